From an optimization exercise on the open Yosys and OpenROAD flow, aimed at small area, a short achievable clock period and few clock cycles; shortcuts taken in it are not production practice.
At most, simulation tests tie the RTL to the original design; equivalence was not proved.
Order is by start time. A run may have started before the one above it ended, and the first run may already hold edits.
The series may have gaps, and a smaller design here may also do less where the tests do not look.
The RTL of run 2 was laid out without a check of its function.
Power figures rest on the tool's default switching activity, not on a simulated workload.

File: flow/design.v
`default_nettype none
module register_file (
    input clk,
    input [4:0] WriteAddress,
    input [31:0] WritePort,
    input WriteEnable,
    input [4:0] ReadAddress1,
    input [4:0] ReadAddress2,
    input rst,
    output [31:0] ReadPort1,
    output [31:0] ReadPort2
);
  reg [31:0] registers[31];
  integer i;
  always @(posedge clk) begin
    if (!rst) begin
      if (WriteEnable & (WriteAddress !== 31)) begin
        registers[WriteAddress] <= WritePort;
      end
    end else begin
      for (i = 0; i < 31; i = i + 1) begin
        registers[i] <= 0;
      end
    end
  end
  assign ReadPort1 = (ReadAddress1 !== 31) ? registers[ReadAddress1] : 0;
  assign ReadPort2 = (ReadAddress2 !== 31) ? registers[ReadAddress2] : 0;
endmodule
`default_nettype none
module Beta_bypass (
    input [4:0] RFAin,
    input [31:0] RFDin,
    input [31:0] ALUin,
    input [31:0] MEMin,
    input [31:0] WBin,
    input [6:0] aP0,
    input [6:0] aP1,
    input [6:0] aP2,
    output logic [31:0] Dout,
    output stall
);
  wire aEq0;
  wire aEq1;
  wire aEq2;
  wire ready0;
  wire ready1;
  logic [31:0] intermediate1;
  logic [31:0] intermediate2;
  assign aEq0   = RFAin == aP0[4:0];
  assign aEq1   = RFAin == aP1[4:0];
  assign aEq2   = RFAin == aP2[4:0];
  assign ready0 = !(aP0[6] || aP0[5]) && aEq0;
  assign ready1 = !(aP1[6] || aP1[5]) && aEq1;
  assign stall  = (ready0 || ready1) && (RFAin != 31);
  always_comb begin
    case (aEq1)   
      1: intermediate1 = MEMin;
      default: intermediate1 = WBin;
    endcase
    case (aEq0)   
      1: intermediate2 = ALUin;
      default: intermediate2 = intermediate1;
    endcase
    case (aEq0 || aEq1 || aEq2)  
      1: Dout = (RFAin != 31) ? intermediate2 : RFDin;
      default: Dout = RFDin;
    endcase
  end
endmodule
`default_nettype none
module Beta_ALU (
    input clk,
    input [3:0] AluFn,
    input [31:0] InA,
    input [31:0] InB,
    output logic [31:0] Result
);
  wire cmpeq;
  wire cmplt;
  assign cmpeq = InA == InB;
  assign cmplt = $signed(InA) < $signed(InB);
  always_comb begin
    case (AluFn)
      default: Result = InA + InB;
      4'b0001: Result = InA - InB;
      4'b0100: Result = cmpeq;
      4'b0101: Result = cmplt;
      4'b0110: Result = cmpeq || cmplt;
      4'b1000: Result = InA & InB;
      4'b1001: Result = InA | InB;
      4'b1010: Result = InA ^ InB;
      4'b1011: Result = ~(InA ^ InB);
      4'b1100: Result = InA << InB[4:0];
      4'b1101: Result = InA >> InB[4:0];
      4'b1110: Result = $signed(InA) >>> InB[4:0];
      4'b1111: Result = InA;
    endcase
  end
endmodule
`default_nettype none
module Beta_IF (
    input clk,
    input rst,
    input stall,
    input [31:0] cRelativeA,
    input [31:0] jt,
    input [31:0] memWaitAddr,
    input [2:0] PCSEL,
    output [31:0] pcOut,
    output [31:0] iAddress,
    input [31:0] iData,
    output [31:0] irout
);
  reg  [31:0] pc;   
  wire [31:0] pcNext;
  assign iAddress = pc;
  assign pcNext = pc + 4;
  assign pcOut = pcNext;
  assign irout = iData;
  always @(posedge clk) begin
    if (rst) begin
      pc <= 32'h0;
    end else if (stall) begin
      pc <= pc;
    end else begin
      case (PCSEL)
        default: pc <= 32'h4;
        0: pc <= pcNext;
        1: pc <= cRelativeA;
        2: pc <= jt;
        3: pc <= 32'h4;
        4: pc <= 32'h8;
        5: pc <= memWaitAddr;
      endcase
    end
  end
endmodule
`default_nettype none
module Beta_RF (
    input clk,
    input rst,
    input stall,
    input [1:0] irsrc,
    input [31:0] pcin,
    input [31:0] irin,
    output [4:0] ra1,
    output [4:0] ra2,
    input [31:0] rd1,
    input [31:0] rd2,
    output [31:0] pcout,
    output [31:0] irout,
    output [31:0] cRelativeA,
    output [31:0] a,
    output [31:0] b,
    output [31:0] d,
    output [31:0] jt,
    output logic [1:0] pcsel,
    output [6:0] bypassAddr,
    output halt
);
  reg [31:0] pc;
  reg [31:0] ir;
  wire [31:0] sxtConstant;
  wire ra2sel;
  wire asel;
  wire bsel;
  wire ra1Disable;
  wire ra2Disable;
  wire z;
  wire [5:0] opcode;
  assign opcode = ir[31:26];   
  assign sxtConstant = $signed(ir[15:0]);   
  assign cRelativeA = pc + (sxtConstant << 2);  
  assign ra2sel = (ir[31:26] == 6'b011001);   
  assign asel = (ir[31:26] == 6'b011111);   
  assign bsel = !(ir[31:30] == 2'b10);   
  assign ra1Disable = asel;   
  assign ra2Disable = bsel && !(ra2sel);   
  assign ra1 = ra1Disable ? 5'b11111 : ir[20:16];   
  assign ra2 = ra2Disable ? 5'b11111 : (ra2sel ? ir[25:21] : ir[15:11]);  
  assign a = asel ? cRelativeA : rd1;   
  assign b = bsel ? sxtConstant : rd2;   
  assign jt = rd1;   
  assign d = rd2;   
  assign z = !(|rd1);   
  assign bypassAddr = {
    (ir[31:26] == 6'b011011 || ir[31:26] == 6'b011101 || ir[31:26] == 6'b011110),
    ir[31],
    (ir[31:26] == 6'b011001) ? 5'b11111 : ir[25:21]
  };   
  always @(posedge clk) begin
    if (rst) begin
      ir <= 32'b10000011111111111111111111111111;
    end else if (stall) begin   
      pc <= pc;
      ir <= ir;
    end else begin   
      pc <= pcin;
      case (irsrc)   
        0: ir <= irin;
        1: ir <= 32'b01111011110111111111111111111111;
        default: ir <= 32'b10000011111111111111111111111111;
      endcase
    end
  end
  assign pcout = pc;   
  assign irout = ir;
  assign halt  = !(|ir);   
  always_comb begin   
    if (opcode[5]) begin
      if (!(opcode[3:1] == 3'b001 || opcode[2:0] == 3'b111)) begin
        pcsel = 0;
      end else pcsel = 3;
    end else begin
      case (opcode[2:0])
        3'b000:  pcsel = 0;
        3'b001:  pcsel = 0;
        3'b011:  pcsel = 2;
        3'b101:  pcsel = z;
        3'b110:  pcsel = !z;
        3'b111:  pcsel = 0;
        default: pcsel = 3;
      endcase
    end
  end
endmodule
`default_nettype none
module Beta_ALU_stage (
    input clk,
    input rst,
    input [1:0] irsrc,
    input [31:0] pcin,
    input [31:0] irin,
    input [31:0] ain,
    input [31:0] bin,
    input [31:0] din,
    output [31:0] yout,
    output [31:0] pcout,
    output [31:0] irout,
    output [31:0] dout
);
  reg  [31:0] a;
  reg  [31:0] b;
  reg  [31:0] d;
  reg  [31:0] pc;
  reg  [31:0] ir;   
  logic [ 3:0] AluFn;
  always_comb begin
    if (ir[31:30] == 2'b01) begin   
      AluFn = {(ir[28:26] == 3'b111), (ir[28:26] == 3'b111), (ir[28:26] == 3'b111), (ir[28:26] == 3'b111)};   
    end else begin
      AluFn = ir[29:26];
    end
  end
  Beta_ALU ALU (
      .clk(clk),
      .AluFn(AluFn),
      .InA(a),
      .InB(b),
      .Result(yout)
  );
  assign pcout = pc;
  assign irout = ir;
  assign dout  = d;
  always @(posedge clk) begin
    pc <= pcin;
    a  <= ain;
    b  <= bin;
    d  <= din;
    if (rst) ir <= 32'b10000011111111111111111111111111;
    else
    case (irsrc)   
      0: ir <= irin;
      1: ir <= 32'b01111011110111111111111111111111;
      default: ir <= 32'b10000011111111111111111111111111;
    endcase
  end
endmodule
`default_nettype none
module Beta_MEM (
    input clk,
    input rst,
    input [1:0] irsrc,
    input [31:0] pcin,
    input [31:0] irin,
    input [31:0] yin,
    input [31:0] din,
    output [31:0] wd,
    output [31:0] addr,
    output mwr,
    output moe,
    output [31:0] pcout,
    output [31:0] irout,
    output [31:0] yout
);
  reg [31:0] pc;
  reg [31:0] ir;   
  reg [31:0] y;
  reg [31:0] d;
  assign addr = y;   
  assign yout = y;   
  assign pcout = pc;   
  assign irout = ir;
  assign wd = d;   
  assign mwr = (ir[31:26] == 5'b011001);   
  assign moe = ((ir[31:26] == 5'b011000) | (ir[31:26] == 5'b011111));   
  always @(posedge clk) begin
    pc <= pcin;   
    y  <= yin;
    d  <= din;
    if (rst) ir <= 32'b10000011111111111111111111111111;
    else
    case (irsrc)   
      0: ir <= irin;
      1: ir <= 32'b01111011110111111111111111111111;
      default: ir <= 32'b10000011111111111111111111111111;
    endcase
  end
endmodule
`default_nettype none
module Beta_WB (
    input clk,
    input rst,
    input [1:0] irsrc,
    input [31:0] pcin,
    input [31:0] irin,
    input [31:0] yin,
    input [31:0] rd,
    input memwait,
    output [4:0] wa,
    output logic [31:0] wd,
    output WERF
);
  reg  [31:0] pc;
  reg  [31:0] ir;
  reg  [31:0] y;
  logic [ 1:0] WDSEL;
  assign WERF = (!(ir[31:26] == 6'b011001) && !memwait);  
  assign wa = ir[25:21];   
  always_comb begin   
    case (WDSEL)
      default: wd = pc;
      1: wd = y;
      2: wd = rd;
    endcase
  end
  always_comb begin   
    if (ir[31]) begin
      WDSEL = 1;
    end else begin
      if (ir[30:26] == 5'b11000 || ir[30:26] == 5'b11111) begin
        WDSEL = 2;
      end else begin
        WDSEL = 0;
      end
    end
  end
  always @(posedge clk) begin
    if (rst) begin
      ir <= 32'b10000011111111111111111111111111;
    end else if (!memwait) begin   
      pc <= pcin;   
      y  <= yin;
      case (irsrc)
        0: ir <= irin;
        1: ir <= 32'b01111011110111111111111111111111;
        default: ir <= 32'b10000011111111111111111111111111;
      endcase
    end
  end
endmodule
`default_nettype none
module Beta_core (
    input clk,
    output [31:0] InstructionAddress,
    input [31:0] InstructionData,
    input instructionReady,
    input iMemfault,
    output [31:0] DataAddress,
    input [31:0] DataRead,
    input dataReady,
    input dMemfault,
    output [31:0] DataWrite,
    output logic WriteEnable,
    output ReadEnable,
    input irq,
    input rst
);
  reg halt;
  wire halts;
  wire [31:0] memWaitAddr = 32'h0;
  reg [6:0] accessPipeline[3];
  wire interruptEnable = 1;
  wire [2:0] bypassControl[2];
  logic [1:0] irsrc[4];
  logic irsrcCtrl[3];
  wire [31:0] pcPipe[5];
  wire [31:0] irPipe[5];
  wire [31:0] rd1Bypass;
  wire [31:0] rd2Bypass;
  wire [6:0] bypassAddr;
  wire [31:0] ALUbypass;
  wire [31:0] MEMbypass;
  wire [31:0] WBbypass;
  wire [31:0] a;
  wire [31:0] b;
  wire [31:0] yPipe[2];
  wire [31:0] dPipe[2];
  logic [2:0] PCSEL;
  wire [2:0] pcselRF;
  wire ALUException = 0;
  wire mwr;
  wire stall1;
  wire stall2;
  wire stall;
  wire interrupt;
  wire [4:0] wa;
  wire [31:0] wd;
  wire [4:0] ra1;
  wire [4:0] ra2;
  wire [31:0] rd1;
  wire [31:0] rd2;
  wire werf;
  wire register_rst = rst;
  wire [31:0] cRelativeA;
  wire [31:0] jt;
  always @(posedge clk) begin   
    if (rst) begin
      accessPipeline[0] <= 7'b1111111;
      accessPipeline[1] <= 7'b1111111;
      accessPipeline[2] <= 7'b1111111;
    end else begin
    case (irsrc[1])
      default: accessPipeline[0] <= bypassAddr;
      1: accessPipeline[0] <= 7'b1011110;
      2: accessPipeline[0] <= 6'b111111;
    endcase
    case (irsrc[2])
      default: accessPipeline[1] <= accessPipeline[0];
      1: accessPipeline[1] <= 7'b1011110;
      2: accessPipeline[1] <= 6'b111111;
    endcase
    case (irsrc[3])
      default: accessPipeline[2] <= accessPipeline[1];
      1: accessPipeline[2] <= 7'b1011110;
      2: accessPipeline[2] <= 6'b111111;
    endcase
    end
  end
  always @(posedge clk) begin   
    halt <= rst ? 1'b0 : (halt || halts);
  end
  assign stall = (stall1 || stall2 || !instructionReady || halt);  
  assign interrupt = irq && interruptEnable;  
  assign ALUbypass = accessPipeline[0][6] ? pcPipe[2] : yPipe[0];  
  assign MEMbypass = accessPipeline[1][6] ? pcPipe[3] : yPipe[1];
  assign WBbypass = wd;
  always_comb begin
    if (interrupt) begin   
      PCSEL = 4;
    end else begin
      case ({
        dataReady, (pcselRF != 0)
      })
        default: PCSEL = 3'h0;
        0: PCSEL = 5;
        1: PCSEL = 5;
        3: PCSEL = pcselRF;
      endcase
    end
    if (dataReady) begin
      if (dMemfault) begin
        irsrcCtrl[2] = 1;
        irsrc[3] = 2'd1;
      end else begin
        irsrcCtrl[2] = 0;
        irsrc[3] = 2'd0;
      end
      WriteEnable = mwr;
    end else begin
      WriteEnable = 0;
      irsrc[3] = 2'd2;
      irsrcCtrl[2] = 1;
    end
    if (ALUException) begin
      irsrcCtrl[1] = 1;
      irsrc[2] = irsrcCtrl[2] ? 2'd2 : 2'd1;
    end else begin
      irsrcCtrl[1] = irsrcCtrl[2];
      irsrc[2] = irsrcCtrl[2] ? 2'd2 : 2'd0;
    end
    if (pcselRF != 0) begin
      irsrcCtrl[0] = 1;
      irsrc[1] = (irsrcCtrl[1] || stall) ? 2'd2 : ((pcselRF == 3 || pcselRF == 4) ? 2'd1 : 2'd0);
    end else begin
      irsrcCtrl[0] = irsrcCtrl[1];
      irsrc[1] = (irsrcCtrl[1] || stall) ? 2'd2 : 2'd0;
    end
    if (iMemfault) begin   
      irsrc[0] = (irsrcCtrl[0] && !interrupt) ? 2'd2 : 2'd1;
    end else begin   
      irsrc[0] = interrupt ? 2'd1 : (irsrcCtrl[0] ? 2'd2 : 2'd0);
    end
  end
  Beta_bypass bypass1 (
      .RFAin(ra1),
      .RFDin(rd1),
      .ALUin(ALUbypass),
      .MEMin(MEMbypass),
      .WBin (WBbypass),
      .aP0  (accessPipeline[0]),
      .aP1  (accessPipeline[1]),
      .aP2  (accessPipeline[2]),
      .Dout (rd1Bypass),
      .stall(stall1)
  );
  Beta_bypass bypass2 (
      .RFAin(ra2),
      .RFDin(rd2),
      .ALUin(ALUbypass),
      .MEMin(MEMbypass),
      .WBin (WBbypass),
      .aP0  (accessPipeline[0]),
      .aP1  (accessPipeline[1]),
      .aP2  (accessPipeline[2]),
      .Dout (rd2Bypass),
      .stall(stall2)
  );
  register_file registers (
      .clk(clk),
      .WriteAddress(wa),
      .WritePort(wd),
      .WriteEnable(werf),
      .ReadAddress1(ra1),
      .ReadAddress2(ra2),
      .rst(register_rst),
      .ReadPort1(rd1),
      .ReadPort2(rd2)
  );
  Beta_IF IF (
      .clk(clk),
      .rst(rst),
      .stall(stall),
      .cRelativeA(cRelativeA),
      .jt(jt),
      .PCSEL(PCSEL),
      .pcOut(pcPipe[0]),
      .iAddress(InstructionAddress),
      .iData(InstructionData),
      .irout(irPipe[0]),
      .memWaitAddr(memWaitAddr)
  );
  Beta_RF RF (
      .clk(clk),
      .rst(rst),
      .halt(halts),
      .stall(stall),
      .irsrc(irsrc[0]),
      .pcin(pcPipe[0]),
      .irin(irPipe[0]),
      .ra1(ra1),
      .ra2(ra2),
      .rd1(rd1Bypass),
      .rd2(rd2Bypass),
      .pcout(pcPipe[1]),
      .irout(irPipe[1]),
      .cRelativeA(cRelativeA),
      .a(a),
      .b(b),
      .d(dPipe[0]),
      .jt(jt),
      .pcsel(pcselRF),
      .bypassAddr(bypassAddr)
  );
  Beta_ALU_stage ALU (
      .clk  (clk),
      .rst  (rst),
      .irsrc(irsrc[1]),
      .pcin (pcPipe[1]),
      .irin (irPipe[1]),
      .ain  (a),
      .bin  (b),
      .din  (dPipe[0]),
      .yout (yPipe[0]),
      .pcout(pcPipe[2]),
      .irout(irPipe[2]),
      .dout (dPipe[1])
  );
  Beta_MEM MEM (
      .clk(clk),
      .rst(rst),
      .irsrc(irsrc[2]),
      .pcin(pcPipe[2]),
      .irin(irPipe[2]),
      .yin(yPipe[0]),
      .din(dPipe[1]),
      .wd(DataWrite),
      .addr(DataAddress),
      .mwr(mwr),
      .moe(ReadEnable),
      .pcout(pcPipe[3]),
      .irout(irPipe[3]),
      .yout(yPipe[1])
  );
  Beta_WB WB (
      .clk(clk),
      .rst(rst),
      .irsrc(irsrc[3]),
      .pcin(pcPipe[3]),
      .irin(irPipe[3]),
      .yin(yPipe[1]),
      .rd(DataRead),
      .memwait(!dataReady),
      .wa(wa),
      .wd(wd),
      .WERF(werf)
  );
endmodule
`default_nettype none
module Beta (
    input clk,
    output [31:0] InstructionAddress,
    input [31:0] InstructionData,
    output [31:0] DataAddress,
    input [31:0] DataRead,
    output [31:0] DataWrite,
    output WriteEnable,
    output ReadEnable,
    input rst
);
  Beta_core mainCpu (
      .clk(clk),
      .InstructionAddress(InstructionAddress),
      .InstructionData(InstructionData),
      .instructionReady(1'b1),
      .iMemfault(1'b0),
      .DataAddress(DataAddress),
      .DataRead(DataRead),
      .dataReady(1'b1),
      .dMemfault(1'b0),
      .DataWrite(DataWrite),
      .WriteEnable(WriteEnable),
      .ReadEnable(ReadEnable),
      .irq(1'b0),
      .rst(rst)
  );
endmodule
`default_nettype none
module top (
    input clk,
    output [31:0] InstructionAddress,
    input [31:0] InstructionData,
    output [31:0] DataAddress,
    output [31:0] WriteData,
    input [31:0] ReadData,
    output oe,
    output we,
    input rst
);
  Beta test (
      .clk(clk),
      .InstructionAddress(InstructionAddress),
      .InstructionData(InstructionData),
      .DataAddress(DataAddress),
      .DataRead(ReadData),
      .DataWrite(WriteData),
      .WriteEnable(we),
      .ReadEnable(oe),
      .rst(rst)
  );
endmodule
File: flow/run.sh
#!/bin/bash
# synth_recipe.tcl (not shown) runs the flow's synth.tcl, then flattens the netlist and writes it again
# the make line also repeats each setting of config.mk as NAME=value (left out here)
make -C /OpenROAD-flow-scripts/flow DESIGN_CONFIG=/design/flow/config.mk WORK_HOME=/design/flow/orfs CLKGATE_MAP_FILE= SYNTH_SCRIPT=/design/flow/synth_recipe.tcl finish
File: flow/config.mk
export PLATFORM = sky130hd
export DESIGN_NAME = top
export DESIGN_NICKNAME = top
export VERILOG_FILES = /design/flow/design.v
export SDC_FILE = /design/flow/constraint.sdc
export NUM_CORES = 4
export LEC_CHECK = 0
export CAP_MARGIN = 20
export CORE_MARGIN = 2
export CORE_UTILIZATION = 40
export PLACE_DENSITY = 0.6
export SLEW_MARGIN = 20
File: flow/constraint.sdc
create_clock -name core_clock -period 9.0 [get_ports {clk}]
set_input_delay 1.8000 -clock core_clock [delete_from_list [all_inputs] [get_ports {clk}]]
set_output_delay 1.8000 -clock core_clock [all_outputs]
set_load 0.01 [all_outputs]
==> metrics.cfg, run 1 <==
[pwr]
switching_share_pct=46.6
clock_power_share_pct=25.8
p_seq_share_pct=28.7
p_sw_mw=13.1
power_density_nw_per_um2=307
vdd_drop_max_mv=0.196
p_comb_share_pct=45.4
p_int_mw=15.0
power_leakage_nw=34.0

[sta]
setup_viol=0
fmax_mhz=132
fin_crit_sh_pct=84.1
hold_violations=0
relSlewSlack_pct=14.3
tightest_slew_ns=1.28
finalMaxSlewViolations=0
finalWorstSetupSlack_ns=1.43
post-route-min-period_ns=7.57
rsz0062_at_grt=no
skew_ns=0.0636
setup_tns_ns=0
hold_slack_ns=0.313

[critical_path]
crit_path_max_fanout=57
r2r_cells=21
reg2reg_to=test.mainCpu.IF.pc[26]
start_kind=register
crit_required_ns=9.74
r2r_slack_ns=1.43
crit_start=test.mainCpu.ALU.b[0]
timing.rr.start=test.mainCpu.ALU.b[0]
arrival_ns=8.31
crit_type=register to register
crit_end=test.mainCpu.IF.pc[26]
cp-end-kind=register

[finish]
nets=10700
fill_cells=20100
seqCellArea_um2=30600
top_register=test.mainCpu.registers.registers
final_util_pct=45.2
layout_commonest_cell=nand2_1
largest_reg_flops=1024
drive_above_1_share_pct=9.28
final_cells=13400
multiInputGateArea_um2=47400
final_cell_mix=nand2_1 (1,995), nor2_1 (1,714), dfxtp_1 (1,322)
area_growth_pct=12.0

[place]
gp_congestion=1.02
pre_cts_slack_ns=1.11
portBuffers=163
dp.final_hpwl_um=281000
post-place-cells=13000

[routing]
wire_per_inst_um=31.2
drt-total-wl_um=416000
dr.pass1.iters=7
drtIter0Drc=14300
drc_errors=0
vias=86500
vias_per_cell=6.48
postRouteAntennaNets=0

[clock_network]
cts.sinks=1461
ctsHoldBuffers=0
h-tree-depth=4
clock_latency_ns=0.87
cts-buffers-inserted=166
cts_resized=0
cts-root-buf=clkbuf_16
cts.clk_slew.worst_paths_ns=0.06
cts_tree=built
clock_path_buffers=3
postCtsSetupRepairBufs=0

[global_route]
antenna_found_initial=30
grt_max_degree=205
grt_pass1_vias=78700
grt_usage_pct=38.1
grt_pass1_wl_um=584000
overflow=0

[worst_hold_path]
hold_class=register to register
min_from=test.mainCpu.ALU.d[19]

[floorplanning]
num_rows=165
die_w_um=456
start_util_pct=40.3
ios=164
core-area_um2=203000
die-area_um2=208000
die_h_um=456

[logic_synthesis]
postSynthAreaPerCell_um2=7.50
ys_seq_elements=1461
ys_warn_count=16
syn_area_um2=81700
ys_types=102
synthArstFlopShare_pct=0
syn_inst=10900
synth_edf_count=128
synth_flop_cell=dfxtp_1
ys_seq_area_share_pct=37.4

[status]
outcome=no timing/DRC/antenna violations

[job]
maxCapViolCount=0

-- critical path, cell delays in order (launching register included) --
cell       delay [ns]
dfxtp_4          0.97
ha_1             0.32
inv_1            0.06
fa_1             0.41
nor2b_1          0.19
o21ai_0          0.45
a211oi_1         0.32
o211ai_1         0.34
nand2_1          0.19
a221o_1          0.36
a2111oi_1        0.89
buf_4            0.25
and2_1           0.26
o22a_1           0.24
nand3b_1         0.09
nor3b_1          0.32
nand3_1          0.31
o41a_1           0.43
o21ai_4          0.27
buf_4            0.35
a222oi_1         0.16
a21oi_1          0.18
-- kinds of logic (layout without fill, tap and decap cells) --
kind of cell / count (synthesis) / after routing / synth area share [%]
and+or+nand+nor: 4923 / 4923 / 25.3
AOI/OAI and AO/OA: 2612 / 2612 / 20.0
DFF: 1461 / 1461 / 37.4
buffers and inverters: 1160 / 909 / 5.58
muxes: 514 / 514 / 8.71
adders and majority gates: 134 / 134 / 2.08
xor gates and xnor gates: 89 / 89 / 0.954
other: 1 / 43 / 0.00459
-- worst min-delay path by stage --
stage / end / slack, ns / cells past startpoint
global placement: test.mainCpu.MEM.d[12] / 0.31 / 0
finish: test.mainCpu.MEM.d[19] / 0.31 / 0
floorplan: test.mainCpu.MEM.d[0] / 0.31 / 0
CTS: test.mainCpu.MEM.d[19] / 0.30 / 0
global route: test.mainCpu.MEM.d[19] / 0.31 / 0
detailed placement: test.mainCpu.MEM.d[1] / 0.31 / 0
-- layer usage --
metal  share of wire, %  global-route usage (%)
met4                7.6                    24.5
met2                 42                    57.1
met1                 38                    49.4
met5              0.036                       0
met3                 11                    8.41
-- Yosys cell counts (14+ instances only) --
master | n | share of area, %
nand2_1 | 2027 | 9.3
nor2_1 | 1723 | 7.9
dfxtp_1 | 1333 | 33
a21oi_1 | 1285 | 7.9
clkbuf_1 | 802 | 3.7
nand3_1 | 597 | 3.7
mux2i_1 | 243 | 3.0
o21ai_0 | 243 | 1.5
a311oi_1 | 180 | 1.9
inv_1 | 162 | 0.74
mux4_2 | 145 | 4.0
o22ai_1 | 140 | 1.1
ha_1 | 131 | 2.0
edfxtp_1 | 128 | 4.7
mux2_2 | 123 | 1.7
nor3_1 | 116 | 0.71
and3_1 | 113 | 0.87
buf_1 | 97 | 0.45
o211ai_1 | 82 | 0.75
buf_2 | 68 | 0.42
a31oi_1 | 64 | 0.49
xnor2_1 | 59 | 0.63
nand2b_1 | 53 | 0.41
o221ai_1 | 53 | 0.57
a221oi_1 | 51 | 0.55
a211oi_1 | 50 | 0.46
a22oi_1 | 49 | 0.45
o31ai_1 | 44 | 0.40
nor4_1 | 43 | 0.33
nor2b_1 | 41 | 0.31
or2_2 | 39 | 0.30
a21o_1 | 35 | 0.32
and2_1 | 33 | 0.25
o21a_1 | 33 | 0.30
nand4_1 | 31 | 0.24
xor2_1 | 30 | 0.32
or3_1 | 28 | 0.21
a2111oi_0 | 25 | 0.27
o2111ai_1 | 24 | 0.26
o21ai_1 | 24 | 0.15
o311ai_0 | 21 | 0.23
buf_4 | 18 | 0.17
o31a_1 | 16 | 0.17
a221o_1 | 14 | 0.17
a222oi_1 | 14 | 0.17
-- area by class of cell --
class | count | share of cell area [%]
antenna | 11 | 0.0301
multi-input combinational | 8304 | 51.8
clock inverter | 80 | 1.12
timing repair buffer | 432 | 4.21
inverter | 168 | 0.690
sequential | 1461 | 33.4
clock buffer | 229 | 5.16
tap | 2672 | 3.65
-- power groups by stage --
stage	clock (mW)	combinational, mW	sequential, mW
4_1_cts	7.29	12.2	8.02
6_report	7.26	12.8	8.08
3_3_place_gp	0	12.2	8.15
2_1_floorplan	0	7.06	7.61
3_5_place_dp	0	12.2	8.16
5_1_grt	7.57	13.1	8.07
-- stage by stage --
stage	power, mW	cell area (um2)
6_report	28.1	91500
5_1_grt	28.7	91500
4_1_cts	27.5	91500
3_5_place_dp	20.3	85700
3_3_place_gp	20.4	85700
2_1_floorplan	14.7	81800
Testbench counts, summed over its fixed seeds: cycles 70,625.
==> run 2: changes to the inputs <==
==> flow/design.v (replaced) <==
`default_nettype none
module top (
    input clk,
    output [31:0] InstructionAddress,
    input [31:0] InstructionData,
    output [31:0] DataAddress,
    output [31:0] WriteData,
    input [31:0] ReadData,
    output oe,
    output we,
    input rst
);
  reg  [31:2] pc;   
  reg  [31:0] ir;
  reg         vD;
  reg  [31:0] eA, eB, eS;
  reg  [ 3:0] eFn;
  reg         eWen, eLd, eSt;
  reg  [ 4:0] eRc;
  reg  [31:0] mY;
  reg         mWen, mLd;
  reg  [ 4:0] mRc;
  reg  [31:0] rf   [0:30];
  reg  [30:0] rfv;
  assign InstructionAddress = {pc, 2'b00};
  assign DataAddress = eA;
  assign WriteData = eS;
  assign oe = eLd;
  assign we = eSt;
  wire [5:0] op = ir[31:26];
  wire [4:0] rc = ir[25:21];
  wire [4:0] ra = ir[20:16];
  wire [4:0] rb = ir[15:11];
  wire [31:0] sxt = {{16{ir[15]}}, ir[15:0]};
  wire isAlu = op[5] & ~((op[3:1] == 3'b001) | (op[2:0] == 3'b111));
  wire isAluR = isAlu & ~op[4];
  wire isHalt = (op == 6'b0);
  wire o5 = ~op[5] & ~isHalt;   
  wire isLd = o5 & (op[2:0] == 3'b000);
  wire isSt = o5 & (op[2:0] == 3'b001);
  wire isJmp = o5 & (op[2:0] == 3'b011);
  wire isBeq = o5 & (op[2:0] == 3'b101);
  wire isBne = o5 & (op[2:0] == 3'b110);
  wire isLdr = o5 & (op[2:0] == 3'b111);
  wire isIll = ~isHalt & ~isAlu & ~isLd & ~isSt & ~isJmp & ~isBeq & ~isBne & ~isLdr;
  wire isMem = isLd | isSt;
  wire [4:0] rbx = isSt ? rc : rb;
  wire useA = ~isLdr;
  wire useB = isAluR | isSt;
  wire [31:0] aluY;
  wire [31:0] wd = mLd ? ReadData : mY;
  function automatic [31:0] rfread(input [4:0] r);
    integer i;
    begin
      rfread = 32'b0;
      for (i = 0; i < 31; i = i + 1) rfread = rfread | (rf[i] & {32{(r == i) & rfv[i]}});
    end
  endfunction
  wire eHitA = eWen & (eRc == ra);
  wire eHitB = eWen & (eRc == rbx);
  wire mHitA = mWen & (mRc == ra);
  wire mHitB = mWen & (mRc == rbx);
  wire [31:0] rdA = eHitA ? aluY : (mHitA ? wd : rfread(ra));
  wire [31:0] rdB = eHitB ? aluY : (mHitB ? wd : rfread(rbx));
  wire stall = vD & (isHalt | (eLd & ((eHitA & useA) | (eHitB & useB))) | (isMem & eHitA));
  wire go = vD & ~stall;
  wire z = (rdA == 32'b0);
  wire [31:2] brT = pc + sxt[29:0];
  wire taken = (isBeq & z) | (isBne & ~z);
  wire redirect = go & (taken | isJmp | isIll);
  wire [31:2] target = isJmp ? rdA[31:2] : (isIll ? 30'd1 : brT);
  always @(posedge clk) begin
    if (rst) begin
      pc <= 30'b0;
      vD <= 1'b0;
    end else if (!stall) begin
      pc <= redirect ? target : pc + 30'd1;
      vD <= ~redirect;
    end
    if (!stall) ir <= InstructionData;
  end
  wire link = isJmp | isBeq | isBne | isIll;
  wire [31:0] addr = rdA + sxt;
  always @(posedge clk) begin
    if (rst) begin
      eWen <= 1'b0;
      eLd  <= 1'b0;
      eSt  <= 1'b0;
    end else begin
      eWen <= go & ~isSt & ((isIll ? 5'd30 : rc) != 5'd31);
      eLd  <= go & (isLd | isLdr);
      eSt  <= go & isSt;
    end
    eRc <= isIll ? 5'd30 : rc;
    eA  <= isMem ? addr : (isLdr ? {brT, 2'b00} : (link ? {pc, 2'b00} : rdA));
    eB  <= link ? 32'b0 : (op[4] ? sxt : rdB);
    eFn <= isAlu ? op[3:0] : 4'b0000;
    eS  <= rdB;
  end
  wire sub = (eFn[3:2] == 2'b01) | eFn[0];   
  wire [31:0] bx = sub ? ~eB : eB;
  wire [32:0] sum = {1'b0, eA} + {1'b0, bx} + {32'b0, sub};
  wire lt = (eA[31] ^ eB[31]) ? eA[31] : sum[31];
  wire [31:0] lg;
  assign lg = eFn[1] ? (eFn[0] ? ~(eA ^ eB) : (eA ^ eB)) : (eFn[0] ? (eA | eB) : (eA & eB));
  wire eq = ~|(eA ^ eB);
  wire cmp = (eFn[1:0] == 2'b00) ? eq : (eFn[1:0] == 2'b01) ? lt : (lt | eq);
  wire shl = (eFn[1:0] == 2'b00);
  wire fill = (eFn[1:0] == 2'b10) & eA[31];
  reg [31:0] shin, shout, shr;
  integer k;
  always @* begin
    for (k = 0; k < 32; k = k + 1) shin[k] = shl ? eA[31-k] : eA[k];
    shr = shin;
    if (eB[0]) shr = {{1{fill}}, shr[31:1]};
    if (eB[1]) shr = {{2{fill}}, shr[31:2]};
    if (eB[2]) shr = {{4{fill}}, shr[31:4]};
    if (eB[3]) shr = {{8{fill}}, shr[31:8]};
    if (eB[4]) shr = {{16{fill}}, shr[31:16]};
    for (k = 0; k < 32; k = k + 1) shout[k] = shl ? shr[31-k] : shr[k];
  end
  assign aluY = (eFn[3:2] == 2'b00) ? sum[31:0] :
                (eFn[3:2] == 2'b01) ? {31'b0, cmp} :
                (eFn[3:2] == 2'b10) ? lg : shout;
  always @(posedge clk) begin
    if (rst) begin
      mWen <= 1'b0;
    end else begin
      mWen <= eWen;
    end
    mLd <= eLd;
    mRc <= eRc;
    mY  <= aluY;
  end
  integer j;
  always @(posedge clk) begin
    for (j = 0; j < 31; j = j + 1) begin
      if (mWen && mRc == j) rf[j] <= wd;
    end
    if (rst) rfv <= 31'b0;
    else
      for (j = 0; j < 31; j = j + 1) begin
        if (mWen && mRc == j) rfv[j] <= 1'b1;
      end
  end
endmodule
==> run 2 against run 1 <==
Effect of this change:
- final area decreased by 20%
- count of clock-buffer cells in the layout decreased by 63
- non-clock buffer count decreased by 10
- critical path depth increased by 9
- power decreased by 46%
- first-iteration DRC count decreased by 5.7%
- sequential cell count decreased by 228
- setup slack got worse by 0.52 ns
- worst hold slack improved by 0.10 ns
- final cell count decreased by 41%
- critical path type unchanged
- largest cell class is now sequential cells
- highest routed layer unchanged
==> metrics.cfg, run 2 <==
[sta]
relSlewSlack_pct=10.4  ; was 14.3%
post-route-min-period_ns=8.09  ; was 7.57 ns
fmax_mhz=124  ; was 132 MHz
hold_violations=0  ; unchanged
skew_ns=0.0744  ; was 0.0636 ns
fin_crit_sh_pct=89.9  ; was 84.1%
rsz0062_at_grt=no  ; unchanged
finalMaxSlewViolations=0  ; unchanged
setup_tns_ns=0  ; unchanged
setup_viol=0  ; unchanged
tightest_slew_ns=1.34  ; was 1.28 ns

[logic_synthesis]
synth_flop_cell=edfxtp_1  ; was dfxtp_1
ys_warn_count=2  ; was 16
post-synth-top-count-cell=edfxtp_1  ; was nand2_1
ys_seq_area_share_pct=55.1  ; was 37.4%
netlist_top_cells_area=edfxtp_1 (48%), a22oi_1 (7.2%), dfxtp_1 (6.6%), ha_1 (3.1%), mux2i_1 (2.5%)  ; was dfxtp_1 (33%), nand2_1 (9.3%), nor2_1 (7.9%), a21oi_1 (7.9%), edfxtp_1 (4.7%)
synth_edf_count=1024  ; was 128
ys_types=108  ; was 102
synth_top_cells_by_count=edfxtp_1 (1,024), a22oi_1 (606), nor2_1 (378)  ; was nand2_1 (2,027), nor2_1 (1,723), dfxtp_1 (1,333)
synthArstFlopShare_pct=0  ; unchanged
syn_area_um2=63400  ; was 81,700 um2
ys_seq_elements=1233  ; was 1,461
yosysTopAreaCellShare_pct=48.5  ; was 32.7%
syn_inst=5495  ; was 10,900
postSynthAreaPerCell_um2=11.5  ; was 7.50 um2
synth_top_area_cell=edfxtp_1  ; was dfxtp_1

[floorplanning]
core-area_um2=158000  ; was 203,000 um2
die_w_um=402  ; was 456 um
start_util_pct=40.2  ; was 40.3%
ios=164  ; unchanged
die_h_um=402  ; was 456 um
num_rows=146  ; was 165
die-area_um2=162000  ; was 208,000 um2

[clock_network]
cts.sinks=1233  ; was 1,461
h-tree-depth=4  ; unchanged
cts.clk_slew.worst_paths_ns=0.06  ; about the same
postCtsSetupRepairBufs=0  ; unchanged
clock_latency_ns=0.84  ; was 0.87 ns
ctsHoldBuffers=0  ; unchanged
cts_tree=built  ; unchanged
cts_resized=0  ; unchanged
clock_path_buffers=3  ; unchanged
cts-buffers-inserted=137  ; was 166
cts-root-buf=clkbuf_16  ; unchanged

[critical_path]
arrival_ns=8.77  ; was 8.31 ns
crit_type=register to register  ; unchanged
cp_slowest_stage_delay_ns=0.67  ; was 0.97 ns
cp-end-kind=register  ; unchanged
crit_path_max_fanout=16  ; was 57
r2r_cells=30  ; was 21
timing.rr.start=eFn[2]  ; was test.mainCpu.ALU.b[0]
crit_end=eA[30]  ; was test.mainCpu.IF.pc[26]
reg2reg_to=eA[30]  ; was test.mainCpu.IF.pc[26]
r2r_slack_ns=0.91  ; was 1.43 ns
start_kind=register  ; unchanged
crit_start=eFn[2]  ; was test.mainCpu.ALU.b[0]
crit_top_cell=a21oi_1  ; was buf_4
crit_required_ns=9.68  ; was 9.74 ns
crit_slowest_cell=o41ai_1  ; was dfxtp_4

[global_route]
grt_pass1_vias=55100  ; was 78,700
grt_pass1_wl_um=461000  ; was 584,000 um
grt_usage_pct=41.3  ; was 38.1%
overflow=0  ; unchanged
antenna_found_initial=38  ; was 30
grt_max_degree=59  ; was 205

[pwr]
power_density_nw_per_um2=208  ; was 307 nW/um2
power_leakage_nw=25.8  ; was 34.0 nW
vdd_drop_max_mv=0.281  ; was 0.196 mV

[routing]
vias_per_cell=7.55  ; was 6.48
drc_errors=0  ; unchanged
vias=59300  ; was 86,500
drt-total-wl_um=346000  ; was 416,000 um
dr.pass1.iters=14  ; was 7
wire_per_inst_um=44.1  ; was 31.2 um
drtIter0Drc=13400  ; was 14,300
postRouteAntennaNets=0  ; unchanged

[place]
gp_congestion=1.06  ; was 1.02
place_area_um2=68500  ; was 85,700 um2
portBuffers=161  ; was 163
dp.final_hpwl_um=218000  ; was 281,000 um

[finish]
drive_above_1_share_pct=12.4  ; was 9.28%
largest_reg_flops=992  ; was 1,024
area_growth_pct=15.6  ; was 12.0%
layout_commonest_cell=edfxtp_1  ; was nand2_1
nets=5872  ; was 10,700
final_cell_mix=edfxtp_1 (1,024), a22oi_1 (606), nor2_1 (340)  ; was nand2_1 (1,995), nor2_1 (1,714), dfxtp_1 (1,322)
final_util_pct=46.4  ; was 45.2%
top_register=rf  ; was test.mainCpu.registers.registers
fin_area_um2=73300  ; was 91,500 um2
fill_cells=14200  ; was 20,100

[worst_hold_path]
hold_class=register to register  ; unchanged
min_from=eLd  ; was test.mainCpu.ALU.d[19]

[status]
outcome=no timing/DRC/antenna violations  ; unchanged

[job]
maxCapViolCount=0  ; unchanged

run 2: cell count changes after synthesis, moves of 88 or more:
cell	delta
nor2_1	-1345
clkbuf_1	-468
o22ai_1	-88
a22o_1	+130
nand3_1	-404
edfxtp_1	+896
a311oi_1	-174
a22oi_1	+557
mux4_2	-122
nand4_1	+93
dfxtp_1	-1124
a21oi_1	-1110
o21ai_0	-125
nand2_1	-1774
run 2: worst min-delay path by stage:
stage                        end  slack [ns]  cells past startpoint
after floorplan           mRc[0]        0.37                      0
after global placement    mRc[0]        0.40                      0
after detailed placement  mRc[2]        0.39                      0
after CTS                    mLd        0.41                      0
after global routing      mRc[2]        0.42                      0
final                        mLd        0.41                      0
run 2: where the power goes:
| part | internal (mW) | total (mW) | switching [mW] |
|---|---|---|---|
| registers | 6.75 | 6.93 | 0.180 |
| logic | 0.670 | 2.40 | 1.73 |
| clock network | 3.28 | 5.89 | 2.61 |
| total | 10.7 | 15.2 | 4.52 |
run 2: metrics by stage:
step / hold slack, ns / power, mW / instances / setup slack [ns]
after floorplan: 0.374 / 8.24 / 5496 / 2.17
after global placement: 0.401 / 9.29 / 7575 / 0.958
after detailed placement: 0.394 / 9.30 / 7578 / 1.04
after CTS: 0.415 / 15.1 / 7827 / 1.01
after global routing: 0.418 / 15.5 / 7833 / 0.297
final: 0.413 / 15.2 / 7850 / 0.910
run 2: layer usage:
layer  track usage, %  routed length [um]  share of wire (%)
met2             58.3              139000                 40
met5            0.327                 134              0.039
met4             32.0               35200                 10
met1             48.0              114000                 33
met3             19.8               57700                 17
run 2: cells by family after synthesis:
family	Yosys count	share of synthesized area [%]
other	1	0.00591
flip-flops	1233	55.1
adder cells (fa/ha/maj)	160	3.19
multiplexers	249	4.54
XOR/XNOR	112	1.55
buffers and inverters	522	3.27
AND/OR/NAND/NOR	1513	12.2
AO/OA/AOI/OAI	1705	20.1
run 2: final cells by class:
type / instances / area, um2 / share of cell area (%)
Sequential cell: 1233 / 34900 / 47.7
Inverter: 111 / 418 / 0.570
Clock buffer: 166 / 3580 / 4.88
Clock inverter: 83 / 1100 / 1.51
Antenna cell: 22 / 55.1 / 0.0751
Tap cell: 2072 / 2590 / 3.54
Multi-Input combinational cell: 3741 / 26900 / 36.8
Timing Repair Buffer: 422 / 3680 / 5.02
run 2: worst max-delay path: cells and delay by family (launching register included):
kind / cells / cell delay, ns
buffers and inverters: 1 / 0.07
adders and majority gates: 3 / 1.05
and+or+nand+nor: 6 / 1.44
AOI/OAI and AO/OA: 18 / 4.80
DFF: 1 / 0.31
xor gates and xnor gates: 2 / 0.28
==> run 3: changes to the inputs <==
==> flow/design.v (replaced) <==
`default_nettype none
module top (
    input clk,
    output [31:0] InstructionAddress,
    input [31:0] InstructionData,
    output [31:0] DataAddress,
    output [31:0] WriteData,
    input [31:0] ReadData,
    output oe,
    output we,
    input rst
);
  reg  [31:2] pc;   
  reg  [31:2] pcD;   
  reg         pT;   
  reg  [31:0] ir;
  reg         vD;
  reg  [ 4:0] irB;   
  reg hAE, hAM, hAW, hBE, hBM, hBW;   
  reg  [31:0] eA, eB, eS;
  reg  [ 3:0] eFn;
  reg         eSub, eSlowZ;
  reg  [ 4:0] eSh;   
  reg         eWen, eLd, eSt;
  reg  [ 4:0] eRc;
  reg  [31:0] mY, mS;
  reg         mWen, mLd, mSt;
  reg  [ 4:0] mRc;
  reg         mZ, wZ;   
  reg  [31:0] wY;
  reg         wWen, wLd;
  reg  [ 4:0] wRc;
  reg  [31:0] rf   [0:30];
  reg  [30:0] rfv;
  assign InstructionAddress = {pc, 2'b00};
  assign DataAddress = mY;
  assign WriteData = mS;
  assign oe = mLd;
  assign we = mSt;
  wire [5:0] op = ir[31:26];
  wire [4:0] rc = ir[25:21];
  wire [4:0] ra = ir[20:16];
  wire [4:0] rb = ir[15:11];
  wire [31:0] sxt = {{16{ir[15]}}, ir[15:0]};
  wire isAlu = op[5] & ~((op[3:1] == 3'b001) | (op[2:0] == 3'b111));
  wire isAluR = isAlu & ~op[4];
  wire isHalt = (op == 6'b0);
  wire o5 = ~op[5] & ~isHalt;   
  wire isLd = o5 & (op[2:0] == 3'b000);
  wire isSt = o5 & (op[2:0] == 3'b001);
  wire isJmp = o5 & (op[2:0] == 3'b011);
  wire isBeq = o5 & (op[2:0] == 3'b101);
  wire isBne = o5 & (op[2:0] == 3'b110);
  wire isLdr = o5 & (op[2:0] == 3'b111);
  wire isIll = ~isHalt & ~isAlu & ~isLd & ~isSt & ~isJmp & ~isBeq & ~isBne & ~isLdr;
  wire isBr = isBeq | isBne;
  wire link = isJmp | isBr | isIll;
  wire [4:0] rbx = irB;
  wire useA = ~isLdr;
  wire useB = isAluR | isSt;
  wire [31:0] aluY;
  wire zE;
  wire [31:0] wd = wLd ? ReadData : wY;
  function automatic [31:0] rfread(input [4:0] r);
    integer i;
    begin
      rfread = 32'b0;
      for (i = 0; i < 31; i = i + 1) rfread = rfread | (rf[i] & {32{(r == i) & rfv[i]}});
    end
  endfunction
  wire eHitA = hAE;
  wire eHitB = hBE;
  wire mHitA = hAM;
  wire mHitB = hBM;
  wire wHitA = hAW;
  wire wHitB = hBW;
  wire [31:0] rdA0 = mHitA ? mY : (wHitA ? wd : rfread(ra));
  wire [31:0] rdB0 = mHitB ? mY : (wHitB ? wd : rfread(rbx));
  wire [31:0] rdA = eHitA ? aluY : rdA0;
  wire [31:0] rdB = eHitB ? aluY : rdB0;
  wire ldHaz = ((eLd & eHitA) | (mLd & mHitA)) & useA | ((eLd & eHitB) | (mLd & mHitB)) & useB;
  wire stall = vD & (isHalt | ldHaz | (isBr & eHitA & eSlowZ));
  wire go = vD & ~stall;
  reg [30:0] rfz;   
  reg zRF;
  integer q;
  always @* begin
    zRF = 1'b1;
    for (q = 0; q < 31; q = q + 1) if (ra == q && rfv[q] && !rfz[q]) zRF = 1'b0;
  end
  wire zW = wLd ? (ReadData == 32'b0) : wZ;
  wire z = eHitA ? zE : (mHitA ? mZ : (wHitA ? zW : zRF));
  wire [31:2] brT = pcD + sxt[29:0];
  wire taken = (isBeq & z) | (isBne & ~z);
  wire redirect = go & ((taken ^ pT) | isJmp | isIll);
  wire [31:2] target = isJmp ? rdA[31:2] : (isIll ? 30'd1 : (pT ? pcD : brT));
  wire [5:0] fop = InstructionData[31:26];
  wire fo5 = ~fop[5] & (fop != 6'b0);
  wire fBeq = fo5 & (fop[2:0] == 3'b101);
  wire fBne = fo5 & (fop[2:0] == 3'b110);
  wire fRa31 = (InstructionData[20:16] == 5'd31);
  wire fPred = (fBeq & fRa31) | ((fBeq | fBne) & InstructionData[15] & ~(fBne & fRa31));
  wire [31:2] pcInc = pc + 30'd1;
  wire [31:2] fT = pcInc + {{14{InstructionData[15]}}, InstructionData[15:0]};
  always @(posedge clk) begin
    if (rst) begin
      pc <= 30'b0;
      vD <= 1'b0;
      pT <= 1'b0;
    end else if (!stall) begin
      pc <= redirect ? target : (fPred ? fT : pcInc);
      vD <= ~redirect;
      pT <= fPred;
    end
    if (!stall) ir <= InstructionData;
    if (!stall) pcD <= pcInc;
    if (!stall) irB <= nrb;
    if (rst) begin
      {hAE, hAM, hAW, hBE, hBM, hBW} <= 6'b0;
    end else begin
      hAE <= eWenN & (eRcN == nra);
      hAM <= eWen & (eRc == nra);
      hAW <= mWen & (mRc == nra);
      hBE <= eWenN & (eRcN == nrb);
      hBM <= eWen & (eRc == nrb);
      hBW <= mWen & (mRc == nrb);
    end
  end
  wire [31:0] id = InstructionData;
  wire idSt = ~id[31] & (id[28:26] == 3'b001);
  wire [4:0] nra = stall ? ra : id[20:16];
  wire [4:0] nrb = stall ? irB : (idSt ? id[25:21] : id[15:11]);
  wire sub = isAlu & ((op[3:0] == 4'b0001) | (op[3:2] == 2'b01));
  wire [31:0] imm = link ? 32'b0 : (isLdr ? {sxt[29:0], 2'b00} : sxt);
  wire [31:0] bsel = isAluR ? rdB : imm;
  wire [4:0] eRcN = isIll ? 5'd30 : rc;
  wire eWenN = go & ~isSt & (eRcN != 5'd31);
  always @(posedge clk) begin
    if (rst) begin
      eWen <= 1'b0;
      eLd  <= 1'b0;
      eSt  <= 1'b0;
    end else begin
      eWen <= eWenN;
      eLd  <= go & (isLd | isLdr);
      eSt  <= go & isSt;
    end
    eRc <= eRcN;
    eA <= (isLdr | link) ? {pcD, 2'b00} : rdA;
    eB <= sub ? ~bsel : bsel;
    eSub <= sub;
    eFn <= isAlu ? op[3:0] : 4'b0000;
    eSlowZ <= isAlu & (op[3] ? op[2] : (op[2] & (op[1:0] != 2'b00)));
    eS <= rdB;
    eSh <= (isAlu & op[3] & op[2]) ? bsel[4:0] : 5'b0;
  end
  wire [32:0] sum1 = {eA, eSub} + {eB, eSub};   
  wire [31:0] sum = sum1[32:1];
  wire [31:0] t = eA ^ eB;
  wire eq = &t;   
  wire lt = (eA[31] == eB[31]) ? eA[31] : sum[31];
  wire [31:0] lg = eFn[1] ? (eFn[0] ? ~t : t) : (eFn[0] ? (eA | eB) : (eA & eB));
  wire cmp = (eFn[1:0] == 2'b00) ? eq : (eFn[1:0] == 2'b01) ? lt : (lt | eq);
  wire shl = (eFn[1:0] == 2'b00);
  wire fill = (eFn[1:0] == 2'b10) & eA[31];
  reg [31:0] shin, shout, shr;
  integer k;
  always @* begin
    for (k = 0; k < 32; k = k + 1) shin[k] = shl ? eA[31-k] : eA[k];
    shr = shin;
    if (eSh[0]) shr = {{1{fill}}, shr[31:1]};
    if (eSh[1]) shr = {{2{fill}}, shr[31:2]};
    if (eSh[2]) shr = {{4{fill}}, shr[31:4]};
    if (eSh[3]) shr = {{8{fill}}, shr[31:8]};
    if (eSh[4]) shr = {{16{fill}}, shr[31:16]};
    for (k = 0; k < 32; k = k + 1) shout[k] = shl ? shr[31-k] : shr[k];
  end
  assign aluY = (eFn[3:2] == 2'b00) ? sum :
                (eFn[3:2] == 2'b01) ? {31'b0, cmp} :
                (eFn[3:2] == 2'b10) ? lg : shout;
  wire zSum = (t == {eA[30:0] | eB[30:0], eSub});
  assign zE = (eFn[3:2] == 2'b00) ? zSum : (eFn[3:2] == 2'b01) ? ~eq : ~|lg;
  always @(posedge clk) begin
    if (rst) begin
      mWen <= 1'b0;
      mLd  <= 1'b0;
      mSt  <= 1'b0;
      wWen <= 1'b0;
    end else begin
      mWen <= eWen;
      mLd  <= eLd;
      mSt  <= eSt;
      wWen <= mWen;
    end
    mRc <= eRc;
    mY  <= aluY;
    mZ  <= (aluY == 32'b0);
    wZ  <= mZ;
    mS  <= eS;
    wLd <= mLd;
    wRc <= mRc;
    wY  <= mY;
  end
  integer j;
  always @(posedge clk) begin
    for (j = 0; j < 31; j = j + 1) begin
      if (wWen && wRc == j) rf[j] <= wd;
      if (wWen && wRc == j) rfz[j] <= zW;
    end
    if (rst) rfv <= 31'b0;
    else
      for (j = 0; j < 31; j = j + 1) begin
        if (wWen && wRc == j) rfv[j] <= 1'b1;
      end
  end
endmodule
--- a/flow/config.mk
+++ b/flow/config.mk
@@ -8,5 +8,6 @@
 export CAP_MARGIN = 20
 export CORE_MARGIN = 2
-export CORE_UTILIZATION = 40
-export PLACE_DENSITY = 0.6
+export CORE_UTILIZATION = 45
+export PLACE_DENSITY = 0.5
+export SETUP_SLACK_MARGIN = 5.0
 export SLEW_MARGIN = 20
==> run 3 against run 2 <==
Effect of this change:
- via count up 3.1%
- clock skew shrank 0.031 ns
- die area shrank 4.9%
- count of clock-buffer cells in the layout is 31 higher
- sequential power up about 10%
- synthesized cell count grew 4.3%
- critical path type unchanged
==> metrics.cfg, run 3 <==
[global_route]
use_met2_pct=68.0  ; was 58.3%
grt_pass1_vias=56600  ; was 55,100
grt_usage_pct=46.5  ; was 41.3%
overflow=0  ; unchanged
top_usage_layer=met2  ; unchanged
met3_usage_pct=16.8  ; was 19.8%
grtUsageMet1_pct=56.8  ; was 48.0%
grt_max_degree=66  ; was 59
antenna_found_initial=21  ; was 38
grt_pass1_wl_um=487000  ; was 461,000 um

[logic_synthesis]
ys_seq_elements=1387  ; was 1,233
ys_types=96  ; was 108
synth_edf_count=1090  ; was 1,024
ys_warn_count=2  ; unchanged
syn_inst=5731  ; was 5,495
synth_top_cells_by_count=edfxtp_1 (1,090), a22oi_1 (475), clkbuf_1 (361)  ; was edfxtp_1 (1,024), a22oi_1 (606), nor2_1 (378)
synthArstFlopShare_pct=0  ; unchanged
postSynthAreaPerCell_um2=11.8  ; was 11.5 um2
netlist_top_cells_area=edfxtp_1 (48%), dfxtp_1 (8.8%), a22oi_1 (5.3%), a221oi_1 (3.5%), a22o_1 (3.4%)  ; was edfxtp_1 (48%), a22oi_1 (7.2%), dfxtp_1 (6.6%), ha_1 (3.1%), mux2i_1 (2.5%)
syn_area_um2=67900  ; was 63,400 um2
ys_seq_area_share_pct=57.0  ; was 55.1%
yosysTopAreaCellShare_pct=48.2  ; was 48.5%
post-synth-top-count-cell=edfxtp_1  ; unchanged
synth_top_area_cell=edfxtp_1  ; unchanged
synth_flop_cell=edfxtp_1  ; unchanged

[finish]
nets=6165  ; was 5,872
multiInputGateArea_um2=30100  ; was 26,900 um2
fill_cells=12700  ; was 14,200
drive_above_1_share_pct=21.2  ; was 12.4%
final_cell_mix=edfxtp_1 (1,090), a22oi_1 (467), nand2_1 (304)  ; was edfxtp_1 (1,024), a22oi_1 (606), nor2_1 (340)
area_growth_pct=21.8  ; was 15.6%
seqCellArea_um2=38800  ; was 34,900 um2
fin_area_um2=82700  ; was 73,300 um2
top_register=rf  ; unchanged
layout_commonest_cell=edfxtp_1  ; unchanged
largest_reg_flops=992  ; unchanged

[pwr]
power_leakage_nw=28.4  ; was 25.8 nW
power_density_nw_per_um2=203  ; was 208 nW/um2
p_comb_share_pct=15.9  ; was 15.8%
clock_power_share_pct=38.5  ; was 38.7%
p_int_mw=11.9  ; was 10.7 mW
p_seq_share_pct=45.6  ; was 45.5%
p_sw_mw=4.85  ; was 4.52 mW
totalPowerFinal_mw=16.8  ; was 15.2 mW
vdd_drop_max_mv=0.159  ; was 0.281 mV
switching_share_pct=28.9  ; was 29.7%

[routing]
vias_per_cell=7.51  ; was 7.55
drt-total-wl_um=367000  ; was 346,000 um
drtIter0Drc=11800  ; was 13,400
postRouteAntennaNets=0  ; unchanged
dr.pass1.iters=9  ; was 14
wire_per_inst_um=45.0  ; was 44.1 um
vias=61100  ; was 59,300
drc_errors=0  ; unchanged

[status]
outcome=no timing/DRC/antenna violations  ; unchanged

[sta]
post-route-min-period_ns=4.31  ; was 8.09 ns
finalWorstSetupSlack_ns=4.69  ; was 0.910 ns
skew_ns=0.0437  ; was 0.0744 ns
rsz0062_at_grt=yes  ; was no
relSlewSlack_pct=11.2  ; was 10.4%
tightest_slew_ns=1.31  ; was 1.34 ns
setup_tns_ns=0  ; unchanged
hold_violations=0  ; unchanged
finalMaxSlewViolations=0  ; unchanged
fin_crit_sh_pct=47.9  ; was 89.9%
fmax_mhz=232  ; was 124 MHz
setup_viol=0  ; unchanged

[critical_path]
cp-end-kind=register  ; unchanged
timing.rr.start=ir[19]  ; was eFn[2]
arrival_ns=5.07  ; was 8.77 ns
cp_slowest_stage_delay_ns=0.55  ; was 0.67 ns
r2r_slack_ns=4.69  ; was 0.91 ns
path_cells=buf_4, nor2_2, and3_4, buf_6, a21oi_1, and4_1, nand4_1, nor3_1, buf_4, a211oi_2, a211oi_1, or3_4, a311o_1, a21oi_1
reg2reg_to=pc[12]  ; was eA[30]
crit_type=register to register  ; unchanged
crit_slowest_cell=and3_4  ; was o41ai_1
r2r_cells=14  ; was 30
crit_required_ns=9.76  ; was 9.68 ns
start_kind=register  ; unchanged
crit_path_max_fanout=22  ; was 16

[place]
dp.final_hpwl_um=221000  ; was 218,000 um
gp_congestion=0.986  ; was 1.06
place_area_um2=72400  ; was 68,500 um2
portBuffers=161  ; unchanged
pre_cts_slack_ns=2.37  ; was 1.04 ns

[clock_network]
ctsHoldBuffers=0  ; unchanged
clock_latency_ns=0.84  ; about the same
h-tree-depth=4  ; unchanged
cts-root-buf=clkbuf_16  ; unchanged
cts-buffers-inserted=155  ; was 137
cts_tree=built  ; unchanged
cts.sinks=1387  ; was 1,233
cts.clk_slew.worst_paths_ns=0.06  ; about the same
clock_path_buffers=3  ; unchanged

[floorplanning]
start_util_pct=45.3  ; was 40.2%
die_h_um=392  ; was 402 um
die-area_um2=154000  ; was 162,000 um2
ios=164  ; unchanged
core-area_um2=150000  ; was 158,000 um2
die_w_um=392  ; was 402 um
num_rows=142  ; was 146

[job]
maxCapViolCount=0  ; unchanged

[worst_hold_path]
min_from=eS[4]  ; was eLd
whs_path_depth=0  ; unchanged
min_to=mS[4]  ; was mLd
hold_class=register to register  ; unchanged

## run 3: how the worst max path moves through the flow
stage                         to               start  cells after the start
after floorplan           pc[22]  InstructionData[0]                     13
after global placement    pc[24]        ReadData[28]                     13
after CTS                 eB[29]              irB[2]                     14
final                     pc[12]              ir[19]                     14
after detailed placement  pc[24]        ReadData[28]                     13
after global routing      pc[28]        ReadData[29]                     16
## run 3: kinds of logic after synthesis
| kind of cell | after synthesis | synth area share (%) |
|---|---|---|
| other | 1 | 0.00553 |
| XOR/XNOR | 178 | 2.30 |
| adder cells (fa/ha/maj) | 126 | 2.36 |
| AO/OA/AOI/OAI | 1847 | 20.3 |
| buffers and inverters | 632 | 3.66 |
| multiplexers | 252 | 4.70 |
| flip-flops | 1387 | 57.0 |
| AND/OR/NAND/NOR | 1308 | 9.69 |
## run 3: area by class of cell
class                      count  share of cell area (%)
sequential                  1387                    47.0
clock inverter                89                    1.06
inverter                     177                   0.852
antenna                       19                  0.0575
tap                         2016                    3.05
multi-input combinational   3713                    36.3
clock buffer                 197                    5.08
timing repair buffer         536                    6.58
timing repair inverter         3                  0.0227
## run 3: stage by stage
step / instances / hold slack [ns] / utilization (%)
after global routing: 8123 / 0.330 / 55.2
after floorplan: 5732 / 0.310 / -
after CTS: 8065 / 0.324 / 54.3
after global placement: 7644 / 0.312 / 48.3
final: 8137 / 0.324 / 55.2
after detailed placement: 7645 / 0.312 / 48.3
## run 3: power by group through the flow
stage / Combinational [mW] / Clock [mW] / Sequential, mW
CTS: 2.47 / 6.45 / 7.64
floorplan: 1.23 / 0 / 7.65
global placement: 2.18 / 0 / 7.78
global route: 2.77 / 6.72 / 7.65
detailed placement: 2.18 / 0 / 7.78
finish: 2.67 / 6.46 / 7.65
## run 3: what timing repair did
action                     4_1_cts  5_1_grt
setup buffers                  121       50
gates resized for setup        654      214
setup endpoints to repair      153       96
pin swaps                       92       79
cloned                          13        3
## run 3: worst max-delay path: cells and delay by family (launching register included)
kind | cells | cell delay (ns)
DFF | 1 | 0.50
buffers and inverters | 3 | 0.87
and+or+nand+nor | 6 | 1.73
AOI/OAI and AO/OA | 5 | 1.10
## run 3: metal layers
metal  wire [um]  vias to the layer above  part of all wire (%)
met3       52200                     1673                    14
met2      154000                     5851                    42
met1      126000                    30100                    34
met4       34200                       18                   9.3
met5         167                        -                 0.046
li1            -                    23400                     -
Testbench counts for the RTL of run 3, summed over its fixed seeds: cycles 67,600.
==> run 4: changes to the inputs <==
--- a/flow/config.mk
+++ b/flow/config.mk
@@ -9,4 +9,6 @@
 export CORE_MARGIN = 2
 export CORE_UTILIZATION = 45
+export CTS_CLUSTER_DIAMETER = 100
+export CTS_CLUSTER_SIZE = 20
 export PLACE_DENSITY = 0.5
 export SETUP_SLACK_MARGIN = 5.0
==> run 4 against run 3 <==
Effect of this change:
- register-to-register slack got worse by 0.02 ns
- clock power decreased by 37%
- worst hold slack improved by 0.0053 ns
- count of clock-buffer cells in the layout decreased by 88
- highest routed layer unchanged
- largest cell class unchanged
- final area decreased by 3.7%
- non-clock buffer count decreased by 36
- final cell count decreased by 2.4%
- still clean on timing, DRC and antenna
- combinational power decreased by 2%
==> metrics.cfg, run 4 <==
[floorplanning]
die_h_um=392  ; unchanged
ios=164  ; unchanged
start_util_pct=45.3  ; unchanged
num_rows=142  ; unchanged
die-area_um2=154000  ; unchanged
core-area_um2=150000  ; unchanged
die_w_um=392  ; unchanged

[routing]
drt-total-wl_um=364000  ; was 367,000 um
dr.pass1.iters=7  ; was 9
wire_per_inst_um=45.9  ; was 45.0 um
postRouteAntennaNets=0  ; unchanged
drtIter0Drc=11500  ; was 11,800
drc_errors=0  ; unchanged
vias=60400  ; was 61,100
vias_per_cell=7.61  ; was 7.51

[critical_path]
reg2reg_to=pc[28]  ; was pc[12]
arrival_ns=4.97  ; was 5.07 ns
crit_path_max_fanout=6  ; was 22
crit_required_ns=9.64  ; was 9.76 ns
timing.rr.start=eFn[1]  ; was ir[19]
r2r_cells=18  ; was 14
crit_type=register to register  ; unchanged
r2r_slack_ns=4.67  ; was 4.69 ns
start_kind=register  ; unchanged
cp-end-kind=register  ; unchanged

[logic_synthesis]
yosysTopAreaCellShare_pct=48.2  ; unchanged
synthArstFlopShare_pct=0  ; unchanged
ys_warn_count=2  ; unchanged
syn_area_um2=67900  ; unchanged
post-synth-top-count-cell=edfxtp_1  ; unchanged
ys_seq_area_share_pct=57.0  ; unchanged
synth_edf_count=1090  ; unchanged
netlist_top_cells_area=edfxtp_1 (48%), dfxtp_1 (8.8%), a22oi_1 (5.3%), a221oi_1 (3.5%), a22o_1 (3.4%)  ; unchanged
ys_seq_elements=1387  ; unchanged
synth_top_area_cell=edfxtp_1  ; unchanged
ys_types=96  ; unchanged
syn_inst=5731  ; unchanged
postSynthAreaPerCell_um2=11.8  ; unchanged
synth_flop_cell=edfxtp_1  ; unchanged
synth_top_cells_by_count=edfxtp_1 (1,090), a22oi_1 (475), clkbuf_1 (361)  ; unchanged

[clock_network]
ctsHoldBuffers=0  ; unchanged
cts-root-buf=clkbuf_16  ; unchanged
clock_path_buffers=3  ; unchanged
h-tree-depth=3  ; was 4
cts-buffers-inserted=81  ; was 155
cts_tree=built  ; unchanged
clock_latency_ns=0.77  ; was 0.84 ns
cts.sinks=1387  ; unchanged
cts.clk_slew.worst_paths_ns=0.09  ; was 0.06 ns

[finish]
seqCellArea_um2=38800  ; about the same
largest_reg_flops=992  ; unchanged
multiInputGateArea_um2=30000  ; was 30,100 um2
layout_commonest_cell=edfxtp_1  ; unchanged
drive_above_1_share_pct=18.9  ; was 21.2%
top_register=rf  ; unchanged
nets=6056  ; was 6,165
final_cell_mix=edfxtp_1 (1,090), a22oi_1 (468), nand2_1 (306)  ; was edfxtp_1 (1,090), a22oi_1 (467), nand2_1 (304)
fill_cells=12900  ; was 12,700
area_growth_pct=17.3  ; was 21.8%

[sta]
setup_viol=0  ; unchanged
fmax_mhz=231  ; was 232 MHz
tightest_slew_ns=1.33  ; was 1.31 ns
finalWorstSetupSlack_ns=4.67  ; was 4.69 ns
setup_tns_ns=0  ; unchanged
post-route-min-period_ns=4.33  ; was 4.31 ns
fin_crit_sh_pct=48.1  ; was 47.9%
hold_violations=0  ; unchanged
skew_ns=0.0492  ; was 0.0437 ns
relSlewSlack_pct=9.53  ; was 11.2%
rsz0062_at_grt=yes  ; unchanged
finalMaxSlewViolations=0  ; unchanged

[global_route]
antenna_found_initial=21  ; unchanged
grt_pass1_vias=56000  ; was 56,600
grt_usage_pct=46.1  ; was 46.5%
overflow=0  ; unchanged
grt_pass1_wl_um=484000  ; was 487,000 um
grt_max_degree=66  ; unchanged

[worst_hold_path]
whs_path_depth=0  ; unchanged
min_from=eS[24]  ; was eS[4]
hold_class=register to register  ; unchanged
min_to=mS[24]  ; was mS[4]

[status]
outcome=no timing/DRC/antenna violations  ; unchanged

[pwr]
switching_share_pct=29.9  ; was 28.9%
p_sw_mw=4.29  ; was 4.85 mW
p_seq_share_pct=53.2  ; was 45.6%
totalPowerFinal_mw=14.4  ; was 16.8 mW
clock_power_share_pct=28.6  ; was 38.5%
p_int_mw=10.1  ; was 11.9 mW
power_density_nw_per_um2=180  ; was 203 nW/um2
p_comb_share_pct=18.2  ; was 15.9%
power_leakage_nw=26.9  ; was 28.4 nW
vdd_drop_max_mv=0.141  ; was 0.159 mV

[place]
gp_congestion=0.986  ; unchanged
pre_cts_slack_ns=2.37  ; unchanged
dp.final_hpwl_um=221000  ; unchanged
portBuffers=161  ; unchanged

[job]
maxCapViolCount=0  ; unchanged

[run 4: cell counts after synthesis]
Identical to the previous run, type by type.
[run 4: cell families (layout without fill, tap and decap cells)]
kind of cell | count (synthesis) | in the layout | synth area share, %
fa+ha+maj | 126 | 126 | 2.36
xor+xnor | 178 | 178 | 2.30
other cells | 1 | 20 | 0.00553
buf+inv | 632 | 805 | 3.66
flops | 1387 | 1387 | 57.0
compound gates | 1847 | 1847 | 20.3
simple gates | 1308 | 1308 | 9.69
mux | 252 | 252 | 4.70
[run 4: worst max path at each step]
stage	startpoint	endpoint	slack (ns)
after global placement	ReadData[28]	pc[24]	2.35
after global routing	ReadData[27]	pc[30]	4.64
after CTS	ReadData[29]	pc[28]	4.79
final	eFn[1]	pc[28]	4.67
after detailed placement	ReadData[28]	pc[24]	2.37
after floorplan	InstructionData[0]	pc[22]	4.50
[run 4: layout make-up]
class	instances	share of cell area (%)
sequential	1387	48.8
timing repair inverter	4	0.0299
tap	2016	3.17
clock inverter	15	0.316
multi-input combinational	3713	37.7
inverter	177	0.880
antenna	18	0.0566
timing repair buffer	500	6.36
clock buffer	109	2.72
[run 4: power groups by stage]
stage	Clock, mW	Sequential [mW]	Combinational, mW
finish	4.10	7.64	2.62
global route	4.31	7.65	2.72
CTS	4.08	7.63	2.43
detailed placement	0	7.78	2.18
global placement	0	7.78	2.18
floorplan	0	7.65	1.23
[run 4: per-layer routing]
layer / vias to the layer above / wire [um] / track usage, %
met1: 29900 / 126000 / 56.8
met4: 14 / 34000 / 33.9
li1: 23100 / - / -
met5: - / 85 / 0
met3: 1618 / 51600 / 15.4
met2: 5841 / 153000 / 67.5
[run 4: what timing repair did]
action,in CTS,in global routing
gates cloned,12,4
hold endpoints to repair,0,0
resized for setup,632,220
pin swaps,100,81
setup buffers,104,31
endpoints found under the setup margin,185,95
[run 4: worst max-delay path: stages, from the launching register on]
cell       delay [ns]
dfxtp_4          0.45
buf_8            0.18
buf_4            0.16
mux2_2           0.36
o22ai_4          0.24
nand4_1          0.17
nor4_2           0.35
nand4_1          0.13
buf_4            0.19
a2111o_1         0.46
buf_6            0.14
a2111oi_4        0.38
a2111oi_4        0.08
buf_4            0.18
buf_12           0.13
nor2_4           0.17
clkbuf_16        0.19
o211ai_1         0.07
and3_1           0.17
[run 4: metrics by stage]
stage	hold WS (ns)	instance area [um2]	util, %	cells
after floorplan	0.310	68200	-	5732
after global placement	0.312	72400	48.3	7644
after detailed placement	0.312	72400	48.3	7645
after CTS	0.329	78300	52.3	7885
after global routing	0.336	79600	53.1	7924
final	0.329	79600	53.2	7939
==> run 5: changes to the inputs <==
--- a/flow/design.v
+++ b/flow/design.v
@@ -80,5 +80,5 @@
   wire [31:0] rdB = eHitB ? aluY : rdB0;
   wire ldHaz = ((eLd & eHitA) | (mLd & mHitA)) & useA | ((eLd & eHitB) | (mLd & mHitB)) & useB;
-  wire stall = vD & (isHalt | ldHaz | (isBr & eHitA & eSlowZ));
+  wire stall = vD & (isHalt | ldHaz | (isBr & eHitA & eSlowZ) | ((isBr | isJmp) & wHitA & wLd));
   wire go = vD & ~stall;
   reg [30:0] rfz;   
@@ -90,5 +90,5 @@
   end
   wire zW = wLd ? (ReadData == 32'b0) : wZ;
-  wire z = eHitA ? zE : (mHitA ? mZ : (wHitA ? zW : zRF));
+  wire z = eHitA ? zE : (mHitA ? mZ : (wHitA ? wZ : zRF));   
   wire [31:2] brT = pcD + sxt[29:0];
   wire taken = (isBeq & z) | (isBne & ~z);
@@ -102,5 +102,6 @@
   wire fPred = (fBeq & fRa31) | ((fBeq | fBne) & InstructionData[15] & ~(fBne & fRa31));
   wire [31:2] pcInc = pc + 30'd1;
-  wire [31:2] fT = pcInc + {{14{InstructionData[15]}}, InstructionData[15:0]};
+  wire [30:0] fT1 = {pc, 1'b1} + {{14{InstructionData[15]}}, InstructionData[15:0], 1'b1};
+  wire [31:2] fT = fT1[30:1];   
   always @(posedge clk) begin
     if (rst) begin
--- a/flow/config.mk
+++ b/flow/config.mk
@@ -14,2 +14,3 @@
 export SETUP_SLACK_MARGIN = 5.0
 export SLEW_MARGIN = 20
+export TNS_END_PERCENT = 10
==> run 5 against run 4 <==
Effect of this change:
- still clean on timing, DRC and antenna
- final area shrank 2.3%
- first-iteration DRC count shrank 0.94%
- via count shrank 0.53%
- wire length shrank 0.54%
- global-route usage shrank 0.70 points
- combinational power shrank 5%
- sequential power grew 1%
- setup slack gained 0.11 ns
- non-clock buffer count shrank 20
- power is essentially flat
- largest cell class unchanged
==> metrics.cfg, run 5 <==
[routing]
wire_per_inst_um=45.8  ; was 45.9 um
drt-total-wl_um=362000  ; was 364,000 um
vias=60100  ; was 60,400
vias_per_cell=7.59  ; was 7.61
postRouteAntennaNets=0  ; unchanged
drtIter0Drc=11400  ; was 11,500
drc_errors=0  ; unchanged
dr.pass1.iters=9  ; was 7

[logic_synthesis]
yosysTopAreaCellShare_pct=48.3  ; was 48.2%
synth_xor_area_share_pct=2.39  ; was 2.30%
ys_warn_count=2  ; unchanged
syn_area_um2=67800  ; was 67,900 um2
synth_edf_count=1090  ; unchanged
ys_types=88  ; was 96
synthArstFlopShare_pct=0  ; unchanged
synth_flop_cell=edfxtp_1  ; unchanged
synthMuxAreaShare_pct=4.38  ; was 4.70%
syn_inst=5749  ; was 5,731
postSynthAreaPerCell_um2=11.8  ; about the same
ys_seq_elements=1387  ; unchanged
ys_seq_area_share_pct=57.1  ; was 57.0%
synth_simple_gate_area_share_pct=9.30  ; was 9.69%
synth-compound-area-share_pct=20.7  ; was 20.3%
synth_top_cells_by_count=edfxtp_1 (1,090), a22oi_1 (434), clkbuf_1 (393)  ; was edfxtp_1 (1,090), a22oi_1 (475), clkbuf_1 (361)
netlist_top_cells_area=edfxtp_1 (48%), dfxtp_1 (8.8%), a22oi_1 (4.8%), a221oi_1 (3.9%), a22o_1 (3.6%)  ; was edfxtp_1 (48%), dfxtp_1 (8.8%), a22oi_1 (5.3%), a221oi_1 (3.5%), a22o_1 (3.4%)
post-synth-top-count-cell=edfxtp_1  ; unchanged
synth_top_area_cell=edfxtp_1  ; unchanged
synth_top_family_by_area=compound AO/OA/AOI/OAI gates  ; unchanged
synth_fa_ha_area_share_pct=2.36  ; about the same

[critical_path]
crit_slowest_cell=buf_4  ; was a2111o_1
path_cells=buf_4, nor4b_1, and3_2, buf_4, a22o_1, a221oi_1, nand4_1, nor3_4, a211oi_1, a211oi_1, a21oi_1, o21ai_0, xnor2_1  ; was buf_8, buf_4, mux2_2, o22ai_4, nand4_1, nor4_2, nand4_1, buf_4, a2111o_1, buf_6, a2111oi_4, a2111oi_4, buf_4, buf_12, nor2_4, clkbuf_16, o211ai_1, and3_1
cp-end-kind=register  ; unchanged
arrival_ns=4.77  ; was 4.97 ns
reg2reg_to=eB[15]  ; was pc[28]
start_kind=register  ; unchanged
path_buf_inv=2  ; was 7
r2r_slack_ns=4.78  ; was 4.67 ns
r2r_cells=13  ; was 18
timing.rr.start=irB[1]  ; was eFn[1]
path_delay_family=compound AO/OA/AOI/OAI gates  ; unchanged
crit_required_ns=9.55  ; was 9.64 ns
crit_path_max_fanout=32  ; was 6
cp_slowest_stage_delay_ns=0.75  ; was 0.46 ns
crit_type=register to register  ; unchanged

[global_route]
grt_usage_pct=45.5  ; was 46.1%
overflow=0  ; unchanged
met3_usage_pct=14.4  ; was 15.4%
use_met2_pct=67.9  ; was 67.5%
grt_pass1_wl_um=477000  ; was 484,000 um
top_usage_layer=met2  ; unchanged
grt_max_degree=66  ; unchanged
antenna_found_initial=24  ; was 21
grtUsageMet1_pct=56.0  ; was 56.8%
grt_pass1_vias=55300  ; was 56,000

[sta]
hold_violations=0  ; unchanged
rsz0062_at_grt=yes  ; unchanged
post-route-min-period_ns=4.22  ; was 4.33 ns
setup_tns_ns=0  ; unchanged
skew_ns=0.0541  ; was 0.0492 ns
finalMaxSlewViolations=0  ; unchanged
fin_crit_sh_pct=46.9  ; was 48.1%
relSlewSlack_pct=18.8  ; was 9.53%
tightest_slew_ns=1.22  ; was 1.33 ns
fmax_mhz=237  ; was 231 MHz
setup_viol=0  ; unchanged

[pwr]
power_density_nw_per_um2=185  ; was 180 nW/um2
power_leakage_nw=26.6  ; was 26.9 nW
vdd_drop_max_mv=0.165  ; was 0.141 mV

[worst_hold_path]
whs_path_depth=0  ; unchanged
min_from=eS[23]  ; was eS[24]
hold_class=register to register  ; unchanged
min_to=mS[23]  ; was mS[24]

[finish]
largest_reg_flops=992  ; unchanged
drive_above_1_share_pct=15.3  ; was 18.9%
multiInputGateArea_um2=28700  ; was 30,000 um2
nets=6039  ; was 6,056
final_util_pct=52.0  ; was 53.2%
final_cell_mix=edfxtp_1 (1,090), a22oi_1 (430), nand2_1 (288)  ; was edfxtp_1 (1,090), a22oi_1 (468), nand2_1 (306)
fill_cells=13100  ; was 12,900
area_growth_pct=14.8  ; was 17.3%
top_register=rf  ; unchanged
seqCellArea_um2=38800  ; about the same
layout_commonest_cell=edfxtp_1  ; unchanged

[clock_network]
cts.sinks=1387  ; unchanged
clock_latency_ns=0.76  ; was 0.77 ns
h-tree-depth=3  ; unchanged
cts-buffers-inserted=84  ; was 81
cts_tree=built  ; unchanged
clock_path_buffers=3  ; unchanged
cts-root-buf=clkbuf_16  ; unchanged
cts.clk_slew.worst_paths_ns=0.10  ; was 0.09 ns

[floorplanning]
die_w_um=392  ; about the same
ios=164  ; unchanged
core-area_um2=150000  ; about the same
num_rows=142  ; unchanged
die_h_um=392  ; about the same
die-area_um2=154000  ; about the same
start_util_pct=45.3  ; about the same

[job]
maxCapViolCount=0  ; unchanged

[place]
gp_congestion=1.04  ; was 0.986
dp.final_hpwl_um=218000  ; was 221,000 um
portBuffers=161  ; unchanged

[status]
outcome=no timing/DRC/antenna violations  ; unchanged

==> run 5: cell count changes after synthesis, sizes merged, moves of 22 or more <==
cell,previous run,this run
a211oi,115,150
a221oi,276,298
a22oi,475,434
clkbuf,361,393
nand2,318,288
a21oi,242,269
==> run 5: worst max path at each step <==
stage	slack [ns]	cells after the start	to	startpoint
final	4.78	13	eB[15]	irB[1]
after global routing	4.87	14	pc[11]	ir[18]
after floorplan	4.86	15	pc[24]	InstructionData[0]
after CTS	4.87	13	eB[10]	irB[3]
after global placement	3.32	13	pc[27]	eA[22]
after detailed placement	3.37	13	pc[21]	eA[23]
==> run 5: repair_timing <==
item,4_1_cts,5_1_grt
hold buffers,0,0
pin swaps,51,64
gates resized for setup,315,177
setup buffers,81,56
setup endpoints to repair,143,87
cloned,3,6
==> run 5: cells by family (layout without fill, tap and decap cells) <==
family                   Yosys count  in the layout
flip-flops                      1387           1387
adder cells (fa/ha/maj)          126            126
multiplexers                     243            243
AND/OR/NAND/NOR                 1258           1262
other                              1             15
AO/OA/AOI/OAI                   1886           1886
buffers and inverters            663            800
XOR/XNOR                         185            185
==> run 5: report_power, final <==
part	switching, mW	leakage (nW)	internal [mW]
combinational	1.68	12.8	0.825
clock	2.35	1.18	1.79
sequential	0.303	12.6	7.42
total	4.33	26.6	10.0
==> run 5: layout make-up <==
cell class,count,area share [%]
Clock inverter,16,0.252
Tap cell,2016,3.24
Inverter,190,0.944
Clock buffer,114,2.90
Multi-Input combinational cell,3704,36.9
Timing Repair Buffer,480,5.88
Antenna cell,13,0.0418
Sequential cell,1387,49.8
==> run 5: worst reg2reg max path, cell delays in order, from the launching register on <==
cell	delay [ns]
edfxtp_1	0.37
buf_4	0.20
nor4b_1	0.40
and3_2	0.23
buf_4	0.75
a22o_1	0.28
a221oi_1	0.06
nand4_1	0.14
nor3_4	0.09
a211oi_1	0.31
a211oi_1	0.12
a21oi_1	0.37
o21ai_0	0.16
xnor2_1	0.57
==> run 5: per-layer routing <==
layer	vias up	wire length, um
met5	-	133
met4	20	32200
met3	1618	50000
met2	5690	154000
met1	29800	126000
li1	23000	-
==> run 5: stage by stage <==
step	setup slack [ns]	area, um2	total power, mW	hold WS, ns	std cells
after floorplan	4.86	68000	8.96	0.310	5750
after global placement	3.32	72000	10.0	0.311	7628
after detailed placement	3.37	72000	10.0	0.312	7629
after CTS	4.87	76400	14.1	0.329	7843
after global routing	4.87	77800	14.7	0.335	7909
final	4.78	77800	14.4	0.330	7920
Testbench counts for the RTL of run 5, summed over its fixed seeds: cycles 67,753.
==> run 6: changes to the inputs <==
--- a/flow/config.mk
+++ b/flow/config.mk
@@ -8,8 +8,8 @@
 export CAP_MARGIN = 20
 export CORE_MARGIN = 2
-export CORE_UTILIZATION = 45
+export CORE_UTILIZATION = 60
 export CTS_CLUSTER_DIAMETER = 100
 export CTS_CLUSTER_SIZE = 20
-export PLACE_DENSITY = 0.5
+export PLACE_DENSITY = 0.55
 export SETUP_SLACK_MARGIN = 5.0
 export SLEW_MARGIN = 20
==> run 6 against run 5 <==
Effect of this change:
- sequential share of layout area is 0.98 points higher
- final cell count fell by 7.2%
- sequential power barely moved
- synthesized area did not move
- first-iteration DRC count up 28%
- setup slack lost 0.18 ns
==> metrics.cfg, run 6 <==
[status]
outcome=no timing/DRC/antenna violations  ; unchanged

[pwr]
vdd_drop_max_mv=0.239  ; was 0.165 mV
power_leakage_nw=26.1  ; was 26.6 nW
power_density_nw_per_um2=184  ; was 185 nW/um2
p_seq_share_pct=54.7  ; was 53.7%
p_int_mw=9.93  ; was 10.0 mW
clock_power_share_pct=27.9  ; was 28.9%
p_sw_mw=4.14  ; was 4.33 mW
p_comb_share_pct=17.4  ; about the same
switching_share_pct=29.4  ; was 30.1%

[routing]
postRouteAntennaNets=0  ; unchanged
drt-total-wl_um=323000  ; was 362,000 um
vias_per_cell=8.28  ; was 7.59
vias=60800  ; was 60,100
wire_per_inst_um=44.0  ; was 45.8 um
drtIter0Drc=14600  ; was 11,400
drc_errors=0  ; unchanged
dr.pass1.iters=13  ; was 9

[logic_synthesis]
synth_fa_ha_area_share_pct=2.36  ; unchanged
netlist_top_cells_area=edfxtp_1 (48%), dfxtp_1 (8.8%), a22oi_1 (4.8%), a221oi_1 (3.9%), a22o_1 (3.6%)  ; unchanged
ys_seq_area_share_pct=57.1  ; unchanged
ys_warn_count=2  ; unchanged
synth_simple_gate_area_share_pct=9.30  ; unchanged
synthMuxAreaShare_pct=4.38  ; unchanged
syn_inst=5749  ; unchanged
syn_area_um2=67800  ; unchanged
ys_types=88  ; unchanged
synth_top_family_by_area=compound AO/OA/AOI/OAI gates  ; unchanged
post-synth-top-count-cell=edfxtp_1  ; unchanged
synth_edf_count=1090  ; unchanged
ys_seq_elements=1387  ; unchanged
synth_flop_cell=edfxtp_1  ; unchanged
synth_xor_area_share_pct=2.39  ; unchanged
synth_top_area_cell=edfxtp_1  ; unchanged
synth_top_cells_by_count=edfxtp_1 (1,090), a22oi_1 (434), clkbuf_1 (393)  ; unchanged
yosysTopAreaCellShare_pct=48.3  ; unchanged
synthArstFlopShare_pct=0  ; unchanged
synth-compound-area-share_pct=20.7  ; unchanged
postSynthAreaPerCell_um2=11.8  ; unchanged

[clock_network]
cts.sinks=1387  ; unchanged
clock_path_buffers=3  ; unchanged
cts-root-buf=clkbuf_16  ; unchanged
cts-buffers-inserted=81  ; was 84
cts.clk_slew.worst_paths_ns=0.09  ; was 0.10 ns
cts_tree=built  ; unchanged
h-tree-depth=3  ; unchanged
clock_latency_ns=0.75  ; was 0.76 ns

[finish]
layout_commonest_cell=edfxtp_1  ; unchanged
seqCellArea_um2=38700  ; was 38,800 um2
largest_reg_flops=992  ; unchanged
fin_area_um2=76300  ; was 77,800 um2
drive_above_1_share_pct=13.7  ; was 15.3%
fill_cells=8200  ; was 13,100
final_cell_mix=edfxtp_1 (1,090), a22oi_1 (432), a221oi_1 (294)  ; was edfxtp_1 (1,090), a22oi_1 (430), nand2_1 (288)
multiInputGateArea_um2=28400  ; was 28,700 um2
top_register=rf  ; unchanged
nets=5990  ; was 6,039
area_growth_pct=12.6  ; was 14.8%

[worst_hold_path]
min_from=eS[18]  ; was eS[23]
hold_class=register to register  ; unchanged
whs_path_depth=0  ; unchanged
min_to=mS[18]  ; was mS[23]

[sta]
setup_tns_ns=0  ; unchanged
finalMaxSlewViolations=0  ; unchanged
hold_violations=0  ; unchanged
fmax_mhz=227  ; was 237 MHz
fin_crit_sh_pct=49.0  ; was 46.9%
skew_ns=0.0454  ; was 0.0541 ns
rsz0062_at_grt=yes  ; unchanged
setup_viol=0  ; unchanged
post-route-min-period_ns=4.41  ; was 4.22 ns
relSlewSlack_pct=16.7  ; was 18.8%
tightest_slew_ns=1.21  ; was 1.22 ns

[critical_path]
reg2reg_to=eB[4]  ; was eB[15]
arrival_ns=5.00  ; was 4.77 ns
crit_required_ns=9.59  ; was 9.55 ns
crit_path_max_fanout=18  ; was 32
timing.rr.start=irB[3]  ; was irB[1]
start_kind=register  ; unchanged
r2r_cells=13  ; unchanged
r2r_slack_ns=4.59  ; was 4.78 ns
cp-end-kind=register  ; unchanged
crit_type=register to register  ; unchanged

[global_route]
grt_max_degree=77  ; was 66
overflow=0  ; unchanged
grt_pass1_wl_um=433000  ; was 477,000 um
grt_usage_pct=53.7  ; was 45.5%
antenna_found_initial=17  ; was 24
grt_pass1_vias=55500  ; was 55,300

[floorplanning]
die-area_um2=116000  ; was 154,000 um2
num_rows=123  ; was 142
die_w_um=340  ; was 392 um
die_h_um=340  ; was 392 um
core-area_um2=112000  ; was 150,000 um2
ios=164  ; unchanged
start_util_pct=60.4  ; was 45.3%

[place]
place_area_um2=71200  ; was 72,000 um2
dp.final_hpwl_um=195000  ; was 218,000 um
gp_congestion=1.09  ; was 1.04
portBuffers=161  ; unchanged

[job]
maxCapViolCount=0  ; unchanged

[run 6: logic make-up after synthesis]
group / after synthesis
adders and majority gates: 126
buffers and inverters: 663
muxes: 243
other: 1
and+or+nand+nor: 1258
xor gates and xnor gates: 185
DFF: 1387
AOI/OAI and AO/OA: 1886
[run 6: worst max path at each step]
| stage | from | to | slack (ns) | cells after the start |
|---|---|---|---|---|
| after floorplan | InstructionData[0] | pc[24] | 4.86 | 15 |
| after global placement | InstructionData[15] | pc[31] | 3.47 | 11 |
| after detailed placement | InstructionData[15] | pc[31] | 3.49 | 11 |
| after CTS | ir[16] | pc[18] | 4.81 | 12 |
| after global routing | irB[1] | eB[13] | 4.77 | 13 |
| final | irB[3] | eB[4] | 4.59 | 13 |
[run 6: per-stage QoR]
stage                     std cells  util, %  power [mW]  hold slack [ns]  setup WS (ns)
after floorplan                5750        -        8.96            0.310           4.86
after global placement         7103     63.5        9.93            0.311           3.47
after detailed placement       7103     63.5        9.95            0.312           3.49
after CTS                      7268     66.6        13.8            0.329           4.81
after global routing           7339     68.0        14.3            0.332           4.77
final                          7346     68.0        14.1            0.329           4.59
[run 6: routing by layer]
metal  wire length, um  up-vias  GRT usage [%]
met1            101000    28700           62.8
li1                  -    22900              -
met5               939        -           2.04
met3             59400     2312           28.9
met4             35200       56           40.9
met2            127000     6856           73.6
[run 6: final cells by class]
cell class | instances | area share (%)
Antenna cell | 8 | 0.0262
Multi-Input combinational cell | 3702 | 37.3
Tap cell | 1500 | 2.46
Timing Repair Buffer | 436 | 5.46
Clock inverter | 12 | 0.239
Inverter | 190 | 0.961
Sequential cell | 1387 | 50.8
Clock buffer | 111 | 2.80
[run 6: worst max-delay path: stages (launching register included)]
cell	delay, ns
edfxtp_1	0.57
buf_2	0.27
nor2_1	0.19
and4_4	0.59
buf_4	0.60
a22o_1	0.23
a221oi_1	0.05
nand3_1	0.14
nor3_2	0.12
a211oi_1	0.29
a21oi_2	0.12
a21oi_2	0.46
a21oi_1	0.21
xnor2_2	0.37
[run 6: power by group through the flow]
| stage | combinational (mW) | clock, mW | sequential, mW |
|---|---|---|---|
| global route | 2.53 | 4.08 | 7.69 |
| CTS | 2.23 | 3.86 | 7.67 |
| floorplan | 1.27 | 0 | 7.69 |
| global placement | 2.12 | 0 | 7.82 |
| detailed placement | 2.13 | 0 | 7.82 |
| finish | 2.44 | 3.93 | 7.69 |
[run 6: repair_timing]
item                       CTS  global route
hold endpoints to repair     0             0
setup buffers               40            65
hold buffers                 0             0
setup endpoints to repair  137           161
resized for setup          208           216
cloned                       2             3
pin swaps                   37            44
==> run 7: changes to the inputs <==
--- a/flow/design.v
+++ b/flow/design.v
@@ -27,5 +27,4 @@
   reg         mWen, mLd, mSt;
   reg  [ 4:0] mRc;
-  reg         mZ, wZ;   
   reg  [31:0] wY;
   reg         wWen, wLd;
@@ -89,6 +88,7 @@
     for (q = 0; q < 31; q = q + 1) if (ra == q && rfv[q] && !rfz[q]) zRF = 1'b0;
   end
+  wire wZ = (wY == 32'b0);
   wire zW = wLd ? (ReadData == 32'b0) : wZ;
-  wire z = eHitA ? zE : (mHitA ? mZ : (wHitA ? wZ : zRF));   
+  wire z = eHitA ? zE : (mHitA ? (mY == 32'b0) : (wHitA ? wZ : zRF));   
   wire [31:2] brT = pcD + sxt[29:0];
   wire taken = (isBeq & z) | (isBne & ~z);
@@ -104,4 +104,12 @@
   wire [30:0] fT1 = {pc, 1'b1} + {{14{InstructionData[15]}}, InstructionData[15:0], 1'b1};
   wire [31:2] fT = fT1[30:1];   
+  wire [31:2] seqPc = fPred ? fT : pcInc;
+  wire [31:2] brPc = pT ? pcD : brT;
+  wire jmpIll = go & (isJmp | isIll);
+  wire rdZ = jmpIll | (go & isBr & (isBeq ^ pT));   
+  wire rdNZ = jmpIll | (go & isBr & (isBne ^ pT));   
+  wire [31:2] jiPc = isJmp ? rdA[31:2] : 30'd1;
+  wire [31:2] pcZ = jmpIll ? jiPc : ((go & isBr & (isBeq ^ pT)) ? brPc : seqPc);
+  wire [31:2] pcNZ = jmpIll ? jiPc : ((go & isBr & (isBne ^ pT)) ? brPc : seqPc);
   always @(posedge clk) begin
     if (rst) begin
@@ -110,6 +118,6 @@
       pT <= 1'b0;
     end else if (!stall) begin
-      pc <= redirect ? target : (fPred ? fT : pcInc);
-      vD <= ~redirect;
+      pc <= z ? pcZ : pcNZ;
+      vD <= z ? ~rdZ : ~rdNZ;
       pT <= fPred;
     end
@@ -134,5 +142,8 @@
   wire sub = isAlu & ((op[3:0] == 4'b0001) | (op[3:2] == 2'b01));
   wire [31:0] imm = link ? 32'b0 : (isLdr ? {sxt[29:0], 2'b00} : sxt);
-  wire [31:0] bsel = isAluR ? rdB : imm;
+  wire [31:0] bsel0 = isAluR ? rdB0 : imm;
+  wire bFwd = eHitB & isAluR;   
+  wire aFwd = eHitA & ~(isLdr | link);
+  wire [31:0] aluYx = sub ? ~aluY : aluY;
   wire [4:0] eRcN = isIll ? 5'd30 : rc;
   wire eWenN = go & ~isSt & (eRcN != 5'd31);
@@ -148,11 +159,11 @@
     end
     eRc <= eRcN;
-    eA <= (isLdr | link) ? {pcD, 2'b00} : rdA;
-    eB <= sub ? ~bsel : bsel;
+    eA <= aFwd ? aluY : ((isLdr | link) ? {pcD, 2'b00} : rdA0);
+    eB <= bFwd ? aluYx : (sub ? ~bsel0 : bsel0);
     eSub <= sub;
     eFn <= isAlu ? op[3:0] : 4'b0000;
     eSlowZ <= isAlu & (op[3] ? op[2] : (op[2] & (op[1:0] != 2'b00)));
     eS <= rdB;
-    eSh <= (isAlu & op[3] & op[2]) ? bsel[4:0] : 5'b0;
+    eSh <= (isAlu & op[3] & op[2]) ? (bFwd ? aluY[4:0] : bsel0[4:0]) : 5'b0;
   end
   wire [32:0] sum1 = {eA, eSub} + {eB, eSub};   
@@ -181,5 +192,6 @@
                 (eFn[3:2] == 2'b10) ? lg : shout;
   wire zSum = (t == {eA[30:0] | eB[30:0], eSub});
-  assign zE = (eFn[3:2] == 2'b00) ? zSum : (eFn[3:2] == 2'b01) ? ~eq : ~|lg;
+  wire zLg = eFn[1] ? (eFn[0] ? eq : ~|t) : (eFn[0] ? ~|(eA | eB) : ~|(eA & eB));
+  assign zE = (eFn[3:2] == 2'b00) ? zSum : (eFn[3:2] == 2'b01) ? ~eq : zLg;
   always @(posedge clk) begin
     if (rst) begin
@@ -196,6 +208,4 @@
     mRc <= eRc;
     mY  <= aluY;
-    mZ  <= (aluY == 32'b0);
-    wZ  <= mZ;
     mS  <= eS;
     wLd <= mLd;
--- a/flow/config.mk
+++ b/flow/config.mk
@@ -8,8 +8,8 @@
 export CAP_MARGIN = 20
 export CORE_MARGIN = 2
-export CORE_UTILIZATION = 60
+export CORE_UTILIZATION = 45
 export CTS_CLUSTER_DIAMETER = 100
 export CTS_CLUSTER_SIZE = 20
-export PLACE_DENSITY = 0.55
+export PLACE_DENSITY = 0.5
 export SETUP_SLACK_MARGIN = 5.0
 export SLEW_MARGIN = 20
==> run 7 against run 6 <==
Effect of this change:
- still clean on timing, DRC and antenna
- sequential cell count is 2 lower
- wire length increased by 13%
- maximum frequency increased by 2.5%
- critical path depth fell by 1
- final area is 1.4% higher
- sequential power decreased by 2%
- utilization is 16 points lower
- power is 4.8% lower
- via count is 0.27% higher
- sequential share of layout area fell by 0.74 points
- critical endpoint is now eSh[1]
==> metrics.cfg, run 7 <==
[logic_synthesis]
synthArstFlopShare_pct=0  ; unchanged
netlist_top_cells_area=edfxtp_1 (48%), dfxtp_1 (8.7%), a22oi_1 (6.0%), a221oi_1 (3.0%), a22o_1 (2.8%)  ; was edfxtp_1 (48%), dfxtp_1 (8.8%), a22oi_1 (4.8%), a221oi_1 (3.9%), a22o_1 (3.6%)
ys_warn_count=2  ; unchanged
synth_flop_cell=edfxtp_1  ; unchanged
synth_edf_count=1090  ; unchanged
ys_seq_area_share_pct=56.7  ; was 57.1%
syn_area_um2=68200  ; was 67,800 um2
yosysTopAreaCellShare_pct=48.0  ; was 48.3%
post-synth-top-count-cell=edfxtp_1  ; unchanged
ys_types=98  ; was 88
syn_inst=5851  ; was 5,749
ys_seq_elements=1385  ; was 1,387
synth_top_area_cell=edfxtp_1  ; unchanged
synth_top_cells_by_count=edfxtp_1 (1,090), a22oi_1 (541), clkbuf_1 (382)  ; was edfxtp_1 (1,090), a22oi_1 (434), clkbuf_1 (393)
postSynthAreaPerCell_um2=11.7  ; was 11.8 um2

[pwr]
p_seq_share_pct=56.2  ; was 54.7%
power_density_nw_per_um2=173  ; was 184 nW/um2
switching_share_pct=28.6  ; was 29.4%
clock_power_share_pct=29.9  ; was 27.9%
totalPowerFinal_mw=13.4  ; was 14.1 mW
p_sw_mw=3.83  ; was 4.14 mW
power_leakage_nw=26.4  ; was 26.1 nW
vdd_drop_max_mv=0.145  ; was 0.239 mV
p_int_mw=9.57  ; was 9.93 mW
p_comb_share_pct=13.8  ; was 17.4%

[clock_network]
ctsHoldBuffers=0  ; unchanged
h-tree-depth=3  ; unchanged
cts_tree=built  ; unchanged
cts-buffers-inserted=80  ; was 81
cts.clk_slew.worst_paths_ns=0.09  ; about the same
cts.sinks=1385  ; was 1,387
clock_path_buffers=3  ; unchanged
clock_latency_ns=0.79  ; was 0.75 ns
cts-root-buf=clkbuf_16  ; unchanged

[critical_path]
start_kind=register  ; unchanged
crit_type=register to register  ; unchanged
reg2reg_to=eSh[1]  ; was eB[4]
crit_path_max_fanout=19  ; was 18
arrival_ns=4.87  ; was 5.00 ns
cp-end-kind=register  ; unchanged
crit_required_ns=9.56  ; was 9.59 ns
path_cells=clkbuf_2, and3b_1, and3_2, buf_4, a22o_1, a221oi_1, nand4_1, o31ai_4, o21ai_0, mux2_2, a22oi_1, nor2_1  ; was buf_2, nor2_1, and4_4, buf_4, a22o_1, a221oi_1, nand3_1, nor3_2, a211oi_1, a21oi_2, a21oi_2, a21oi_1, xnor2_2
r2r_slack_ns=4.70  ; was 4.59 ns
crit_slowest_cell=edfxtp_1  ; was buf_4
cp_slowest_stage_delay_ns=0.50  ; was 0.60 ns
r2r_cells=12  ; was 13
timing.rr.start=irB[0]  ; was irB[3]

[finish]
fill_cells=13200  ; was 8,200
final_cell_mix=edfxtp_1 (1,090), a22oi_1 (541), nand2_1 (348)  ; was edfxtp_1 (1,090), a22oi_1 (432), a221oi_1 (294)
top_register=rf  ; unchanged
largest_reg_flops=992  ; unchanged
nets=6096  ; was 5,990
area_growth_pct=13.4  ; was 12.6%
drive_above_1_share_pct=13.6  ; was 13.7%
layout_commonest_cell=edfxtp_1  ; unchanged

[place]
gp_congestion=1.05  ; was 1.09
portBuffers=161  ; unchanged
pre_cts_slack_ns=3.62  ; was 3.49 ns
dp.final_hpwl_um=224000  ; was 195,000 um

[global_route]
grt_max_degree=65  ; was 77
overflow=0  ; unchanged
grt_usage_pct=45.3  ; was 53.7%
grt_pass1_wl_um=485000  ; was 433,000 um
antenna_found_initial=26  ; was 17
grt_pass1_vias=56300  ; was 55,500

[routing]
drt-total-wl_um=365000  ; was 323,000 um
wire_per_inst_um=45.9  ; was 44.0 um
postRouteAntennaNets=0  ; unchanged
drc_errors=0  ; unchanged
drtIter0Drc=11300  ; was 14,600
vias_per_cell=7.66  ; was 8.28
vias=61000  ; was 60,800
dr.pass1.iters=8  ; was 13

[sta]
rsz0062_at_grt=yes  ; unchanged
finalWorstSetupSlack_ns=4.70  ; was 4.59 ns
finalMaxSlewViolations=0  ; unchanged
setup_tns_ns=0  ; unchanged
skew_ns=0.0746  ; was 0.0454 ns
hold_slack_ns=0.328  ; was 0.329 ns
fin_crit_sh_pct=47.8  ; was 49.0%
hold_violations=0  ; unchanged
post-route-min-period_ns=4.30  ; was 4.41 ns
fmax_mhz=232  ; was 227 MHz
tightest_slew_ns=1.32  ; was 1.21 ns
setup_viol=0  ; unchanged
relSlewSlack_pct=9.34  ; was 16.7%

[floorplanning]
die-area_um2=155000  ; was 116,000 um2
core-area_um2=150000  ; was 112,000 um2
ios=164  ; unchanged
start_util_pct=45.4  ; was 60.4%
die_w_um=393  ; was 340 um
die_h_um=393  ; was 340 um
num_rows=142  ; was 123

[worst_hold_path]
min_from=eS[2]  ; was eS[18]
min_to=mS[2]  ; was mS[18]
hold_class=register to register  ; unchanged
whs_path_depth=0  ; unchanged

[job]
maxCapViolCount=0  ; unchanged

[status]
outcome=no timing/DRC/antenna violations  ; unchanged

-- run 7: cell count changes in the layout (fill, tap and decap cells not counted), moves of 30 or more --
cell / delta
nor4_1: +42
nor2_1: -30
nand3_1: +38
nand2_1: +61
a22oi_1: +109
a221oi_1: -65
a22o_1: -59
a21oi_1: +30
-- run 7: per-layer routing --
layer | share of wire, % | GRT usage [%] | wire length (um)
met3 | 14 | 14.7 | 49600
met1 | 35 | 55.6 | 127000
met2 | 43 | 67.8 | 156000
met4 | 8.7 | 30.8 | 31800
met5 | 0.048 | 0.216 | 176
-- run 7: stage by stage --
stage               util (%)  area [um2]  instances
finish                  51.5       77300       7966
floorplan                  -       68300       5852
CTS                     50.5       75900       7900
global route            51.5       77300       7955
global placement        48.2       72300       7738
detailed placement      48.2       72400       7740
-- run 7: kinds of logic (layout without fill, tap and decap cells) --
| group | count (synthesis) | in the layout | share of synthesized area (%) |
|---|---|---|---|
| buf+inv | 652 | 737 | 3.73 |
| flops | 1385 | 1385 | 56.7 |
| mux | 225 | 225 | 4.25 |
| compound gates | 1895 | 1895 | 20.4 |
| xor+xnor | 186 | 186 | 2.39 |
| simple gates | 1381 | 1382 | 10.3 |
| fa+ha+maj | 126 | 126 | 2.34 |
| other cells | 1 | 14 | 0.00550 |
-- run 7: layout make-up --
class / instances / area, um2 / share of cell area, %
inverters: 181 / 703 / 0.909
repair buffers: 439 / 4190 / 5.41
repair inverters: 1 / 5.00 / 0.00647
clock inverters: 12 / 224 / 0.290
multi-input cells: 3816 / 28800 / 37.3
flip-flops and latches: 1385 / 38700 / 50.1
well taps: 2016 / 2520 / 3.26
clock buffers: 104 / 2120 / 2.74
diodes: 12 / 30.0 / 0.0388
-- run 7: worst max-delay path by stage --
stage                     endpoint  depth (start not counted)  slack, ns                start
final                       eSh[1]                         12       4.70               irB[0]
after global routing        pc[30]                         13       4.86  InstructionData[10]
after CTS                   eB[17]                         13       4.79               irB[1]
after detailed placement     pc[2]                         11       3.62  InstructionData[15]
after global placement       pc[2]                         11       3.60  InstructionData[15]
after floorplan             pc[30]                         15       4.72   InstructionData[0]
-- run 7: timing repair --
| item | in CTS | in global routing |
|---|---|---|
| gates cloned | 0 | 2 |
| pin swaps | 18 | 47 |
| resized for setup | 203 | 226 |
| setup endpoints to repair | 181 | 111 |
| setup buffers | 44 | 52 |
-- run 7: power groups by stage --
stage / clock, mW / combinational [mW] / sequential [mW]
floorplan: 0 / 0.952 / 7.52
global placement: 0 / 1.67 / 7.66
detailed placement: 0 / 1.68 / 7.66
CTS: 4.00 / 1.71 / 7.51
global route: 4.20 / 1.93 / 7.53
finish: 4.01 / 1.86 / 7.53
-- run 7: critical path: cells and delay by family (launching register included) --
kind,cells,cell delay (ns)
AO/OA/AOI/OAI,5,1.77
AND/OR/NAND/NOR,4,0.89
multiplexers,1,0.39
flip-flops,1,0.50
buffers and inverters,2,0.53
Testbench counts for the RTL of run 7, summed over its fixed seeds: cycles 67,753.
==> run 8: changes to the inputs <==
==> flow/flow/run.sh (new file) <==
#!/bin/bash
# The standard layout (standard.sh), with the input and output port buffers
# made of sky130_fd_sc_hd__buf_4 rather than the cell buffer_ports picks by
# default (a slow delay cell). Every port is still buffered.
export BUFFER_PORTS_ARGS="-buffer_cell sky130_fd_sc_hd__buf_4"
bash standard.sh > standard.log 2>&1
==> flow/standard.sh (new file) <==
#!/bin/bash
# synth_recipe.tcl (not shown) runs the flow's synth.tcl, then flattens the netlist and writes it again
# the make line also repeats each setting of config.mk as NAME=value (left out here)
make -C /OpenROAD-flow-scripts/flow DESIGN_CONFIG=/design/flow/config.mk WORK_HOME=/design/flow/orfs CLKGATE_MAP_FILE= SYNTH_SCRIPT=/design/flow/synth_recipe.tcl "${@:-finish}"
removed: flow/run.sh
==> run 8 against run 7 <==
Effect of this change:
- global-route usage is 0.51 points lower
- maximum frequency is 2.6% higher
- final area decreased by 1.7%
- power fell by 0.25%
- clock skew is 0.0040 ns lower
- utilization decreased by 0.89 points
- non-clock buffer count down 59
- sequential cell count unchanged
- critical path depth up 1
- largest cell class unchanged
- highest routed layer unchanged
==> metrics.cfg, run 8 <==
[critical_path]
path_delay_family=compound AO/OA/AOI/OAI gates  ; unchanged
arrival_ns=4.86  ; was 4.87 ns
timing.rr.start=eFn[0]  ; was irB[0]
r2r_cells=13  ; was 12
path_buf_inv=2  ; unchanged
crit_type=register to register  ; unchanged
start_kind=register  ; unchanged
crit_path_max_fanout=39  ; was 19
crit_slowest_cell=mux4_2  ; was edfxtp_1
crit_top_cell=a21oi_1
crit_required_ns=9.66  ; was 9.56 ns
reg2reg_to=pc[28]  ; was eSh[1]
path_cells=buf_8, or2_4, buf_6, mux2i_1, mux4_2, a31o_1, nor4b_2, a21oi_1, nand2b_1, a22o_1, a21oi_1, nand2_1, a311oi_2  ; was clkbuf_2, and3b_1, and3_2, buf_4, a22o_1, a221oi_1, nand4_1, o31ai_4, o21ai_0, mux2_2, a22oi_1, nor2_1
cp_slowest_stage_delay_ns=0.53  ; was 0.50 ns
r2r_slack_ns=4.81  ; was 4.70 ns
cp-end-kind=register  ; unchanged

[logic_synthesis]
netlist_top_cells_area=edfxtp_1 (48%), dfxtp_1 (8.7%), a22oi_1 (6.0%), a221oi_1 (3.0%), a22o_1 (2.8%)  ; unchanged
postSynthAreaPerCell_um2=11.7  ; unchanged
ys_seq_area_share_pct=56.7  ; unchanged
ys_types=98  ; unchanged
ys_seq_elements=1385  ; unchanged
ys_warn_count=2  ; unchanged
syn_inst=5851  ; unchanged
synthArstFlopShare_pct=0  ; unchanged
synth_top_area_cell=edfxtp_1  ; unchanged
synth_fa_ha_area_share_pct=2.34  ; unchanged
synth_top_family_by_area=compound AO/OA/AOI/OAI gates  ; unchanged
synthMuxAreaShare_pct=4.25  ; unchanged
yosysTopAreaCellShare_pct=48.0  ; unchanged
synth-compound-area-share_pct=20.4  ; unchanged
syn_area_um2=68200  ; unchanged
post-synth-top-count-cell=edfxtp_1  ; unchanged
synth_top_cells_by_count=edfxtp_1 (1,090), a22oi_1 (541), clkbuf_1 (382)  ; unchanged
synth_xor_area_share_pct=2.39  ; unchanged
synth_flop_cell=edfxtp_1  ; unchanged
synth_edf_count=1090  ; unchanged
synth_simple_gate_area_share_pct=10.3  ; unchanged

[worst_hold_path]
hold_class=register to register  ; unchanged
whs_path_depth=0  ; unchanged
min_from=eS[18]  ; was eS[2]
min_to=mS[18]  ; was mS[2]

[sta]
finalMaxSlewViolations=0  ; unchanged
setup_tns_ns=0  ; unchanged
skew_ns=0.0706  ; was 0.0746 ns
fmax_mhz=239  ; was 232 MHz
hold_violations=0  ; unchanged
finalWorstSetupSlack_ns=4.81  ; was 4.70 ns
relSlewSlack_pct=17.5  ; was 9.34%
fin_crit_sh_pct=46.6  ; was 47.8%
rsz0062_at_grt=yes  ; unchanged
setup_viol=0  ; unchanged
tightest_slew_ns=1.20  ; was 1.32 ns
post-route-min-period_ns=4.19  ; was 4.30 ns

[global_route]
grtUsageMet1_pct=56.4  ; was 55.6%
grt_pass1_vias=55600  ; was 56,300
grt_usage_pct=44.8  ; was 45.3%
top_usage_layer=met2  ; unchanged
use_met2_pct=67.0  ; was 67.8%
grt_pass1_wl_um=481000  ; was 485,000 um
overflow=0  ; unchanged
antenna_found_initial=16  ; was 26
grt_max_degree=67  ; was 65
met3_usage_pct=13.2  ; was 14.7%

[routing]
dr.pass1.iters=9  ; was 8
drc_errors=0  ; unchanged
vias_per_cell=7.62  ; was 7.66
wire_per_inst_um=45.8  ; was 45.9 um
drt-total-wl_um=362000  ; was 365,000 um
postRouteAntennaNets=0  ; unchanged
vias=60200  ; was 61,000
drtIter0Drc=11800  ; was 11,300

[floorplanning]
core-area_um2=150000  ; unchanged
num_rows=142  ; unchanged
start_util_pct=45.4  ; unchanged
die_w_um=393  ; unchanged
die_h_um=393  ; unchanged
die-area_um2=155000  ; unchanged
ios=164  ; unchanged

[clock_network]
clock_path_buffers=3  ; unchanged
h-tree-depth=3  ; unchanged
clock_latency_ns=0.78  ; was 0.79 ns
ctsHoldBuffers=0  ; unchanged
cts.clk_slew.worst_paths_ns=0.09  ; about the same
cts-buffers-inserted=81  ; was 80
cts-root-buf=clkbuf_16  ; unchanged
cts_tree=built  ; unchanged
cts.sinks=1385  ; unchanged

[place]
portBuffers=161  ; unchanged
dp.final_hpwl_um=221000  ; was 224,000 um
pre_cts_slack_ns=4.07  ; was 3.62 ns
gp_congestion=1.05  ; about the same

[pwr]
power_leakage_nw=26.1  ; was 26.4 nW
power_density_nw_per_um2=176  ; was 173 nW/um2
vdd_drop_max_mv=0.163  ; was 0.145 mV

[finish]
final_cell_mix=edfxtp_1 (1,090), a22oi_1 (540), nand2_1 (348)  ; was edfxtp_1 (1,090), a22oi_1 (541), nand2_1 (348)
largest_reg_flops=992  ; unchanged
nets=6039  ; was 6,096
top_register=rf  ; unchanged
layout_commonest_cell=edfxtp_1  ; unchanged
area_growth_pct=11.4  ; was 13.4%
drive_above_1_share_pct=14.6  ; was 13.6%

[status]
outcome=no timing/DRC/antenna violations  ; unchanged

[job]
maxCapViolCount=0  ; unchanged

-- run 8: cell counts after synthesis --
Identical to the previous run, type by type.
-- run 8: final cells by class --
type	count	area [um2]
Clock buffer	106	2140
Timing Repair Buffer	380	3160
Inverter	181	694
Tap cell	2016	2520
Multi-Input combinational cell	3818	28500
Sequential cell	1385	38700
Antenna cell	7	17.5
Clock inverter	12	236
Fill cell	13200	74200
-- run 8: how the worst max path moves through the flow --
stage,start,end,depth (start not counted)
floorplan,InstructionData[0],pc[30],15
global placement,ReadData[2],rfz[28],6
global route,irB[4],eB[8],12
detailed placement,eFn[0],pc[29],13
finish,eFn[0],pc[28],13
CTS,ir[17],pc[4],12
-- run 8: per-layer routing --
layer | up-vias | share of wire, %
li1 | 23200 | -
met1 | 29700 | 35
met2 | 5832 | 43
met3 | 1530 | 14
met4 | 22 | 8.5
met5 | - | 0.066
-- run 8: cells by family after synthesis --
logic type      after synthesis
other cells                   1
mux                         225
simple gates               1381
fa+ha+maj                   126
compound gates             1895
xor+xnor                    186
flops                      1385
buf+inv                     652
-- run 8: metrics by stage --
step	std cells	hold WS, ns	power (mW)	area [um2]	utilization, %
floorplan	5852	0.310	8.48	68300	-
global placement	7734	0.314	9.29	71900	47.9
detailed placement	7734	0.313	9.29	71900	47.9
CTS	7860	0.292	13.2	74900	49.9
global route	7899	0.301	13.6	76000	50.6
finish	7905	0.312	13.4	76000	50.6
-- run 8: repair_timing --
action | 4_1_cts | 5_1_grt
pin swaps | 6 | 24
hold endpoints to repair | 0 | 0
gates cloned | 1 | 2
endpoints found under the setup margin | 147 | 123
setup buffers | 7 | 35
resized for setup | 139 | 198
-- run 8: report_power, final --
group	switching, mW	total [mW]	internal (mW)
combinational	1.23	1.76	0.532
clock	2.33	4.05	1.72
sequential	0.274	7.55	7.27
==> run 9: changes to the inputs <==
--- a/flow/design.v
+++ b/flow/design.v
@@ -20,5 +20,6 @@
   reg  [31:0] eA, eB, eS;
   reg  [ 3:0] eFn;
-  reg         eSub, eSlowZ;
+  reg         eSub;
+  reg         eBr, eBeq, ePT;   
   reg  [ 4:0] eSh;   
   reg         eWen, eLd, eSt;
@@ -30,5 +31,5 @@
   reg         wWen, wLd;
   reg  [ 4:0] wRc;
-  reg  [31:0] rf   [0:30];
+  reg  [991:0] rf;   
   reg  [30:0] rfv;
   assign InstructionAddress = {pc, 2'b00};
@@ -59,11 +60,10 @@
   wire useB = isAluR | isSt;
   wire [31:0] aluY;
-  wire zE;
   wire [31:0] wd = wLd ? ReadData : wY;
-  function automatic [31:0] rfread(input [4:0] r);
+  function automatic [31:0] rfread(input [4:0] r, input [991:0] regs, input [30:0] v);
     integer i;
     begin
       rfread = 32'b0;
-      for (i = 0; i < 31; i = i + 1) rfread = rfread | (rf[i] & {32{(r == i) & rfv[i]}});
+      for (i = 0; i < 31; i = i + 1) rfread = rfread | (regs[i*32+:32] & {32{(r == i) & v[i]}});
     end
   endfunction
@@ -74,11 +74,14 @@
   wire wHitA = hAW;
   wire wHitB = hBW;
-  wire [31:0] rdA0 = mHitA ? mY : (wHitA ? wd : rfread(ra));
-  wire [31:0] rdB0 = mHitB ? mY : (wHitB ? wd : rfread(rbx));
+  wire [31:0] rdA0 = mHitA ? mY : (wHitA ? wd : rfread(ra, rf, rfv));
+  wire [31:0] rdB0 = mHitB ? mY : (wHitB ? wd : rfread(rbx, rf, rfv));
   wire [31:0] rdA = eHitA ? aluY : rdA0;
   wire [31:0] rdB = eHitB ? aluY : rdB0;
   wire ldHaz = ((eLd & eHitA) | (mLd & mHitA)) & useA | ((eLd & eHitB) | (mLd & mHitB)) & useB;
-  wire stall = vD & (isHalt | ldHaz | (isBr & eHitA & eSlowZ) | ((isBr | isJmp) & wHitA & wLd));
-  wire go = vD & ~stall;
+  wire stall = vD & (isHalt | ldHaz | ((isBr | isJmp) & wHitA & wLd));
+  wire mZ = (mY == 32'b0);
+  wire eRedir = eBr & ((eBeq ? mZ : ~mZ) ^ ePT);
+  wire go = vD & ~stall & ~eRedir;
+  wire defer = isBr & eHitA;
   reg [30:0] rfz;   
   reg zRF;
@@ -90,9 +93,6 @@
   wire wZ = (wY == 32'b0);
   wire zW = wLd ? (ReadData == 32'b0) : wZ;
-  wire z = eHitA ? zE : (mHitA ? (mY == 32'b0) : (wHitA ? wZ : zRF));   
+  wire z = mHitA ? mZ : (wHitA ? wZ : zRF);   
   wire [31:2] brT = pcD + sxt[29:0];
-  wire taken = (isBeq & z) | (isBne & ~z);
-  wire redirect = go & ((taken ^ pT) | isJmp | isIll);
-  wire [31:2] target = isJmp ? rdA[31:2] : (isIll ? 30'd1 : (pT ? pcD : brT));
   wire [5:0] fop = InstructionData[31:26];
   wire fo5 = ~fop[5] & (fop != 6'b0);
@@ -107,9 +107,10 @@
   wire [31:2] brPc = pT ? pcD : brT;
   wire jmpIll = go & (isJmp | isIll);
-  wire rdZ = jmpIll | (go & isBr & (isBeq ^ pT));   
-  wire rdNZ = jmpIll | (go & isBr & (isBne ^ pT));   
+  wire brNow = go & isBr & ~defer;
+  wire rdZ = jmpIll | (brNow & (isBeq ^ pT));   
+  wire rdNZ = jmpIll | (brNow & (isBne ^ pT));   
   wire [31:2] jiPc = isJmp ? rdA[31:2] : 30'd1;
-  wire [31:2] pcZ = jmpIll ? jiPc : ((go & isBr & (isBeq ^ pT)) ? brPc : seqPc);
-  wire [31:2] pcNZ = jmpIll ? jiPc : ((go & isBr & (isBne ^ pT)) ? brPc : seqPc);
+  wire [31:2] pcZ = jmpIll ? jiPc : ((brNow & (isBeq ^ pT)) ? brPc : seqPc);
+  wire [31:2] pcNZ = jmpIll ? jiPc : ((brNow & (isBne ^ pT)) ? brPc : seqPc);
   always @(posedge clk) begin
     if (rst) begin
@@ -117,4 +118,7 @@
       vD <= 1'b0;
       pT <= 1'b0;
+    end else if (eRedir) begin
+      pc <= eS[31:2];
+      vD <= 1'b0;
     end else if (!stall) begin
       pc <= z ? pcZ : pcNZ;
@@ -153,9 +157,13 @@
       eLd  <= 1'b0;
       eSt  <= 1'b0;
+      eBr  <= 1'b0;
     end else begin
       eWen <= eWenN;
       eLd  <= go & (isLd | isLdr);
       eSt  <= go & isSt;
-    end
+      eBr  <= go & defer;
+    end
+    eBeq <= isBeq;
+    ePT <= pT;
     eRc <= eRcN;
     eA <= aFwd ? aluY : ((isLdr | link) ? {pcD, 2'b00} : rdA0);
@@ -163,6 +171,5 @@
     eSub <= sub;
     eFn <= isAlu ? op[3:0] : 4'b0000;
-    eSlowZ <= isAlu & (op[3] ? op[2] : (op[2] & (op[1:0] != 2'b00)));
-    eS <= rdB;
+    eS <= defer ? {brPc, 2'b00} : rdB;   
     eSh <= (isAlu & op[3] & op[2]) ? (bFwd ? aluY[4:0] : bsel0[4:0]) : 5'b0;
   end
@@ -191,7 +198,4 @@
                 (eFn[3:2] == 2'b01) ? {31'b0, cmp} :
                 (eFn[3:2] == 2'b10) ? lg : shout;
-  wire zSum = (t == {eA[30:0] | eB[30:0], eSub});
-  wire zLg = eFn[1] ? (eFn[0] ? eq : ~|t) : (eFn[0] ? ~|(eA | eB) : ~|(eA & eB));
-  assign zE = (eFn[3:2] == 2'b00) ? zSum : (eFn[3:2] == 2'b01) ? ~eq : zLg;
   always @(posedge clk) begin
     if (rst) begin
@@ -216,5 +220,5 @@
   always @(posedge clk) begin
     for (j = 0; j < 31; j = j + 1) begin
-      if (wWen && wRc == j) rf[j] <= wd;
+      if (wWen && wRc == j) rf[j*32+:32] <= wd;
       if (wWen && wRc == j) rfz[j] <= zW;
     end
==> run 9 against run 8 <==
Effect of this change:
- still clean
- synthesized cell count grew 4.8%
- final area is 1.2% higher
- die area grew 1.2%
- synthesized area grew 1.2%
- critical path depth fell by 2
- final cell count increased by 4.4%
- maximum frequency grew 0.38%
- clock skew down 0.027 ns
- utilization fell by 0.074 points
- critical path type unchanged
- critical endpoint is now eB[29]
==> metrics.cfg, run 9 <==
[logic_synthesis]
ys_seq_elements=1387  ; was 1,385
synthMuxAreaShare_pct=4.04  ; was 4.25%
postSynthAreaPerCell_um2=11.3  ; was 11.7 um2
ys_seq_area_share_pct=56.1  ; was 56.7%
synth_fa_ha_area_share_pct=2.32  ; was 2.34%
ys_types=94  ; was 98
yosysTopAreaCellShare_pct=47.4  ; was 48.0%
synth_top_cells_by_count=edfxtp_1 (1,090), a22oi_1 (852), nand2_1 (537)  ; was edfxtp_1 (1,090), a22oi_1 (541), clkbuf_1 (382)
synth_flop_cell=edfxtp_1  ; unchanged
netlist_top_cells_area=edfxtp_1 (47%), a22oi_1 (9.3%), dfxtp_1 (8.6%), nand2_1 (2.9%), ha_1 (2.2%)  ; was edfxtp_1 (48%), dfxtp_1 (8.7%), a22oi_1 (6.0%), a221oi_1 (3.0%), a22o_1 (2.8%)
synth_edf_count=1090  ; unchanged
synth-compound-area-share_pct=20.2  ; was 20.4%
synth_simple_gate_area_share_pct=11.9  ; was 10.3%
syn_area_um2=69000  ; was 68,200 um2
synthArstFlopShare_pct=0  ; unchanged
synth_top_family_by_area=compound AO/OA/AOI/OAI gates  ; unchanged
synth_xor_area_share_pct=1.90  ; was 2.39%
post-synth-top-count-cell=edfxtp_1  ; unchanged
ys_warn_count=1  ; was 2
syn_inst=6131  ; was 5,851
synth_top_area_cell=edfxtp_1  ; unchanged

[pwr]
vdd_drop_max_mv=0.170  ; was 0.163 mV
p_int_mw=9.48  ; was 9.52 mW
power_leakage_nw=27.1  ; was 26.1 nW
clock_power_share_pct=30.7  ; was 30.3%
totalPowerFinal_mw=13.2  ; was 13.4 mW
switching_share_pct=28.2  ; was 28.7%
power_density_nw_per_um2=172  ; was 176 nW/um2
p_sw_mw=3.72  ; was 3.84 mW
p_seq_share_pct=57.1  ; was 56.5%
p_comb_share_pct=12.3  ; was 13.2%

[global_route]
overflow=0  ; unchanged
grt_pass1_vias=57600  ; was 55,600
antenna_found_initial=28  ; was 16
grt_pass1_wl_um=497000  ; was 481,000 um
grt_max_degree=70  ; was 67
grt_usage_pct=46.2  ; was 44.8%

[critical_path]
path_buf_inv=1  ; was 2
arrival_ns=4.82  ; was 4.86 ns
crit_type=register to register  ; unchanged
cp-end-kind=register  ; unchanged
start_kind=register  ; unchanged
path_cells=and3b_1, and3_4, buf_4, a22oi_1, nand2_1, nor3_1, a221oi_2, a211oi_1, o21a_1, a21oi_1, xor2_1  ; was buf_8, or2_4, buf_6, mux2i_1, mux4_2, a31o_1, nor4b_2, a21oi_1, nand2b_1, a22o_1, a21oi_1, nand2_1, a311oi_2
crit_path_max_fanout=20  ; was 39
path_delay_family=compound AO/OA/AOI/OAI gates  ; unchanged
crit_required_ns=9.64  ; was 9.66 ns
cp_slowest_stage_delay_ns=0.58  ; was 0.53 ns
crit_slowest_cell=buf_4  ; was mux4_2

[routing]
wire_per_inst_um=45.3  ; was 45.8 um
postRouteAntennaNets=0  ; unchanged
drtIter0Drc=13100  ; was 11,800
vias=62600  ; was 60,200
dr.pass1.iters=12  ; was 9
drc_errors=0  ; unchanged
drt-total-wl_um=374000  ; was 362,000 um
vias_per_cell=7.58  ; was 7.62

[clock_network]
ctsHoldBuffers=0  ; unchanged
cts_tree=built  ; unchanged
cts-buffers-inserted=82  ; was 81
h-tree-depth=3  ; unchanged
clock_latency_ns=0.75  ; was 0.78 ns
clock_path_buffers=3  ; unchanged
cts-root-buf=clkbuf_16  ; unchanged
cts.sinks=1387  ; was 1,385
cts.clk_slew.worst_paths_ns=0.09  ; about the same

[finish]
largest_reg_flops=992  ; unchanged
fin_area_um2=76900  ; was 76,000 um2
area_growth_pct=11.4  ; about the same
layout_commonest_cell=edfxtp_1  ; unchanged
final_cell_mix=edfxtp_1 (1,090), a22oi_1 (851), nand2_1 (534)  ; was edfxtp_1 (1,090), a22oi_1 (540), nand2_1 (348)
multiInputGateArea_um2=29200  ; was 28,500 um2
drive_above_1_share_pct=14.1  ; was 14.6%
top_register=rf  ; unchanged
fill_cells=13600  ; was 13,200
seqCellArea_um2=38700  ; about the same
nets=6363  ; was 6,039

[floorplanning]
num_rows=143  ; was 142
start_util_pct=45.4  ; about the same
die_h_um=396  ; was 393 um
core-area_um2=152000  ; was 150,000 um2
die-area_um2=156000  ; was 155,000 um2
die_w_um=396  ; was 393 um
ios=164  ; unchanged

[place]
pre_cts_slack_ns=3.62  ; was 4.07 ns
dp.final_hpwl_um=238000  ; was 221,000 um
portBuffers=161  ; unchanged
gp_congestion=1.03  ; was 1.05
place_area_um2=72900  ; was 71,900 um2

[sta]
skew_ns=0.0432  ; was 0.0706 ns
tightest_slew_ns=1.27  ; was 1.20 ns
finalMaxSlewViolations=0  ; unchanged
setup_viol=0  ; unchanged
rsz0062_at_grt=yes  ; unchanged
fin_crit_sh_pct=46.4  ; was 46.6%
setup_tns_ns=0  ; unchanged
relSlewSlack_pct=12.8  ; was 17.5%
post-route-min-period_ns=4.18  ; was 4.19 ns
finalWorstSetupSlack_ns=4.82  ; was 4.81 ns
fmax_mhz=239  ; about the same
hold_violations=0  ; unchanged

[worst_hold_path]
hold_class=register to register  ; unchanged

[job]
maxCapViolCount=0  ; unchanged

[status]
outcome=no timing/DRC/antenna violations  ; unchanged

-- run 9: stage by stage --
stage / cells / utilization (%) / hold slack (ns)
global route: 8241 / 50.5 / 0.323
global placement: 8054 / 47.9 / 0.314
floorplan: 6132 / - / 0.310
detailed placement: 8058 / 47.9 / 0.312
CTS: 8204 / 49.9 / 0.323
finish: 8254 / 50.5 / 0.322
-- run 9: what timing repair did --
| action | CTS | global route |
|---|---|---|
| buffers inserted | 21 | 35 |
| resized for setup | 135 | 128 |
| setup endpoints to repair | 137 | 120 |
| pin swaps | 6 | 16 |
| cloned | 1 | 1 |
-- run 9: layer usage --
| metal | vias to the layer above | GRT usage (%) | share of wire (%) |
|---|---|---|---|
| met3 | 1605 | 14.2 | 14 |
| met2 | 6053 | 68.4 | 42 |
| met4 | 18 | 31.0 | 8.6 |
| li1 | 24100 | - | - |
| met1 | 30800 | 58.0 | 35 |
| met5 | - | 0 | 0.039 |
-- run 9: path summary, 6_finish.rpt --
kind / from / end / slack (ns) / depth (start not counted)
max: irB[0] / eB[29] / 4.82 / 11
min: eS[1] / mS[1] / 0.32 / 0
max reg2reg: irB[0] / eB[29] / 4.82 / 11
min reg2reg: eS[1] / mS[1] / 0.32 / 0
-- run 9: area by class of cell --
| type | instances | share of cell area, % |
|---|---|---|
| Sequential cell | 1387 | 50.4 |
| Inverter | 172 | 0.853 |
| Antenna cell | 13 | 0.0423 |
| Tap cell | 2030 | 3.30 |
| Clock inverter | 9 | 0.142 |
| Clock buffer | 115 | 2.90 |
| Multi-Input combinational cell | 4114 | 38.0 |
| Timing Repair Buffer | 414 | 4.42 |
-- run 9: cell families (layout without fill, tap and decap cells) --
group                    after synthesis  after routing
AO/OA/AOI/OAI                       1960           1960
buffers and inverters                633            710
other                                  1             15
AND/OR/NAND/NOR                     1662           1664
flip-flops                          1387           1387
multiplexers                         212            212
XOR/XNOR                             150            150
adder cells (fa/ha/maj)              126            126
-- run 9: power groups by stage --
stage / combinational [mW] / sequential (mW) / clock, mW
finish: 1.62 / 7.53 / 4.05
global route: 1.70 / 7.52 / 4.25
CTS: 1.53 / 7.51 / 4.03
detailed placement: 1.49 / 7.66 / 0
global placement: 1.48 / 7.66 / 0
floorplan: 0.846 / 7.51 / 0
Testbench counts for the RTL of run 9, summed over its fixed seeds: cycles 68,480.
==> run 10: changes to the inputs <==
==> flow/design.v: back to that of run 7 <==
==> flow/flow/run.sh (replaced) <==
#!/bin/bash
# The standard layout (standard.sh), with the input and output port buffers
# made of sky130_fd_sc_hd__buf_2 rather than the cell buffer_ports picks by
# default (a slow delay cell). Every port is still buffered.
export BUFFER_PORTS_ARGS="-buffer_cell sky130_fd_sc_hd__buf_2"
bash standard.sh > standard.log 2>&1
==> run 10 against run 9 <==
Effect of this change:
- clock power down 1%
- critical path depth up 2
- via count down 3.4%
- non-clock buffer count down 25
- setup slack worse by 0.11 ns
- count of clock-buffer cells in the layout down 11
- worst hold slack better by 0.0073 ns
- largest cell class unchanged
- largest power group unchanged
- highest routed layer unchanged
==> metrics.cfg, run 10 <==
[logic_synthesis]
synth_top_cells_by_count=edfxtp_1 (1,090), a22oi_1 (541), clkbuf_1 (382)  ; was edfxtp_1 (1,090), a22oi_1 (852), nand2_1 (537)
synth_flop_cell=edfxtp_1  ; unchanged
ys_warn_count=2  ; was 1
postSynthAreaPerCell_um2=11.7  ; was 11.3 um2
netlist_top_cells_area=edfxtp_1 (48%), dfxtp_1 (8.7%), a22oi_1 (6.0%), a221oi_1 (3.0%), a22o_1 (2.8%)  ; was edfxtp_1 (47%), a22oi_1 (9.3%), dfxtp_1 (8.6%), nand2_1 (2.9%), ha_1 (2.2%)
synth_edf_count=1090  ; unchanged
ys_seq_area_share_pct=56.7  ; was 56.1%
syn_area_um2=68200  ; was 69,000 um2
ys_types=98  ; was 94
syn_inst=5851  ; was 6,131
ys_seq_elements=1385  ; was 1,387
post-synth-top-count-cell=edfxtp_1  ; unchanged
yosysTopAreaCellShare_pct=48.0  ; was 47.4%
synthArstFlopShare_pct=0  ; unchanged
synth_top_area_cell=edfxtp_1  ; unchanged

[sta]
fin_crit_sh_pct=47.7  ; was 46.4%
skew_ns=0.0620  ; was 0.0432 ns
fmax_mhz=233  ; was 239 MHz
hold_violations=0  ; unchanged
relSlewSlack_pct=7.42  ; was 12.8%
rsz0062_at_grt=yes  ; unchanged
setup_viol=0  ; unchanged
finalMaxSlewViolations=0  ; unchanged
setup_tns_ns=0  ; unchanged
tightest_slew_ns=1.35  ; was 1.27 ns
post-route-min-period_ns=4.29  ; was 4.18 ns

[finish]
top_register=rf  ; unchanged
drive_above_1_share_pct=14.7  ; was 14.1%
nets=6045  ; was 6,363
layout_commonest_cell=edfxtp_1  ; unchanged
area_growth_pct=10.9  ; was 11.4%
final_cells=7910  ; was 8,254
final_cell_mix=edfxtp_1 (1,090), a22oi_1 (540), nand2_1 (346)  ; was edfxtp_1 (1,090), a22oi_1 (851), nand2_1 (534)
largest_reg_flops=992  ; unchanged

[global_route]
grt_usage_pct=45.2  ; was 46.2%
grt_max_degree=65  ; was 70
overflow=0  ; unchanged
grt_pass1_vias=55500  ; was 57,600
antenna_found_initial=25  ; was 28
grt_pass1_wl_um=483000  ; was 497,000 um

[critical_path]
crit_path_max_fanout=16  ; was 20
reg2reg_to=eB[14]  ; was eB[29]
crit_type=register to register  ; unchanged
r2r_slack_ns=4.71  ; was 4.82 ns
r2r_cells=13  ; was 11
cp-end-kind=register  ; unchanged
start_kind=register  ; unchanged
arrival_ns=4.88  ; was 4.82 ns
crit_required_ns=9.59  ; was 9.64 ns
timing.rr.start=irB[4]  ; was irB[0]

[job]
maxCapViolCount=0  ; unchanged

[floorplanning]
die-area_um2=155000  ; was 156,000 um2
die_w_um=393  ; was 396 um
start_util_pct=45.4  ; about the same
ios=164  ; unchanged
die_h_um=393  ; was 396 um
core-area_um2=150000  ; was 152,000 um2
num_rows=142  ; was 143

[clock_network]
clock_path_buffers=3  ; unchanged
cts.clk_slew.worst_paths_ns=0.08  ; was 0.09 ns
cts_tree=built  ; unchanged
ctsHoldBuffers=0  ; unchanged
clock_latency_ns=0.78  ; was 0.75 ns
cts-root-buf=clkbuf_16  ; unchanged
cts.sinks=1385  ; was 1,387
cts-buffers-inserted=81  ; was 82
h-tree-depth=3  ; unchanged

[pwr]
power_density_nw_per_um2=176  ; was 172 nW/um2
power_leakage_nw=26.1  ; was 27.1 nW
vdd_drop_max_mv=0.160  ; was 0.170 mV

[routing]
postRouteAntennaNets=0  ; unchanged
wire_per_inst_um=45.9  ; was 45.3 um
dr.pass1.iters=9  ; was 12
drt-total-wl_um=363000  ; was 374,000 um
drc_errors=0  ; unchanged
vias=60400  ; was 62,600
vias_per_cell=7.64  ; was 7.58
drtIter0Drc=11200  ; was 13,100

[place]
gp_congestion=1.03  ; unchanged
post-place-cells=7749  ; was 8,058
portBuffers=161  ; unchanged
dp.final_hpwl_um=225000  ; was 238,000 um

[worst_hold_path]
whs_path_depth=0  ; unchanged
min_from=eS[20]  ; was eS[1]
min_to=mS[20]  ; was mS[1]
hold_class=register to register  ; unchanged

[status]
outcome=no timing/DRC/antenna violations  ; unchanged

run 10: changes by cell type in the layout (fill, tap and decap cells not counted), moves of 61 or more:
cell      previous run  this run
a22o_1              33       221
buf_4              365       161
buf_2                2       160
nor3_1             133        60
o21ai_0            186       125
a221oi_1            84       226
a22oi_1            851       540
nand2_1            534       346
run 10: layout make-up:
type                       instances  area, um2
antenna                            8       20.0
clock buffer                     104       2110
clock inverter                    12        223
fill                           13300      74500
inverter                         181        694
multi-input combinational       3815      28400
sequential                      1385      38700
tap                             2016       2520
timing repair buffer             389       2940
run 10: worst max-delay path: stages (launching register included):
cell and delay [ns]:
edfxtp_1 0.50, nor2b_2 0.30, and3_4 0.31, buf_4 0.26
buf_8 0.26, a22o_1 0.28, a221oi_2 0.18, nand3_1 0.18
nor4_4 0.71, a211oi_2 0.17, a211oi_2 0.33, a21oi_2 0.13
a21oi_2 0.31, xnor2_4 0.14
run 10: power breakdown:
| group | internal [mW] | switching [mW] |
|---|---|---|
| registers | 7.27 | 0.257 |
| clock network | 1.69 | 2.31 |
| logic | 0.501 | 1.24 |
| total | 9.47 | 3.81 |
run 10: how the worst max path moves through the flow:
| stage | startpoint | to | depth (start not counted) |
|---|---|---|---|
| floorplan | InstructionData[0] | pc[30] | 15 |
| global placement | ReadData[2] | rfz[10] | 6 |
| detailed placement | eA[16] | pc[24] | 13 |
| CTS | irB[1] | eB[17] | 13 |
| global route | ir[18] | pc[11] | 13 |
| finish | irB[4] | eB[14] | 13 |
run 10: layer usage:
layer | wire (um) | share of wire [%] | up-vias | track usage, %
met5 | 171 | 0.047 | - | 0.0924
met4 | 32300 | 8.9 | 26 | 31.8
met3 | 50700 | 14 | 1613 | 15.3
met2 | 155000 | 43 | 5743 | 66.9
met1 | 125000 | 34 | 29800 | 55.3
li1 | - | - | 23200 | -
run 10: logic make-up (layout without fill, tap and decap cells):
kind of cell    count (synthesis)  in the layout  synth area share, %
compound gates               1895           1895                 20.4
xor+xnor                      186            186                 2.39
fa+ha+maj                     126            126                 2.34
buf+inv                       652            686                 3.73
flops                        1385           1385                 56.7
mux                           225            225                 4.25
other cells                     1             10              0.00550
simple gates                 1381           1381                 10.3
run 10: stage by stage:
stage | total power [mW] | cell area, um2 | hold slack [ns] | setup WS [ns] | utilization (%)
floorplan | 8.48 | 68300 | 0.310 | 4.72 | -
global placement | 9.27 | 71600 | 0.311 | 3.93 | 47.7
detailed placement | 9.27 | 71600 | 0.312 | 3.98 | 47.7
CTS | 13.1 | 74700 | 0.328 | 4.74 | 49.8
global route | 13.5 | 75600 | 0.333 | 4.76 | 50.4
finish | 13.3 | 75600 | 0.329 | 4.71 | 50.4
run 10: timing repair:
| action | 4_1_cts | 5_1_grt |
|---|---|---|
| pin swaps | 7 | 27 |
| gates resized for setup | 165 | 155 |
| gates cloned | 1 | 1 |
| endpoints found under the setup margin | 144 | 116 |
| setup buffers | 13 | 21 |
Testbench counts for the RTL of run 10, summed over its fixed seeds: cycles 67,753.
==> run 11: changes to the inputs <==
--- a/flow/design.v
+++ b/flow/design.v
@@ -16,9 +16,11 @@
   reg  [31:0] ir;
   reg         vD;
-  reg  [ 4:0] irB;   
+  reg  [30:0] selA, selB;   
+  integer u;
   reg hAE, hAM, hAW, hBE, hBM, hBW;   
   reg  [31:0] eA, eB, eS;
   reg  [ 3:0] eFn;
-  reg         eSub, eSlowZ;
+  reg         eSub;
+  reg         eBr, eBeq, ePT;   
   reg  [ 4:0] eSh;   
   reg         eWen, eLd, eSt;
@@ -30,5 +32,5 @@
   reg         wWen, wLd;
   reg  [ 4:0] wRc;
-  reg  [31:0] rf   [0:30];
+  reg  [991:0] rf;   
   reg  [30:0] rfv;
   assign InstructionAddress = {pc, 2'b00};
@@ -55,15 +57,14 @@
   wire isBr = isBeq | isBne;
   wire link = isJmp | isBr | isIll;
-  wire [4:0] rbx = irB;
+  wire [4:0] rbx = isSt ? rc : rb;
   wire useA = ~isLdr;
   wire useB = isAluR | isSt;
   wire [31:0] aluY;
-  wire zE;
   wire [31:0] wd = wLd ? ReadData : wY;
-  function automatic [31:0] rfread(input [4:0] r);
+  function automatic [31:0] rfread(input [30:0] sel, input [991:0] regs);
     integer i;
     begin
       rfread = 32'b0;
-      for (i = 0; i < 31; i = i + 1) rfread = rfread | (rf[i] & {32{(r == i) & rfv[i]}});
+      for (i = 0; i < 31; i = i + 1) rfread = rfread | (regs[i*32+:32] & {32{sel[i]}});
     end
   endfunction
@@ -74,11 +75,14 @@
   wire wHitA = hAW;
   wire wHitB = hBW;
-  wire [31:0] rdA0 = mHitA ? mY : (wHitA ? wd : rfread(ra));
-  wire [31:0] rdB0 = mHitB ? mY : (wHitB ? wd : rfread(rbx));
+  wire [31:0] rdA0 = mHitA ? mY : (wHitA ? wd : rfread(selA, rf));
+  wire [31:0] rdB0 = mHitB ? mY : (wHitB ? wd : rfread(selB, rf));
   wire [31:0] rdA = eHitA ? aluY : rdA0;
   wire [31:0] rdB = eHitB ? aluY : rdB0;
   wire ldHaz = ((eLd & eHitA) | (mLd & mHitA)) & useA | ((eLd & eHitB) | (mLd & mHitB)) & useB;
-  wire stall = vD & (isHalt | ldHaz | (isBr & eHitA & eSlowZ) | ((isBr | isJmp) & wHitA & wLd));
-  wire go = vD & ~stall;
+  wire stall = vD & (isHalt | ldHaz | ((isBr | isJmp) & wHitA & wLd));
+  wire mZ = (mY == 32'b0);
+  wire eRedir = eBr & ((eBeq ? mZ : ~mZ) ^ ePT);
+  wire go = vD & ~stall & ~eRedir;
+  wire defer = isBr & eHitA;
   reg [30:0] rfz;   
   reg zRF;
@@ -86,13 +90,10 @@
   always @* begin
     zRF = 1'b1;
-    for (q = 0; q < 31; q = q + 1) if (ra == q && rfv[q] && !rfz[q]) zRF = 1'b0;
+    for (q = 0; q < 31; q = q + 1) if (selA[q] && !rfz[q]) zRF = 1'b0;
   end
   wire wZ = (wY == 32'b0);
   wire zW = wLd ? (ReadData == 32'b0) : wZ;
-  wire z = eHitA ? zE : (mHitA ? (mY == 32'b0) : (wHitA ? wZ : zRF));   
+  wire z = mHitA ? mZ : (wHitA ? wZ : zRF);   
   wire [31:2] brT = pcD + sxt[29:0];
-  wire taken = (isBeq & z) | (isBne & ~z);
-  wire redirect = go & ((taken ^ pT) | isJmp | isIll);
-  wire [31:2] target = isJmp ? rdA[31:2] : (isIll ? 30'd1 : (pT ? pcD : brT));
   wire [5:0] fop = InstructionData[31:26];
   wire fo5 = ~fop[5] & (fop != 6'b0);
@@ -107,9 +108,10 @@
   wire [31:2] brPc = pT ? pcD : brT;
   wire jmpIll = go & (isJmp | isIll);
-  wire rdZ = jmpIll | (go & isBr & (isBeq ^ pT));   
-  wire rdNZ = jmpIll | (go & isBr & (isBne ^ pT));   
+  wire brNow = go & isBr & ~defer;
+  wire rdZ = jmpIll | (brNow & (isBeq ^ pT));   
+  wire rdNZ = jmpIll | (brNow & (isBne ^ pT));   
   wire [31:2] jiPc = isJmp ? rdA[31:2] : 30'd1;
-  wire [31:2] pcZ = jmpIll ? jiPc : ((go & isBr & (isBeq ^ pT)) ? brPc : seqPc);
-  wire [31:2] pcNZ = jmpIll ? jiPc : ((go & isBr & (isBne ^ pT)) ? brPc : seqPc);
+  wire [31:2] pcZ = jmpIll ? jiPc : ((brNow & (isBeq ^ pT)) ? brPc : seqPc);
+  wire [31:2] pcNZ = jmpIll ? jiPc : ((brNow & (isBne ^ pT)) ? brPc : seqPc);
   always @(posedge clk) begin
     if (rst) begin
@@ -117,4 +119,7 @@
       vD <= 1'b0;
       pT <= 1'b0;
+    end else if (eRedir) begin
+      pc <= eS[31:2];
+      vD <= 1'b0;
     end else if (!stall) begin
       pc <= z ? pcZ : pcNZ;
@@ -124,5 +129,8 @@
     if (!stall) ir <= InstructionData;
     if (!stall) pcD <= pcInc;
-    if (!stall) irB <= nrb;
+    for (u = 0; u < 31; u = u + 1) begin
+      selA[u] <= (nra == u) & rfvN[u];
+      selB[u] <= (nrb == u) & rfvN[u];
+    end
     if (rst) begin
       {hAE, hAM, hAW, hBE, hBM, hBW} <= 6'b0;
@@ -139,5 +147,10 @@
   wire idSt = ~id[31] & (id[28:26] == 3'b001);
   wire [4:0] nra = stall ? ra : id[20:16];
-  wire [4:0] nrb = stall ? irB : (idSt ? id[25:21] : id[15:11]);
+  wire [4:0] nrb = stall ? rbx : (idSt ? id[25:21] : id[15:11]);
+  reg [30:0] rfvN;
+  integer n;
+  always @* begin
+    for (n = 0; n < 31; n = n + 1) rfvN[n] = ~rst & (rfv[n] | (wWen && wRc == n));
+  end
   wire sub = isAlu & ((op[3:0] == 4'b0001) | (op[3:2] == 2'b01));
   wire [31:0] imm = link ? 32'b0 : (isLdr ? {sxt[29:0], 2'b00} : sxt);
@@ -153,9 +166,13 @@
       eLd  <= 1'b0;
       eSt  <= 1'b0;
+      eBr  <= 1'b0;
     end else begin
       eWen <= eWenN;
       eLd  <= go & (isLd | isLdr);
       eSt  <= go & isSt;
-    end
+      eBr  <= go & defer;
+    end
+    eBeq <= isBeq;
+    ePT <= pT;
     eRc <= eRcN;
     eA <= aFwd ? aluY : ((isLdr | link) ? {pcD, 2'b00} : rdA0);
@@ -163,6 +180,5 @@
     eSub <= sub;
     eFn <= isAlu ? op[3:0] : 4'b0000;
-    eSlowZ <= isAlu & (op[3] ? op[2] : (op[2] & (op[1:0] != 2'b00)));
-    eS <= rdB;
+    eS <= defer ? {brPc, 2'b00} : rdB;   
     eSh <= (isAlu & op[3] & op[2]) ? (bFwd ? aluY[4:0] : bsel0[4:0]) : 5'b0;
   end
@@ -191,7 +207,4 @@
                 (eFn[3:2] == 2'b01) ? {31'b0, cmp} :
                 (eFn[3:2] == 2'b10) ? lg : shout;
-  wire zSum = (t == {eA[30:0] | eB[30:0], eSub});
-  wire zLg = eFn[1] ? (eFn[0] ? eq : ~|t) : (eFn[0] ? ~|(eA | eB) : ~|(eA & eB));
-  assign zE = (eFn[3:2] == 2'b00) ? zSum : (eFn[3:2] == 2'b01) ? ~eq : zLg;
   always @(posedge clk) begin
     if (rst) begin
@@ -216,5 +229,5 @@
   always @(posedge clk) begin
     for (j = 0; j < 31; j = j + 1) begin
-      if (wWen && wRc == j) rf[j] <= wd;
+      if (wWen && wRc == j) rf[j*32+:32] <= wd;
       if (wWen && wRc == j) rfz[j] <= zW;
     end
==> flow/flow/run.sh (replaced) <==
#!/bin/bash
# The standard layout (standard.sh), with the input and output port buffers
# made of sky130_fd_sc_hd__buf_4 rather than the cell buffer_ports picks by
# default (a slow delay cell). Every port is still buffered.
export BUFFER_PORTS_ARGS="-buffer_cell sky130_fd_sc_hd__buf_4"
bash standard.sh > standard.log 2>&1
==> run 11 against run 10 <==
Effect of this change:
- first-iteration DRC count fell by 0.50%
- worst hold slack better by 0.011 ns
- utilization fell by 0.27 points
- sequential power up 3.5%
- largest cell class unchanged
- critical path type unchanged
- final cell count grew 1.0%
- critical path depth is 2 lower
- critical endpoint is now pc[14]
==> metrics.cfg, run 11 <==
[finish]
nets=6104  ; was 6,045
seqCellArea_um2=39900  ; was 38,700 um2
layout_commonest_cell=edfxtp_1  ; unchanged
drive_above_1_share_pct=13.2  ; was 14.7%
top_register=rf  ; unchanged
multiInputGateArea_um2=28000  ; was 28,400 um2
final_util_pct=50.1  ; was 50.4%
fill_cells=13700  ; was 13,300
area_growth_pct=10.3  ; was 10.9%
final_cells=7989  ; was 7,910
largest_reg_flops=992  ; unchanged
final_cell_mix=edfxtp_1 (1,085), a22oi_1 (479), buf_4 (350)  ; was edfxtp_1 (1,090), a22oi_1 (540), nand2_1 (346)

[logic_synthesis]
syn_inst=5867  ; was 5,851
post-synth-top-count-cell=edfxtp_1  ; unchanged
synth_top_cells_by_count=edfxtp_1 (1,085), a22oi_1 (480), dfxtp_1 (359)  ; was edfxtp_1 (1,090), a22oi_1 (541), clkbuf_1 (382)
synthArstFlopShare_pct=0  ; unchanged
ys_seq_elements=1444  ; was 1,385
ys_types=97  ; was 98
yosysTopAreaCellShare_pct=47.0  ; was 48.0%
synth_top_area_cell=edfxtp_1  ; unchanged
ys_seq_area_share_pct=57.4  ; was 56.7%
ys_warn_count=1  ; was 2
synth_edf_count=1085  ; was 1,090
synth_flop_cell=edfxtp_1  ; unchanged
syn_area_um2=69300  ; was 68,200 um2
netlist_top_cells_area=edfxtp_1 (47%), dfxtp_1 (10%), a22oi_1 (5.2%), a221oi_1 (3.3%), a22o_1 (3.2%)  ; was edfxtp_1 (48%), dfxtp_1 (8.7%), a22oi_1 (6.0%), a221oi_1 (3.0%), a22o_1 (2.8%)
postSynthAreaPerCell_um2=11.8  ; was 11.7 um2

[sta]
finalMaxSlewViolations=0  ; unchanged
fin_crit_sh_pct=46.3  ; was 47.7%
hold_violations=0  ; unchanged
post-route-min-period_ns=4.17  ; was 4.29 ns
relSlewSlack_pct=12.3  ; was 7.42%
rsz0062_at_grt=yes  ; unchanged
fmax_mhz=240  ; was 233 MHz
skew_ns=0.0358  ; was 0.0620 ns
setup_viol=0  ; unchanged
hold_slack_ns=0.340  ; was 0.329 ns
tightest_slew_ns=1.32  ; was 1.35 ns
setup_tns_ns=0  ; unchanged

[worst_hold_path]
min_from=eS[0]  ; was eS[20]
min_to=mS[0]  ; was mS[20]
hold_class=register to register  ; unchanged
whs_path_depth=0  ; unchanged

[pwr]
p_int_mw=9.78  ; was 9.47 mW
switching_share_pct=27.8  ; was 28.7%
power_leakage_nw=26.1  ; about the same
vdd_drop_max_mv=0.171  ; was 0.160 mV
clock_power_share_pct=30.4  ; was 30.2%
p_seq_share_pct=57.5  ; was 56.7%
totalPowerFinal_mw=13.5  ; was 13.3 mW
p_sw_mw=3.77  ; was 3.81 mW
power_density_nw_per_um2=177  ; was 176 nW/um2
p_comb_share_pct=12.1  ; was 13.1%

[global_route]
grt_pass1_wl_um=484000  ; was 483,000 um
grt_max_degree=74  ; was 65
antenna_found_initial=20  ; was 25
grt_pass1_vias=56100  ; was 55,500
overflow=0  ; unchanged
grt_usage_pct=44.9  ; was 45.2%

[routing]
postRouteAntennaNets=0  ; unchanged
vias_per_cell=7.60  ; was 7.64
routed.top_layer=met5  ; unchanged
wl_met1_um=129000  ; was 125,000 um
vias=60700  ; was 60,400
dr_wl_met3_um=50600  ; was 50,700 um
drc_errors=0  ; unchanged
wire_per_inst_um=45.4  ; was 45.9 um
route.met2.wl_um=153000  ; was 155,000 um
dr.pass1.iters=12  ; was 9
drt-total-wl_um=362000  ; was 363,000 um
drtIter0Drc=11200  ; about the same

[floorplanning]
die_w_um=396  ; was 393 um
start_util_pct=45.4  ; about the same
ios=164  ; unchanged
core-area_um2=152000  ; was 150,000 um2
die_h_um=396  ; was 393 um
die-area_um2=157000  ; was 155,000 um2
num_rows=143  ; was 142

[critical_path]
arrival_ns=4.79  ; was 4.88 ns
path_delay_family=compound AO/OA/AOI/OAI gates  ; was simple AND/OR/NAND/NOR gates
r2r_slack_ns=4.83  ; was 4.71 ns
path_cells=buf_4, buf_4, a22o_1, a221oi_1, nand4_1, nor3_2, a211oi_1, a211oi_1, a21oi_1, nand2_1, a21oi_1  ; was nor2b_2, and3_4, buf_4, buf_8, a22o_1, a221oi_2, nand3_1, nor4_4, a211oi_2, a211oi_2, a21oi_2, a21oi_2, xnor2_4
start_kind=register  ; unchanged
path_buf_inv=2  ; unchanged
reg2reg_to=pc[14]  ; was eB[14]
timing.rr.start=selA[4]  ; was irB[4]
cp_slowest_stage_delay_ns=0.75  ; was 0.71 ns
crit_type=register to register  ; unchanged
crit_required_ns=9.62  ; was 9.59 ns
r2r_cells=11  ; was 13
crit_slowest_cell=a211oi_1  ; was nor4_4
cp-end-kind=register  ; unchanged
crit_path_max_fanout=13  ; was 16

[clock_network]
clock_latency_ns=0.76  ; was 0.78 ns
cts-buffers-inserted=83  ; was 81
cts_tree=built  ; unchanged
clock_path_buffers=3  ; unchanged
h-tree-depth=3  ; unchanged
cts-root-buf=clkbuf_16  ; unchanged
cts.clk_slew.worst_paths_ns=0.09  ; was 0.08 ns
cts.sinks=1444  ; was 1,385

[status]
outcome=no timing/DRC/antenna violations  ; unchanged

[place]
portBuffers=161  ; unchanged
dp.final_hpwl_um=222000  ; was 225,000 um
post-place-cells=7828  ; was 7,749
gp_congestion=1.04  ; was 1.03

[job]
maxCapViolCount=0  ; unchanged

## run 11: cell types whose count changed after synthesis, moves of 23 or more
cell,before,now
a221oi_1,235,260
nand3_1,164,134
nand2_1,350,314
clkbuf_1,382,340
xor2_1,84,47
a22oi_1,541,480
dfxtp_1,295,359
mux2_2,20,43
o21ai_0,129,156
a22o_1,221,252
## run 11: area by class of cell
cell class	count	share of cell area, %
Antenna cell	4	0.0131
Clock buffer	119	2.92
Clock inverter	9	0.205
Inverter	192	0.976
Multi-Input combinational cell	3824	36.6
Sequential cell	1444	52.2
Tap cell	2030	3.33
Timing Repair Buffer	367	3.72
## run 11: worst max-delay path by stage
stage              to  cells past startpoint          startpoint
4_1_cts        pc[10]                     11             selA[4]
3_3_place_gp   pc[27]                     12  InstructionData[1]
6_report       pc[14]                     11             selA[4]
5_1_grt        pc[21]                     11              eFn[1]
2_1_floorplan  pc[26]                     14  InstructionData[0]
3_5_place_dp   pc[27]                     12  InstructionData[1]
## run 11: worst register-to-register path, stage by stage (launching register included)
cell      delay, ns
dfxtp_2        0.60
buf_4          0.38
buf_4          0.31
a22o_1         0.27
a221oi_1       0.26
nand4_1        0.16
nor3_2         0.61
a211oi_1       0.12
a211oi_1       0.75
a21oi_1        0.22
nand2_1        0.28
a21oi_1        0.10
## run 11: metrics by stage
step,setup WS [ns],instance area [um2]
4_1_cts,4.80,76000
2_1_floorplan,4.96,69300
3_5_place_dp,4.04,73200
3_3_place_gp,3.86,73200
5_1_grt,4.84,76400
6_report,4.83,76400
## run 11: per-layer routing
layer	global-route usage, %	vias up
met5	0	-
met4	29.1	28
met3	13.3	1409
met2	66.4	5628
met1	57.2	30200
li1	-	23500
## run 11: cells by family (layout without fill, tap and decap cells)
family | Yosys count | after routing | synth area share [%]
muxes | 235 | 235 | 4.39
DFF | 1444 | 1444 | 57.4
buffers and inverters | 600 | 687 | 3.38
and+or+nand+nor | 1335 | 1335 | 9.64
AOI/OAI and AO/OA | 1977 | 1977 | 21.0
xor gates and xnor gates | 149 | 149 | 1.88
adders and majority gates | 126 | 126 | 2.31
other | 1 | 6 | 0.00541
## run 11: power groups by stage
stage	Clock, mW	Combinational, mW	Sequential, mW
4_1_cts	4.11	1.56	7.77
6_report	4.12	1.64	7.79
5_1_grt	4.34	1.72	7.78
2_1_floorplan	0	0.889	7.79
3_3_place_gp	0	1.52	7.93
3_5_place_dp	0	1.53	7.93
## run 11: what timing repair did
item | CTS | global route
hold buffers | 0 | 0
endpoints found under the setup margin | 185 | 152
pin swaps | 5 | 5
endpoints found under the hold margin | 0 | 0
resized for setup | 42 | 61
setup buffers | 22 | 7
Testbench counts for the RTL of run 11, summed over its fixed seeds: cycles 68,480.
==> run 12: changes to the inputs <==
==> flow/design.v: back to that of run 7 <==
--- a/flow/config.mk
+++ b/flow/config.mk
@@ -10,5 +10,5 @@
 export CORE_UTILIZATION = 45
 export CTS_CLUSTER_DIAMETER = 100
-export CTS_CLUSTER_SIZE = 20
+export CTS_CLUSTER_SIZE = 24
 export PLACE_DENSITY = 0.5
 export SETUP_SLACK_MARGIN = 5.0
==> run 12 against run 11 <==
Effect of this change:
- critical path type unchanged
- register-to-register slack got worse by 0.06 ns
- critical path depth up 2
- wire length is 0.31% lower
- first-iteration DRC count is 5.3% higher
- worst hold slack got worse by 0.0074 ns
- combinational power up 8%
- sequential cell count fell by 59
- non-clock buffer count rose by 41
- critical endpoint is now pc[9]
==> metrics.cfg, run 12 <==
[status]
outcome=no timing/DRC/antenna violations  ; unchanged

[routing]
postRouteAntennaNets=0  ; unchanged
vias=60200  ; was 60,700
drc_errors=0  ; unchanged
dr.pass1.iters=7  ; was 12
wire_per_inst_um=45.6  ; was 45.4 um
drtIter0Drc=11800  ; was 11,200
vias_per_cell=7.60  ; about the same
drt-total-wl_um=361000  ; was 362,000 um

[finish]
area_growth_pct=11.5  ; was 10.3%
final_cells=7919  ; was 7,989
drive_above_1_share_pct=15.2  ; was 13.2%
top_register=rf  ; unchanged
final_cell_mix=edfxtp_1 (1,090), a22oi_1 (540), nand2_1 (348)  ; was edfxtp_1 (1,085), a22oi_1 (479), buf_4 (350)
layout_commonest_cell=edfxtp_1  ; unchanged
largest_reg_flops=992  ; unchanged
nets=6056  ; was 6,104

[critical_path]
crit_path_max_fanout=21  ; was 13
crit_start=ir[16]  ; was selA[4]
timing.rr.start=ir[16]  ; was selA[4]
start_kind=register  ; unchanged
cp-end-kind=register  ; unchanged
arrival_ns=4.85  ; was 4.79 ns
r2r_slack_ns=4.77  ; was 4.83 ns
r2r_cells=13  ; was 11
crit_type=register to register  ; unchanged
crit_end=pc[9]  ; was pc[14]
reg2reg_to=pc[9]  ; was pc[14]
crit_required_ns=9.62  ; about the same

[global_route]
met3_usage_pct=13.2  ; was 13.3%
use_met2_pct=66.8  ; was 66.4%
grtUsageMet1_pct=56.3  ; was 57.2%
top_usage_layer=met2  ; unchanged
grt_pass1_vias=55300  ; was 56,100
antenna_found_initial=20  ; unchanged
overflow=0  ; unchanged
grt_usage_pct=44.7  ; was 44.9%
grt_max_degree=67  ; was 74
grt_pass1_wl_um=480000  ; was 484,000 um

[logic_synthesis]
synthArstFlopShare_pct=0  ; unchanged
ys_seq_area_share_pct=56.7  ; was 57.4%
yosysTopAreaCellShare_pct=48.0  ; was 47.0%
ys_warn_count=2  ; was 1
postSynthAreaPerCell_um2=11.7  ; was 11.8 um2
synth_flop_cell=edfxtp_1  ; unchanged
synth_top_family_by_area=compound AO/OA/AOI/OAI gates  ; unchanged
syn_inst=5851  ; was 5,867
netlist_top_cells_area=edfxtp_1 (48%), dfxtp_1 (8.7%), a22oi_1 (6.0%), a221oi_1 (3.0%), a22o_1 (2.8%)  ; was edfxtp_1 (47%), dfxtp_1 (10%), a22oi_1 (5.2%), a221oi_1 (3.3%), a22o_1 (3.2%)
synth_top_cells_by_count=edfxtp_1 (1,090), a22oi_1 (541), clkbuf_1 (382)  ; was edfxtp_1 (1,085), a22oi_1 (480), dfxtp_1 (359)
post-synth-top-count-cell=edfxtp_1  ; unchanged
synth_fa_ha_area_share_pct=2.34  ; was 2.31%
synth_edf_count=1090  ; was 1,085
ys_seq_elements=1385  ; was 1,444
synth_xor_area_share_pct=2.39  ; was 1.88%
synth_simple_gate_area_share_pct=10.3  ; was 9.64%
synth-compound-area-share_pct=20.4  ; was 21.0%
ys_types=98  ; was 97
synth_top_area_cell=edfxtp_1  ; unchanged
syn_area_um2=68200  ; was 69,300 um2
synthMuxAreaShare_pct=4.25  ; was 4.39%

[worst_hold_path]
hold_class=register to register  ; unchanged

[clock_network]
clock_latency_ns=0.74  ; was 0.76 ns
cts-root-buf=clkbuf_16  ; unchanged
cts_tree=built  ; unchanged
h-tree-depth=3  ; unchanged
cts.sinks=1385  ; was 1,444
clock_path_buffers=3  ; unchanged
cts.clk_slew.worst_paths_ns=0.10  ; was 0.09 ns
cts-buffers-inserted=70  ; was 83

[pwr]
vdd_drop_max_mv=0.163  ; was 0.171 mV
power_leakage_nw=26.2  ; was 26.1 nW
power_density_nw_per_um2=172  ; was 177 nW/um2

[floorplanning]
die-area_um2=155000  ; was 157,000 um2
ios=164  ; unchanged
die_w_um=393  ; was 396 um
num_rows=142  ; was 143
die_h_um=393  ; was 396 um
core-area_um2=150000  ; was 152,000 um2
start_util_pct=45.4  ; about the same

[sta]
fin_crit_sh_pct=46.9  ; was 46.3%
hold_slack_ns=0.333  ; was 0.340 ns
hold_violations=0  ; unchanged
rsz0062_at_grt=yes  ; unchanged
tightest_slew_ns=1.20  ; was 1.32 ns
post-route-min-period_ns=4.23  ; was 4.17 ns
setup_viol=0  ; unchanged
finalMaxSlewViolations=0  ; unchanged
relSlewSlack_pct=17.4  ; was 12.3%
skew_ns=0.0572  ; was 0.0358 ns
setup_tns_ns=0  ; unchanged
fmax_mhz=237  ; was 240 MHz

[place]
post-place-cells=7734  ; was 7,828
dp.final_hpwl_um=221000  ; was 222,000 um
gp_congestion=1.05  ; was 1.04
portBuffers=161  ; unchanged

[job]
maxCapViolCount=0  ; unchanged

run 12: cell types whose count changed after synthesis, moves of 23 or more:
cell      change
a22o_1       -31
xor2_1       +37
a22oi_1      +61
dfxtp_1      -64
a221oi_1     -25
clkbuf_1     +42
nand2_1      +36
o21ai_0      -27
mux2_2       -23
nand3_1      +30
run 12: worst max-delay path, cell delays in order (launching register included):
cell and delay [ns]:
edfxtp_1 0.54, buf_4 0.20, nor3b_4 0.34, and3_4 0.51
buf_6 0.46, a22o_1 0.23, a221oi_1 0.05, nand4_1 0.17
nor3_1 0.13, a211oi_1 0.35, a211oi_1 0.14, a21oi_1 0.57
nand2_1 0.11, a311oi_1 0.27
run 12: what timing repair did:
action / in CTS / in global routing
setup buffers: 8 / 62
pin swaps: 6 / 28
hold buffers: 0 / 0
cloned: 1 / 2
resized for setup: 141 / 236
setup endpoints to repair: 140 / 121
run 12: layer usage:
layer | part of all wire (%) | up-vias
met3 | 14 | 1512
li1 | - | 23200
met2 | 43 | 5746
met5 | 0.066 | -
met1 | 35 | 29700
met4 | 8.3 | 32
run 12: report_power, final:
part	total (mW)	switching, mW	internal [mW]
Combinational	1.77	1.23	0.541
Clock	3.77	2.23	1.54
Sequential	7.55	0.275	7.27
run 12: cells by family (layout without fill, tap and decap cells):
logic type / Yosys count / in the layout
buffers and inverters: 652 / 693
flip-flops: 1385 / 1385
multiplexers: 225 / 225
AO/OA/AOI/OAI: 1895 / 1895
other: 1 / 9
XOR/XNOR: 186 / 186
AND/OR/NAND/NOR: 1381 / 1384
adder cells (fa/ha/maj): 126 / 126
run 12: cell type report:
type / instances / area, um2
fillers: 13300 / 74100
flip-flops and latches: 1385 / 38700
multi-input cells: 3818 / 28600
repair buffers: 408 / 3430
well taps: 2016 / 2520
clock buffers: 95 / 1930
inverters: 181 / 697
clock inverters: 9 / 140
diodes: 7 / 17.5
run 12: how the worst min path moves through the flow:
| stage | start | end | slack, ns | cells after the start |
|---|---|---|---|---|
| CTS | eS[18] | mS[18] | 0.33 | 0 |
| global placement | eS[31] | mS[31] | 0.31 | 0 |
| floorplan | eS[0] | mS[0] | 0.31 | 0 |
| finish | eS[23] | mS[23] | 0.33 | 0 |
| detailed placement | eS[18] | mS[18] | 0.31 | 0 |
| global route | eS[18] | mS[18] | 0.33 | 0 |
run 12: per-stage QoR:
stage	util, %	setup slack (ns)	area, um2	total power, mW
floorplan	-	4.72	68300	8.48
global placement	47.9	3.97	71900	9.29
detailed placement	47.9	4.07	71900	9.29
CTS	49.7	4.73	74600	12.9
global route	50.7	4.86	76100	13.4
finish	50.7	4.77	76100	13.1
Testbench counts for the RTL of run 12, summed over its fixed seeds: cycles 67,753.
==> run 13: changes to the inputs <==
==> flow/design.v: back to that of run 11 <==
--- a/flow/config.mk
+++ b/flow/config.mk
@@ -8,8 +8,8 @@
 export CAP_MARGIN = 20
 export CORE_MARGIN = 2
-export CORE_UTILIZATION = 45
+export CORE_UTILIZATION = 50
 export CTS_CLUSTER_DIAMETER = 100
-export CTS_CLUSTER_SIZE = 24
-export PLACE_DENSITY = 0.5
+export CTS_CLUSTER_SIZE = 20
+export PLACE_DENSITY = 0.55
 export SETUP_SLACK_MARGIN = 5.0
 export SLEW_MARGIN = 20
==> run 13 against run 12 <==
Effect of this change:
- critical path type unchanged
- largest power group unchanged
- clock power grew 12%
- critical endpoint is now pc[7]
- first-iteration DRC count grew 8.1%
- synthesized area grew 1.6%
- final cell count shrank 1.8%
==> metrics.cfg, run 13 <==
[status]
outcome=no timing/DRC/antenna violations  ; unchanged

[logic_synthesis]
ys_seq_area_share_pct=57.4  ; was 56.7%
postSynthAreaPerCell_um2=11.8  ; was 11.7 um2
synth_simple_gate_area_share_pct=9.64  ; was 10.3%
synth_top_family_by_area=compound AO/OA/AOI/OAI gates  ; unchanged
synth-compound-area-share_pct=21.0  ; was 20.4%
synth_flop_cell=edfxtp_1  ; unchanged
ys_seq_elements=1444  ; was 1,385
ys_warn_count=1  ; was 2
synth_top_cells_by_count=edfxtp_1 (1,085), a22oi_1 (480), dfxtp_1 (359)  ; was edfxtp_1 (1,090), a22oi_1 (541), clkbuf_1 (382)
netlist_top_cells_area=edfxtp_1 (47%), dfxtp_1 (10%), a22oi_1 (5.2%), a221oi_1 (3.3%), a22o_1 (3.2%)  ; was edfxtp_1 (48%), dfxtp_1 (8.7%), a22oi_1 (6.0%), a221oi_1 (3.0%), a22o_1 (2.8%)
syn_inst=5867  ; was 5,851
synthMuxAreaShare_pct=4.39  ; was 4.25%
syn_area_um2=69300  ; was 68,200 um2
post-synth-top-count-cell=edfxtp_1  ; unchanged
synth_top_area_cell=edfxtp_1  ; unchanged
yosysTopAreaCellShare_pct=47.0  ; was 48.0%
synthArstFlopShare_pct=0  ; unchanged
synth_fa_ha_area_share_pct=2.31  ; was 2.34%
synth_edf_count=1085  ; was 1,090
ys_types=97  ; was 98
synth_xor_area_share_pct=1.88  ; was 2.39%

[critical_path]
cp-end-kind=register  ; unchanged
crit_path_max_fanout=20  ; was 21
arrival_ns=4.94  ; was 4.85 ns
start_kind=register  ; unchanged
crit_type=register to register  ; unchanged
crit_required_ns=9.62  ; about the same

[place]
place_area_um2=73000  ; was 71,900 um2
gp_congestion=1.04  ; was 1.05
dp.final_hpwl_um=218000  ; was 221,000 um
portBuffers=161  ; unchanged

[sta]
rsz0062_at_grt=yes  ; unchanged
setup_viol=0  ; unchanged
fmax_mhz=231  ; was 237 MHz
post-route-min-period_ns=4.32  ; was 4.23 ns
skew_ns=0.0615  ; was 0.0572 ns
finalMaxSlewViolations=0  ; unchanged
fin_crit_sh_pct=48.0  ; was 46.9%
setup_tns_ns=0  ; unchanged
relSlewSlack_pct=8.38  ; was 17.4%
hold_violations=0  ; unchanged
tightest_slew_ns=1.36  ; was 1.20 ns

[pwr]
power_leakage_nw=26.2  ; about the same
vdd_drop_max_mv=0.181  ; was 0.163 mV
power_density_nw_per_um2=179  ; was 172 nW/um2

[finish]
largest_reg_flops=992  ; unchanged
top_register=rf  ; unchanged
nets=6122  ; was 6,056
fin_area_um2=76300  ; was 76,100 um2
final_cell_mix=edfxtp_1 (1,085), a22oi_1 (479), buf_4 (370)  ; was edfxtp_1 (1,090), a22oi_1 (540), nand2_1 (348)
layout_commonest_cell=edfxtp_1  ; unchanged
area_growth_pct=10.1  ; was 11.5%
drive_above_1_share_pct=13.6  ; was 15.2%

[global_route]
grt_pass1_vias=56500  ; was 55,300
antenna_found_initial=14  ; was 20
overflow=0  ; unchanged
grt_usage_pct=48.7  ; was 44.7%
grt_pass1_wl_um=474000  ; was 480,000 um
grt_max_degree=77  ; was 67

[clock_network]
ctsHoldBuffers=0  ; unchanged
cts.clk_slew.worst_paths_ns=0.09  ; was 0.10 ns
cts_tree=built  ; unchanged
clock_path_buffers=3  ; unchanged
h-tree-depth=3  ; unchanged
cts-root-buf=clkbuf_16  ; unchanged
clock_latency_ns=0.79  ; was 0.74 ns
cts-buffers-inserted=84  ; was 70
cts.sinks=1444  ; was 1,385

[routing]
drt-total-wl_um=355000  ; was 361,000 um
postRouteAntennaNets=0  ; unchanged
drtIter0Drc=12700  ; was 11,800
vias=61600  ; was 60,200
vias_per_cell=7.93  ; was 7.60
drc_errors=0  ; unchanged
dr.pass1.iters=10  ; was 7
wire_per_inst_um=45.6  ; about the same

[floorplanning]
num_rows=136  ; was 142
start_util_pct=50.4  ; was 45.4%
die_w_um=376  ; was 393 um
ios=164  ; unchanged
die-area_um2=142000  ; was 155,000 um2
die_h_um=376  ; was 393 um
core-area_um2=137000  ; was 150,000 um2

[worst_hold_path]
hold_class=register to register  ; unchanged

[job]
maxCapViolCount=0  ; unchanged

==> run 13: cell count changes in the layout (fill, tap and decap cells not counted), moves of 31 or more <==
cell / before / now
and3_4: 43 / 0
and3_1: 30 / 96
a22oi_1: 540 / 479
nor3_1: 52 / 89
dfxtp_2: 25 / 66
buf_6: 39 / 5
xor2_1: 81 / 47
nand2_1: 348 / 312
a22o_1: 221 / 252
a221oi_1: 225 / 256
==> run 13: worst paths after layout <==
kind	startpoint	depth (start not counted)	slack, ns	end
hold reg to reg	eS[1]	0	0.33	mS[1]
setup / recovery	selA[26]	10	4.68	pc[7]
hold / removal	eS[1]	0	0.33	mS[1]
setup reg to reg	selA[26]	10	4.68	pc[7]
==> run 13: layout make-up <==
cell class | instances | area (um2)
diodes | 14 | 35.0
repair inverters | 1 | 5.00
fillers | 11700 | 61200
clock inverters | 11 | 224
well taps | 1794 | 2240
multi-input cells | 3825 | 27900
inverters | 192 | 749
repair buffers | 382 | 2930
clock buffers | 110 | 2270
flip-flops and latches | 1444 | 39900
==> run 13: kinds of logic after synthesis <==
family / after synthesis
AO/OA/AOI/OAI: 1977
AND/OR/NAND/NOR: 1335
buffers and inverters: 600
adder cells (fa/ha/maj): 126
XOR/XNOR: 149
multiplexers: 235
other: 1
flip-flops: 1444
==> run 13: power breakdown <==
part / internal, mW / leakage [nW] / total (mW) / switching [mW]
logic: 0.476 / 12.1 / 1.63 / 1.16
registers: 7.54 / 12.9 / 7.80 / 0.258
clock network: 1.84 / 1.20 / 4.21 / 2.38
total: 9.85 / 26.2 / 13.6 / 3.79
==> run 13: stage by stage <==
step	instances	setup WS (ns)	util (%)	power [mW]	hold WS [ns]
floorplan	5868	4.96	-	8.68	0.310
global placement	7601	3.64	53.1	9.44	0.312
detailed placement	7601	3.66	53.1	9.44	0.312
CTS	7743	4.89	55.2	13.5	0.331
global route	7759	4.73	55.5	13.9	0.341
finish	7773	4.68	55.5	13.6	0.332
==> run 13: timing repair <==
| item | CTS | global route |
|---|---|---|
| setup endpoints to repair | 199 | 141 |
| gates resized for setup | 49 | 40 |
| pin swaps | 7 | 4 |
| gates cloned | 2 | 0 |
| buffers inserted | 19 | 13 |
==> run 13: layer usage <==
metal / global-route usage [%] / share of wire (%) / vias to the layer above / wire [um]
met3: 17.6 / 16 / 1775 / 55000
met4: 34.7 / 9.6 / 12 / 34000
met2: 70.5 / 41 / 6371 / 146000
met5: 0 / 0.022 / - / 77
met1: 60.3 / 34 / 30000 / 120000
li1: - / - / 23500 / -
==> run 13: critical path, stage by stage, from the launching register on <==
cell and delay, ns:
dfxtp_2 0.55, buf_4 0.45, a22o_1 0.29, a221oi_1 0.24, nand4_1 0.15, nor3_1 1.03, a211oi_1 0.19, a211oi_1 0.71
a21oi_1 0.23, nand2_1 0.20, a21oi_1 0.09
Testbench counts for the RTL of run 13, summed over its fixed seeds: cycles 68,480.
==> run 14: changes to the inputs <==
==> flow/design.v: back to that of run 7 <==
==> run 14 against run 13 <==
Effect of this change:
- final area down 0.32%
- power fell by 2.3%
- setup slack better by 0.18 ns
- maximum frequency grew 4.2%
- final cell count fell by 1.4%
- largest cell class unchanged
- utilization rose by 0.65 points
- combinational power up about 10%
- wire length fell by 3.1%
- worst hold slack worse by 0.0039 ns
- still clean on timing, DRC and antenna
- first-iteration DRC count down 3.0%
- synthesized cell count is 0.27% lower
==> metrics.cfg, run 14 <==
[status]
outcome=no timing/DRC/antenna violations  ; unchanged

[finish]
final_util_pct=56.1  ; was 55.5%
fill_cells=11400  ; was 11,700
largest_reg_flops=992  ; unchanged
multiInputGateArea_um2=28800  ; was 27,900 um2
layout_commonest_cell=edfxtp_1  ; unchanged
nets=6037  ; was 6,122
seqCellArea_um2=38700  ; was 39,900 um2
drive_above_1_share_pct=15.4  ; was 13.6%
area_growth_pct=11.5  ; was 10.1%
final_cell_mix=edfxtp_1 (1,090), a22oi_1 (541), nand2_1 (348)  ; was edfxtp_1 (1,085), a22oi_1 (479), buf_4 (370)
top_register=rf  ; unchanged

[critical_path]
arrival_ns=4.76  ; was 4.94 ns
crit_path_max_fanout=26  ; was 20
path_cells=clkbuf_2, and3b_1, and3_4, buf_6, a22o_1, a221oi_1, nand4_1, nor3_4, a211oi_1, a211oi_2, a21oi_1, a21oi_1, xnor2_1  ; was buf_4, a22o_1, a221oi_1, nand4_1, nor3_1, a211oi_1, a211oi_1, a21oi_1, nand2_1, a21oi_1
crit_slowest_cell=nor3_4  ; was nor3_1
r2r_cells=13  ; was 10
r2r_slack_ns=4.86  ; was 4.68 ns
crit_type=register to register  ; unchanged
path_delay_family=compound AO/OA/AOI/OAI gates  ; unchanged
crit_required_ns=9.62  ; about the same
cp_slowest_stage_delay_ns=0.51  ; was 1.03 ns
timing.rr.start=irB[1]  ; was selA[26]
crit_start=irB[1]  ; was selA[26]
crit_top_cell=a21oi_1
reg2reg_to=eB[7]  ; was pc[7]
path_depth=13  ; was 10
start_kind=register  ; unchanged
path_buf_inv=2  ; was 1
crit_end=eB[7]  ; was pc[7]
cp-end-kind=register  ; unchanged

[global_route]
overflow=0  ; unchanged
grt_max_degree=70  ; was 77
antenna_found_initial=14  ; unchanged
grt_usage_pct=47.5  ; was 48.7%
use_met2_pct=68.3  ; was 70.5%
grt_pass1_wl_um=461000  ; was 474,000 um
grtUsageMet1_pct=59.3  ; was 60.3%
met3_usage_pct=17.8  ; was 17.6%
top_usage_layer=met2  ; unchanged
grt_pass1_vias=55000  ; was 56,500

[sta]
relSlewSlack_pct=15.3  ; was 8.38%
hold_violations=0  ; unchanged
hold_slack_ns=0.328  ; was 0.332 ns
post-route-min-period_ns=4.14  ; was 4.32 ns
setup_viol=0  ; unchanged
skew_ns=0.0637  ; was 0.0615 ns
fmax_mhz=241  ; was 231 MHz
rsz0062_at_grt=yes  ; unchanged
tightest_slew_ns=1.23  ; was 1.36 ns
fin_crit_sh_pct=46.1  ; was 48.0%
setup_tns_ns=0  ; unchanged
finalMaxSlewViolations=0  ; unchanged

[routing]
wire_per_inst_um=44.8  ; was 45.6 um
dr.pass1.iters=8  ; was 10
vias_per_cell=7.91  ; was 7.93
vias=60700  ; was 61,600
postRouteAntennaNets=0  ; unchanged
drt-total-wl_um=344000  ; was 355,000 um
drtIter0Drc=12300  ; was 12,700
drc_errors=0  ; unchanged

[logic_synthesis]
ys_warn_count=2  ; was 1
ys_seq_elements=1385  ; was 1,444
synthArstFlopShare_pct=0  ; unchanged
synth_edf_count=1090  ; was 1,085
ys_types=98  ; was 97
syn_area_um2=68200  ; was 69,300 um2
yosysTopAreaCellShare_pct=48.0  ; was 47.0%
synth_top_area_cell=edfxtp_1  ; unchanged
ys_seq_area_share_pct=56.7  ; was 57.4%
netlist_top_cells_area=edfxtp_1 (48%), dfxtp_1 (8.7%), a22oi_1 (6.0%), a221oi_1 (3.0%), a22o_1 (2.8%)  ; was edfxtp_1 (47%), dfxtp_1 (10%), a22oi_1 (5.2%), a221oi_1 (3.3%), a22o_1 (3.2%)
post-synth-top-count-cell=edfxtp_1  ; unchanged
synth_flop_cell=edfxtp_1  ; unchanged
syn_inst=5851  ; was 5,867
synth_top_cells_by_count=edfxtp_1 (1,090), a22oi_1 (541), clkbuf_1 (382)  ; was edfxtp_1 (1,085), a22oi_1 (480), dfxtp_1 (359)
postSynthAreaPerCell_um2=11.7  ; was 11.8 um2

[pwr]
power_density_nw_per_um2=175  ; was 179 nW/um2
power_leakage_nw=26.3  ; was 26.2 nW
vdd_drop_max_mv=0.170  ; was 0.181 mV
totalPowerFinal_mw=13.3  ; was 13.6 mW

[clock_network]
cts-root-buf=clkbuf_16  ; unchanged
h-tree-depth=3  ; unchanged
ctsHoldBuffers=0  ; unchanged
cts.clk_slew.worst_paths_ns=0.09  ; about the same
clock_path_buffers=3  ; unchanged
clock_latency_ns=0.77  ; was 0.79 ns
cts.sinks=1385  ; was 1,444
cts_tree=built  ; unchanged
cts-buffers-inserted=81  ; was 84

[place]
dp.final_hpwl_um=212000  ; was 218,000 um
gp_congestion=1.04  ; about the same
portBuffers=161  ; unchanged

[floorplanning]
die_h_um=373  ; was 376 um
num_rows=135  ; was 136
die-area_um2=139000  ; was 142,000 um2
die_w_um=373  ; was 376 um
core-area_um2=135000  ; was 137,000 um2
ios=164  ; unchanged
start_util_pct=50.3  ; was 50.4%

[job]
maxCapViolCount=0  ; unchanged

[worst_hold_path]
hold_class=register to register  ; unchanged

## run 14: cell count changes after synthesis, sizes merged, moves of 30 or more
cell and delta:
dfxtp -64, a22oi +61, clkbuf +42, xor2 +37, nand2 +36, a22o -31, nand3 +30, o21ai -30
## run 14: worst min-delay path by stage
stage,startpoint,to,slack (ns),cells past startpoint
final,eS[5],mS[5],0.33,0
after global routing,eS[5],mS[5],0.33,0
after CTS,eS[8],mS[8],0.33,0
after detailed placement,eS[4],mS[4],0.31,0
after global placement,eS[23],mS[23],0.31,0
after floorplan,eS[0],mS[0],0.31,0
## run 14: routing by layer
| layer | vias to the layer above | wire length, um |
|---|---|---|
| li1 | 23200 | - |
| met1 | 29700 | 117000 |
| met2 | 6103 | 142000 |
| met3 | 1687 | 53600 |
| met4 | 26 | 30800 |
| met5 | - | 281 |
## run 14: through the flow
step | std cells | setup WS [ns] | instance area [um2]
3_5_place_dp | 7483 | 3.94 | 71500
6_report | 7666 | 4.86 | 76000
2_1_floorplan | 5852 | 4.72 | 68300
5_1_grt | 7657 | 4.90 | 76000
4_1_cts | 7605 | 4.78 | 74500
3_3_place_gp | 7483 | 4.03 | 71500
## run 14: power breakdown
group          switching (mW)  total (mW)  leakage (nW)  internal [mW]
combinational            1.26        1.80          12.6          0.536
clock                    2.27        3.99          1.13           1.73
sequential              0.263        7.54          12.6           7.27
## run 14: logic make-up after synthesis
| logic type | count (synthesis) | share of synthesized area, % |
|---|---|---|
| compound gates | 1895 | 20.4 |
| mux | 225 | 4.25 |
| simple gates | 1381 | 10.3 |
| other cells | 1 | 0.00550 |
| fa+ha+maj | 126 | 2.34 |
| flops | 1385 | 56.7 |
| xor+xnor | 186 | 2.39 |
| buf+inv | 652 | 3.73 |
## run 14: cell type report
cell class                      count  share of cell area [%]
Sequential cell                  1385                    50.9
Antenna cell                        9                  0.0296
Timing Repair Buffer              381                    4.24
Inverter                          181                   0.925
Multi-Input combinational cell   3815                    37.9
Tap cell                         1781                    2.93
Clock buffer                      105                    2.85
Clock inverter                      9                   0.245
## run 14: timing repair
| action | CTS | global route |
|---|---|---|
| setup endpoints to repair | 169 | 122 |
| setup buffers | 8 | 52 |
| hold endpoints to repair | 0 | 0 |
| pin swaps | 5 | 36 |
| resized for setup | 144 | 253 |
Testbench counts for the RTL of run 14, summed over its fixed seeds: cycles 67,753.

[afterwards: timing with drivers on the ports]
The results above use ideal ports. As a check the final layouts listed here were re-extracted and re-timed, cells and wires unchanged. Step 1, drivers: a clkbuf_16 drives clk and a buf_2 each remaining input, both assumed. Step 2 also shifts input and output timing later by t, the mid clock arrival at the registers, as if the neighbouring blocks saw the same clock. Three values: no drivers, after step 1, after step 2; two values: the first two.
run | t, ns | setup slack, ns | hold WS [ns] | worst register clock-pin slew, ns
run 1 | 0.925 | 1.432 / 1.432 / 1.432 | 0.313 / 0.313 / 0.313 | 0.07 / 0.07
run 2 | 0.890 | 0.910 / 0.910 / 0.910 | 0.413 / 0.413 / 0.413 | 0.07 / 0.07
run 3 | 0.905 | 4.689 / 4.689 / 3.891 | 0.324 / 0.324 / 0.324 | 0.07 / 0.07
run 4 | 0.827 | 4.670 / 4.670 / 3.916 | 0.329 / 0.329 / 0.329 | 0.10 / 0.10
run 5 | 0.818 | 4.776 / 4.776 / 4.131 | 0.330 / 0.330 / 0.330 | 0.10 / 0.10
run 6 | 0.813 | 4.592 / 4.592 / 4.094 | 0.329 / 0.329 / 0.329 | 0.09 / 0.09
run 7 | 0.838 | 4.698 / 4.698 / 4.160 | 0.328 / 0.328 / 0.328 | 0.10 / 0.10
run 8 | 0.838 | 4.808 / 4.808 / 4.146 | 0.312 / 0.312 / 0.312 | 0.10 / 0.10
run 9 | 0.803 | 4.823 / 4.823 / 4.194 | 0.322 / 0.322 / 0.322 | 0.10 / 0.10
run 10 | 0.833 | 4.710 / 4.710 / 4.173 | 0.329 / 0.329 / 0.329 | 0.10 / 0.10
run 11 | 0.817 | 4.834 / 4.834 / 4.255 | 0.340 / 0.340 / 0.340 | 0.10 / 0.10
run 12 | 0.806 | 4.775 / 4.775 / 4.179 | 0.333 / 0.333 / 0.333 | 0.11 / 0.11
run 13 | 0.835 | 4.680 / 4.680 / 4.182 | 0.332 / 0.332 / 0.332 | 0.10 / 0.10
run 14 | 0.823 | 4.855 / 4.855 / 4.218 | 0.328 / 0.328 / 0.328 | 0.10 / 0.10
After both steps every run listed still meets setup and hold. For run 3, which loses most, drivers alone change the setup slack by 0.000 ns; drivers and shift together by -0.798 ns.
